What follows belongs to an exercise in optimizing a design on an open flow for small area; a production flow would make more cautious choices.
The RTL was checked by simulation tests, not by an equivalence proof against the original design.
The runs stand in the order in which they began. Some may have run side by side, so a run need not build on the results above it, and the first need not be the original design.
Some runs may be left out. An edit can pass the tests and still lose a function that they never use.
Power and IR drop assume default switching activity.

$ cat flow/config.mk
export PLATFORM = sky130hd
export DESIGN_NAME = Greedy_snake
export DESIGN_NICKNAME = Greedy_snake
export VERILOG_FILES = /design/flow/design.v
export SDC_FILE = /design/flow/constraint.sdc
export NUM_CORES = 4
export LEC_CHECK = 0
export CAP_MARGIN = 20
export CORE_MARGIN = 2
export CORE_UTILIZATION = 40
export SLEW_MARGIN = 20
$ cat flow/constraint.sdc
create_clock -name core_clock -period 8.0 [get_ports {clk}]
set_input_delay 1.6000 -clock core_clock [delete_from_list [all_inputs] [get_ports {clk}]]
set_output_delay 1.6000 -clock core_clock [all_outputs]
set_load 0.01 [all_outputs]
$ cat flow/design.v
module  debounce(
        input                   clk                     ,
        input                   rst_n                   ,
        input                   key_in                  ,
        output  wire            key_out 
);
parameter   TIME_20MS   =       10_000                          ; 
reg     [ 1: 0]                 key_r                           ;
reg     [13: 0]                 cnt                             ;
wire                            add_cnt                         ;
wire                            end_cnt                         ;
wire                            flag_20ms                       ;
reg                             flag_20ms_r                     ; 
always  @(posedge clk or negedge rst_n)begin
    if(rst_n==1'b0)begin
        key_r   <=      'd0;
    end
    else begin
        key_r   <=      {key_r[0],key_in};
    end
end
always @(posedge clk or negedge rst_n)begin
    if(!rst_n)begin
        cnt <= 0;
    end
    else if(add_cnt)begin
        if(end_cnt)
            cnt <= cnt; 
        else
            cnt <= cnt + 1'b1;
    end
    else
        cnt <= 0;
end
assign add_cnt      =       key_r[1] == 0;       
assign end_cnt      =       add_cnt && cnt== TIME_20MS-1;   
assign flag_20ms    =       end_cnt;
always  @(posedge clk or negedge rst_n)begin
    if(rst_n==1'b0)begin
        flag_20ms_r     <=      0;
    end
    else begin
        flag_20ms_r     <=      flag_20ms;
    end
end
assign key_out  =   flag_20ms & (!flag_20ms_r);
endmodule
module  key(
        input                   clk                     ,
        input                   rst_n                   ,
        input                   key3                    ,
        input                   key2                    ,
        input                   key1                    ,
        input                   key0                    ,
        output  wire            key_left                ,
        output  wire            key_right               ,
        output  wire            key_up                  ,
        output  wire            key_down 
);
debounce    debounce_left_inst(
        .clk                    (clk                    ),
        .rst_n                  (rst_n                  ),
        .key_in                 (key3                   ),
        .key_out                (key_left               )
);
debounce    debounce_right_inst(
        .clk                    (clk                    ),
        .rst_n                  (rst_n                  ),
        .key_in                 (key2                   ),
        .key_out                (key_right              )
);
debounce    debounce_up_inst(
        .clk                    (clk                    ),
        .rst_n                  (rst_n                  ),
        .key_in                 (key1                   ),
        .key_out                (key_up                 )
);
debounce    debounce_down_inst(
        .clk                    (clk                    ),
        .rst_n                  (rst_n                  ),
        .key_in                 (key0                   ),
        .key_out                (key_down               )
);
endmodule
module  snake_ctrl(
        input                   clk                     ,
        input                   rst_n                   ,
        input                   key_left                ,
        input                   key_right               ,
        input                   key_up                  ,
        input                   key_down                ,
        input         [ 9: 0]   pixel_x                 ,
        input         [ 9: 0]   pixel_y                 ,
        input         [ 2: 0]   game_status             ,
        input                   body_add_sig            ,
        output  wire  [ 5: 0]   head_x                  ,
        output  wire  [ 4: 0]   head_y                  ,
        output  reg             hit_body                ,
        output  reg             hit_wall                ,
        output  reg   [ 1: 0]   object 
);
parameter   TIME_250MS  =       25_000                          ;
localparam  PLAY    =           3'b010                          ;
parameter   IDLE        =       3'd0                            ; 
parameter   LETF        =       3'd1                            ;
parameter   RIGHT       =       3'd2                            ;
parameter   UP          =       3'd3                            ;
parameter   DOWN        =       3'd4                            ;
reg     [ 2: 0]                 status_c                        ;
reg     [ 2: 0]                 status_n                        ;
parameter   NONE        =       2'b00                           ;
parameter   HEAD        =       2'b01                           ;
parameter   BODY        =       2'b10                           ; 
wire    [ 5: 0]                 block_x                         ;
wire    [ 5: 0]                 block_y                         ;
reg     [14: 0]                 cnt0                            ;
wire                            add_cnt0                        ;
wire                            end_cnt0                        ;
reg     [ 5: 0]                 body_x[15: 0]                   ;
reg     [ 4: 0]                 body_y[15: 0]                   ;
reg     [15: 0]                 snake_light                     ;
reg     [ 3: 0]                 body_num                        ; 
assign  head_x      =       body_x[0];
assign  head_y      =       body_y[0];
always @(posedge clk or negedge rst_n)begin
    if(!rst_n)begin
        cnt0 <= 0;
    end
    else if(add_cnt0)begin
        if(end_cnt0)
            cnt0 <= 0;
        else
            cnt0 <= cnt0 + 1'b1;
    end
end
assign add_cnt0     =       1'b1;       
assign end_cnt0     =       add_cnt0 && cnt0 == TIME_250MS;
parameter   D_RIGHT     =       3'd0                           ;
parameter   D_LEFT      =       3'd1                           ;
parameter   D_UP        =       3'd2                           ;
parameter   D_DOWN      =       3'd3                           ;
parameter   D_NONE      =       3'd4                           ;
reg     [ 2: 0]                 direct                          ; 
always  @(posedge clk or negedge rst_n)begin
    if(rst_n==1'b0)begin
        direct  <=  D_NONE;
    end
    else if(key_left)begin
        direct  <=  D_LEFT;
    end
    else if(key_right)begin
        direct  <=  D_RIGHT;
    end
    else if(key_up)begin
        direct  <=  D_UP;
    end
    else if(key_down)begin
        direct  <=  D_DOWN;
    end
    else 
        direct  <=  D_NONE;
end
always@(posedge clk or negedge rst_n)begin
    if(!rst_n)begin
        status_c <= IDLE;
    end
    else begin
        status_c <= status_n;
    end
end
always@(*)begin
    if(game_status == PLAY)
        case(status_c)
            IDLE:begin 
                if(direct == D_UP)begin
                    status_n = UP;
                end
                else if(direct == D_DOWN)begin
                    status_n = DOWN;
                end
                else if(direct == D_RIGHT)begin
                    status_n = RIGHT;
                end
                else begin
                    status_n = status_c;
                end
            end
            RIGHT:begin
                if(direct == D_UP)begin
                    status_n = UP;
                end
                else if(direct == D_DOWN)begin
                    status_n = DOWN;
                end
                else begin
                    status_n = status_c;
                end
            end
            LETF:begin
                if(direct == D_UP)begin
                    status_n = UP;
                end
                else if(direct == D_DOWN)begin
                    status_n = DOWN;
                end
                else begin
                    status_n = status_c;
                end
            end
            UP:begin
                if(direct == D_RIGHT)begin
                    status_n = RIGHT;
                end
                else if(direct == D_LEFT)begin
                    status_n = LETF;
                end
                else begin
                    status_n = status_c;
                end
            end
            DOWN:begin
                if(direct == D_RIGHT)begin
                    status_n = RIGHT;
                end
                else if(direct == D_LEFT)begin
                    status_n = LETF;
                end
                else begin
                    status_n = status_c;
                end
            end
            default:begin
                status_n = IDLE;
            end
        endcase
    else
        status_n    <=      IDLE;
end
always  @(posedge clk or negedge rst_n)begin
    if(rst_n==1'b0)begin
        hit_wall    <=      1'b0;
    end
    else if(game_status == PLAY)begin
        case(status_c)
            UP:if(body_y[0] == 5'd0)
                    hit_wall    <=      1'b1;
                else
                    hit_wall    <=      1'b0;
            DOWN:if(body_y[0] == 5'd29)
                    hit_wall    <=      1'b1;
                else
                    hit_wall    <=      1'b0;
            RIGHT:if(body_x[0] == 6'd39)
                    hit_wall    <=      1'b1;
                else
                    hit_wall    <=      1'b0;
            LETF:if(body_x[0] == 6'd0)
                    hit_wall    <=      1'b1;
                else
                    hit_wall    <=      1'b0;
            default:
                hit_wall    <=      1'b0;
        endcase
    end
    else
        hit_wall    <=      1'b0;
end
always  @(posedge clk or negedge rst_n)begin
    if(rst_n==1'b0)begin
        hit_body    <=      1'b0; 
    end
    else if((body_x[0] == body_x[ 1] && body_y[0] == body_y[ 1] && snake_light[ 1] == 1'b1)|
            (body_x[0] == body_x[ 2] && body_y[0] == body_y[ 2] && snake_light[ 2] == 1'b1)|
            (body_x[0] == body_x[ 3] && body_y[0] == body_y[ 3] && snake_light[ 3] == 1'b1)|
            (body_x[0] == body_x[ 4] && body_y[0] == body_y[ 4] && snake_light[ 4] == 1'b1)|
            (body_x[0] == body_x[ 5] && body_y[0] == body_y[ 5] && snake_light[ 5] == 1'b1)|
            (body_x[0] == body_x[ 6] && body_y[0] == body_y[ 6] && snake_light[ 6] == 1'b1)|
            (body_x[0] == body_x[ 7] && body_y[0] == body_y[ 7] && snake_light[ 7] == 1'b1)|
            (body_x[0] == body_x[ 8] && body_y[0] == body_y[ 8] && snake_light[ 8] == 1'b1)|
            (body_x[0] == body_x[ 9] && body_y[0] == body_y[ 9] && snake_light[ 9] == 1'b1)|
            (body_x[0] == body_x[10] && body_y[0] == body_y[10] && snake_light[10] == 1'b1)|
            (body_x[0] == body_x[11] && body_y[0] == body_y[11] && snake_light[11] == 1'b1)|
            (body_x[0] == body_x[12] && body_y[0] == body_y[12] && snake_light[12] == 1'b1)|
            (body_x[0] == body_x[13] && body_y[0] == body_y[13] && snake_light[13] == 1'b1)|
            (body_x[0] == body_x[14] && body_y[0] == body_y[14] && snake_light[14] == 1'b1)|
            (body_x[0] == body_x[15] && body_y[0] == body_y[15] && snake_light[15] == 1'b1)
            )begin
        hit_body    <=      1'b1;
    end
    else
        hit_body    <=      1'b0;
end
always  @(posedge clk or negedge rst_n)begin
    if(rst_n==1'b0)begin
        body_x[0]    <=      'd10;
        body_y[0]    <=      'd5;
    end
    else if(game_status == PLAY)begin
        case(status_c)
            UP:     if(end_cnt0)    
                        body_y[0]   <=  body_y[0] - 1'b1;
            DOWN:   if(end_cnt0)   
                        body_y[0]   <=  body_y[0] + 1'b1;
            RIGHT:  if(end_cnt0)
                        body_x[0]   <=  body_x[0] + 1'b1;
            LETF:   if(end_cnt0)
                        body_x[0]   <=  body_x[0] - 1'b1;            
            default:begin
                body_x[0]    <=      'd10;
                body_y[0]    <=      'd5;
            end
        endcase
    end
    else begin
        body_x[0]    <=      'd10;
        body_y[0]    <=      'd5;
    end
end
always  @(posedge clk or negedge rst_n)begin
    if(rst_n==1'b0)begin
        body_x[ 1]   <=      6'd9;
        body_y[ 1]   <=      5'd5;
        body_x[ 2]   <=      6'd8;
        body_y[ 2]   <=      5'd5;
        body_x[ 3]   <=      6'd0;
        body_y[ 3]   <=      5'd0;
        body_x[ 4]   <=      6'd0;
        body_y[ 4]   <=      5'd0;
        body_x[ 5]   <=      6'd0;
        body_y[ 5]   <=      5'd0;
        body_x[ 6]   <=      6'd0;
        body_y[ 6]   <=      5'd0;
        body_x[ 7]   <=      6'd0;
        body_y[ 7]   <=      5'd0;
        body_x[ 8]   <=      6'd0;
        body_y[ 8]   <=      5'd0;
        body_x[ 9]   <=      6'd0;
        body_y[ 9]   <=      5'd0;
        body_x[10]   <=      6'd0;
        body_y[10]   <=      5'd0;
        body_x[11]   <=      6'd0;
        body_y[11]   <=      5'd0;
        body_x[12]   <=      6'd0;
        body_y[12]   <=      5'd0;
        body_x[13]   <=      6'd0;
        body_y[13]   <=      5'd0;
        body_x[14]   <=      6'd0;
        body_y[14]   <=      5'd0;
        body_x[15]   <=      6'd0;
        body_y[15]   <=      5'd0;
    end
    else if(status_c != IDLE && end_cnt0 && game_status == PLAY)begin
        body_x[ 1]   <=      body_x[ 0];   
        body_y[ 1]   <=      body_y[ 0];
        body_x[ 2]   <=      body_x[ 1];
        body_y[ 2]   <=      body_y[ 1];
        body_x[ 3]   <=      body_x[ 2];
        body_y[ 3]   <=      body_y[ 2];
        body_x[ 4]   <=      body_x[ 3];
        body_y[ 4]   <=      body_y[ 3];
        body_x[ 5]   <=      body_x[ 4];
        body_y[ 5]   <=      body_y[ 4];
        body_x[ 6]   <=      body_x[ 5];
        body_y[ 6]   <=      body_y[ 5];
        body_x[ 7]   <=      body_x[ 6];
        body_y[ 7]   <=      body_y[ 6];
        body_x[ 8]   <=      body_x[ 7];
        body_y[ 8]   <=      body_y[ 7];
        body_x[ 9]   <=      body_x[ 8];
        body_y[ 9]   <=      body_y[ 8];
        body_x[10]   <=      body_x[ 9];
        body_y[10]   <=      body_y[ 9];
        body_x[11]   <=      body_x[10];
        body_y[11]   <=      body_y[10];
        body_x[12]   <=      body_x[11];
        body_y[12]   <=      body_y[11];
        body_x[13]   <=      body_x[12];
        body_y[13]   <=      body_y[12];
        body_x[14]   <=      body_x[13];
        body_y[14]   <=      body_y[13];
        body_x[15]   <=      body_x[14];
        body_y[15]   <=      body_y[14];
    end
    else if(game_status != PLAY)begin
        body_x[ 1]   <=      6'd9;
        body_y[ 1]   <=      5'd5;
        body_x[ 2]   <=      6'd8;
        body_y[ 2]   <=      5'd5;
        body_x[ 3]   <=      6'd0;
        body_y[ 3]   <=      5'd0;
        body_x[ 4]   <=      6'd0;
        body_y[ 4]   <=      5'd0;
        body_x[ 5]   <=      6'd0;
        body_y[ 5]   <=      5'd0;
        body_x[ 6]   <=      6'd0;
        body_y[ 6]   <=      5'd0;
        body_x[ 7]   <=      6'd0;
        body_y[ 7]   <=      5'd0;
        body_x[ 8]   <=      6'd0;
        body_y[ 8]   <=      5'd0;
        body_x[ 9]   <=      6'd0;
        body_y[ 9]   <=      5'd0;
        body_x[10]   <=      6'd0;
        body_y[10]   <=      5'd0;
        body_x[11]   <=      6'd0;
        body_y[11]   <=      5'd0;
        body_x[12]   <=      6'd0;
        body_y[12]   <=      5'd0;
        body_x[13]   <=      6'd0;
        body_y[13]   <=      5'd0;
        body_x[14]   <=      6'd0;
        body_y[14]   <=      5'd0;
        body_x[15]   <=      6'd0;
        body_y[15]   <=      5'd0;
    end
end
always  @(posedge clk or negedge rst_n)begin
    if(rst_n==1'b0)begin
        snake_light             <=  16'h0007;
    end
    else if(body_add_sig && game_status == PLAY)begin
        snake_light[body_num]   <=  1'b1;
    end
    else if(game_status != PLAY)begin
        snake_light <=  16'h0007;
    end
end
always  @(posedge clk or negedge rst_n)begin
    if(rst_n==1'b0)begin
        body_num    <=      'd3;
    end
    else if(body_add_sig && game_status == PLAY)begin
        body_num    <=      body_num + 1'b1;
    end
    else if(game_status != PLAY)begin
        body_num    <=      'd3;
    end
end
assign  block_x    =       pixel_x[9:4];
assign  block_y    =       pixel_y[9:4];
always  @(posedge clk or negedge rst_n)begin
    if(rst_n==1'b0)begin
        object  <=  NONE;
    end
    else if(block_x == body_x[0] && block_y == body_y[0] && snake_light[0] == 1'b1)begin
        object  <=  HEAD;
    end
    else if((block_x == body_x[ 1] && block_y == body_y[ 1] && snake_light[ 1] == 1'b1)|
            (block_x == body_x[ 2] && block_y == body_y[ 2] && snake_light[ 2] == 1'b1)|
            (block_x == body_x[ 3] && block_y == body_y[ 3] && snake_light[ 3] == 1'b1)|
            (block_x == body_x[ 4] && block_y == body_y[ 4] && snake_light[ 4] == 1'b1)|
            (block_x == body_x[ 5] && block_y == body_y[ 5] && snake_light[ 5] == 1'b1)|
            (block_x == body_x[ 6] && block_y == body_y[ 6] && snake_light[ 6] == 1'b1)|
            (block_x == body_x[ 7] && block_y == body_y[ 7] && snake_light[ 7] == 1'b1)|
            (block_x == body_x[ 8] && block_y == body_y[ 8] && snake_light[ 8] == 1'b1)|
            (block_x == body_x[ 9] && block_y == body_y[ 9] && snake_light[ 9] == 1'b1)|
            (block_x == body_x[10] && block_y == body_y[10] && snake_light[10] == 1'b1)|
            (block_x == body_x[11] && block_y == body_y[11] && snake_light[11] == 1'b1)|
            (block_x == body_x[12] && block_y == body_y[12] && snake_light[12] == 1'b1)|
            (block_x == body_x[13] && block_y == body_y[13] && snake_light[13] == 1'b1)|
            (block_x == body_x[14] && block_y == body_y[14] && snake_light[14] == 1'b1)|
            (block_x == body_x[15] && block_y == body_y[15] && snake_light[15] == 1'b1)
            )begin
        object  <=  BODY;
    end
    else begin
        object  <=  NONE;
    end
end
endmodule
module  apple_generate(
        input                   clk                     ,
        input                   rst_n                   ,
        input         [ 5: 0]   head_x                  ,
        input         [ 4: 0]   head_y                  ,
        output  reg   [ 5: 0]   apple_x                 ,
        output  reg   [ 4: 0]   apple_y                 ,
        output  reg             body_add_sig 
);
parameter   TIME_5MS        =   2_500                           ; 
parameter   APPLE_X_MAX     =   38                              ;
parameter   APPLE_Y_MAX     =   28                              ; 
reg     [ 5: 0]                 cnt0                            ;
wire                            add_cnt0                        ;
wire                            end_cnt0                        ;
always @(posedge clk or negedge rst_n)begin
    if(!rst_n)begin
        cnt0 <= 0;
    end
    else if(add_cnt0)begin
        if(end_cnt0)
            cnt0 <= 0;
        else
            cnt0 <= cnt0 + 1'b1;
    end
end
assign add_cnt0     =       1'b1;       
assign end_cnt0     =       add_cnt0 && cnt0== APPLE_X_MAX-1;
reg     [ 4: 0]                 cnt1                            ;
wire                            add_cnt1                        ;
wire                            end_cnt1                        ;
always @(posedge clk or negedge rst_n)begin
    if(!rst_n)begin
        cnt1 <= 0;
    end
    else if(add_cnt1)begin
        if(end_cnt1)
            cnt1 <= 0;
        else
            cnt1 <= cnt1 + 1'b1;
    end
end
assign add_cnt1     =       1'b1;       
assign end_cnt1     =       add_cnt1 && cnt1== APPLE_Y_MAX-1;
reg     [11: 0]                 cnt2                            ;
wire                            add_cnt2                        ;
wire                            end_cnt2                        ;
always @(posedge clk or negedge rst_n)begin
    if(!rst_n)begin
        cnt2 <= 0;
    end
    else if(add_cnt2)begin
        if(end_cnt2)
            cnt2 <= 0;
        else
            cnt2 <= cnt2 + 1'b1;
    end
end
assign add_cnt2     =       1'b1;       
assign end_cnt2     =       add_cnt2 && cnt2== TIME_5MS;
always  @(posedge clk or negedge rst_n)begin
    if(rst_n==1'b0)begin
        apple_x     <=      6'd10; 
        apple_y     <=      5'd13;
    end
    else if(end_cnt2 && apple_x == head_x && apple_y == head_y)begin
        apple_x     <=      cnt0;
        apple_y     <=      cnt1;
    end
end
always  @(posedge clk or negedge rst_n)begin
    if(rst_n==1'b0)begin
        body_add_sig    <=      1'b0;
    end
    else if(end_cnt2 && apple_x == head_x && apple_y == head_y)begin
        body_add_sig    <=      1'b1;
    end
    else begin
        body_add_sig    <=      1'b0;
    end
end
endmodule
module  vga_play(
        input                   clk                     ,
        input                   rst_n                   ,
        input         [ 1: 0]   object                  ,
        input         [ 5: 0]   apple_x                 ,
        input         [ 4: 0]   apple_y                 ,
        output  reg   [ 9: 0]   pixel_x                 ,
        output  reg   [ 9: 0]   pixel_y                 ,
        output  reg   [ 7: 0]   play_vga_r              ,
        output  reg   [ 7: 0]   play_vga_g              ,
        output  reg   [ 7: 0]   play_vga_b              ,
        output  wire            play_hs                 ,
        output  wire            play_vs 
);
parameter   LinePeriod      =       800                         ;
parameter   H_SyncPulse     =       96                          ;
parameter   H_BackPorch     =       48                          ;
parameter   H_ActivePix     =       640                         ;
parameter   H_FrontPorch    =       16                          ;
parameter   Hde_start       =       H_SyncPulse + H_BackPorch   ; 
parameter   Hde_end         =       Hde_start + H_ActivePix     ; 
parameter   FramePeriod     =       525                         ;
parameter   V_SyncPulse     =       2                           ;
parameter   V_BackPorch     =       33                          ;
parameter   V_ActivePix     =       480                         ;
parameter   V_FrontPorch    =       10                          ;
parameter   Vde_start       =       V_SyncPulse + V_BackPorch   ; 
parameter   Vde_end         =       Vde_start + V_ActivePix     ; 
parameter   Red_Wide        =       16                          ;
parameter   NONE            =       2'b00                       ;
parameter   HEAD            =       2'b01                       ;
parameter   BODY            =       2'b10                       ;
reg                             hsync                           ;
reg                             vsync                           ;
reg     [ 9: 0]                 h_cnt                           ;
wire                            add_h_cnt                       ;
wire                            end_h_cnt                       ;
reg     [ 9: 0]                 v_cnt                           ;
wire                            add_v_cnt                       ; 
wire                            end_v_cnt                       ;
wire                            valid_area                      ; 
reg     [ 3: 0]                 snake_x                         ;
reg     [ 3: 0]                 snake_y                         ; 
wire                            wall_area                       ; 
assign  play_hs      =       hsync;
assign  play_vs      =       vsync;
always @(posedge clk or negedge rst_n)begin
    if(!rst_n)begin
        h_cnt <= 0;
    end
    else if(add_h_cnt)begin
        if(end_h_cnt)
            h_cnt <= 0;
        else
            h_cnt <= h_cnt + 1'b1;
    end
end
assign add_h_cnt     =       1'b1;
assign end_h_cnt     =       add_h_cnt && h_cnt== LinePeriod-1;
always @(posedge clk or negedge rst_n)begin 
    if(!rst_n)begin
        v_cnt <= 0;
    end
    else if(add_v_cnt)begin
        if(end_v_cnt)
            v_cnt <= 0;
        else
            v_cnt <= v_cnt + 1'b1;
    end
end
assign add_v_cnt     =       end_h_cnt;
assign end_v_cnt     =       add_v_cnt && v_cnt== FramePeriod-1;
always @(posedge clk or negedge rst_n)begin
    if(!rst_n)begin
        pixel_x <= 0;
        pixel_y <= 0;
    end
    else if(valid_area)begin
            pixel_x <= h_cnt - Hde_start + 2; 
            pixel_y <= v_cnt - Vde_start; 
    end
    else begin
        pixel_x <= 0;
        pixel_y <= 0;
    end
end
always  @(posedge clk or negedge rst_n)begin
    if(rst_n==1'b0)begin
        hsync   <=      1'b0;
    end
    else if(add_h_cnt && h_cnt == H_SyncPulse-1)begin
        hsync   <=      1'b1;
    end
    else if(end_h_cnt)begin
        hsync   <=      1'b0;
    end
end
always  @(posedge clk or negedge rst_n)begin
    if(rst_n==1'b0)begin
        vsync   <=      1'b0;
    end
    else if(add_v_cnt && v_cnt == V_SyncPulse-1)begin
        vsync   <=      1'b1;
    end
    else if(end_v_cnt)begin
        vsync   <=      1'b0;
    end
end
assign  valid_area        =   (h_cnt >= Hde_start - 1 && h_cnt < Hde_end - 1 && v_cnt >= Vde_start && v_cnt < Vde_end); 
assign  wall_area    =   (h_cnt >= Hde_start -1 && h_cnt < Hde_start - 1 + Red_Wide) || (h_cnt >= Hde_end - 1 - Red_Wide && h_cnt < Hde_end - 1) || (v_cnt >= Vde_start && v_cnt < Vde_start + Red_Wide) || (v_cnt >= Vde_end - Red_Wide && v_cnt < Vde_end);
always  @(posedge clk or negedge rst_n)begin
    if(rst_n==1'b0)begin
        play_vga_r   <=      8'h0;
        play_vga_g   <=      8'h0;
        play_vga_b   <=      8'h0;
    end
    else if(valid_area)begin
        if(wall_area)begin
            play_vga_r   <=      8'hff;
            play_vga_g   <=      8'h00;
            play_vga_b   <=      8'h00;
        end
        else if(pixel_x[9:4] == apple_x && pixel_y[9:4] == apple_y)begin 
            play_vga_r   <=      8'hff;
            play_vga_g   <=      8'hff;
            play_vga_b   <=      8'h00;
        end
        else if(object == NONE)begin
                play_vga_r   <=      8'h00;
                play_vga_g   <=      8'h00;
                play_vga_b   <=      8'h00;
            end
        else if(object == HEAD || object == BODY)begin
            case({snake_x,snake_y})
                8'b0000_0000,8'b0000_1111,8'b1111_0000,8'b1111_1111:begin
                    play_vga_r   <=      8'h00;
                    play_vga_g   <=      8'h00;
                    play_vga_b   <=      8'h00;
                end    
                default:begin
                    if(object == HEAD)begin
                        play_vga_r   <=      8'h00;
                        play_vga_g   <=      8'hff;
                        play_vga_b   <=      8'h00;
                    end
                    else begin
                        play_vga_r   <=      8'h00;
                        play_vga_g   <=      8'hff;
                        play_vga_b   <=      8'hff;
                    end
                end
            endcase
        end
    end
    else begin
        play_vga_r   <=      8'h0;
        play_vga_g   <=      8'h0;
        play_vga_b   <=      8'h0;
    end
end
always  @(posedge clk or negedge rst_n)begin
    if(rst_n==1'b0)begin
        snake_x     <=      'd0;
        snake_y     <=      'd0;
    end
    else if(valid_area)begin
        snake_x     <=      pixel_x[3:0];
        snake_y     <=      pixel_y[3:0];
    end
end
endmodule
module  start_end(
        input                   clk                     ,
        input                   rst_n                   ,
        output  reg   [ 7: 0]   vga_r                   ,
        output  reg   [ 7: 0]   vga_g                   ,
        output  reg   [ 7: 0]   vga_b                   ,
        output  wire            vga_hs                  ,
        output  wire            vga_vs                  ,
        input         [ 7: 0]   rom_data                ,
        output  reg             rom_rd_en 
);
parameter   LinePeriod      =       800                         ;
parameter   H_SyncPulse     =       96                          ;
parameter   H_BackPorch     =       48                          ;
parameter   H_ActivePix     =       640                         ;
parameter   H_FrontPorch    =       16                          ;
parameter   Hde_start       =       H_SyncPulse + H_BackPorch   ; 
parameter   Hde_end         =       Hde_start + H_ActivePix     ; 
parameter   FramePeriod     =       525                         ;
parameter   V_SyncPulse     =       2                           ;
parameter   V_BackPorch     =       33                          ;
parameter   V_ActivePix     =       480                         ;
parameter   V_FrontPorch    =       10                          ;
parameter   Vde_start       =       V_SyncPulse + V_BackPorch   ; 
parameter   Vde_end         =       Vde_start + V_ActivePix     ; 
parameter   Red_Wide        =       20                          ;
parameter   Red_Length      =       30                          ; 
reg                             hsync                           ;
reg                             vsync                           ;
reg     [ 9: 0]                 h_cnt                           ;
wire                            add_h_cnt                       ;
wire                            end_h_cnt                       ;
reg     [ 9: 0]                 v_cnt                           ;
wire                            add_v_cnt                       ; 
wire                            end_v_cnt                       ;
wire							start_area	                    ;
assign  vga_hs      =       hsync;
assign  vga_vs      =       vsync;
always @(posedge clk or negedge rst_n)begin
    if(!rst_n)begin
        h_cnt <= 0;
    end
    else if(add_h_cnt)begin
        if(end_h_cnt)
            h_cnt <= 0;
        else
            h_cnt <= h_cnt + 1'b1;
    end
end
assign add_h_cnt     =       1'b1;
assign end_h_cnt     =       add_h_cnt && h_cnt== LinePeriod-1;
always @(posedge clk or negedge rst_n)begin 
    if(!rst_n)begin
        v_cnt <= 0;
    end
    else if(add_v_cnt)begin
        if(end_v_cnt)
            v_cnt <= 0;
        else
            v_cnt <= v_cnt + 1'b1;
    end
end
assign add_v_cnt     =       end_h_cnt;
assign end_v_cnt     =       add_v_cnt && v_cnt== FramePeriod-1;
always  @(posedge clk or negedge rst_n)begin
    if(rst_n==1'b0)begin
        hsync   <=      1'b0;
    end
    else if(add_h_cnt && h_cnt == H_SyncPulse-1)begin
        hsync   <=      1'b1;
    end
    else if(end_h_cnt)begin
        hsync   <=      1'b0;
    end
end
always  @(posedge clk or negedge rst_n)begin
    if(rst_n==1'b0)begin
        vsync   <=      1'b0;
    end
    else if(add_v_cnt && v_cnt == V_SyncPulse-1)begin
        vsync   <=      1'b1;
    end
    else if(end_v_cnt)begin
        vsync   <=      1'b0;
    end
end
assign  start_area        =   (h_cnt >= Hde_start - 2 + 220 && h_cnt < Hde_start - 2 + 420 && v_cnt >= Vde_start + 140 && v_cnt < Vde_start + 340); 
always  @(posedge clk or negedge rst_n)begin
    if(rst_n==1'b0)begin
        vga_r   <=      8'h0;
        vga_g   <=      8'h0;
        vga_b   <=      8'h0;
    end
    else if(rom_rd_en)begin
        vga_r   <=      {rom_data[7:5],5'h0};
        vga_g   <=      {rom_data[4:2],5'h0};
        vga_b   <=      {rom_data[1:0],6'h0};
    end
    else begin
        vga_r   <=      8'h0;
        vga_g   <=      8'h0;
        vga_b   <=      8'h0;
    end
end
always  @(posedge clk or negedge rst_n)begin
    if(rst_n==1'b0)begin
        rom_rd_en   <=      1'b0;
    end
    else if(start_area)begin
        rom_rd_en   <=      1'b1;
    end
    else begin
        rom_rd_en   <=      1'b0;
    end
end
endmodule
module  rom_start_ctrl(
        input                   clk                     ,
        input                   rst_n                   ,
        input                   start_rd_en             ,
        output  wire  [ 7: 0]   start_data                 ,
        output  wire  [15: 0]   rom_addr_o              ,
        input         [ 7: 0]   rom_q 
);
localparam  ADDR_END    =       40000                           ;
reg     [15: 0]                 rom_addr                        ; 
wire                            add_rom_addr                    ;
wire                            end_rom_addr                    ; 
always @(posedge clk or negedge rst_n)begin
    if(!rst_n)begin
        rom_addr <= 0;
    end
    else if(add_rom_addr)begin
        if(end_rom_addr)
            rom_addr <= 0;
        else
            rom_addr <= rom_addr + 1'b1;
    end
end
assign add_rom_addr      =       start_rd_en;       
assign end_rom_addr      =       add_rom_addr && rom_addr== ADDR_END-1;   
assign  rom_addr_o   =       rom_addr;
assign  start_data    =       rom_q;
endmodule
module  rom_end_ctrl(
        input                   clk                     ,
        input                   rst_n                   ,
        input                   end_rd_en               ,
        output  wire  [ 7: 0]   end_data                 ,
        output  wire  [15: 0]   rom_addr_o              ,
        input         [ 7: 0]   rom_q 
);
localparam  ADDR_END    =       40000                           ;
reg     [15: 0]                 rom_addr                        ; 
wire                            add_rom_addr                    ;
wire                            end_rom_addr                    ; 
always @(posedge clk or negedge rst_n)begin
    if(!rst_n)begin
        rom_addr <= 0;
    end
    else if(add_rom_addr)begin
        if(end_rom_addr)
            rom_addr <= 0;
        else
            rom_addr <= rom_addr + 1'b1;
    end
end
assign add_rom_addr      =       end_rd_en;       
assign end_rom_addr      =       add_rom_addr && rom_addr== ADDR_END-1;   
assign  rom_addr_o   =       rom_addr;
assign  end_data    =       rom_q;
endmodule
module  game_ctrl(
        input                   clk                     ,
        input                   rst_n                   ,
        input                   key_left                ,
        input                   key_right               ,
        input                   key_up                  ,
        input                   key_down                ,
        input                   hit_wall                ,
        input                   hit_body                ,
        input         [ 7: 0]   play_vga_r              ,
        input         [ 7: 0]   play_vga_g              ,
        input         [ 7: 0]   play_vga_b              ,
        input                   play_hs                 ,
        input                   play_vs                 ,
        output  wire  [ 2: 0]   game_status             ,
        output  reg   [ 7: 0]   vga_r                   ,
        output  reg   [ 7: 0]   vga_g                   ,
        output  reg   [ 7: 0]   vga_b                   ,
        output  reg             vga_hs                  ,
        output  reg             vga_vs                  ,
        output  wire  [15: 0]   rom_start_addr          ,
        input         [ 7: 0]   rom_start_q             ,
        output  wire  [15: 0]   rom_end_addr            ,
        input         [ 7: 0]   rom_end_q 
);
localparam  START   =           3'b001                          ;
localparam  PLAY    =           3'b010                          ;
localparam  END     =           3'b100                          ;
reg     [ 2: 0]                 status_c                        ;
reg     [ 2: 0]                 status_n                        ; 
wire    [ 7: 0]                 start_vga_r                     ; 
wire    [ 7: 0]                 start_vga_g                     ;
wire    [ 7: 0]                 start_vga_b                     ;
wire                            start_hs                        ;
wire                            start_vs                        ;
wire    [ 7: 0]                 end_vga_r                       ;
wire    [ 7: 0]                 end_vga_g                       ;
wire    [ 7: 0]                 end_vga_b                       ;
wire                            end_hs                          ;
wire                            end_vs                          ;
wire    [ 7: 0]                 start_data                      ;
wire                            start_rd_en                     ;
wire    [ 7: 0]                 end_data                        ;
wire                            end_rd_en                       ; 
assign	game_status		=		status_c;
always@(posedge clk or negedge rst_n)begin
    if(!rst_n)begin
        status_c <= START;
    end
    else begin
        status_c <= status_n;
    end
end
always@(*)begin
    case(status_c)
        START:begin
            if(key_right||key_up||key_down)begin
                status_n = PLAY;
            end
            else begin
                status_n = status_c;
            end
        end
        PLAY:begin
            if(hit_body||hit_wall)begin
                status_n = END;
            end
            else begin
                status_n = status_c;
            end
        end
        END:begin
            if(key_left||key_right||key_up||key_down)begin
                status_n = START;
            end
            else begin
                status_n = status_c;
            end
        end
        default:begin
            status_n = START;
        end
    endcase
end
always  @(posedge clk or negedge rst_n)begin
    if(!rst_n)begin
        vga_r        <=     8'h0; 
        vga_g        <=     8'h0; 
        vga_b        <=     8'h0; 
        vga_hs       <=     1'b0; 
        vga_vs       <=     1'b0; 
    end
    else 
        case(status_c)
            START:begin
                vga_r        <=     start_vga_r; 
                vga_g        <=     start_vga_g; 
                vga_b        <=     start_vga_b; 
                vga_hs       <=     start_hs; 
                vga_vs       <=     start_vs; 
            end
            PLAY:begin
                vga_r        <=     play_vga_r; 
                vga_g        <=     play_vga_g; 
                vga_b        <=     play_vga_b; 
                vga_hs       <=     play_hs; 
                vga_vs       <=     play_vs; 
            end
            END:begin
                vga_r        <=     end_vga_r; 
                vga_g        <=     end_vga_g; 
                vga_b        <=     end_vga_b; 
                vga_hs       <=     end_hs; 
                vga_vs       <=     end_vs; 
            end
            default:begin
                vga_r        <=     start_vga_r; 
                vga_g        <=     start_vga_g; 
                vga_b        <=     start_vga_b; 
                vga_hs       <=     start_hs; 
                vga_vs       <=     start_vs; 
            end
        endcase
end
start_end   start_inst(
        .clk                    (clk                    ),
        .rst_n                  (rst_n                  ),
        .vga_r                  (start_vga_r            ),
        .vga_g                  (start_vga_g            ),
        .vga_b                  (start_vga_b            ),
        .vga_hs                 (start_hs               ),
        .vga_vs                 (start_vs               ),
        .rom_data               (start_data             ),
        .rom_rd_en              (start_rd_en            )
);
rom_start_ctrl  rom_start_ctrl_inst(
        .clk                    (clk                    ),
        .rst_n                  (rst_n                  ),
        .start_rd_en            (start_rd_en            ),
        .start_data             (start_data             ),
        .rom_addr_o             (rom_start_addr         ),
        .rom_q                  (rom_start_q            )
);
start_end   end_inst(
        .clk                    (clk                    ),
        .rst_n                  (rst_n                  ),
        .vga_r                  (end_vga_r              ),
        .vga_g                  (end_vga_g              ),
        .vga_b                  (end_vga_b              ),
        .vga_hs                 (end_hs                 ),
        .vga_vs                 (end_vs                 ),
        .rom_data               (end_data               ),
        .rom_rd_en              (end_rd_en              )
);
rom_end_ctrl    rom_end_ctrl_inst(
        .clk                    (clk                    ),
        .rst_n                  (rst_n                  ),
        .end_rd_en              (end_rd_en              ),
        .end_data               (end_data               ),
        .rom_addr_o             (rom_end_addr           ),
        .rom_q                  (rom_end_q              )
);
endmodule
module  Greedy_snake(
        input                   clk                     ,
        input                   rst_n                   ,
        input         [ 3: 0]   KEY                     ,
        output  wire            VGA_SYNC_N              ,
        output  wire            VGA_BLANK_N             ,
        output  wire            VGA_HS                  ,
        output  wire            VGA_VS                  ,
        output  wire  [ 7: 0]   VGA_R                   ,
        output  wire  [ 7: 0]   VGA_G                   ,
        output  wire  [ 7: 0]   VGA_B                   ,
        output  wire  [15: 0]   ROM_START_ADDR          ,
        input         [ 7: 0]   ROM_START_Q             ,
        output  wire  [15: 0]   ROM_END_ADDR            ,
        input         [ 7: 0]   ROM_END_Q 
);
wire                            clk_25m                         ;
wire                            rom_rd_en                       ;
wire    [ 7: 0]                 rom_data                        ; 
wire                            key_left                        ; 
wire                            key_right                       ;   
wire                            key_up                          ;
wire                            key_down                        ;
wire                            hit_wall                        ;
wire                            hit_body                        ;
wire    [ 7: 0]                 play_vga_r                      ;
wire    [ 7: 0]                 play_vga_g                      ;
wire    [ 7: 0]                 play_vga_b                      ;
wire                            play_hs                         ;
wire                            play_vs                         ;
wire    [ 1: 0]                 object                          ;
wire    [ 5: 0]                 apple_x                         ;
wire    [ 4: 0]                 apple_y                         ;
wire    [ 9: 0]                 pixel_x                         ;
wire    [ 9: 0]                 pixel_y                         ;
wire    [ 5: 0]                 head_x                          ;
wire    [ 4: 0]                 head_y                          ; 
wire    [ 2: 0]                 game_status                     ; 
wire                            body_add_sig                    ;
assign  clk_25m     =       clk;
assign  VGA_BLANK_N =       VGA_HS && VGA_VS;
assign  VGA_SYNC_N  =       1'b0;
game_ctrl   game_ctrl_inst(
        .clk                    (clk_25m                ),
        .rst_n                  (rst_n                  ),
        .key_left               (key_left               ),
        .key_right              (key_right              ),
        .key_up                 (key_up                 ),
        .key_down               (key_down               ),
        .hit_wall               (hit_wall               ),
        .hit_body               (hit_body               ),
        .game_status            (game_status            ),
        .play_vga_r             (play_vga_r             ),
        .play_vga_g             (play_vga_g             ),
        .play_vga_b             (play_vga_b             ),
        .play_hs                (play_hs                ),
        .play_vs                (play_vs                ),
        .vga_r                  (VGA_R                  ),
        .vga_g                  (VGA_G                  ),
        .vga_b                  (VGA_B                  ),
        .vga_hs                 (VGA_HS                 ),
        .vga_vs                 (VGA_VS                 ),
        .rom_start_addr         (ROM_START_ADDR         ),
        .rom_start_q            (ROM_START_Q            ),
        .rom_end_addr           (ROM_END_ADDR           ),
        .rom_end_q              (ROM_END_Q              )
);
vga_play    vga_play_inst(
        .clk                    (clk_25m                ),
        .rst_n                  (rst_n                  ),
        .object                 (object                 ),
        .apple_x                (apple_x                ),
        .apple_y                (apple_y                ),
        .pixel_x                (pixel_x                ),
        .pixel_y                (pixel_y                ),
        .play_vga_r             (play_vga_r             ),
        .play_vga_g             (play_vga_g             ),
        .play_vga_b             (play_vga_b             ),
        .play_hs                (play_hs                ),
        .play_vs                (play_vs                )
);
key key_inst(
        .clk                    (clk_25m                ),
        .rst_n                  (rst_n                  ),
        .key3                   (KEY[3]                 ),
        .key2                   (KEY[2]                 ),
        .key1                   (KEY[1]                 ),
        .key0                   (KEY[0]                 ),
        .key_left               (key_left               ),
        .key_right              (key_right              ),
        .key_up                 (key_up                 ),
        .key_down               (key_down               )
);
snake_ctrl  snake_ctrl_inst(
        .clk                    (clk_25m                ),
        .rst_n                  (rst_n                  ),
        .key_left               (key_left               ),
        .key_right              (key_right              ),
        .key_up                 (key_up                 ),
        .key_down               (key_down               ),
        .pixel_x                (pixel_x                ),
        .pixel_y                (pixel_y                ),
        .game_status            (game_status            ),
        .body_add_sig           (body_add_sig           ),
        .head_x                 (head_x                 ),
        .head_y                 (head_y                 ),
        .hit_body               (hit_body               ),
        .hit_wall               (hit_wall               ),
        .object                 (object                 )
);
apple_generate  apple_generate_inst(
        .clk                    (clk_25m                ),
        .rst_n                  (rst_n                  ),
        .head_x                 (head_x                 ),
        .head_y                 (head_y                 ),
        .apple_x                (apple_x                ),
        .apple_y                (apple_y                ),
        .body_add_sig           (body_add_sig           )
);
endmodule
$ cat flow/run.sh
#!/bin/bash
# synth_recipe.tcl (not shown) runs the flow's synth.tcl, then flattens the netlist and writes it again
# the make line also repeats each setting of config.mk as NAME=value (left out here)
make -C /OpenROAD-flow-scripts/flow DESIGN_CONFIG=/design/flow/config.mk WORK_HOME=/design/flow/orfs CLKGATE_MAP_FILE= SYNTH_SCRIPT=/design/flow/synth_recipe.tcl finish
==> results of run 1 <==
-- worst paths after layout --
path / endpoint / slack [ns] / cells past startpoint
setup / recovery: snake_ctrl_inst.body_y[8][1]$_DFFE_PN0P_ / 4.33 / 7
hold / removal: key_inst.debounce_right_inst.key_r[1]$_DFF_PN0_ / 0.35 / 0
setup reg to reg: snake_ctrl_inst.body_y[8][1]$_DFFE_PN0P_ / 4.33 / 7
hold reg to reg: key_inst.debounce_right_inst.key_r[1]$_DFF_PN0_ / 0.35 / 0
max in group asynchronous: apple_generate_inst.cnt1[1]$_DFF_PN0_ / 5.38 / 3
min in group asynchronous: snake_ctrl_inst.body_x[0][5]$_DFFE_PN0P_ / 0.84 / 1
-- metal layers --
layer / GRT usage (%) / part of all wire, %
met4: 5.20 / 2.3
met3: 2.64 / 4.7
met1: 27.0 / 46
met2: 31.6 / 47
met5: 0 / 0
-- worst max-delay path: stages (launching register included) --
cell	delay (ns)
dfrtp_1	0.43
nor4bb_1	0.37
and4_1	0.64
nand2b_1	0.20
nor2_4	0.10
buf_4	0.52
buf_4	0.94
a22o_1	0.25
-- state kept, by name, indices dropped and copies added (netlist names), 12 cells and up --
register,count
key_inst.debounce_up_inst.cnt,14
snake_ctrl_inst.body_y,80
key_inst.debounce_down_inst.cnt,14
game_ctrl_inst.rom_start_ctrl_inst.rom_addr,16
key_inst.debounce_right_inst.cnt,14
snake_ctrl_inst.snake_light,16
game_ctrl_inst.rom_end_ctrl_inst.rom_addr,16
key_inst.debounce_left_inst.cnt,14
apple_generate_inst.cnt2,12
snake_ctrl_inst.cnt0,15
snake_ctrl_inst.body_x,96
-- stage by stage --
step	total power [uW]	util [%]	setup WS, ns
after floorplan	2530	-	5.62
after global placement	2600	42.5	4.57
after detailed placement	2600	42.5	4.44
after CTS	5170	45.4	4.39
after global routing	5290	45.5	4.09
final	5110	45.5	4.33
-- final cells by class --
type,instances,area share (%)
sequential,487,42.8
multi-input combinational,1712,42.5
clock buffer,71,5.24
timing repair buffer,113,3.92
tap,846,3.71
clock inverter,27,1.21
inverter,48,0.631
-- synthesized netlist by cell type, drive strengths merged (8+ instances only) --
library cell	n	area [um^2]
clkbuf	51	206
dfstp	23	604
nor3b	19	143
inv	48	180
nor4	39	244
mux2	24	270
nor3	57	329
o31ai	9	67.6
nor2	210	791
o21ai	59	295
or3	10	62.6
a31oi	11	68.8
a221o	8	80.1
xnor2	330	2890
and3	39	246
nand3	76	380
nand4	113	728
dfrtp	464	11600
nor4b	9	113
buf	103	564
nor2b	11	68.8
xor2	185	1620
nand2b	14	87.6
a22o	160	1400
ha	39	488
a21oi	47	246
o22ai	8	56.3
nand2	114	428
and2	28	175
-- power by group through the flow --
stage               combinational, uW  sequential [uW]  clock, uW
floorplan                        13.9             2520          0
global placement                 72.2             2530          0
detailed placement               74.5             2530          0
CTS                              74.7             2480       2620
global route                     85.0             2480       2730
finish                           71.8             2480       2550
-- logic make-up after synthesis --
group / Yosys count / synth area share [%]
muxes: 29 / 1.27
DFF: 487 / 48.4
and+or+nand+nor: 779 / 16.4
other: 1 / 0.0148
buffers and inverters: 202 / 3.76
AOI/OAI and AO/OA: 347 / 10.3
xor gates and xnor gates: 515 / 17.9
adders and majority gates: 41 / 2.09
==> metrics.cfg, run 1 <==
[run_status]
status = no timing/DRC/antenna violations

[route]
drtPass1Iterations = 5
drt-vias-per-instance = 5.44
wire_per_inst_um = 19.0
route.detailed.drc = 0
drtIter0Drc = 1361
routed_wl_um = 62900
final_antenna_net_count = 0
vias = 17987

[clocking]
clock_latency_ns = 0.62
cts_hold_buffers = 0
cts_resized = 0
cts_tree = done
clk_pin_slew_ns = 0.06
htree_levels = 2
postCtsSetupRepairBufs = 0
clock-root-buffer = clkbuf_16
numCtsBuffers = 53
clock-sinks = 487
cts_buffer_depth = 3

[placement]
gp_congestion = 0.851
placedCellCount = 3204
dp_hpwl_um = 40400
port_buffers = 80
place_area_um2 = 26600

[die]
initial_core_util_pct = 40.3
die_w_um = 255
fp.coreArea_um2 = 62700
die-area_um2 = 65200
die_height_um = 255
row_count = 92
io_pins = 82

[power]
p_comb_share_pct = 1.4
clkPwrFrac_pct = 50.0
swShare_pct = 21.6
leakage_uw = 0.0126
vdd_drop_max_mv = 0.145
power.switching_uw = 1110
p_int_uw = 4000
power_frac_seq_pct = 48.6
p_per_area_nw_per_um2 = 179

[grt]
grt_max_degree = 180
grt_pass1_vias = 18064
antenna_found_initial = 1
grt_pass1_wl_um = 103000
grt_usage_pct = 19.3
grt_overflow = 0

[setup_path]
cp-end-kind = flip-flop
worstPathMaxFanout = 100
crit_type = reg -> reg
critPathLaunchType = flip-flop
rr_startpoint = snake_ctrl_inst.cnt0[2]$_DFF_PN0_
crit_arrival_ns = 4.18
cp-startpoint = snake_ctrl_inst.cnt0[2]$_DFF_PN0_
required_ns = 8.52

[cells_and_area]
nFillCells = 5829
finalNonFillerCells = 3304
regArea_um2 = 12200
multi_input_area_um2 = 12100
drive_gt1_share_pct = 7.81
final_cell_mix = dfrtp_1, xnor2_1, nor2_1
syn_to_final_growth_pct = 12.9
final_nets = 2478
layout_commonest_cell = dfrtp_1
n_antenna_cell = 0
design_area_um2 = 28500

[timing]
rsz0062_at_grt = false
worst_pin_slew_ns = 1.12
tns_ns = 0
skew_ns = 0.0367
fmax_ghz = 0.273
max_slew_margin_pct = 25.5
whs_ns = 0.345
finalSetupViolCount = 0
fin_crit_sh_pct = 45.8
finalHoldViolations = 0
period_needed_ns = 3.67
slew_violations = 0

[synthesis]
syn-cell-area_um2 = 25300
syn-num-nets = 2464
async_flop_share_pct = 100
synth-edff-count = 0
ys_seq_area_share_pct = 48.4
syn_area_per_cell_um2 = 10.5
ys.warnings.count = 10
synth-seq-cells = 487
synth-main-ff-cell = dfrtp_1
synthCells = 2401
post_synth_num_cell_types = 79

[min_path]
hold_path.class = reg -> reg
min_from = key_inst.debounce_right_inst.key_r[0]$_DFF_PN0_

[flow_run]
drv_cap = 0

==> run 2, diff against run 1 <==
==> flow/design.v (replaced) <==
module  debounce(
        input                   clk                     ,
        input                   rst_n                   ,
        input                   key_in                  ,
        output  wire            key_out
);
parameter   TIME_20MS   =       10_000                          ;
reg     [ 1: 0]                 key_r                           ;
reg     [13: 0]                 cnt                             ;
always  @(posedge clk or negedge rst_n)begin
    if(rst_n==1'b0)
        key_r   <=      2'd0;
    else
        key_r   <=      {key_r[0],key_in};
end
always  @(posedge clk or negedge rst_n)begin
    if(rst_n==1'b0)
        cnt     <=      14'd0;
    else if(key_r[1])
        cnt     <=      14'd0;
    else if(cnt != TIME_20MS)
        cnt     <=      cnt + 1'b1;
end
assign  key_out =       (key_r[1] == 1'b0) && (cnt == TIME_20MS-1);
endmodule
module  snake_core(
        input                   clk                     ,
        input                   rst_n                   ,
        input                   key_left                ,
        input                   key_right               ,
        input                   key_up                  ,
        input                   key_down                ,
        input                   play                    ,
        input                   body_add_sig            ,
        input         [ 5: 0]   bx                      ,
        input         [ 5: 0]   by                      ,
        output  wire  [ 5: 0]   head_x                  ,
        output  wire  [ 4: 0]   head_y                  ,
        output  reg             hit_body                ,
        output  reg             hit_wall                ,
        output  reg   [ 1: 0]   object
);
localparam  IDLE    =   3'd0;
localparam  LETF    =   3'd1;
localparam  RIGHT   =   3'd2;
localparam  UP      =   3'd3;
localparam  DOWN    =   3'd4;
localparam  D_RIGHT =   3'd0;
localparam  D_LEFT  =   3'd1;
localparam  D_UP    =   3'd2;
localparam  D_DOWN  =   3'd3;
localparam  D_NONE  =   3'd4;
reg     [14: 0]     cnt0;
wire                end_cnt0    =   (cnt0 == 15'd25000);
always  @(posedge clk or negedge rst_n)begin
    if(!rst_n)
        cnt0    <=  15'd0;
    else if(end_cnt0)
        cnt0    <=  15'd0;
    else
        cnt0    <=  cnt0 + 1'b1;
end
reg     [ 2: 0]     direct;
always  @(posedge clk or negedge rst_n)begin
    if(!rst_n)
        direct  <=  D_NONE;
    else if(key_left)
        direct  <=  D_LEFT;
    else if(key_right)
        direct  <=  D_RIGHT;
    else if(key_up)
        direct  <=  D_UP;
    else if(key_down)
        direct  <=  D_DOWN;
    else
        direct  <=  D_NONE;
end
reg     [ 2: 0]     status_c;
reg     [ 2: 0]     status_n;
always  @(*)begin
    status_n = status_c;
    if(!play)
        status_n = IDLE;
    else case(status_c)
        IDLE:   if(direct == D_UP) status_n = UP; else if(direct == D_DOWN) status_n = DOWN; else if(direct == D_RIGHT) status_n = RIGHT;
        RIGHT,
        LETF:   if(direct == D_UP) status_n = UP; else if(direct == D_DOWN) status_n = DOWN;
        UP,
        DOWN:   if(direct == D_RIGHT) status_n = RIGHT; else if(direct == D_LEFT) status_n = LETF;
        default: status_n = IDLE;
    endcase
end
always  @(posedge clk or negedge rst_n)begin
    if(!rst_n)
        status_c    <=  IDLE;
    else
        status_c    <=  status_n;
end
reg     [ 5: 0]     body_x[15: 0];
reg     [ 4: 0]     body_y[15: 0];
reg     [ 3: 0]     nlit;            
wire    [15: 0]     lit;
genvar  gi;
generate for(gi = 0; gi < 16; gi = gi + 1)begin: g_lit
    assign  lit[gi] =   (gi < 3) ? 1'b1 : (nlit > gi - 3);
end endgenerate
assign  head_x  =   body_x[0];
assign  head_y  =   body_y[0];
always  @(posedge clk or negedge rst_n)begin
    if(!rst_n)
        hit_wall    <=  1'b0;
    else if(play)
        case(status_c)
            UP:     hit_wall    <=  (body_y[0] == 5'd0);
            DOWN:   hit_wall    <=  (body_y[0] == 5'd29);
            RIGHT:  hit_wall    <=  (body_x[0] == 6'd39);
            LETF:   hit_wall    <=  (body_x[0] == 6'd0);
            default:hit_wall    <=  1'b0;
        endcase
    else
        hit_wall    <=  1'b0;
end
reg                 hb;
reg                 ob_body;
integer             k;
always  @(*)begin
    hb      = 1'b0;
    ob_body = 1'b0;
    for(k = 1; k < 16; k = k + 1)begin
        if(body_x[0] == body_x[k] && body_y[0] == body_y[k] && lit[k])
            hb = 1'b1;
        if(bx == body_x[k] && by == {1'b0, body_y[k]} && lit[k])
            ob_body = 1'b1;
    end
end
always  @(posedge clk or negedge rst_n)begin
    if(!rst_n)
        hit_body    <=  1'b0;
    else
        hit_body    <=  hb;
end
wire    moving  =   (status_c == LETF) || (status_c == RIGHT) || (status_c == UP) || (status_c == DOWN);
wire    step    =   play && moving && end_cnt0;
always  @(posedge clk or negedge rst_n)begin
    if(!rst_n)begin
        body_x[0]   <=  6'd10;
        body_y[0]   <=  5'd5;
    end
    else if(play && moving)begin
        if(end_cnt0)
            case(status_c)
                UP:     body_y[0]   <=  body_y[0] - 1'b1;
                DOWN:   body_y[0]   <=  body_y[0] + 1'b1;
                RIGHT:  body_x[0]   <=  body_x[0] + 1'b1;
                default:body_x[0]   <=  body_x[0] - 1'b1;
            endcase
    end
    else begin
        body_x[0]   <=  6'd10;
        body_y[0]   <=  5'd5;
    end
end
always  @(posedge clk or negedge rst_n)begin
    if(!rst_n)begin
        for(k = 1; k < 16; k = k + 1)begin
            body_x[k]   <=  (k == 1) ? 6'd9 : (k == 2) ? 6'd8 : 6'd0;
            body_y[k]   <=  (k < 3) ? 5'd5 : 5'd0;
        end
    end
    else if(step)begin
        for(k = 1; k < 16; k = k + 1)begin
            body_x[k]   <=  body_x[k-1];
            body_y[k]   <=  body_y[k-1];
        end
    end
    else if(!play)begin
        for(k = 1; k < 16; k = k + 1)begin
            body_x[k]   <=  (k == 1) ? 6'd9 : (k == 2) ? 6'd8 : 6'd0;
            body_y[k]   <=  (k < 3) ? 5'd5 : 5'd0;
        end
    end
end
always  @(posedge clk or negedge rst_n)begin
    if(!rst_n)
        nlit    <=  4'd0;
    else if(!play)
        nlit    <=  4'd0;
    else if(body_add_sig && nlit != 4'd13)
        nlit    <=  nlit + 1'b1;
end
always  @(posedge clk or negedge rst_n)begin
    if(!rst_n)
        object  <=  2'b00;
    else if(bx == body_x[0] && by == {1'b0, body_y[0]})
        object  <=  2'b01;
    else if(ob_body)
        object  <=  2'b10;
    else
        object  <=  2'b00;
end
endmodule
module  Greedy_snake(
        input                   clk                     ,
        input                   rst_n                   ,
        input         [ 3: 0]   KEY                     ,
        output  wire            VGA_SYNC_N              ,
        output  wire            VGA_BLANK_N             ,
        output  wire            VGA_HS                  ,
        output  wire            VGA_VS                  ,
        output  wire  [ 7: 0]   VGA_R                   ,
        output  wire  [ 7: 0]   VGA_G                   ,
        output  wire  [ 7: 0]   VGA_B                   ,
        output  wire  [15: 0]   ROM_START_ADDR          ,
        input         [ 7: 0]   ROM_START_Q             ,
        output  wire  [15: 0]   ROM_END_ADDR            ,
        input         [ 7: 0]   ROM_END_Q
);
localparam  G_START =   2'd0;
localparam  G_PLAY  =   2'd1;
localparam  G_END   =   2'd2;
wire    key_left, key_right, key_up, key_down;
debounce u_k3(.clk(clk), .rst_n(rst_n), .key_in(KEY[3]), .key_out(key_left ));
debounce u_k2(.clk(clk), .rst_n(rst_n), .key_in(KEY[2]), .key_out(key_right));
debounce u_k1(.clk(clk), .rst_n(rst_n), .key_in(KEY[1]), .key_out(key_up   ));
debounce u_k0(.clk(clk), .rst_n(rst_n), .key_in(KEY[0]), .key_out(key_down ));
reg     [ 9: 0]     px;
reg     [ 9: 0]     py;
wire                px_eol  =   (px == 10'd880);
always  @(posedge clk or negedge rst_n)begin
    if(!rst_n)
        px  <=  10'd881;
    else if(px == 10'd639)
        px  <=  10'd864;
    else
        px  <=  px + 1'b1;
end
always  @(posedge clk or negedge rst_n)begin
    if(!rst_n)
        py  <=  10'd490;
    else if(px_eol)begin
        if(py == 10'd524)
            py  <=  10'd0;
        else
            py  <=  py + 1'b1;
    end
end
wire    x_vis   =   ~(px[9] & px[8]);
wire    y_vis   =   (py < 10'd480);
wire    valid   =   x_vis & y_vis;
wire    [5:0]   bx  =   px[9:4];
wire    [5:0]   by  =   py[9:4];
wire    wall    =   (bx == 6'd0) || (bx == 6'd39) || (by == 6'd0) || (by == 6'd29);
wire    corner  =   (px[3:1] == 3'd0) && ((py[3:0] == 4'd0) || (py[3:0] == 4'd15));
wire    hs_d    =   ~((px >= 10'd881) && (px <= 10'd976));
wire    vs_d    =   ~((py == 10'd490) || (py == 10'd491));
wire    rd_en   =   (px >= 10'd220) && (px < 10'd420) && (py >= 10'd140) && (py < 10'd340);
reg     [15: 0]     rom_addr;
always  @(posedge clk or negedge rst_n)begin
    if(!rst_n)
        rom_addr    <=  16'd0;
    else if(rd_en)begin
        if(rom_addr == 16'd39999)
            rom_addr    <=  16'd0;
        else
            rom_addr    <=  rom_addr + 1'b1;
    end
end
assign  ROM_START_ADDR  =   rom_addr;
assign  ROM_END_ADDR    =   rom_addr;
reg     [ 1: 0]     gstat;
reg     [ 1: 0]     gstat_n;
wire                hit_wall, hit_body;
always  @(*)begin
    case(gstat)
        G_START:    gstat_n = (key_right | key_up | key_down) ? G_PLAY : G_START;
        G_PLAY:     gstat_n = (hit_body | hit_wall) ? G_END : G_PLAY;
        G_END:      gstat_n = (key_left | key_right | key_up | key_down) ? G_START : G_END;
        default:    gstat_n = G_START;
    endcase
end
always  @(posedge clk or negedge rst_n)begin
    if(!rst_n)
        gstat   <=  G_START;
    else
        gstat   <=  gstat_n;
end
wire    play    =   (gstat == G_PLAY);
reg     [ 5: 0]     cx;
reg     [ 4: 0]     cy;
reg     [11: 0]     ca;
wire                end_ca  =   (ca == 12'd2500);
reg     [ 5: 0]     apple_x;
reg     [ 4: 0]     apple_y;
reg                 body_add_sig;
wire    [ 5: 0]     head_x;
wire    [ 4: 0]     head_y;
wire                eat     =   end_ca && (apple_x == head_x) && (apple_y == head_y);
always  @(posedge clk or negedge rst_n)begin
    if(!rst_n)begin
        cx  <=  6'd0;
        cy  <=  5'd0;
        ca  <=  12'd0;
    end
    else begin
        cx  <=  (cx == 6'd37) ? 6'd0 : cx + 1'b1;
        cy  <=  (cy == 5'd27) ? 5'd0 : cy + 1'b1;
        ca  <=  end_ca ? 12'd0 : ca + 1'b1;
    end
end
always  @(posedge clk or negedge rst_n)begin
    if(!rst_n)begin
        apple_x         <=  6'd10;
        apple_y         <=  5'd13;
        body_add_sig    <=  1'b0;
    end
    else begin
        body_add_sig    <=  eat;
        if(eat)begin
            apple_x     <=  cx;
            apple_y     <=  cy;
        end
    end
end
wire    [ 1: 0]     object;
snake_core  u_snake(
        .clk            (clk            ),
        .rst_n          (rst_n          ),
        .key_left       (key_left       ),
        .key_right      (key_right      ),
        .key_up         (key_up         ),
        .key_down       (key_down       ),
        .play           (play           ),
        .body_add_sig   (body_add_sig   ),
        .bx             (bx             ),
        .by             (by             ),
        .head_x         (head_x         ),
        .head_y         (head_y         ),
        .hit_body       (hit_body       ),
        .hit_wall       (hit_wall       ),
        .object         (object         )
);
wire    apple_on    =   (bx == apple_x) && (by == {1'b0,apple_y});
wire    snake_on    =   (object != 2'b00) && !corner;
wire    c_r         =   valid & (wall | apple_on);
wire    c_g         =   valid & !wall & (apple_on | snake_on);
wire    c_b         =   valid & !wall & !apple_on & snake_on & (object == 2'b10);
reg     [ 7: 0]     mid;
reg     [ 7: 0]     outq;
reg                 out_play;
reg                 hs_q, vs_q;
wire    [ 7: 0]     rom_q   =   (gstat_n == G_END) ? ROM_END_Q : ROM_START_Q;
always  @(posedge clk or negedge rst_n)begin
    if(!rst_n)begin
        mid         <=  8'd0;
        outq        <=  8'd0;
        out_play    <=  1'b0;
        hs_q        <=  1'b0;
        vs_q        <=  1'b0;
    end
    else begin
        if(gstat_n == G_PLAY)
            mid     <=  {c_r, c_r, c_r, c_g, c_g, c_g, c_b, c_b};
        else if(rd_en)
            mid     <=  rom_q;
        else
            mid     <=  8'd0;
        outq        <=  mid;
        out_play    <=  play;
        hs_q        <=  hs_d;
        vs_q        <=  vs_d;
    end
end
assign  VGA_R       =   {outq[7:5], {5{outq[7] & out_play}}};
assign  VGA_G       =   {outq[4:2], {5{outq[4] & out_play}}};
assign  VGA_B       =   {outq[1:0], {6{outq[1] & out_play}}};
assign  VGA_HS      =   hs_q;
assign  VGA_VS      =   vs_q;
assign  VGA_BLANK_N =   hs_q & vs_q;
assign  VGA_SYNC_N  =   1'b0;
endmodule
==> run 2 against run 1 <==
Compared with the run above: power is 24% lower; worst hold slack better by 0.0032 ns; cell area shrank 19%; synthesized cell count fell by 3.6%; final cell count shrank 9.0%; global-route usage grew 2.3 points; area after synthesis down 17%; worst setup slack got worse by 0.018 ns; highest routed layer unchanged; clock power decreased by 24%; critical path type unchanged; core utilization down 0.42 points; critical path depth grew 1.
==> metrics.cfg, run 2 <==
[die]
initial_core_util_pct = 40.6
die_height_um = 233
die_w_um = 233
io_pins = 82
row_count = 83
fp.coreArea_um2 = 51500
die-area_um2 = 54100

[route]
route.detailed.drc = 0
final_antenna_net_count = 0
wire_per_inst_um = 19.3
drtIter0Drc = 1517
vias = 16584
drt-vias-per-instance = 5.52
drtPass1Iterations = 5
routed_wl_um = 58000

[setup_path]
crit_arrival_ns = 4.19
critPathLaunchType = flip-flop
worstPathMaxFanout = 86
cp-end-kind = flip-flop
crit_type = reg -> reg
required_ns = 8.51

[clocking]
cts_tree = done
cts_buffer_depth = 3
numCtsBuffers = 41
cts_resized = 0
clk_pin_slew_ns = 0.06
clock-root-buffer = clkbuf_16
postCtsSetupRepairBufs = 0
clock-sinks = 361
htree_levels = 2
cts_hold_buffers = 0
clock_latency_ns = 0.58

[cells_and_area]
largest_reg_flops = 96
finalNonFillerCells = 3006
largestRegisters = u_snake.body_x (96), u_snake.body_y (80), rom_addr (16)
design_area_um2 = 23200
layout_commonest_cell = nand2_1
max_flop_register = u_snake.body_x
final_cell_mix = nand2_1, dfrtp_1, xor2_1
drive_gt1_share_pct = 5.85
n_antenna_cell = 0
final_nets = 2350
syn_to_final_growth_pct = 11.0

[placement]
placedCellCount = 2930
dp_hpwl_um = 36300
gp_congestion = 0.841
port_buffers = 80
place_area_um2 = 21800

[synthesis]
synth-edff-count = 0
syn-num-nets = 2372
ys.warnings.count = 5
syn-cell-area_um2 = 20900
synth_top_cell_area_share_pct = 39.7
async_flop_share_pct = 100
synth-seq-cells = 361
synth-main-ff-cell = dfrtp_1
synthCells = 2315
synth_area_leaders = dfrtp_1, xor2_1, xnor2_1
synthTopCellsByCount = nand2_1, dfrtp_1, xor2_1
yosysMostFrequentCell = nand2_1
synth_area_leader_cell = dfrtp_1
syn_area_per_cell_um2 = 9.03
ys_seq_area_share_pct = 43.4
post_synth_num_cell_types = 77

[grt]
grt_pass1_wl_um = 93000
grt_max_degree = 147
grt_usage_pct = 21.7
antenna_found_initial = 0
grt_pass1_vias = 16345
grt_overflow = 0

[timing]
max_slew_margin_pct = 32.0
finalSetupViolCount = 0
period_needed_ns = 3.68
skew_ns = 0.0202
worst_pin_slew_ns = 1.02
rsz0062_at_grt = false
fin_crit_sh_pct = 46.0
tns_ns = 0
slew_violations = 0
fmax_ghz = 0.272
finalHoldViolations = 0

[power]
p_per_area_nw_per_um2 = 166
vdd_drop_max_mv = 0.163
leakage_uw = 0.0110

[run_status]
status = no timing/DRC/antenna violations

[min_path]
hold_path.class = reg -> reg

[flow_run]
drv_cap = 0

-- run 2: worst paths after layout --
check | start | to | slack (ns) | cells after the start
min | u_k2.key_r[0]$_DFF_PN0_ | u_k2.key_r[1]$_DFF_PN0_ | 0.35 | 0
min in group asynchronous | rst_n | u_snake.body_y[15][1]$_DFFE_PN0P_ | 1.10 | 1
min reg2reg | u_k2.key_r[0]$_DFF_PN0_ | u_k2.key_r[1]$_DFF_PN0_ | 0.35 | 0
max reg2reg | gstat[1]$_DFF_PN0_ | u_snake.body_y[14][0]$_DFFE_PN0P_ | 4.32 | 8
max | gstat[1]$_DFF_PN0_ | u_snake.body_y[14][0]$_DFFE_PN0P_ | 4.32 | 8
max in group asynchronous | rst_n | u_k0.key_r[1]$_DFF_PN0_ | 5.50 | 2
-- run 2: logic make-up (layout without fill, tap and decap cells) --
family | Yosys count | count (layout) | synth area share (%)
flip-flops | 361 | 361 | 43.4
multiplexers | 2 | 2 | 0.102
adder cells (fa/ha/maj) | 36 | 36 | 2.21
XOR/XNOR | 464 | 464 | 19.4
AND/OR/NAND/NOR | 1082 | 1082 | 25.1
AO/OA/AOI/OAI | 162 | 162 | 4.68
buffers and inverters | 207 | 218 | 5.10
other | 1 | 1 | 0.0179
-- run 2: critical path: stages, from the launching register on --
cell,delay (ns)
dfrtp_1,0.39
nand2b_1,0.15
buf_4,0.22
inv_4,0.60
o21a_1,0.34
and2_4,0.80
buf_4,0.79
nand2_1,0.14
nand2_1,0.09
-- run 2: power by group --
part	total, uW	internal [uW]	leakage [uW]	switching (uW)
Clock	1950	1160	0.000679	792
Combinational	66.3	19.2	0.00543	47.1
Sequential	1840	1830	0.00485	10.7
Total	3860	3010	0.0110	850
-- run 2: metrics by stage --
step | total power, uW | worst slack [ns] | util (%) | hold slack (ns)
final | 3860 | 4.32 | 45.1 | 0.348
after global routing | 3990 | 4.00 | 45.1 | 0.353
after CTS | 3910 | 4.31 | 45.1 | 0.352
after detailed placement | 1950 | 4.33 | 42.4 | 0.338
after global placement | 1940 | 4.45 | 42.4 | 0.333
after floorplan | 1890 | 5.61 | - | 0.331
-- run 2: per-layer routing --
layer / vias up / track usage, % / share of wire (%)
met5: - / 0 / 0
met1: 8207 / 30.4 / 45
met3: 130 / 3.20 / 6.5
met4: 0 / 7.54 / 3.1
li1: 7703 / - / -
met2: 544 / 34.0 / 45
-- run 2: layout make-up --
type | instances | area (um^2)
fill | 5030 | 28300
multi-input combinational | 1747 | 10800
sequential | 361 | 9070
clock buffer | 61 | 1180
timing repair buffer | 100 | 968
tap | 680 | 851
clock inverter | 15 | 204
inverter | 42 | 160
==> run 3, diff against run 2 <==
--- a/flow/design.v
+++ b/flow/design.v
@@ -34,6 +34,8 @@
         input                   body_add_sig            ,
-        input         [ 5: 0]   bx                      ,
+        input         [ 3: 0]   phase                   ,    
+        input         [ 5: 0]   bx                      ,    
         input         [ 5: 0]   by                      ,
-        output  wire  [ 5: 0]   head_x                  ,
-        output  wire  [ 4: 0]   head_y                  ,
+        input         [ 5: 0]   tx                      ,    
+        output  reg   [ 5: 0]   head_x                  ,
+        output  reg   [ 4: 0]   head_y                  ,
         output  reg             hit_body                ,
@@ -42,12 +44,6 @@
 );
-localparam  IDLE    =   3'd0;
-localparam  LETF    =   3'd1;
-localparam  RIGHT   =   3'd2;
-localparam  UP      =   3'd3;
-localparam  DOWN    =   3'd4;
-localparam  D_RIGHT =   3'd0;
-localparam  D_LEFT  =   3'd1;
-localparam  D_UP    =   3'd2;
-localparam  D_DOWN  =   3'd3;
-localparam  D_NONE  =   3'd4;
+localparam  D_R     =   2'b00;
+localparam  D_L     =   2'b01;
+localparam  D_D     =   2'b10;
+localparam  D_U     =   2'b11;
 reg     [14: 0]     cnt0;
@@ -63,135 +59,164 @@
 reg     [ 2: 0]     direct;
-always  @(posedge clk or negedge rst_n)begin
-    if(!rst_n)
-        direct  <=  D_NONE;
-    else if(key_left)
-        direct  <=  D_LEFT;
+always  @(posedge clk)begin
+    if(key_left)
+        direct  <=  {1'b1, D_L};
     else if(key_right)
-        direct  <=  D_RIGHT;
+        direct  <=  {1'b1, D_R};
     else if(key_up)
-        direct  <=  D_UP;
+        direct  <=  {1'b1, D_U};
     else if(key_down)
-        direct  <=  D_DOWN;
+        direct  <=  {1'b1, D_D};
     else
-        direct  <=  D_NONE;
+        direct  <=  3'b000;
 end
-reg     [ 2: 0]     status_c;
-reg     [ 2: 0]     status_n;
-always  @(*)begin
-    status_n = status_c;
+reg     [ 2: 0]     status;
+always  @(posedge clk)begin
     if(!play)
-        status_n = IDLE;
-    else case(status_c)
-        IDLE:   if(direct == D_UP) status_n = UP; else if(direct == D_DOWN) status_n = DOWN; else if(direct == D_RIGHT) status_n = RIGHT;
-        RIGHT,
-        LETF:   if(direct == D_UP) status_n = UP; else if(direct == D_DOWN) status_n = DOWN;
-        UP,
-        DOWN:   if(direct == D_RIGHT) status_n = RIGHT; else if(direct == D_LEFT) status_n = LETF;
-        default: status_n = IDLE;
-    endcase
-end
-always  @(posedge clk or negedge rst_n)begin
-    if(!rst_n)
-        status_c    <=  IDLE;
-    else
-        status_c    <=  status_n;
+        status  <=  3'b000;
+    else if(direct[2])begin
+        if(!status[2])begin
+            if(direct[1:0] != D_L)
+                status  <=  direct;
+        end
+        else if(direct[1] != status[1])
+            status  <=  direct;
+    end
 end
-reg     [ 5: 0]     body_x[15: 0];
-reg     [ 4: 0]     body_y[15: 0];
+wire                moving  =   status[2];
+wire    [ 1: 0]     sdir    =   status[1:0];
+wire                step    =   play && moving && end_cnt0;
+reg     [ 1: 0]     d   [15: 1];
+reg     [ 3: 0]     n;               
 reg     [ 3: 0]     nlit;            
-wire    [15: 0]     lit;
-genvar  gi;
-generate for(gi = 0; gi < 16; gi = gi + 1)begin: g_lit
-    assign  lit[gi] =   (gi < 3) ? 1'b1 : (nlit > gi - 3);
-end endgenerate
-assign  head_x  =   body_x[0];
-assign  head_y  =   body_y[0];
-always  @(posedge clk or negedge rst_n)begin
-    if(!rst_n)
-        hit_wall    <=  1'b0;
-    else if(play)
-        case(status_c)
-            UP:     hit_wall    <=  (body_y[0] == 5'd0);
-            DOWN:   hit_wall    <=  (body_y[0] == 5'd29);
-            RIGHT:  hit_wall    <=  (body_x[0] == 6'd39);
-            LETF:   hit_wall    <=  (body_x[0] == 6'd0);
-            default:hit_wall    <=  1'b0;
+integer             k;
+wire    [ 5: 0]     hx_p    =   head_x + 1'b1;
+wire    [ 5: 0]     hx_m    =   head_x - 1'b1;
+wire    [ 4: 0]     hy_p    =   head_y + 1'b1;
+wire    [ 4: 0]     hy_m    =   head_y - 1'b1;
+always  @(posedge clk)begin
+    if(!play || !moving)begin
+        head_x  <=  6'd10;
+        head_y  <=  5'd5;
+    end
+    else if(end_cnt0)begin
+        case(sdir)
+            D_R:    head_x  <=  hx_p;
+            D_L:    head_x  <=  hx_m;
+            D_D:    head_y  <=  hy_p;
+            default:head_y  <=  hy_m;
         endcase
-    else
-        hit_wall    <=  1'b0;
+    end
 end
-reg                 hb;
-reg                 ob_body;
-integer             k;
-always  @(*)begin
-    hb      = 1'b0;
-    ob_body = 1'b0;
-    for(k = 1; k < 16; k = k + 1)begin
-        if(body_x[0] == body_x[k] && body_y[0] == body_y[k] && lit[k])
-            hb = 1'b1;
-        if(bx == body_x[k] && by == {1'b0, body_y[k]} && lit[k])
-            ob_body = 1'b1;
+always  @(posedge clk)begin
+    if(!play)begin
+        d[1]    <=  D_R;
+        d[2]    <=  D_R;
+    end
+    else if(step)begin
+        d[1]    <=  sdir;
+        d[2]    <=  d[1];
     end
 end
-always  @(posedge clk or negedge rst_n)begin
-    if(!rst_n)
-        hit_body    <=  1'b0;
-    else
-        hit_body    <=  hb;
+always  @(posedge clk)begin
+    if(step)
+        for(k = 3; k < 16; k = k + 1)
+            d[k]    <=  d[k-1];
 end
-wire    moving  =   (status_c == LETF) || (status_c == RIGHT) || (status_c == UP) || (status_c == DOWN);
-wire    step    =   play && moving && end_cnt0;
-always  @(posedge clk or negedge rst_n)begin
-    if(!rst_n)begin
-        body_x[0]   <=  6'd10;
-        body_y[0]   <=  5'd5;
-    end
-    else if(play && moving)begin
-        if(end_cnt0)
-            case(status_c)
-                UP:     body_y[0]   <=  body_y[0] - 1'b1;
-                DOWN:   body_y[0]   <=  body_y[0] + 1'b1;
-                RIGHT:  body_x[0]   <=  body_x[0] + 1'b1;
-                default:body_x[0]   <=  body_x[0] - 1'b1;
-            endcase
+always  @(posedge clk)begin
+    if(!play)
+        n   <=  4'd2;
+    else if(step && n != 4'd15)
+        n   <=  n + 1'b1;
+end
+always  @(posedge clk)begin
+    if(!play)
+        nlit    <=  4'd0;
+    else if(body_add_sig && nlit != 4'd13)
+        nlit    <=  nlit + 1'b1;
+end
+function automatic lit_k(input [3:0] kk, input [3:0] nl);
+    lit_k   =   (kk <= 4'd2) || ((kk - 4'd3) < nl);
+endfunction
+always  @(posedge clk)begin
+    hit_wall    <=  play && moving && (
+                    (sdir == D_R && head_x == 6'd39) ||
+                    (sdir == D_L && head_x == 6'd0 ) ||
+                    (sdir == D_D && head_y == 5'd29) ||
+                    (sdir == D_U && head_y == 5'd0 ));
+end
+reg     [ 5: 0]     p_x;
+reg     [ 4: 0]     p_y;
+reg                 mvw;             
+reg                 wdone;           
+reg     [ 4: 0]     kacc;            
+reg     [ 4: 0]     kcur;            
+wire                ph15    =   (phase == 4'd15);
+wire    [ 4: 0]     iota    =   {1'b0, phase} + mvw;
+wire                ival    =   (iota <= {1'b0, n});
+wire    [ 3: 0]     dix     =   phase + mvw + 1'b1;
+reg     [ 1: 0]     dsel;
+always  @(*)begin
+    dsel    =   2'b00;
+    for(k = 1; k < 16; k = k + 1)
+        if(dix == k)
+            dsel    =   d[k];
+end
+wire                pm      =   (p_x == tx) && ({1'b0, p_y} == by);
+wire                m_disp  =   !wdone && ival && pm;
+function automatic [4:0] kinc(input [4:0] kv);
+    kinc    =   (kv[4] && kv[3:0] != 4'd15) ? {1'b1, kv[3:0] + 4'd1} : 5'd0;
+endfunction
+wire    [ 4: 0]     kacc_0  =   kacc[4] ? kacc : (m_disp ? {1'b1, iota[3:0]} : 5'd0);
+wire    [ 4: 0]     kacc_u  =   step ? kinc(kacc_0) : kacc_0;
+function automatic [4:0] kinit(input [5:0] xx, input [5:0] yy);
+    if(yy != 6'd5)
+        kinit   =   5'd0;
+    else if(xx == 6'd10)
+        kinit   =   5'b10000;
+    else if(xx == 6'd9)
+        kinit   =   5'b10001;
+    else if(xx == 6'd8)
+        kinit   =   5'b10010;
+    else
+        kinit   =   5'd0;
+endfunction
+wire    [ 5: 0]     bx_n    =   ph15 ? tx : bx;
+wire    [ 5: 0]     tx_n    =   ph15 ? tx + 1'b1 : tx;
+always  @(posedge clk)begin
+    if(!play)begin
+        kacc    <=  kinit(tx_n, by);
+        kcur    <=  kinit(bx_n, by);
+        wdone   <=  1'b1;
+    end
+    else if(ph15)begin
+        kcur    <=  kacc_u;
+        kacc    <=  5'd0;
+        wdone   <=  1'b0;
     end
     else begin
-        body_x[0]   <=  6'd10;
-        body_y[0]   <=  5'd5;
+        kacc    <=  kacc_u;
+        if(step)
+            kcur    <=  kinc(kcur);
     end
 end
-always  @(posedge clk or negedge rst_n)begin
-    if(!rst_n)begin
-        for(k = 1; k < 16; k = k + 1)begin
-            body_x[k]   <=  (k == 1) ? 6'd9 : (k == 2) ? 6'd8 : 6'd0;
-            body_y[k]   <=  (k < 3) ? 5'd5 : 5'd0;
-        end
-    end
-    else if(step)begin
-        for(k = 1; k < 16; k = k + 1)begin
-            body_x[k]   <=  body_x[k-1];
-            body_y[k]   <=  body_y[k-1];
-        end
+always  @(posedge clk)begin
+    mvw     <=  ph15 ? step : (mvw | step);
+    if(ph15)begin
+        p_x     <=  head_x;
+        p_y     <=  head_y;
     end
-    else if(!play)begin
-        for(k = 1; k < 16; k = k + 1)begin
-            body_x[k]   <=  (k == 1) ? 6'd9 : (k == 2) ? 6'd8 : 6'd0;
-            body_y[k]   <=  (k < 3) ? 5'd5 : 5'd0;
-        end
+    else begin
+        case(dsel)
+            D_R:    p_x <=  p_x - 1'b1;
+            D_L:    p_x <=  p_x + 1'b1;
+            D_D:    p_y <=  p_y - 1'b1;
+            default:p_y <=  p_y + 1'b1;
+        endcase
     end
 end
-always  @(posedge clk or negedge rst_n)begin
-    if(!rst_n)
-        nlit    <=  4'd0;
-    else if(!play)
-        nlit    <=  4'd0;
-    else if(body_add_sig && nlit != 4'd13)
-        nlit    <=  nlit + 1'b1;
-end
-always  @(posedge clk or negedge rst_n)begin
-    if(!rst_n)
-        object  <=  2'b00;
-    else if(bx == body_x[0] && by == {1'b0, body_y[0]})
+wire                head_on =   (head_x == bx) && ({1'b0, head_y} == by);
+always  @(posedge clk)begin
+    if(head_on)
         object  <=  2'b01;
-    else if(ob_body)
+    else if(kcur[4] && kcur[3:0] != 4'd0 && lit_k(kcur[3:0], nlit))
         object  <=  2'b10;
@@ -200,2 +225,47 @@
 end
+reg     [ 2: 0]     kd  [ 3: 0];
+reg                 hdone;
+reg     [ 2: 0]     kmin_hit;
+wire                hacc    =   !hdone && !wdone && !mvw;
+wire                hv      =   (iota != 5'd0) && (iota <= 5'd13) && ival;
+wire                ex0     =   (p_x == head_x);
+wire                eyz     =   (p_y == head_y);
+wire    [ 3: 0]     hm;
+assign  hm[D_R]     =   (p_x == hx_p) && eyz;
+assign  hm[D_L]     =   (p_x == hx_m) && eyz;
+assign  hm[D_D]     =   ex0 && (p_y == hy_p);
+assign  hm[D_U]     =   ex0 && (p_y == hy_m);
+wire    [ 2: 0]     kval    =   iota[3:1] + 3'd1;
+integer             j;
+always  @(posedge clk)begin
+    if(ph15 && !hdone && (wdone || mvw || step))begin
+        for(j = 0; j < 4; j = j + 1)
+            kd[j]   <=  3'd0;
+    end
+    else begin
+        for(j = 0; j < 4; j = j + 1)
+            if(hacc && hv && hm[j] && kd[j] == 3'd0)
+                kd[j]   <=  kval;
+    end
+end
+always  @(posedge clk)begin
+    if(!play || step)
+        hdone   <=  1'b0;
+    else if(ph15 && !wdone && !mvw)
+        hdone   <=  1'b1;
+end
+always  @(posedge clk)begin
+    if(!play)
+        kmin_hit    <=  3'd0;
+    else if(step)begin
+        if(n == 4'd2)
+            kmin_hit    <=  (sdir == D_L) ? 3'd1 : 3'd0;
+        else
+            kmin_hit    <=  kd[sdir];
+    end
+end
+wire                hit_chain   =   (kmin_hit != 3'd0) && lit_k({kmin_hit, 1'b0}, nlit);
+always  @(posedge clk)begin
+    hit_body    <=  hit_chain;
+end
 endmodule
@@ -333,3 +403,5 @@
         .body_add_sig   (body_add_sig   ),
+        .phase          (px[3:0]        ),
         .bx             (bx             ),
+        .tx             (bx + 6'd1      ),
         .by             (by             ),
==> run 3 against run 2 <==
Compared with the run above: wire length down 41%; largest cell class unchanged; global-route usage down 3.9 points; register-to-register slack worse by 1.2 ns; largest power group unchanged; non-clock buffer count down 9; combinational power down 36%.
==> metrics.cfg, run 3 <==
[run_status]
status = no timing/DRC/antenna violations

[setup_path]
rrSetupSlack_ns = 3.16
worstPathMaxFanout = 25
crit_chain = inv_1 -> ha_1 -> mux4_2 -> and3_1 -> a41oi_1 -> nand4_1 -> o32a_1 -> nor2_1 -> ha_1 -> a21o_1 -> a21oi_1 -> xnor2_1 -> nand2_1 -> nor2_1 -> mux2i_1 -> o211a_1
slowest_delay_ns = 0.84
critPathLaunchType = flip-flop
worstRegToRegCells = 16
cp-end-kind = flip-flop
reg2reg_to = u_snake.p_y[4]$_DFFE_PP_
rr_startpoint = px[0]$_DFF_PN1_
critical_path_buf_inv_count = 1
critPathTopFamily = adder cells
crit_arrival_ns = 5.16
slowest_stage = ha_1
crit_type = reg -> reg
required_ns = 8.32

[timing]
worst_pin_slew_ns = 1.01
period_needed_ns = 4.84
rsz0062_at_grt = false
finalSetupViolCount = 0
whs_ns = 0.345
tns_ns = 0
skew_ns = 0.0135
fmax_ghz = 0.207
max_slew_margin_pct = 32.8
finalHoldViolations = 0
fin_crit_sh_pct = 60.5
slew_violations = 0

[synthesis]
synthSimpleGateAreaFrac_pct = 20.6
synth_top_cell_area_share_pct = 25.5
ys_seq_area_share_pct = 44.2
synth-seq-cells = 269
synth.area.mux_share_pct = 3.10
ys.warnings.count = 5
synth_top_family_by_area = simple AND/OR/NAND/NOR gates
post_synth_num_cell_types = 87
syn-num-nets = 1691
syn_area_per_cell_um2 = 9.45
async_flop_share_pct = 63.6
synth_area_leader_cell = dfrtp_1
yosysMostFrequentCell = nor2_1
syn-cell-area_um2 = 15100
synth-main-ff-cell = dfrtp_1
synthTopCellsByCount = nor2_1, dfrtp_1, nand2_1
synth-edff-count = 42
synth_fa_ha_area_share_pct = 5.72
synth_area_leaders = dfrtp_1, edfxtp_1, dfxtp_1
synth_compound_area_share_pct = 10.8
synth_xor_area_share_pct = 10.6
synthCells = 1601

[cells_and_area]
syn_to_final_growth_pct = 13.9
largestRegisters = u_snake.d (30), rom_addr (16), u_snake.cnt0 (15)
final_nets = 1718
largest_reg_flops = 30
drive_gt1_share_pct = 7.81
nFillCells = 3576
final_cell_mix = nor2_1, dfrtp_1, nand2_1
n_antenna_cell = 0
max_flop_register = u_snake.d
layout_commonest_cell = nor2_1

[clocking]
cts_buffer_depth = 3
numCtsBuffers = 30
clk_pin_slew_ns = 0.06
clock-sinks = 269
cts_hold_buffers = 0
htree_levels = 1
cts_tree = done
clock-root-buffer = clkbuf_16
cts_resized = 0
postCtsSetupRepairBufs = 0
clock_latency_ns = 0.57

[min_path]
hold_path.class = reg -> reg
min_path_cells = 0
whs_endpoint = outq[1]$_DFF_PN0_
min_from = mid[1]$_DFF_PN0_

[grt]
grt_usage_pct = 17.8
grt_max_degree = 63
grt_pass1_wl_um = 57100
grt_overflow = 0
antenna_found_initial = 0
grt_pass1_vias = 11027

[route]
vias = 11416
routed_wl_um = 34400
final_antenna_net_count = 0
drt-vias-per-instance = 5.28
drtIter0Drc = 637
route.detailed.drc = 0
wire_per_inst_um = 15.9
drtPass1Iterations = 5

[die]
fp.coreArea_um2 = 37500
row_count = 71
die_w_um = 198
initial_core_util_pct = 40.4
die-area_um2 = 39400
io_pins = 82
die_height_um = 198

[placement]
port_buffers = 80
dp_hpwl_um = 24500
gp_congestion = 0.849

[power]
leakage_uw = 0.00689
p_per_area_nw_per_um2 = 168
vdd_drop_max_mv = 0.160

[flow_run]
drv_cap = 0

run 3: cell types whose count changed in the layout (fill, tap and decap cells not counted), sizes merged, moves of 42 or more:
cell,change
nand2,-280
xor2,-212
dfrtp,-178
nand3,-150
xnor2,-73
nor4,-62
dfxtp,+56
a21oi,+42
edfxtp,+42
run 3: power by group:
group | internal, uW | switching, uW | total [uW]
Sequential | 1390 | 10.7 | 1400
Clock | 883 | 569 | 1450
Combinational | 17.2 | 25.0 | 42.3
Total | 2290 | 605 | 2890
run 3: worst max path at each step:
stage,startpoint,to,depth (start not counted)
final,px[0]$_DFF_PN1_,u_snake.p_y[4]$_DFFE_PP_,16
after global routing,px[0]$_DFF_PN1_,u_snake.p_x[5]$_DFFE_PP_,18
after CTS,px[0]$_DFF_PN1_,u_snake.p_x[5]$_DFFE_PP_,16
after detailed placement,px[0]$_DFF_PN1_,u_snake.p_x[5]$_DFFE_PP_,16
after global placement,px[0]$_DFF_PN1_,u_snake.p_y[4]$_DFFE_PP_,16
after floorplan,px[0]$_DFF_PN1_,u_snake.p_x[5]$_DFFE_PP_,19
run 3: cell families after synthesis:
group,after synthesis
other,1
AO/OA/AOI/OAI,267
adder cells (fa/ha/maj),68
buffers and inverters,162
AND/OR/NAND/NOR,613
flip-flops,269
XOR/XNOR,180
multiplexers,41
run 3: layout make-up:
class	count	area, um^2	share of cell area, %
clock buffer	48	995	5.77
clock inverter	8	75.1	0.436
inverter	66	248	1.44
multi-input combinational	1170	7700	44.7
sequential	269	6680	38.8
tap	511	639	3.71
timing repair buffer	91	885	5.13
run 3: stage by stage:
step | area [um^2] | utilization (%) | power, uW | setup slack, ns | cells
2_1_floorplan | 15100 | - | 1440 | 4.07 | 1601
3_3_place_gp | 16200 | 43.1 | 1470 | 3.31 | 2107
3_5_place_dp | 16200 | 43.1 | 1470 | 3.18 | 2107
4_1_cts | 17200 | 46.0 | 2940 | 3.17 | 2163
5_1_grt | 17200 | 46.0 | 3000 | 2.79 | 2163
6_report | 17200 | 46.0 | 2890 | 3.16 | 2163
run 3: routing by layer:
| layer | track usage (%) | routed length [um] | vias to the layer above |
|---|---|---|---|
| met5 | 0 | 0 | - |
| met4 | 5.28 | 952 | 0 |
| li1 | - | - | 5638 |
| met2 | 28.8 | 15700 | 244 |
| met3 | 2.15 | 1370 | 52 |
| met1 | 24.9 | 16300 | 5482 |
==> run 4, diff against run 3 <==
--- a/flow/design.v
+++ b/flow/design.v
@@ -6,10 +6,12 @@
 );
-parameter   TIME_20MS   =       10_000                          ;
-reg     [ 1: 0]                 key_r                           ;
+localparam  [13: 0]     DB_B    =   14'h36a;
+reg                             key_r                           ;
 reg     [13: 0]                 cnt                             ;
+wire                            at_b    =   (cnt == DB_B);
+wire    [13: 0]                 stp     =   {cnt[12:0], ~(cnt[13] ^ cnt[12] ^ cnt[11] ^ cnt[1])};
 always  @(posedge clk or negedge rst_n)begin
     if(rst_n==1'b0)
-        key_r   <=      2'd0;
+        key_r   <=      1'b0;
     else
-        key_r   <=      {key_r[0],key_in};
+        key_r   <=      key_in;
 end
@@ -17,9 +19,11 @@
     if(rst_n==1'b0)
+        cnt     <=      14'd1;
+    else if(key_r)
         cnt     <=      14'd0;
-    else if(key_r[1])
-        cnt     <=      14'd0;
-    else if(cnt != TIME_20MS)
-        cnt     <=      cnt + 1'b1;
+    else if(at_b)
+        cnt     <=      14'h3fff;
+    else
+        cnt     <=      stp;
 end
-assign  key_out =       (key_r[1] == 1'b0) && (cnt == TIME_20MS-1);
+assign  key_out =       at_b;
 endmodule
@@ -48,11 +52,11 @@
 localparam  D_U     =   2'b11;
+localparam  [14: 0]     MV_A    =   15'h393a;
+localparam  [14: 0]     MV_R    =   15'h7275;
 reg     [14: 0]     cnt0;
-wire                end_cnt0    =   (cnt0 == 15'd25000);
+wire                end_cnt0    =   (cnt0 == MV_A);
 always  @(posedge clk or negedge rst_n)begin
     if(!rst_n)
-        cnt0    <=  15'd0;
-    else if(end_cnt0)
-        cnt0    <=  15'd0;
+        cnt0    <=  MV_R;
     else
-        cnt0    <=  cnt0 + 1'b1;
+        cnt0    <=  {cnt0[13:0], ~(cnt0[14] ^ cnt0[13]) ^ end_cnt0};
 end
@@ -357,6 +361,11 @@
 wire    play    =   (gstat == G_PLAY);
-reg     [ 5: 0]     cx;
-reg     [ 4: 0]     cy;
+reg     [ 4: 0]     cx_hi;           
+reg     [ 2: 0]     cy_hi;           
+wire    [ 1: 0]     t_lo    =   px[1:0] - 2'd1;
+wire    [ 5: 0]     cx      =   {cx_hi, t_lo[0]};
+wire    [ 4: 0]     cy      =   {cy_hi, t_lo};
+localparam  [11: 0]     AP_A    =   12'hdb6;
+localparam  [11: 0]     AP_R    =   12'hb6c;
 reg     [11: 0]     ca;
-wire                end_ca  =   (ca == 12'd2500);
+wire                end_ca  =   (ca == AP_A);
 reg     [ 5: 0]     apple_x;
@@ -369,10 +378,12 @@
     if(!rst_n)begin
-        cx  <=  6'd0;
-        cy  <=  5'd0;
-        ca  <=  12'd0;
+        cx_hi   <=  5'd0;
+        cy_hi   <=  3'd0;
+        ca  <=  AP_R;
     end
     else begin
-        cx  <=  (cx == 6'd37) ? 6'd0 : cx + 1'b1;
-        cy  <=  (cy == 5'd27) ? 5'd0 : cy + 1'b1;
-        ca  <=  end_ca ? 12'd0 : ca + 1'b1;
+        if(t_lo[0])
+            cx_hi   <=  (cx_hi == 5'd18) ? 5'd0 : cx_hi + 1'b1;
+        if(t_lo == 2'd3)
+            cy_hi   <=  (cy_hi == 3'd6) ? 3'd0 : cy_hi + 1'b1;
+        ca  <=  {ca[10:0], ~(ca[11] ^ ca[10] ^ ca[9] ^ ca[3]) ^ end_ca};
     end
--- a/flow/config.mk
+++ b/flow/config.mk
@@ -7,5 +7,6 @@
 export LEC_CHECK = 0
+export ABC_AREA = 1
 export CAP_MARGIN = 20
 export CORE_MARGIN = 2
-export CORE_UTILIZATION = 40
+export CORE_UTILIZATION = 60
 export SLEW_MARGIN = 20
==> run 4 against run 3 <==
Compared with the run above: global-route usage rose by 8.8 points; clock-buffer cell count fell by 8; die area fell by 38%; via count fell by 3.1%; critical path type unchanged; critical endpoint is now u_snake.p_x[5]$_DFFE_PP_.
==> metrics.cfg, run 4 <==
[run_status]
status = no timing/DRC/antenna violations

[die]
die_height_um = 156
fp.coreArea_um2 = 22600
row_count = 55
die_w_um = 156
die-area_um2 = 24400
initial_core_util_pct = 61.3
io_pins = 82

[min_path]
hold_path.class = reg -> reg
min_from = mid[5]$_DFF_PN0_

[cells_and_area]
final_cell_mix = inv_1, nand2_1, nor2_1
syn_to_final_growth_pct = 12.4
largestRegisters = u_snake.d (30), rom_addr (16), u_snake.cnt0 (15)
layout_commonest_cell = inv_1
nFillCells = 1836
largest_reg_flops = 30
fin_util_pct = 68.9
final_nets = 1753
finalNonFillerCells = 1978
drive_gt1_share_pct = 7.56
max_flop_register = u_snake.d
n_antenna_cell = 0

[route]
route.met2.wl_um = 15200
drtIter0Drc = 852
wire_per_inst_um = 16.3
maxUsedRoutingLayer = met4
final_antenna_net_count = 0
drtPass1Iterations = 5
drt-vias-per-instance = 5.59
routed_wl_um = 32200
vias = 11061
route.detailed.drc = 0
wl_met1_um = 14100
wl_met3_um = 1850

[timing]
period_needed_ns = 4.66
finalHoldViolations = 0
worst_pin_slew_ns = 0.910
fmax_ghz = 0.215
fin_ws_ns = 3.34
finalSetupViolCount = 0
max_slew_margin_pct = 39.3
fin_crit_sh_pct = 58.2
rsz0062_at_grt = false
skew_ns = 0.0134
slew_violations = 0
tns_ns = 0

[synthesis]
synth-main-ff-cell = dfrtp_1
ys.warnings.count = 5
synth-edff-count = 42
synth-seq-cells = 262
synth_area_leader_cell = dfrtp_1
syn-num-nets = 1710
synth_fa_ha_area_share_pct = 5.61
synth_top_family_by_area = simple AND/OR/NAND/NOR gates
synth_xor_area_share_pct = 6.04
synth.area.mux_share_pct = 0
syn_area_per_cell_um2 = 8.53
syn-cell-area_um2 = 13900
yosysMostFrequentCell = inv_1
synthTopCellsByCount = inv_1, nand2_1, nor2_1
synthCells = 1627
synth_compound_area_share_pct = 10.1
post_synth_num_cell_types = 62
async_flop_share_pct = 62.6
synthSimpleGateAreaFrac_pct = 21.4
synth_area_leaders = dfrtp_1, edfxtp_1, dfxtp_1
synth_top_cell_area_share_pct = 22.9
ys_seq_area_share_pct = 47.1

[clocking]
clock-root-buffer = clkbuf_16
numCtsBuffers = 29
cts_hold_buffers = 0
htree_levels = 1
cts_resized = 0
cts_tree = done
cts_buffer_depth = 3
clk_pin_slew_ns = 0.06
clock-sinks = 262
clock_latency_ns = 0.56
postCtsSetupRepairBufs = 0

[placement]
port_buffers = 80
dp_hpwl_um = 23300
gp_congestion = 0.909
pre_cts_ws_ns = 3.39
placedCellCount = 1924

[setup_path]
cp-end-kind = flip-flop
crit_type = reg -> reg
rr_startpoint = px[0]$_DFF_PN1_
cp-startpoint = px[0]$_DFF_PN1_
crit_arrival_ns = 4.97
required_ns = 8.32
worstPathMaxFanout = 9
critPathLaunchType = flip-flop

[flow_run]
drv_cap = 0

[grt]
antenna_found_initial = 0
grt_pass1_vias = 10572
grt_pass1_wl_um = 52300
grt_usage_pct = 26.6
grt_overflow = 0
grt_max_degree = 103

run 4: cell count changes in the layout (fill, tap and decap cells not counted), sizes merged, moves of 21 or more:
cell / before / now
and3: 24 / 3
xnor2: 107 / 31
dfrtp: 154 / 127
inv: 67 / 246
nand4: 35 / 68
or3: 26 / 0
mux2i: 21 / 0
nand2: 139 / 237
run 4: layout make-up:
type / count / area, um^2 / share of cell area, %
timing repair buffer: 85 / 840 / 5.38
clock inverter: 14 / 145 / 0.930
tap: 285 / 357 / 2.29
clock buffer: 40 / 797 / 5.11
inverter: 248 / 933 / 5.98
multi-input combinational: 1044 / 5990 / 38.4
sequential: 262 / 6530 / 41.9
run 4: metal layers:
layer	up-vias	track usage, %
li1	5460	-
met1	5194	35.3
met2	331	44.5
met3	76	4.06
met4	0	9.70
met5	-	0
run 4: worst max-delay path, stage by stage (launching register included):
cell and delay [ns]:
dfstp_2 0.64, inv_1 0.21, ha_1 0.25, inv_1 0.10, ha_1 0.20, xnor2_2 0.19
inv_1 0.17, nor2_1 0.27, inv_1 0.10, nor2_1 0.17, nand2_1 0.07, nand4_1 0.09
nor2_1 0.05, nand4_1 0.06, nand2_1 0.12, inv_1 0.09, nand2_1 0.14, ha_1 0.38
a21oi_1 0.16, inv_1 0.05, a31oi_1 0.19, nor2_1 0.08, o21ai_0 0.15, nand2_1 0.08
xor2_1 0.18, nand3_1 0.10, nand3_1 0.09, nand2_1 0.05
run 4: final timing paths:
check | endpoint | slack, ns | cells past startpoint
max | u_snake.p_x[5]$_DFFE_PP_ | 3.34 | 27
min | outq[5]$_DFF_PN0_ | 0.34 | 0
max reg2reg | u_snake.p_x[5]$_DFFE_PP_ | 3.34 | 27
min reg2reg | outq[5]$_DFF_PN0_ | 0.34 | 0
max in group asynchronous | outq[7]$_DFF_PN0_ | 5.52 | 2
min in group asynchronous | u_k0.cnt[9]$_DFF_PN0_ | 1.14 | 1
run 4: through the flow:
| stage | area, um^2 | hold slack, ns |
|---|---|---|
| 2_1_floorplan | 13900 | 0.331 |
| 3_3_place_gp | 14700 | 0.333 |
| 3_5_place_dp | 14700 | 0.336 |
| 4_1_cts | 15600 | 0.349 |
| 5_1_grt | 15600 | 0.354 |
| 6_report | 15600 | 0.344 |
run 4: cells by family (layout without fill, tap and decap cells):
logic type | after synthesis | in the layout
simple gates | 642 | 642
xor+xnor | 94 | 94
other cells | 1 | 1
buf+inv | 321 | 387
flops | 262 | 262
fa+ha+maj | 61 | 61
compound gates | 246 | 246
Power of run 4 is not shown: the default activity estimate is doubtful for this run.
==> run 5, diff against run 4 <==
==> flow/flow/run.sh (new file) <==
#!/bin/bash
# Own layout flow: the standard flow, with two changes.
#  1. After the standard synthesis, the gates between the flip-flops are
#     mapped again by ABC with an area script (flow/resynth.tcl); the
#     flip-flops keep their instances, names and cell types.
#  2. Port buffers use the smallest buffer cell (buf_1).
# Each tool's output goes to a log file of its own in the work folder.
set -euo pipefail
W=$PWD
R=$W/orfs/results/$FLOW_PLATFORM/Greedy_snake/base
LIB=$FLOW_HOME/platforms/$FLOW_PLATFORM/lib/sky130_fd_sc_hd__tt_025C_1v80.lib
YOSYS=$(command -v yosys || echo "$FLOW_HOME/../tools/install/yosys/bin/yosys")

bash standard.sh synth > $W/log_1_standard_synth.log 2>&1
cp $R/1_2_yosys.v $W/standard_1_2_yosys.v

RS_LIB=$LIB RS_IN=$W/standard_1_2_yosys.v RS_OUT=$W/resynth.v \
RS_ABC=$W/flow/area.abc RS_TOP=$FLOW_TOP \
  "$YOSYS" -c $W/flow/resynth.tcl > $W/log_2_resynth.log 2>&1

cp $W/resynth.v $R/1_2_yosys.v
rm -f $R/1_synth.odb $R/1_synth.sdc
bash standard.sh "BUFFER_PORTS_ARGS=-buffer_cell sky130_fd_sc_hd__buf_1" finish \
  > $W/log_3_standard_finish.log 2>&1
==> flow/flow/area.abc (new file) <==
strash
&get -n
&fraig -x
&put
scorr
dc2
strash
&get -n
&dch -f
&nf -R 1000
&put
==> flow/flow/resynth.tcl (new file) <==
# Re-map the combinational logic of the standard synthesis netlist for area.
# Every flip-flop stays as it is: same instance, name and cell type; only the
# gates between them are mapped again, by ABC with an area-oriented script.
yosys -import
set lib    $::env(RS_LIB)
set in     $::env(RS_IN)
set out    $::env(RS_OUT)
set script $::env(RS_ABC)
read_liberty -ignore_miss_func $lib
# sequential and tie cells stay opaque instances
foreach m [list sky130_fd_sc_hd__df* sky130_fd_sc_hd__edf* sky130_fd_sc_hd__sdf* \
             sky130_fd_sc_hd__sedf* sky130_fd_sc_hd__dl* sky130_fd_sc_hd__sdl* \
             sky130_fd_sc_hd__conb_1] {
  catch { blackbox $m }
}
read_verilog -overwrite $in
hierarchy -top $::env(RS_TOP)
flatten
opt -purge
set dont {}
foreach p {sky130_fd_sc_hd__lpflow_* sky130_fd_sc_hd__probe* sky130_fd_sc_hd__bleeder*} {
  lappend dont -dont_use $p
}
abc -liberty $lib {*}$dont -script $script
opt_clean -purge
hilomap -singleton -hicell sky130_fd_sc_hd__conb_1 HI -locell sky130_fd_sc_hd__conb_1 LO
opt_clean -purge
tee -o $out.stat stat -liberty $lib
write_verilog -noattr -noexpr -nohex -nodec $out
==> flow/standard.sh (new file) <==
#!/bin/bash
# synth_recipe.tcl (not shown) runs the flow's synth.tcl, then flattens the netlist and writes it again
# the make line also repeats each setting of config.mk as NAME=value (left out here)
make -C /OpenROAD-flow-scripts/flow DESIGN_CONFIG=/design/flow/config.mk WORK_HOME=/design/flow/orfs CLKGATE_MAP_FILE= SYNTH_SCRIPT=/design/flow/synth_recipe.tcl "${@:-finish}"
--- a/flow/config.mk
+++ b/flow/config.mk
@@ -11,2 +11,5 @@
 export CORE_UTILIZATION = 60
+export CTS_BUF_LIST = sky130_fd_sc_hd__clkbuf_16
+export CTS_CLUSTER_DIAMETER = 100
+export CTS_CLUSTER_SIZE = 25
 export SLEW_MARGIN = 20
removed: flow/run.sh
==> run 5 against run 4 <==
Compared with the run above: wire length is 15% lower; core utilization shrank 2.1 points; first-iteration DRC count decreased by 11%; non-clock buffer count is 8 higher; die area is 15% lower; worst hold slack improved by 0.012 ns; clock-buffer cell count shrank 25; critical endpoint unchanged; largest cell class unchanged.
==> metrics.cfg, run 5 <==
[timing]
finalSetupViolCount = 0
tns_ns = 0
worst_pin_slew_ns = 1.04
fmax_ghz = 0.184
finalHoldViolations = 0
slew_violations = 0
period_needed_ns = 5.43
max_slew_margin_pct = 29.0
skew_ns = 0.0263
rsz0062_at_grt = false
fin_crit_sh_pct = 67.9

[placement]
gp_congestion = 0.882
port_buffers = 80
dp_hpwl_um = 19500

[clocking]
postCtsSetupRepairBufs = 0
clock-root-buffer = clkbuf_16
htree_levels = 1
cts_buffer_depth = 3
clk_pin_slew_ns = 0.10
clock_latency_ns = 0.50
cts_hold_buffers = 0
cts_resized = 0
numCtsBuffers = 14
cts_tree = done
clock-sinks = 262

[die]
row_count = 51
io_pins = 82
die-area_um2 = 20700
die_w_um = 144
fp.coreArea_um2 = 19300
initial_core_util_pct = 60.7
die_height_um = 144

[power]
power_frac_seq_pct = 63.1
p_comb_share_pct = 1.3
p_per_area_nw_per_um2 = 167
power.switching_uw = 447
clkPwrFrac_pct = 35.6
leakage_uw = 0.00507
swShare_pct = 20.8
vdd_drop_max_mv = 0.238
p_total_uw = 2150
p_int_uw = 1710

[cells_and_area]
n_antenna_cell = 0
final_cell_mix = nor2_1, dfrtp_1, nand2_1
drive_gt1_share_pct = 5.47
largestRegisters = u_snake.d (30), rom_addr (16), u_snake.cnt0 (15)
syn_to_final_growth_pct = 9.94
max_flop_register = u_snake.d
largest_reg_flops = 30
layout_commonest_cell = nor2_1
final_nets = 1294

[grt]
grt_pass1_wl_um = 44200
grt_max_degree = 84
antenna_found_initial = 0
grt_usage_pct = 26.8
grt_overflow = 0
grt_pass1_vias = 8653

[setup_path]
crit_arrival_ns = 5.67
worstPathMaxFanout = 14
critPathLaunchType = flip-flop
required_ns = 8.24
crit_type = reg -> reg
cp-end-kind = flip-flop

[flow_run]
drv_cap = 0

[route]
wl_met1_um = 12200
drtIter0Drc = 755
routed_wl_um = 27400
drt-vias-per-instance = 5.95
vias = 9186
drtPass1Iterations = 6
wire_per_inst_um = 17.7
route.detailed.drc = 0
maxUsedRoutingLayer = met4
route.met2.wl_um = 12800
wl_met3_um = 1600
final_antenna_net_count = 0

[run_status]
status = no timing/DRC/antenna violations

[synthesis]
syn-num-nets = 1185
syn_area_per_cell_um2 = 10.1
synthCells = 1163
ys.warnings.count = 5
syn-cell-area_um2 = 11700

[min_path]
hold_path.class = reg -> reg

run 5: cell count changes in the layout (fill, tap and decap cells not counted), sizes merged, moves of 41 or more:
cell | previous run | this run
ha | 59 | 0
clkdlybuf4s50 | 79 | 0
inv | 246 | 8
nand4 | 68 | 27
o21ai | 90 | 44
nand2 | 237 | 85
buf | 6 | 92
run 5: final timing paths:
check	startpoint	to	slack, ns	depth (start not counted)
worst min register to register	mid[3]$_DFF_PN0_	outq[3]$_DFF_PN0_	0.36	0
max in group asynchronous	rst_n	u_k2.cnt[7]$_DFF_PN0_	5.89	2
worst max register to register	px[0]$_DFF_PN1_	u_snake.p_x[5]$_DFFE_PP_	2.57	15
worst min-delay path	mid[3]$_DFF_PN0_	outq[3]$_DFF_PN0_	0.36	0
worst max-delay path	px[0]$_DFF_PN1_	u_snake.p_x[5]$_DFFE_PP_	2.57	15
min in group asynchronous	rst_n	cx_hi[2]$_DFFE_PN0N_	1.03	1
run 5: metrics by stage:
step | setup slack (ns) | util, % | instances | hold slack (ns) | instance area, um^2
after global routing | 2.24 | 66.8 | 1545 | 0.371 | 12900
after detailed placement | 2.59 | 64.6 | 1521 | 0.335 | 12500
after floorplan | 3.32 | - | 1163 | 0.331 | 11700
after global placement | 2.81 | 64.6 | 1521 | 0.331 | 12500
final | 2.57 | 66.8 | 1545 | 0.356 | 12900
after CTS | 2.59 | 66.8 | 1545 | 0.360 | 12900
run 5: power groups by stage:
stage / Sequential, uW / Clock (uW) / Combinational [uW]
after CTS: 1360 / 789 / 29.5
after global routing: 1360 / 839 / 33.4
final: 1360 / 766 / 28.3
after detailed placement: 1390 / 0 / 29.4
after floorplan: 1380 / 0 / 7.14
after global placement: 1390 / 0 / 29.0
run 5: cell type report:
type	count	area, um^2
Sequential cell	262	6530
Clock buffer	15	375
Multi-Input combinational cell	858	5060
Tap cell	265	332
Inverter	43	161
Clock inverter	9	42.5
Fill cell	1533	6420
Timing Repair Buffer	93	405
run 5: critical path, stage by stage (launching register included):
cell and delay (ns):
dfstp_2 0.72, a21oi_1 0.18, or2_0 0.42, and2_0 0.41, a222oi_1 0.45, a21oi_1 0.12
a211oi_1 0.26, nand4_1 0.21, or2_0 0.51, a21o_1 0.30, o21a_1 0.13, maj3_1 0.40
maj3_1 0.41, maj3_1 0.39, xnor2_1 0.18, a21oi_1 0.08
run 5: routing by layer:
| metal | global-route usage (%) | vias up |
|---|---|---|
| li1 | - | 4401 |
| met1 | 38.7 | 4467 |
| met2 | 42.6 | 268 |
| met3 | 3.87 | 50 |
| met4 | 7.74 | 0 |
| met5 | 0 | - |
==> run 6, diff against run 5 <==
--- a/flow/design.v
+++ b/flow/design.v
@@ -93,3 +93,3 @@
 reg     [ 3: 0]     n;               
-reg     [ 3: 0]     nlit;            
+reg     [ 3: 0]     llit;            
 integer             k;
@@ -136,8 +136,8 @@
     if(!play)
-        nlit    <=  4'd0;
-    else if(body_add_sig && nlit != 4'd13)
-        nlit    <=  nlit + 1'b1;
+        llit    <=  4'd2;
+    else if(body_add_sig && llit != 4'd15)
+        llit    <=  llit + 1'b1;
 end
-function automatic lit_k(input [3:0] kk, input [3:0] nl);
-    lit_k   =   (kk <= 4'd2) || ((kk - 4'd3) < nl);
+function automatic lit_k(input [3:0] kk, input [3:0] ll);
+    lit_k   =   (kk <= ll);
 endfunction
@@ -224,3 +224,3 @@
         object  <=  2'b01;
-    else if(kcur[4] && kcur[3:0] != 4'd0 && lit_k(kcur[3:0], nlit))
+    else if(kcur[4] && kcur[3:0] != 4'd0 && lit_k(kcur[3:0], llit))
         object  <=  2'b10;
@@ -234,9 +234,11 @@
 wire                hv      =   (iota != 5'd0) && (iota <= 5'd13) && ival;
-wire                ex0     =   (p_x == head_x);
-wire                eyz     =   (p_y == head_y);
+wire    [ 5: 0]     rdx     =   p_x - head_x;
+wire    [ 4: 0]     rdy     =   p_y - head_y;
+wire                ex0     =   (rdx == 6'd0);
+wire                eyz     =   (rdy == 5'd0);
 wire    [ 3: 0]     hm;
-assign  hm[D_R]     =   (p_x == hx_p) && eyz;
-assign  hm[D_L]     =   (p_x == hx_m) && eyz;
-assign  hm[D_D]     =   ex0 && (p_y == hy_p);
-assign  hm[D_U]     =   ex0 && (p_y == hy_m);
+assign  hm[D_R]     =   (rdx == 6'd1) && eyz;
+assign  hm[D_L]     =   (rdx == 6'h3f) && eyz;
+assign  hm[D_D]     =   ex0 && (rdy == 5'd1);
+assign  hm[D_U]     =   ex0 && (rdy == 5'h1f);
 wire    [ 2: 0]     kval    =   iota[3:1] + 3'd1;
@@ -270,3 +272,3 @@
 end
-wire                hit_chain   =   (kmin_hit != 3'd0) && lit_k({kmin_hit, 1'b0}, nlit);
+wire                hit_chain   =   (kmin_hit != 3'd0) && (kmin_hit <= llit[3:1]);
 always  @(posedge clk)begin
@@ -390,2 +392,5 @@
 end
+always  @(posedge clk)begin
+    body_add_sig    <=  eat;
+end
 always  @(posedge clk or negedge rst_n)begin
@@ -394,6 +399,4 @@
         apple_y         <=  5'd13;
-        body_add_sig    <=  1'b0;
     end
     else begin
-        body_add_sig    <=  eat;
         if(eat)begin
==> run 6 against run 5 <==
Compared with the run above: still clean on timing, DRC and antenna; area after synthesis barely moved; register-to-register slack improved by 1.1 ns; cell area fell by 0.29%; worst hold slack got worse by 0.0019 ns; synthesized cell count rose by 1.6%; global-route usage fell by 1.1 points; largest power group unchanged.
==> metrics.cfg, run 6 <==
[run_status]
status = no timing/DRC/antenna violations

[cells_and_area]
multi_input_area_um2 = 5020
largestRegisters = u_snake.d (30), rom_addr (16), u_snake.cnt0 (15)
final_nets = 1311
layout_commonest_cell = nor2_1
nFillCells = 1637
finalNonFillerCells = 1562
final_cell_mix = nor2_1, dfrtp_1, nand2_1
syn_to_final_growth_pct = 9.70
drive_gt1_share_pct = 5.09
largest_reg_flops = 30
regArea_um2 = 6530
n_antenna_cell = 0
max_flop_register = u_snake.d

[grt]
grt_max_degree = 79
grt_busiest_layer = met2
use_met2_pct = 40.8
met3_usage_pct = 2.97
grt_use_met1_pct = 37.7
grt_pass1_wl_um = 42200
grt_overflow = 0
grt_usage_pct = 25.7
grt_pass1_vias = 8198
antenna_found_initial = 0

[synthesis]
synthCells = 1182
syn_area_per_cell_um2 = 9.93
syn-num-nets = 1204
ys.warnings.count = 5
syn-cell-area_um2 = 11700

[route]
wire_per_inst_um = 16.9
route.detailed.drc = 0
drt-vias-per-instance = 5.77
routed_wl_um = 26300
drtPass1Iterations = 6
drtIter0Drc = 706
vias = 9006
final_antenna_net_count = 0

[timing]
fmax_ghz = 0.228
period_needed_ns = 4.38
max_slew_margin_pct = 36.2
rsz0062_at_grt = false
worst_pin_slew_ns = 0.946
slew_violations = 0
fin_crit_sh_pct = 54.7
tns_ns = 0
skew_ns = 0.0266
finalHoldViolations = 0
finalSetupViolCount = 0

[setup_path]
required_ns = 8.24
crit_type = reg -> reg
slowest_stage = dfstp_2
crit_end = u_snake.p_y[4]$_DFFE_PP_
cp-end-kind = flip-flop
critPathTopFamily = compound AO/OA/AOI/OAI gates
critical_path_buf_inv_count = 0
crit_chain = o21ai_0 -> xnor2_1 -> nor2_1 -> a32oi_1 -> nand3_1 -> o22ai_1 -> nor2_1 -> maj3_1 -> maj3_1 -> o21ai_0 -> xnor2_1 -> a21oi_1
cp-startpoint = px[0]$_DFF_PN1_
rrSetupSlack_ns = 3.62
crit_arrival_ns = 4.62
cp.depth = 12
rr_startpoint = px[0]$_DFF_PN1_
worstRegToRegCells = 12
reg2reg_to = u_snake.p_y[4]$_DFFE_PP_
worstPathMaxFanout = 17
critPathLaunchType = flip-flop
slowest_delay_ns = 0.77

[clocking]
clock-sinks = 262
cts_resized = 0
numCtsBuffers = 14
cts_tree = done
clk_pin_slew_ns = 0.11
htree_levels = 1
cts_buffer_depth = 3
cts_hold_buffers = 0
postCtsSetupRepairBufs = 0
clock_latency_ns = 0.50
clock-root-buffer = clkbuf_16

[placement]
placedCellCount = 1538
port_buffers = 80
dp_hpwl_um = 18800
gp_congestion = 0.915

[power]
p_per_area_nw_per_um2 = 168
vdd_drop_max_mv = 0.239
leakage_uw = 0.00514

[flow_run]
drv_cap = 0

[die]
die_w_um = 144
fp.coreArea_um2 = 19300
die_height_um = 144
io_pins = 82
die-area_um2 = 20700
initial_core_util_pct = 60.7
row_count = 51

[min_path]
hold_path.class = reg -> reg

-- run 6: layout make-up --
class | instances | area share [%]
sequential | 262 | 50.7
multi-input combinational | 871 | 39.0
timing repair buffer | 91 | 3.00
clock buffer | 15 | 2.92
tap | 265 | 2.58
inverter | 49 | 1.43
clock inverter | 9 | 0.340
-- run 6: worst min-delay path by stage --
stage                startpoint                 to  cells past startpoint
2_1_floorplan  mid[0]$_DFF_PN0_  outq[0]$_DFF_PN0_                      0
3_3_place_gp   mid[2]$_DFF_PN0_  outq[2]$_DFF_PN0_                      0
3_5_place_dp   mid[7]$_DFF_PN0_  outq[7]$_DFF_PN0_                      0
4_1_cts        mid[1]$_DFF_PN0_  outq[1]$_DFF_PN0_                      0
5_1_grt        mid[0]$_DFF_PN0_  outq[0]$_DFF_PN0_                      0
6_report       mid[1]$_DFF_PN0_  outq[1]$_DFF_PN0_                      0
-- run 6: power breakdown --
group	internal (uW)	leakage (uW)	total [uW]	switching, uW
Combinational	7.84	0.00194	28.1	20.3
Sequential	1350	0.00297	1360	6.58
Clock	346	0.000231	771	425
Total	1710	0.00514	2160	452
-- run 6: through the flow --
stage          area, um^2  utilization, %  hold slack [ns]  power (uW)  setup slack (ns)
6_report            12900            66.6            0.354        2160              3.62
5_1_grt             12900            66.6            0.366        2230              3.23
4_1_cts             12900            66.6            0.353        2180              3.65
3_5_place_dp        12500            64.4            0.335        1420              3.72
3_3_place_gp        12500            64.4            0.332        1420              3.86
2_1_floorplan       11700               -            0.331        1390              3.27
-- run 6: routing by layer --
layer	routed length (um)	vias to the layer above
li1	-	4430
met1	12300	4270
met2	12000	257
met3	1340	49
met4	690	0
met5	0	-
==> run 7, diff against run 6 <==
--- a/flow/design.v
+++ b/flow/design.v
@@ -6,3 +6,3 @@
 );
-localparam  [13: 0]     DB_B    =   14'h36a;
+localparam  [13: 0]     DB_B    =   14'h184b;
 reg                             key_r                           ;
@@ -10,3 +10,3 @@
 wire                            at_b    =   (cnt == DB_B);
-wire    [13: 0]                 stp     =   {cnt[12:0], ~(cnt[13] ^ cnt[12] ^ cnt[11] ^ cnt[1])};
+wire    [13: 0]                 stp     =   {cnt[12:0], ~(cnt[13] ^ cnt[12])};
 always  @(posedge clk or negedge rst_n)begin
@@ -167,3 +167,11 @@
 end
-wire                pm      =   (p_x == tx) && ({1'b0, p_y} == by);
+wire                hitwin  =   (bx[5:2] == 4'b1110) && (bx[1:0] != 2'd3);
+wire    [ 1: 0]     hj      =   (bx[1:0] == 2'd0) ? d[1] : {~d[1][1], bx[1]};
+wire    [ 5: 0]     t_x     =   !hitwin         ? tx    :
+                                (hj == D_R)     ? hx_p  :
+                                (hj == D_L)     ? hx_m  : head_x;
+wire    [ 5: 0]     t_y     =   !hitwin         ? by    :
+                                (hj == D_D)     ? {1'b0, hy_p} :
+                                (hj == D_U)     ? {1'b0, hy_m} : {1'b0, head_y};
+wire                pm      =   (p_x == t_x) && ({1'b0, p_y} == t_y);
 wire                m_disp  =   !wdone && ival && pm;
@@ -229,34 +237,8 @@
 end
-reg     [ 2: 0]     kd  [ 3: 0];
-reg                 hdone;
+reg     [ 2: 0]     kd  [ 2: 0];
 reg     [ 2: 0]     kmin_hit;
-wire                hacc    =   !hdone && !wdone && !mvw;
-wire                hv      =   (iota != 5'd0) && (iota <= 5'd13) && ival;
-wire    [ 5: 0]     rdx     =   p_x - head_x;
-wire    [ 4: 0]     rdy     =   p_y - head_y;
-wire                ex0     =   (rdx == 6'd0);
-wire                eyz     =   (rdy == 5'd0);
-wire    [ 3: 0]     hm;
-assign  hm[D_R]     =   (rdx == 6'd1) && eyz;
-assign  hm[D_L]     =   (rdx == 6'h3f) && eyz;
-assign  hm[D_D]     =   ex0 && (rdy == 5'd1);
-assign  hm[D_U]     =   ex0 && (rdy == 5'h1f);
-wire    [ 2: 0]     kval    =   iota[3:1] + 3'd1;
-integer             j;
-always  @(posedge clk)begin
-    if(ph15 && !hdone && (wdone || mvw || step))begin
-        for(j = 0; j < 4; j = j + 1)
-            kd[j]   <=  3'd0;
-    end
-    else begin
-        for(j = 0; j < 4; j = j + 1)
-            if(hacc && hv && hm[j] && kd[j] == 3'd0)
-                kd[j]   <=  kval;
-    end
-end
+wire    [ 2: 0]     kval    =   (kacc_u[4] && kacc_u[3:0] != 4'd15) ? kacc_u[3:1] + 3'd1 : 3'd0;
 always  @(posedge clk)begin
-    if(!play || step)
-        hdone   <=  1'b0;
-    else if(ph15 && !wdone && !mvw)
-        hdone   <=  1'b1;
+    if(ph15 && hitwin)
+        kd[bx[1:0]] <=  kval;
 end
@@ -268,4 +250,8 @@
             kmin_hit    <=  (sdir == D_L) ? 3'd1 : 3'd0;
+        else if(sdir == d[1])
+            kmin_hit    <=  kd[0];
+        else if(sdir[1] != d[1][1])
+            kmin_hit    <=  sdir[0] ? kd[2] : kd[1];
         else
-            kmin_hit    <=  kd[sdir];
+            kmin_hit    <=  3'd1;
     end
==> run 7 against run 6 <==
Compared with the run above: still clean on timing, DRC and antenna; core utilization is 1.0 points higher; via count rose by 0.59%; synthesized cell count decreased by 2.7%; die area is 1.3% lower; flip-flop and latch count is 4 lower; area after synthesis down 1.3%; critical path type unchanged; critical endpoint is now u_snake.kcur[3]$_SDFFCE_PN0P_.
==> metrics.cfg, run 7 <==
[run_status]
status = no timing/DRC/antenna violations

[route]
final_antenna_net_count = 0
drt-vias-per-instance = 5.93
maxUsedRoutingLayer = met4
wire_per_inst_um = 18.0
routed_wl_um = 27400
route.met2.wl_um = 12700
vias = 9059
route.detailed.drc = 0
drtIter0Drc = 752
drtPass1Iterations = 7
wl_met3_um = 1480
wl_met1_um = 12400

[cells_and_area]
fin_util_pct = 67.6
syn_to_final_growth_pct = 9.96
largestRegisters = u_snake.d (30), rom_addr (16), u_snake.cnt0 (15)
drive_gt1_share_pct = 5.44
nFillCells = 1492
max_flop_register = u_snake.d
final_cell_mix = nor2_1, dfrtp_1, nand2_1
final_nets = 1282
layout_commonest_cell = nor2_1
n_antenna_cell = 0
finalNonFillerCells = 1528
largest_reg_flops = 30

[clocking]
numCtsBuffers = 14
clock_latency_ns = 0.50
cts_resized = 0
clock-sinks = 258
cts_hold_buffers = 0
clock-root-buffer = clkbuf_16
htree_levels = 1
cts_tree = done
postCtsSetupRepairBufs = 0
cts_buffer_depth = 3
clk_pin_slew_ns = 0.10

[grt]
antenna_found_initial = 0
grt_overflow = 0
grt_usage_pct = 27.4
grt_pass1_wl_um = 44300
grt_max_degree = 65
grt_pass1_vias = 8525

[flow_run]
drv_cap = 0

[setup_path]
worstPathMaxFanout = 14
critPathTopFamily = compound AO/OA/AOI/OAI gates
required_ns = 8.22
crit_chain = nor2_1 -> xnor2_1 -> nor2_1 -> a21oi_1 -> a21oi_1 -> xnor2_1 -> nor4_1 -> nand4_1 -> a2111oi_0 -> or2_0 -> nand3_1 -> a21oi_1 -> nand2b_1 -> o21ai_0 -> nand2_1 -> nand2_1 -> o22a_1 -> nor2_1
crit_type = reg -> reg
slowest_delay_ns = 0.80
cp-end-kind = flip-flop
crit_arrival_ns = 5.45
critPathLaunchType = flip-flop
slowest_stage = a2111oi_0
critical_path_buf_inv_count = 0

[placement]
gp_congestion = 0.974
port_buffers = 80
placedCellCount = 1504
dp_hpwl_um = 19700
pre_cts_ws_ns = 2.92

[die]
fp.coreArea_um2 = 18800
row_count = 50
die-area_um2 = 20400
die_height_um = 143
io_pins = 82
initial_core_util_pct = 61.5
die_w_um = 143

[timing]
skew_ns = 0.0284
tns_ns = 0
fin_ws_ns = 2.77
rsz0062_at_grt = false
finalHoldViolations = 0
fmax_ghz = 0.191
period_needed_ns = 5.23
finalSetupViolCount = 0
max_slew_margin_pct = 31.7
fin_crit_sh_pct = 65.4
worst_pin_slew_ns = 0.999
slew_violations = 0

[synthesis]
ys.warnings.count = 4
syn-cell-area_um2 = 11600
synthCells = 1150
syn_area_per_cell_um2 = 10.1
syn-num-nets = 1172

[min_path]
hold_path.class = reg -> reg

[run 7: routing by layer]
layer	up-vias	GRT usage, %
met5	-	0
met4	0	8.65
met3	56	2.98
met2	273	43.4
met1	4370	40.2
li1	4360	-
[run 7: layout make-up]
class | count | area [um^2] | share of cell area [%]
sequential | 258 | 6540 | 51.4
tap | 260 | 325 | 2.56
multi-input combinational | 848 | 4880 | 38.3
clock inverter | 10 | 66.3 | 0.521
inverter | 44 | 165 | 1.30
clock buffer | 14 | 350 | 2.75
timing repair buffer | 94 | 409 | 3.21
[run 7: final timing paths]
path                            slack, ns  depth (start not counted)                       endpoint        startpoint
worst min register to register       0.33                          0              outq[7]$_DFF_PN0_  mid[7]$_DFF_PN0_
worst max-delay path                 2.77                         18  u_snake.kcur[3]$_SDFFCE_PN0P_   px[5]$_DFF_PN1_
max in group asynchronous            5.50                          2      u_snake.cnt0[1]$_DFF_PN0_             rst_n
worst min-delay path                 0.33                          0              outq[7]$_DFF_PN0_  mid[7]$_DFF_PN0_
worst max register to register       2.77                         18  u_snake.kcur[3]$_SDFFCE_PN0P_   px[5]$_DFF_PN1_
min in group asynchronous            1.18                          1              outq[2]$_DFF_PN0_             rst_n
[run 7: worst reg2reg max path: stages, from the launching register on]
cell	delay, ns
dfstp_2	0.72
nor2_1	0.17
xnor2_1	0.60
nor2_1	0.21
a21oi_1	0.18
a21oi_1	0.11
xnor2_1	0.14
nor4_1	0.32
nand4_1	0.12
a2111oi_0	0.80
or2_0	0.27
nand3_1	0.16
a21oi_1	0.23
nand2b_1	0.11
o21ai_0	0.37
nand2_1	0.13
nand2_1	0.14
o22a_1	0.15
nor2_1	0.04
[run 7: metrics by stage]
step / instance area (um^2) / hold slack, ns
after global routing: 12700 / 0.332
final: 12700 / 0.335
after CTS: 12700 / 0.337
after global placement: 12300 / 0.332
after detailed placement: 12300 / 0.335
after floorplan: 11600 / 0.331
Power of run 7 is not shown: the default activity estimate is doubtful for this run.
==> run 8, diff against run 7 <==
--- a/flow/design.v
+++ b/flow/design.v
@@ -215,14 +215,4 @@
     mvw     <=  ph15 ? step : (mvw | step);
-    if(ph15)begin
-        p_x     <=  head_x;
-        p_y     <=  head_y;
-    end
-    else begin
-        case(dsel)
-            D_R:    p_x <=  p_x - 1'b1;
-            D_L:    p_x <=  p_x + 1'b1;
-            D_D:    p_y <=  p_y - 1'b1;
-            default:p_y <=  p_y + 1'b1;
-        endcase
-    end
+    p_x     <=  ph15 ? head_x : p_x + {{5{dsel == D_R}}, !dsel[1]};
+    p_y     <=  ph15 ? head_y : p_y + {{4{dsel == D_D}}, dsel[1]};
 end
==> run 8 against run 7 <==
Compared with the run above: maximum frequency down 0.96%; non-clock buffer count down 5; die area down 0.20%; clock-buffer cell count up 2; flip-flop and latch count unchanged; clock skew down 0.0023 ns; largest cell class unchanged; first-iteration DRC count down 6.4%; highest routed layer unchanged; area after synthesis down 0.21%; critical path type unchanged; sequential share of layout area down 0.77 points; still clean on timing, DRC and antenna.
==> metrics.cfg, run 8 <==
[setup_path]
crit_chain = nor2_1 -> xnor2_1 -> nor2_1 -> o21ai_0 -> a22o_1 -> nor2_1 -> a2111oi_0 -> nand4_1 -> a2111oi_0 -> nand3_1 -> nor2b_1 -> nor3_1 -> nand3_1 -> nand2b_1 -> nor2_1 -> o21ai_0 -> nand2_1
reg2reg_to = u_snake.kcur[4]$_DFFE_PP_
worstPathMaxFanout = 20
crit_type = reg -> reg
critPathLaunchType = flip-flop
slowest_stage = dfstp_2
cp-end-kind = flip-flop
slowest_delay_ns = 0.78
worstRegToRegCells = 17
crit_top_cell = nor2_1
rrSetupSlack_ns = 2.72
crit_arrival_ns = 5.53
required_ns = 8.25
rr_startpoint = px[5]$_DFF_PN1_

[timing]
fin_ws_ns = 2.72
tns_ns = 0
slew_violations = 0
fmax_ghz = 0.189
worst_pin_slew_ns = 1.01
finalSetupViolCount = 0
fin_crit_sh_pct = 66.0
skew_ns = 0.0261
max_slew_margin_pct = 30.8
rsz0062_at_grt = false
period_needed_ns = 5.28
finalHoldViolations = 0

[cells_and_area]
final_nets = 1281
layout_commonest_cell = nor2_1
max_flop_register = u_snake.d
n_antenna_cell = 0
largest_reg_flops = 30
largestRegisters = u_snake.d (30), rom_addr (16), u_snake.cnt0 (15)
drive_gt1_share_pct = 5.21
fin_util_pct = 67.5
syn_to_final_growth_pct = 9.97
final_cell_mix = nor2_1, dfrtp_1, nand2_1

[die]
die-area_um2 = 20400
initial_core_util_pct = 61.4
die_w_um = 143
fp.coreArea_um2 = 18800
die_height_um = 143
row_count = 50
io_pins = 82

[clocking]
cts_buffer_depth = 3
clock-root-buffer = clkbuf_16
clk_pin_slew_ns = 0.10
htree_levels = 1
cts_tree = done
numCtsBuffers = 14
clock-sinks = 258
cts_resized = 0
clock_latency_ns = 0.49
cts_hold_buffers = 0
postCtsSetupRepairBufs = 0

[synthesis]
syn_area_per_cell_um2 = 10.0
syn-cell-area_um2 = 11600
synthCells = 1154
syn-num-nets = 1176
ys.warnings.count = 4

[route]
final_antenna_net_count = 0
drtPass1Iterations = 5
drt-vias-per-instance = 5.89
wire_per_inst_um = 17.3
route.detailed.drc = 0
vias = 9001
routed_wl_um = 26400
drtIter0Drc = 704

[placement]
dp_hpwl_um = 18500
gp_congestion = 0.969
pre_cts_ws_ns = 3.05
port_buffers = 80

[min_path]
min_from = u_snake.cnt0[5]$_DFF_PN1_
whs_endpoint = u_snake.cnt0[6]$_DFF_PN1_
hold_path.class = reg -> reg
min_path_cells = 0

[grt]
antenna_found_initial = 0
grt_usage_pct = 26.5
grt_pass1_vias = 8478
grt_max_degree = 82
grt_pass1_wl_um = 43100
grt_overflow = 0

[flow_run]
drv_cap = 0

[run_status]
status = no timing/DRC/antenna violations

## run 8: changes by cell type in the layout (fill, tap and decap cells not counted), moves of 7 or more
cell      previous run  this run
and3_1              12        20
mux2_1               1         8
edfxtp_1            51        40
dfxtp_1             44        55
a21oi_1             64        79
a22oi_1             15         6
nand2_1            116       109
xnor2_1             66        58
## run 8: metal layers
layer,wire length (um),track usage [%],share of wire [%]
met5,0,0,0
met3,1580,4.46,6.0
met1,12000,37.4,45
met2,12100,42.3,46
met4,755,8.29,2.9
## run 8: worst max-delay path by stage
| stage | from | endpoint | slack, ns |
|---|---|---|---|
| CTS | px[5]$_DFF_PN1_ | u_snake.kcur[4]$_DFFE_PP_ | 2.96 |
| finish | px[5]$_DFF_PN1_ | u_snake.kcur[4]$_DFFE_PP_ | 2.72 |
| floorplan | gstat[1]$_DFF_PN0_ | u_snake.kcur[4]$_DFFE_PP_ | 1.71 |
| global placement | px[5]$_DFF_PN1_ | u_snake.kd[0][1]$_DFFE_PP_ | 3.37 |
| detailed placement | px[5]$_DFF_PN1_ | u_snake.kd[1][1]$_DFFE_PP_ | 3.05 |
| global route | px[5]$_DFF_PN1_ | u_snake.kcur[4]$_DFFE_PP_ | 2.35 |
## run 8: cell type report
cell class | count | area (um^2)
sequential | 258 | 6430
fill | 1516 | 6120
inverter | 42 | 158
clock buffer | 16 | 400
tap | 260 | 325
timing repair buffer | 89 | 372
clock inverter | 8 | 42.5
multi-input combinational | 854 | 4980
## run 8: metrics by stage
| stage | hold slack (ns) | area (um^2) | std cells |
|---|---|---|---|
| 2_1_floorplan | 0.331 | 11600 | 1154 |
| 3_3_place_gp | 0.332 | 12300 | 1503 |
| 3_5_place_dp | 0.335 | 12300 | 1503 |
| 4_1_cts | 0.350 | 12700 | 1527 |
| 5_1_grt | 0.347 | 12700 | 1527 |
| 6_report | 0.353 | 12700 | 1527 |
## run 8: critical path: cells and delay by family (launching register included)
kind	cells	cell delay, ns
and+or+nand+nor	11	2.04
AOI/OAI and AO/OA	5	1.53
DFF	1	0.78
xor gates and xnor gates	1	0.68
Power of run 8 is not shown: the default activity estimate is doubtful for this run.
==> run 9, diff against run 8 <==
==> flow/flow/area.abc (replaced) <==
strash
&get -n
&fraig -x
&put
scorr
dc2
strash
dch -f
amap
==> run 9 against run 8 <==
Compared with the run above: still clean on timing, DRC and antenna; sequential share of layout area is 0.19 points higher; die area hardly changed; non-clock buffer count is 1 higher.
==> metrics.cfg, run 9 <==
[run_status]
status = no timing/DRC/antenna violations

[clocking]
clock-sinks = 258
cts_tree = done
clk_pin_slew_ns = 0.10
cts_hold_buffers = 0
htree_levels = 1
cts_buffer_depth = 3
cts_resized = 0
numCtsBuffers = 14
clock-root-buffer = clkbuf_16
clock_latency_ns = 0.51
postCtsSetupRepairBufs = 0

[timing]
rsz0062_at_grt = false
finalSetupViolCount = 0
max_slew_margin_pct = 26.2
worst_pin_slew_ns = 1.11
period_needed_ns = 5.55
slew_violations = 0
finalHoldViolations = 0
fmax_ghz = 0.180
fin_crit_sh_pct = 69.4
tns_ns = 0
skew_ns = 0.0380

[cells_and_area]
design_area_um2 = 12700
layout_commonest_cell = nor2_1
final_nets = 1384
max_flop_register = u_snake.d
n_antenna_cell = 0
syn_to_final_growth_pct = 9.60
largestRegisters = u_snake.d (30), rom_addr (16), u_snake.cnt0 (15)
final_cell_mix = nor2_1, clkinv_1, dfrtp_1
drive_gt1_share_pct = 4.89
largest_reg_flops = 30

[setup_path]
required_ns = 8.26
critPathLaunchType = flip-flop
crit_top_cell = nor2_1
cp.depth = 23
slowest_stage = dfstp_2
cp-startpoint = px[0]$_DFF_PN1_
critPathTopFamily = simple AND/OR/NAND/NOR gates
critical_path_buf_inv_count = 5
crit_arrival_ns = 5.81
cp-end-kind = flip-flop
crit_type = reg -> reg
slowest_delay_ns = 0.65
crit_end = u_snake.kcur[4]$_DFFE_PP_
worstPathMaxFanout = 19
worstRegToRegCells = 23
rrSetupSlack_ns = 2.45
crit_chain = clkinv_1 -> nor2_1 -> clkinv_1 -> nor2_1 -> clkinv_1 -> nor2_2 -> buf_4 -> a22oi_1 -> nor2_1 -> a211oi_1 -> a2111o_1 -> a211oi_1 -> o2111ai_1 -> or4_1 -> a2111oi_0 -> buf_4 -> nor2_1 -> nor3_1 -> nand2_1 -> o22ai_1 -> nor2_1 -> o21ai_0 -> o41ai_1
rr_startpoint = px[0]$_DFF_PN1_
reg2reg_to = u_snake.kcur[4]$_DFFE_PP_

[die]
initial_core_util_pct = 61.5
die-area_um2 = 20400
io_pins = 82
die_height_um = 143
fp.coreArea_um2 = 18800
die_w_um = 143
row_count = 50

[route]
wire_per_inst_um = 18.3
drtPass1Iterations = 8
route.detailed.drc = 0
vias = 9768
routed_wl_um = 29400
final_antenna_net_count = 0
drt-vias-per-instance = 6.09
drtIter0Drc = 854

[grt]
grt_usage_pct = 29.1
grt_pass1_wl_um = 46700
antenna_found_initial = 1
grt_overflow = 0
grt_max_degree = 66
grt_pass1_vias = 9119

[placement]
gp_congestion = 1.08
port_buffers = 80
place_area_um2 = 12200
dp_hpwl_um = 21700

[synthesis]
synthCells = 1256
syn-cell-area_um2 = 11600
ys.warnings.count = 4
syn_area_per_cell_um2 = 9.20
syn-num-nets = 1278

[min_path]
hold_path.class = reg -> reg
min_from = mid[7]$_DFF_PN0_

[flow_run]
drv_cap = 0

==> run 9: worst min path at each step <==
stage,endpoint,depth (start not counted)
global placement,outq[7]$_DFF_PN0_,0
detailed placement,outq[4]$_DFF_PN0_,0
floorplan,outq[0]$_DFF_PN0_,0
CTS,outq[2]$_DFF_PN0_,0
finish,outq[7]$_DFF_PN0_,0
global route,outq[7]$_DFF_PN0_,0
==> run 9: routing by layer <==
layer | GRT usage [%] | up-vias | wire length, um | share of wire, %
li1 | - | 4723 | - | -
met1 | 39.6 | 4583 | 12500 | 42
met4 | 10.3 | 2 | 1240 | 4.2
met3 | 4.80 | 97 | 2120 | 7.2
met2 | 47.8 | 363 | 13500 | 46
met5 | 0 | - | 13 | 0.044
==> run 9: through the flow <==
stage | worst slack [ns] | std cells | hold slack, ns | utilization, %
5_1_grt | 1.82 | 1604 | 0.360 | 67.5
4_1_cts | 2.50 | 1604 | 0.354 | 67.5
3_5_place_dp | 2.56 | 1580 | 0.335 | 65.2
3_3_place_gp | 2.73 | 1580 | 0.332 | 65.2
2_1_floorplan | 2.52 | 1256 | 0.331 | -
6_report | 2.45 | 1604 | 0.356 | 67.5
==> run 9: cell type report <==
class / instances / area [um^2]
inverters: 185 / 694
clock inverters: 9 / 50.0
well taps: 234 / 293
multi-input cells: 813 / 4440
clock buffers: 15 / 375
fillers: 1503 / 6110
flip-flops and latches: 258 / 6430
repair buffers: 90 / 379
==> run 9: worst register-to-register path: stages, from the launching register on <==
cell       delay [ns]
dfstp_2          0.65
clkinv_1         0.18
nor2_1           0.18
clkinv_1         0.13
nor2_1           0.19
clkinv_1         0.13
nor2_2           0.52
buf_4            0.30
a22oi_1          0.14
nor2_1           0.11
a211oi_1         0.05
a2111o_1         0.31
a211oi_1         0.20
o2111ai_1        0.15
or4_1            0.42
a2111oi_0        0.34
buf_4            0.22
nor2_1           0.05
nor3_1           0.27
nand2_1          0.16
o22ai_1          0.26
nor2_1           0.07
o21ai_0          0.17
o41ai_1          0.09
Power of run 9 is not shown: the default activity estimate is doubtful for this run.
==> run 10, diff against run 9 <==
--- a/flow/design.v
+++ b/flow/design.v
@@ -9,3 +9,4 @@
 reg     [13: 0]                 cnt                             ;
-wire                            at_b    =   (cnt == DB_B);
+localparam  [13: 0]     DB_M    =   14'h1feb;
+wire                            at_b    =   ((cnt & DB_M) == (DB_B & DB_M));
 wire    [13: 0]                 stp     =   {cnt[12:0], ~(cnt[13] ^ cnt[12])};
@@ -55,3 +56,4 @@
 reg     [14: 0]     cnt0;
-wire                end_cnt0    =   (cnt0 == MV_A);
+localparam  [14: 0]     MV_M    =   15'h7dfb;
+wire                end_cnt0    =   ((cnt0 & MV_M) == (MV_A & MV_M));
 always  @(posedge clk or negedge rst_n)begin
@@ -313,3 +315,3 @@
     else if(rd_en)begin
-        if(rom_addr == 16'd39999)
+        if(&(rom_addr | ~16'd39999))
             rom_addr    <=  16'd0;
@@ -347,3 +349,4 @@
 reg     [11: 0]     ca;
-wire                end_ca  =   (ca == AP_A);
+localparam  [11: 0]     AP_M    =   12'hbfd;
+wire                end_ca  =   ((ca & AP_M) == (AP_A & AP_M));
 reg     [ 5: 0]     apple_x;
==> flow/flow/area.abc (replaced) <==
strash
&get -n
&fraig -x
&put
scorr
dc2
strash
&get -n
&dch -f
&nf -R 1000
&put
==> run 10 against run 9 <==
Compared with the run above: maximum frequency is 7.2% higher; non-clock buffer count is 4 lower; clock-buffer cell count stayed put; global-route usage is 3.1 points lower; sequential share of layout area is 0.72 points higher; worst hold slack worse by 0.0015 ns; die area is 1.3% lower; synthesized cell count is 11% lower; flip-flop and latch count stayed put; first-iteration DRC count is 14% lower; cell area is 1.4% lower.
==> metrics.cfg, run 10 <==
[route]
routed_wl_um = 26000
vias = 8776
drt-vias-per-instance = 6.02
wire_per_inst_um = 17.8
final_antenna_net_count = 0
drtPass1Iterations = 6
drtIter0Drc = 736
route.detailed.drc = 0

[clocking]
clock_latency_ns = 0.49
postCtsSetupRepairBufs = 0
numCtsBuffers = 14
cts_tree = done
htree_levels = 1
clk_pin_slew_ns = 0.10
cts_resized = 0
clock-root-buffer = clkbuf_16
clock-sinks = 258
cts_buffer_depth = 3
cts_hold_buffers = 0

[placement]
port_buffers = 80
dp_hpwl_um = 18200
place_area_um2 = 12000
gp_congestion = 0.933

[setup_path]
cp-startpoint = px[5]$_DFF_PN1_
worstPathMaxFanout = 19
required_ns = 8.25
critical_path_buf_inv_count = 0
crit_chain = nor2_1 -> xor2_1 -> nor2_1 -> a222oi_1 -> o21ai_0 -> xor2_1 -> a2111oi_0 -> nand4_1 -> nor4_1 -> nor2_1 -> or3_1 -> nor3_1 -> or2_0 -> nor2_1 -> o21ai_0 -> nand2_1
worstRegToRegCells = 16
cp-end-kind = flip-flop
rrSetupSlack_ns = 2.82
crit_type = reg -> reg
critPathLaunchType = flip-flop
critPathTopFamily = simple AND/OR/NAND/NOR gates
crit_top_cell = nor2_1
rr_startpoint = px[5]$_DFF_PN1_
reg2reg_to = u_snake.kcur[4]$_DFFE_PP_
slowest_stage = dfstp_2
slowest_delay_ns = 0.76
crit_arrival_ns = 5.43

[timing]
rsz0062_at_grt = false
skew_ns = 0.0201
slew_violations = 0
fin_crit_sh_pct = 64.7
finalHoldViolations = 0
finalSetupViolCount = 0
period_needed_ns = 5.18
fmax_ghz = 0.193
worst_pin_slew_ns = 0.987
max_slew_margin_pct = 32.5
tns_ns = 0

[synthesis]
synthCells = 1114
ys.warnings.count = 4
syn-num-nets = 1136
syn_area_per_cell_um2 = 10.2
syn-cell-area_um2 = 11400

[die]
initial_core_util_pct = 61.1
io_pins = 82
row_count = 50
fp.coreArea_um2 = 18600
die_w_um = 142
die-area_um2 = 20100
die_height_um = 142

[min_path]
min_path_cells = 0
min_from = mid[7]$_DFF_PN0_
whs_endpoint = outq[7]$_DFF_PN0_
hold_path.class = reg -> reg

[cells_and_area]
max_flop_register = u_snake.d
drive_gt1_share_pct = 5.07
largest_reg_flops = 30
n_antenna_cell = 0
syn_to_final_growth_pct = 9.55
design_area_um2 = 12500
fin_util_pct = 67.0
layout_commonest_cell = nor2_1
final_cell_mix = nor2_1, dfrtp_1, nand2_1
largestRegisters = u_snake.d (30), rom_addr (16), u_snake.cnt0 (15)
final_nets = 1238

[power]
p_per_area_nw_per_um2 = 170
leakage_uw = 0.00502
vdd_drop_max_mv = 0.192

[run_status]
status = no timing/DRC/antenna violations

[grt]
antenna_found_initial = 0
grt_pass1_vias = 8122
grt_usage_pct = 26.0
grt_overflow = 0
grt_max_degree = 83
grt_pass1_wl_um = 42100

[flow_run]
drv_cap = 0

-- run 10: where the power goes --
group / internal [uW] / switching [uW] / total [uW] / leakage [uW]
Combinational: 5.87 / 19.5 / 25.4 / 0.00187
Clock: 349 / 415 / 764 / 0.000237
Sequential: 1330 / 5.96 / 1340 / 0.00291
Total: 1680 / 441 / 2130 / 0.00502
-- run 10: worst max path at each step --
stage,to,slack [ns],cells past startpoint
floorplan,u_snake.kcur[4]$_DFFE_PP_,2.23,11
finish,u_snake.kcur[4]$_DFFE_PP_,2.82,16
CTS,u_snake.kcur[4]$_DFFE_PP_,3.00,16
global route,u_snake.kcur[4]$_DFFE_PP_,2.36,17
global placement,u_snake.kcur[4]$_DFFE_PP_,3.27,16
detailed placement,u_snake.kcur[4]$_DFFE_PP_,3.15,16
-- run 10: layout make-up --
type                    instances  area [um^2]
flip-flops and latches        258         6430
fillers                      1464         6160
multi-input cells             817         4840
clock buffers                  15          375
repair buffers                 86          353
well taps                     234          293
inverters                      39          146
clock inverters                 9         50.0
-- run 10: per-layer routing --
metal  wire length [um]  track usage [%]  share of wire [%]  vias to the layer above
li1                   -                -                  -                     4235
met1              12200             39.0                 47                     4194
met2              11700             40.5                 45                      295
met3               1490             3.51                5.7                       52
met4                638             6.84                2.5                        0
met5                  0                0                  0                        -
-- run 10: per-stage QoR --
stage / setup slack, ns / instances / hold slack (ns) / power [uW]
finish: 2.82 / 1458 / 0.354 / 2130
floorplan: 2.23 / 1114 / 0.331 / 1370
global route: 2.36 / 1458 / 0.370 / 2200
CTS: 3.00 / 1458 / 0.361 / 2150
detailed placement: 3.15 / 1434 / 0.336 / 1390
global placement: 3.27 / 1434 / 0.332 / 1390
==> run 11, diff against run 10 <==
==> flow/flow/area.abc (replaced) <==
strash
&get -n
&fraig -x
&put
scorr
dc2
strash
dch -f
amap
==> run 11 against run 10 <==
Compared with the run above: via count rose by 9.1%; sequential share of layout area fell by 0.12 points; final cell count rose by 8.9%; synthesized cell count rose by 11%; first-iteration DRC count fell by 5.2%; area after synthesis barely moved; cell area rose by 0.24%; maximum frequency fell by 7.6%; critical path depth rose by 2.
==> metrics.cfg, run 11 <==
[cells_and_area]
final_cell_mix = nor2_1, clkinv_1, dfrtp_1
max_flop_register = u_snake.d
largest_reg_flops = 30
syn_to_final_growth_pct = 9.73
largestRegisters = u_snake.d (30), rom_addr (16), u_snake.cnt0 (15)
layout_commonest_cell = nor2_1
final_nets = 1368
n_antenna_cell = 0
drive_gt1_share_pct = 4.87

[timing]
tns_ns = 0
period_needed_ns = 5.60
fin_crit_sh_pct = 70.0
slew_violations = 0
fmax_ghz = 0.178
worst_pin_slew_ns = 1.03
finalSetupViolCount = 0
max_slew_margin_pct = 31.0
rsz0062_at_grt = false
skew_ns = 0.0345
finalHoldViolations = 0

[flow_run]
drv_cap = 0

[grt]
grt_usage_pct = 28.7
grt_overflow = 0
grt_max_degree = 71
grt_pass1_wl_um = 46100
grt_pass1_vias = 9022
antenna_found_initial = 1

[setup_path]
slowest_delay_ns = 0.79
crit_arrival_ns = 5.83
crit_chain = nor2_1 -> clkinv_1 -> o22ai_1 -> clkinv_1 -> nor2_1 -> clkinv_1 -> nor2_1 -> a211oi_1 -> o21ai_0 -> nor2_1 -> a2111oi_0 -> nand4_1 -> nor3_1 -> nor2_1 -> a211oi_1 -> clkinv_1 -> nor2_1 -> o21ai_0
critPathLaunchType = flip-flop
crit_top_cell = nor2_1
crit_type = reg -> reg
worstPathMaxFanout = 14
required_ns = 8.23
cp-end-kind = flip-flop
slowest_stage = o22ai_1

[synthesis]
syn_area_per_cell_um2 = 9.20
syn-cell-area_um2 = 11400
ys.warnings.count = 4
syn-num-nets = 1262
synthCells = 1240

[route]
routed_wl_um = 28500
drtPass1Iterations = 5
wl_met3_um = 2190
drtIter0Drc = 698
route.met2.wl_um = 13200
route.detailed.drc = 0
drt-vias-per-instance = 6.03
wire_per_inst_um = 17.9
final_antenna_net_count = 0
wl_met1_um = 12200
maxUsedRoutingLayer = met4
vias = 9573

[die]
initial_core_util_pct = 61.0
row_count = 50
fp.coreArea_um2 = 18700
die_height_um = 142
io_pins = 82
die_w_um = 142
die-area_um2 = 20100

[clocking]
clk_pin_slew_ns = 0.10
cts_buffer_depth = 3
cts_tree = done
clock-root-buffer = clkbuf_16
htree_levels = 1
postCtsSetupRepairBufs = 0
numCtsBuffers = 14
clock_latency_ns = 0.49
clock-sinks = 258
cts_hold_buffers = 0
cts_resized = 0

[placement]
port_buffers = 80
dp_hpwl_um = 21200
gp_congestion = 0.986

[run_status]
status = no timing/DRC/antenna violations

[min_path]
hold_path.class = reg -> reg

## run 11: final cells by class
class,instances,area (um^2)
clock buffers,15,375
fillers,1541,6190
clock inverters,9,50.0
flip-flops and latches,258,6430
multi-input cells,825,4400
repair buffers,90,379
inverters,157,589
well taps,234,293
## run 11: routing by layer
metal / global-route usage (%) / vias up
met5: 0 / -
met4: 9.79 / 0
met3: 4.59 / 70
met2: 47.0 / 369
met1: 39.4 / 4498
li1: - / 4636
## run 11: final timing paths
kind | startpoint | to | slack, ns | cells past startpoint
worst max-delay path | px[5]$_DFF_PN1_ | u_snake.kd[0][2]$_DFFE_PP_ | 2.40 | 18
worst min-delay path | mid[1]$_DFF_PN0_ | outq[1]$_DFF_PN0_ | 0.33 | 0
worst max register to register | px[5]$_DFF_PN1_ | u_snake.kd[0][2]$_DFFE_PP_ | 2.40 | 18
worst min register to register | mid[1]$_DFF_PN0_ | outq[1]$_DFF_PN0_ | 0.33 | 0
max in group asynchronous | rst_n | outq[5]$_DFF_PN0_ | 5.36 | 2
min in group asynchronous | rst_n | apple_x[5]$_DFFE_PN0P_ | 1.28 | 1
## run 11: metrics by stage
step / setup slack (ns) / hold WS, ns / cells / utilization [%] / instance area, um^2
CTS: 2.59 / 0.343 / 1588 / 66.9 / 12500
detailed placement: 2.60 / 0.336 / 1564 / 64.6 / 12100
global route: 1.81 / 0.355 / 1588 / 66.9 / 12500
floorplan: 2.06 / 0.331 / 1240 / - / 11400
global placement: 2.87 / 0.334 / 1564 / 64.6 / 12100
finish: 2.40 / 0.334 / 1588 / 66.9 / 12500
## run 11: worst max-delay path: cells and delay by family (launching register included)
family / cells / cell delay [ns]
AND/OR/NAND/NOR: 8 / 1.78
flip-flops: 1 / 0.43
buffers and inverters: 4 / 1.10
AO/OA/AOI/OAI: 6 / 2.03
Power of run 11 is not shown: the default activity estimate is doubtful for this run.

separate check: timing with driven ports:
No port has a modelled driver above. Below, the same layouts with a new extraction and two added sets of constraints.
Step 1 (the two cells are an assumption about what drives the block):
set clk [get_ports {clk}]
set_driving_cell -lib_cell sky130_fd_sc_hd__clkbuf_16 $clk
set_driving_cell -lib_cell sky130_fd_sc_hd__buf_2 [delete_from_list [all_inputs] $clk]
Step 2, shift: input delay + t, output delay - t, t = (earliest + latest rising clock arrival at the registers) / 2. This alone moves slack from input paths to output paths.
Three values: ideal, step 1, step 2; two values: the first two.
run	t, ns	slack for setup (ns)	latest minus earliest clock arrival (ns)
run 1	0.661	4.335 / 4.335 / 4.335	0.038 / 0.038
run 2	0.623	4.317 / 4.317 / 4.317	0.021 / 0.021
run 3	0.614	3.164 / 3.164 / 3.164	0.014 / 0.014
run 4	0.607	3.341 / 3.341 / 3.341	0.014 / 0.015
run 5	0.535	2.569 / 2.569 / 2.569	0.027 / 0.026
run 6	0.539	3.621 / 3.621 / 3.621	0.027 / 0.028
run 7	0.535	2.770 / 2.770 / 2.770	0.029 / 0.028
run 8	0.526	2.719 / 2.719 / 2.719	0.027 / 0.027
run 9	0.540	2.448 / 2.448 / 2.448	0.039 / 0.039
run 10	0.527	2.822 / 2.822 / 2.822	0.022 / 0.022
run 11	0.524	2.397 / 2.397 / 2.397	0.042 / 0.041
After both steps setup and hold are still met in every run listed.
